Background: an optimization exercise with open tools, aiming at small area, a short achievable clock period and few clock cycles per item. Do not read the settings as production practice.
Function was checked by simulation only, so behaviour that the tests miss may differ from the original.
The runs stand in the order in which they began. Some may have run side by side, so a run need not build on the results above it, and the first need not be the original design.
The series may have gaps, and a smaller design here may also do less where the tests do not look.
Power figures rest on the tool's default switching activity, not on a simulated workload.

File: flow/design.v
`timescale 1ns / 1ps
module DES_Core(
    input wire clk,
    input wire reset,
    input wire start_i,
    input wire [63:0] plaintext_i,
    input wire [63:0] key_i,
    output reg [63:0] ciphertext_o,
    output reg done_o
    );
    reg [1:0] state;
    localparam IDLE = 2'd0, PROCESS = 2'd1, DONE = 2'd2;
    reg [3:0] round_ctr;
    reg [31:0] L, R, next_L, next_R;
    reg [63:0] k_reg;
    always @(posedge clk or posedge reset) begin
        if (reset) begin
            state <= IDLE;
            done_o <= 0;
            round_ctr <= 0;
            ciphertext_o <= 0;
        end else begin
            case (state)
                IDLE: begin
                    done_o <= 0;
                    if (start_i) begin
                        L <= plaintext_i[63:32];
                        R <= plaintext_i[31:0];
                        k_reg <= key_i;
                        round_ctr <= 0;
                        state <= PROCESS;
                    end
                end
                PROCESS: begin
                    L <= R;
                    R <= L ^ {R[28:0], R[31:29]} ^ k_reg[31:0]; 
                    k_reg <= {k_reg[62:0], k_reg[63]};
                    if (round_ctr == 15) begin
                        state <= DONE;
                    end else begin
                        round_ctr <= round_ctr + 1;
                    end
                end
                DONE: begin
                    ciphertext_o <= {R, L}; 
                    done_o <= 1'b1;
                    if (!start_i) state <= IDLE;  
                end
            endcase
        end
    end
endmodule
File: flow/run.sh
#!/bin/bash
# synth_recipe.tcl (not shown) runs the flow's synth.tcl, then flattens the netlist and writes it again
# the make line also repeats each setting of config.mk as NAME=value (left out here)
make -C /OpenROAD-flow-scripts/flow DESIGN_CONFIG=/design/flow/config.mk WORK_HOME=/design/flow/orfs CLKGATE_MAP_FILE= SYNTH_SCRIPT=/design/flow/synth_recipe.tcl finish
File: flow/config.mk
export PLATFORM = sky130hd
export DESIGN_NAME = DES_Core
export DESIGN_NICKNAME = DES_Core
export VERILOG_FILES = /design/flow/design.v
export SDC_FILE = /design/flow/constraint.sdc
export NUM_CORES = 4
export LEC_CHECK = 0
export CAP_MARGIN = 20
export CORE_MARGIN = 2
export CORE_UTILIZATION = 40
export SLEW_MARGIN = 20
File: flow/constraint.sdc
create_clock -name core_clock -period 5.0 [get_ports {clk}]
set_input_delay 1.0000 -clock core_clock [delete_from_list [all_inputs] [get_ports {clk}]]
set_output_delay 1.0000 -clock core_clock [all_outputs]
set_load 0.01 [all_outputs]
==> results.py, run 1 <==
metrics = {
    "global_route": {
        "grt_pass1_wl_um": 29600,
        "grt_use_met1_pct": 21.6,
        "grt_max_degree": 87,
        "grt.met3_usage_pct": 5.73,
        "overflow": 0,
        "antenna_found_initial": 0,
        "grt_pass1_vias": 5370,
        "track_usage_pct": 16.4,
        "grt_use_met2_pct": 25.7,
        "busiest_layer": "met2",
    },
    "placement": {
        "dp_slack_ns": 1.87,
        "dp_hpwl_um": 12400,
        "place_area_um2": 11000,
        "portBuffers": 195,
        "gp_congestion": 0.700,
    },
    "synth": {
        "yosys-top-cells-count": "193 x mux2_2, 128 x edfxtp_1, 71 x dfrtp_1",
        "syn-num-nets": 650,
        "synth_most_common_cell": "mux2_2",
        "seq_area_frac_synth_pct": 64.3,
        "yosysTopAreaCell": "edfxtp_1",
        "synth_async_sr_flop_share_pct": 35.7,
        "synth_edf_count": 128,
        "synth_flop_cell": "edfxtp_1",
        "synth_top_area_share_pct": 43.9,
        "synth_cells": 513,
        "syn_area_per_cell_um2": 17.0,
        "yosys_warnings": 1,
        "synth_cell_types": 25,
        "syn_area_um2": 8750,
        "ys_seq_elements": 199,
        "ys_top_cells_by_area": "edfxtp_1 44%, mux2_2 25%, dfrtp_1 20%",
    },
    "worst_setup_path": {
        "critPathRequiredTime_ns": 5.06,
        "criticalPathCategory": "input port to flop",
        "end_kind": "flop",
        "start_kind": "input port",
        "crit_path_start": "start_i",
        "r2r_start": "state[0]",
        "worstPathArrival_ns": 2.75,
        "cp_max_fo": 86,
    },
    "sta": {
        "setup_tns_ns": 0,
        "fin_ws_ns": 2.31,
        "hold_viol": 0,
        "layout_min_cycle_time_ns": 2.69,
        "setup_viol": 0,
        "fmax_ghz": 0.372,
        "finalMaxSlewViolations": 0,
        "whs_ns": 0.506,
        "slew_headroom_pct": 32.6,
        "tightestPinTransition_ns": 1.01,
        "period_share_pct": 53.8,
        "grt_setup_unrepaired": "false",
        "finClkSkew_ns": 0.00976,
    },
    "routing": {
        "antenna_left": 0,
        "num_vias": 4851,
        "vias_per_cell": 4.83,
        "drt_iter0_markers": 165,
        "wire_per_inst_um": 18.5,
        "drc": 0,
        "first_pass_iters": 6,
        "wl_um": 18600,
    },
    "final_layout": {
        "nets": 848,
        "areaGrowthSynthToFinish_pct": 32.8,
        "drive_gt1_share_pct": 32.3,
        "fin_area_um2": 11600,
        "fill_cells": 1789,
        "antenna-diode-count": 0,
    },
    "floorplan": {
        "coreArea_um2": 21600,
        "die-area_um2": 23100,
        "start_util_pct": 40.5,
        "die_w_um": 152,
        "die_h_um": 152,
        "pin_count": 196,
        "rows": 54,
    },
    "cts": {
        "htree_levels": 4,
        "holdBufCountCts": 0,
        "clock_sinks": 199,
        "cts-root-buf": "clkbuf_16",
        "cts_resized": 0,
        "cts_buffers": 17,
        "cts.path.max_buffers": 2,
        "path_clk_slew_ns": 0.07,
        "clk_latency_ns": 0.43,
        "cts_tree": "built",
        "cts_setup_buffers": 0,
    },
    "min_path": {
        "hold_class": "flop to flop",
        "hp-start": "ciphertext_o[18]",
    },
    "pwr": {
        "p_leak_nw": 4.12,
        "ir_drop_mv": 0.246,
        "power_density_nw_per_um2": 594,
    },
    "outcome": {
        "status": "no timing/DRC/antenna violations",
    },
    "run": {
        "cap_violations": 0,
    },
}
==> area by class of cell <==
cell class                 count  area (um2)  share of cell area (%)
clock buffer                  20         437                    3.76
clock inverter                12         128                    1.10
inverter                       7        28.8                   0.248
multi-input combinational    285        3020                    26.0
sequential                   199        5620                    48.4
tap                          280         350                    3.02
timing repair buffer         201        2030                    17.5
==> cells by family (layout without fill, tap and decap cells) <==
family | Yosys count | in the layout | share of synthesized area (%)
DFF | 199 | 199 | 64.3
buffers and inverters | 29 | 240 | 1.59
xor gates and xnor gates | 64 | 64 | 6.41
muxes | 196 | 196 | 25.2
AOI/OAI and AO/OA | 6 | 6 | 0.773
and+or+nand+nor | 13 | 13 | 0.916
adders and majority gates | 6 | 6 | 0.858
==> per-layer routing <==
metal,share of wire [%],vias up,wire length [um]
met5,0,-,0
met4,1.1,0,207
met3,7.1,15,1310
met2,47,140,8670
met1,45,2403,8420
li1,-,2293,-
==> where the power goes <==
part	total [mW]	internal [mW]	switching [mW]
clock	1.34	0.738	0.605
combinational	2.59	1.58	1.01
sequential	2.97	2.59	0.378
==> worst max-delay path, cell delays in order <==
cell,delay (ns)
clkdlybuf4s50_1,0.50
mux2i_1,0.19
nor2_4,0.50
buf_12,0.40
==> placed cells by master (no fill, tap or decap), types with 2 or more instances in the layout <==
master,netlist,layout
buf_4,1,4
bufinv_16,0,2
clkbuf_1,0,3
clkbuf_16,0,17
clkdlybuf4s50_1,0,195
clkinv_1,0,2
clkinv_2,0,2
clkinv_4,0,2
clkinvlp_4,0,2
dfrtp_1,71,71
edfxtp_1,128,128
ha_1,6,3
ha_4,0,2
inv_1,7,6
inv_6,0,2
mux2_2,193,193
mux2i_1,3,3
nand3_1,3,3
nor2b_1,2,2
xnor2_1,64,64
==> stage by stage <==
step | total power, mW | utilization, % | std cells
after CTS | 6.98 | 53.6 | 1003
after detailed placement | 5.61 | 51.0 | 971
after global routing | 7.29 | 53.7 | 1004
after global placement | 5.55 | 51.0 | 971
final | 6.90 | 53.7 | 1004
after floorplan | 4.57 | - | 513
==> path summary, 6_finish.rpt <==
check | end | slack, ns | cells after the start
max | k_reg[63] | 2.31 | 4
min | ciphertext_o[18] | 0.51 | 1
max reg2reg | k_reg[63] | 2.53 | 5
min reg2reg | ciphertext_o[18] | 0.51 | 1
max in group asynchronous | ciphertext_o[33] | 3.00 | 3
min in group asynchronous | ciphertext_o[37] | 1.22 | 2
Testbench counts, summed over its fixed seeds: cycles 43,208, blocks 2,400.
==> run 2, diff against run 1 <==
==> flow/design.v (replaced) <==
`timescale 1ns / 1ps
module DES_Core(
    input wire clk,
    input wire reset,
    input wire start_i,
    input wire [63:0] plaintext_i,
    input wire [63:0] key_i,
    output reg [63:0] ciphertext_o,
    output reg done_o
    );
    wire s0, s1, s2, s3, s4, s5, s6, s7, s8, s9, s10, s11, s12, s13, s14, s15, s16, s17, s18, s19, s20, s21, s22, s23, s24, s25, s26, s27, s28, s29, s30, s31, s32, s33, s34, s35, s36, s37, s38, s39, s40, s41, s42, s43, s44, s45, s46, s47, s48, s49, s50, s51, s52, s53, s54, s55, s56, s57, s58, s59, s60, s61, s62, s63, s64, s65, s66, s67, s68, s69, s70, s71, s72, s73, s74, s75, s76, s77, s78, s79, s80, s81, s82, s83, s84, s85, s86, s87, s88, s89, s90, s91, s92, s93, s94, s95, s96, s97, s98, s99, s100, s101, s102, s103, s104, s105, s106, s107, s108, s109, s110, s111, s112, s113, s114, s115, s116, s117, s118, s119, s120, s121, s122, s123, s124, s125, s126, s127, s128, s129, s130, s131, s132, s133, s134, s135, s136, s137, s138, s139, s140, s141, s142, s143, s144, s145, s146, s147, s148, s149, s150, s151, s152, s153, s154, s155, s156, s157, s158, s159, s160, s161, s162, s163, s164, s165, s166, s167, s168, s169, s170, s171, s172, s173, s174, s175, s176, s177, s178, s179, s180, s181, s182, s183, s184, s185, s186, s187, s188, s189, s190, s191, s192, s193, s194, s195, s196, s197, s198, s199, s200, s201, s202, s203, s204, s205, s206, s207, s208, s209, s210, s211, s212, s213, s214, s215, s216, s217, s218, s219, s220, s221, s222, s223, s224, s225, s226, s227, s228, s229, s230, s231, s232, s233, s234, s235, s236, s237, s238, s239, s240, s241, s242, s243, s244, s245, s246, s247, s248, s249, s250, s251, s252, s253, s254, s255, s256, s257, s258, s259, s260, s261, s262, s263, s264, s265, s266, s267, s268, s269, s270, s271, s272, s273, s274, s275, s276, s277, s278, s279, s280, s281, s282, s283, s284, s285, s286, s287, s288, s289, s290, s291, s292, s293, s294, s295, s296, s297, s298, s299, s300, s301, s302, s303, s304, s305, s306, s307, s308, s309, s310, s311, s312, s313, s314, s315, s316, s317, s318, s319, s320, s321, s322, s323, s324, s325, s326, s327, s328, s329, s330, s331, s332, s333, s334, s335, s336, s337, s338, s339, s340, s341, s342, s343, s344, s345, s346, s347, s348, s349, s350, s351, s352, s353, s354, s355, s356, s357, s358, s359, s360, s361, s362, s363, s364, s365, s366, s367, s368, s369, s370, s371, s372, s373, s374, s375, s376, s377, s378, s379, s380, s381, s382, s383, s384, s385, s386, s387, s388, s389, s390, s391, s392, s393, s394, s395, s396, s397, s398, s399, s400, s401, s402, s403, s404, s405, s406, s407, s408, s409, s410, s411, s412, s413, s414, s415, s416, s417, s418, s419, s420, s421, s422, s423, s424, s425, s426, s427, s428, s429, s430, s431, s432, s433, s434, s435, s436, s437, s438, s439, s440, s441, s442, s443, s444, s445, s446, s447, s448, s449, s450, s451, s452, s453, s454, s455, s456, s457, s458, s459, s460, s461, s462, s463, s464, s465, s466, s467, s468, s469, s470, s471, s472, s473, s474, s475, s476, s477, s478, s479, s480, s481, s482, s483, s484, s485, s486, s487, s488, s489, s490, s491, s492, s493, s494, s495, s496, s497, s498, s499, s500, s501, s502, s503, s504, s505, s506, s507, s508, s509, s510, s511, s512, s513, s514, s515, s516, s517, s518, s519, s520, s521, s522, s523, s524, s525, s526, s527, s528, s529, s530, s531, s532, s533, s534, s535, s536, s537, s538, s539, s540, s541, s542, s543, s544, s545, s546, s547;
    assign s0 = key_i[2] ^ key_i[60];
    assign s1 = key_i[1] ^ key_i[59];
    assign s2 = key_i[10] ^ key_i[28];
    assign s3 = key_i[3] ^ key_i[5];
    assign s4 = key_i[4] ^ key_i[6];
    assign s5 = key_i[7] ^ key_i[9];
    assign s6 = key_i[8] ^ key_i[24];
    assign s7 = key_i[11] ^ key_i[13];
    assign s8 = key_i[12] ^ key_i[14];
    assign s9 = key_i[0] ^ key_i[58];
    assign s10 = key_i[15] ^ key_i[17];
    assign s11 = key_i[18] ^ key_i[56];
    assign s12 = key_i[19] ^ key_i[61];
    assign s13 = key_i[16] ^ key_i[20];
    assign s14 = key_i[25] ^ key_i[55];
    assign s15 = key_i[27] ^ key_i[57];
    assign s16 = key_i[23] ^ key_i[63];
    assign s17 = key_i[26] ^ key_i[62];
    assign s18 = key_i[21] ^ s12;
    assign s19 = key_i[22] ^ s2;
    assign s20 = key_i[29] ^ s5;
    assign s21 = key_i[53] ^ s7;
    assign s22 = key_i[54] ^ s8;
    assign s23 = s6 ^ s9;
    assign s24 = key_i[20] ^ s17;
    assign s25 = key_i[30] ^ s0;
    assign s26 = key_i[63] ^ s10;
    assign s27 = s1 ^ s3;
    assign s28 = s15 ^ s16;
    assign s29 = plaintext_i[63] ^ key_i[31];
    assign s30 = key_i[6] ^ s13;
    assign s31 = key_i[16] ^ s4;
    assign s32 = key_i[17] ^ s14;
    assign s33 = s0 ^ s11;
    assign s34 = plaintext_i[6] ^ key_i[5];
    assign s35 = plaintext_i[10] ^ key_i[9];
    assign s36 = plaintext_i[14] ^ key_i[13];
    assign s37 = plaintext_i[15] ^ key_i[14];
    assign s38 = plaintext_i[30] ^ key_i[21];
    assign s39 = key_i[0] ^ key_i[8];
    assign s40 = key_i[2] ^ key_i[4];
    assign s41 = key_i[12] ^ key_i[54];
    assign s42 = key_i[52] ^ key_i[58];
    assign s43 = plaintext_i[8] ^ s1;
    assign s44 = key_i[7] ^ s3;
    assign s45 = plaintext_i[39] ^ s18;
    assign s46 = key_i[11] ^ s20;
    assign s47 = key_i[24] ^ s22;
    assign s48 = key_i[51] ^ s21;
    assign s49 = plaintext_i[0] ^ key_i[3];
    assign s50 = plaintext_i[3] ^ key_i[62];
    assign s51 = plaintext_i[4] ^ key_i[57];
    assign s52 = plaintext_i[12] ^ key_i[15];
    assign s53 = plaintext_i[16] ^ key_i[19];
    assign s54 = plaintext_i[22] ^ key_i[11];
    assign s55 = plaintext_i[35] ^ key_i[61];
    assign s56 = key_i[18] ^ key_i[60];
    assign s57 = key_i[50] ^ key_i[52];
    assign s58 = plaintext_i[1] ^ s40;
    assign s59 = plaintext_i[5] ^ s4;
    assign s60 = plaintext_i[21] ^ s2;
    assign s61 = plaintext_i[33] ^ s14;
    assign s62 = plaintext_i[51] ^ s5;
    assign s63 = plaintext_i[59] ^ s10;
    assign s64 = key_i[0] ^ s11;
    assign s65 = key_i[56] ^ s57;
    assign s66 = s1 ^ s34;
    assign s67 = plaintext_i[2] ^ s27;
    assign s68 = plaintext_i[7] ^ s30;
    assign s69 = plaintext_i[9] ^ s23;
    assign s70 = plaintext_i[18] ^ s32;
    assign s71 = plaintext_i[31] ^ s25;
    assign s72 = plaintext_i[60] ^ s19;
    assign s73 = s12 ^ s21;
    assign s74 = s22 ^ s42;
    assign s75 = plaintext_i[0] ^ plaintext_i[26];
    assign s76 = plaintext_i[1] ^ plaintext_i[13];
    assign s77 = plaintext_i[2] ^ plaintext_i[28];
    assign s78 = plaintext_i[3] ^ plaintext_i[38];
    assign s79 = plaintext_i[4] ^ plaintext_i[28];
    assign s80 = plaintext_i[5] ^ plaintext_i[31];
    assign s81 = plaintext_i[7] ^ plaintext_i[19];
    assign s82 = plaintext_i[8] ^ plaintext_i[24];
    assign s83 = plaintext_i[10] ^ key_i[3];
    assign s84 = plaintext_i[11] ^ plaintext_i[17];
    assign s85 = plaintext_i[12] ^ plaintext_i[18];
    assign s86 = plaintext_i[13] ^ plaintext_i[29];
    assign s87 = plaintext_i[16] ^ key_i[25];
    assign s88 = plaintext_i[17] ^ plaintext_i[25];
    assign s89 = plaintext_i[17] ^ plaintext_i[52];
    assign s90 = plaintext_i[19] ^ plaintext_i[25];
    assign s91 = plaintext_i[19] ^ key_i[4];
    assign s92 = plaintext_i[20] ^ plaintext_i[55];
    assign s93 = plaintext_i[22] ^ plaintext_i[57];
    assign s94 = plaintext_i[23] ^ plaintext_i[29];
    assign s95 = plaintext_i[23] ^ key_i[12];
    assign s96 = plaintext_i[24] ^ key_i[59];
    assign s97 = plaintext_i[26] ^ key_i[15];
    assign s98 = plaintext_i[26] ^ key_i[23];
    assign s99 = plaintext_i[27] ^ plaintext_i[62];
    assign s100 = plaintext_i[30] ^ key_i[63];
    assign s101 = plaintext_i[33] ^ key_i[9];
    assign s102 = plaintext_i[34] ^ key_i[26];
    assign s103 = plaintext_i[34] ^ key_i[62];
    assign s104 = plaintext_i[37] ^ key_i[5];
    assign s105 = plaintext_i[38] ^ key_i[14];
    assign s106 = plaintext_i[42] ^ key_i[22];
    assign s107 = plaintext_i[43] ^ key_i[1];
    assign s108 = plaintext_i[43] ^ key_i[57];
    assign s109 = plaintext_i[45] ^ key_i[13];
    assign s110 = plaintext_i[47] ^ key_i[19];
    assign s111 = plaintext_i[47] ^ key_i[25];
    assign s112 = plaintext_i[49] ^ key_i[59];
    assign s113 = plaintext_i[53] ^ key_i[1];
    assign s114 = plaintext_i[54] ^ key_i[16];
    assign s115 = plaintext_i[61] ^ key_i[21];
    assign s116 = key_i[8] ^ key_i[52];
    assign s117 = key_i[10] ^ key_i[60];
    assign s118 = plaintext_i[9] ^ s6;
    assign s119 = plaintext_i[11] ^ s2;
    assign s120 = plaintext_i[20] ^ s36;
    assign s121 = plaintext_i[32] ^ s0;
    assign s122 = plaintext_i[36] ^ s6;
    assign s123 = plaintext_i[40] ^ s13;
    assign s124 = plaintext_i[42] ^ s4;
    assign s125 = plaintext_i[46] ^ s17;
    assign s126 = plaintext_i[48] ^ s8;
    assign s127 = plaintext_i[50] ^ s39;
    assign s128 = plaintext_i[51] ^ s7;
    assign s129 = plaintext_i[56] ^ s8;
    assign s130 = key_i[16] ^ s80;
    assign s131 = key_i[23] ^ s29;
    assign s132 = key_i[26] ^ s41;
    assign s133 = key_i[29] ^ s16;
    assign s134 = key_i[29] ^ s54;
    assign s135 = key_i[30] ^ s41;
    assign s136 = key_i[53] ^ s53;
    assign s137 = key_i[61] ^ s83;
    assign s138 = key_i[62] ^ s56;
    assign s139 = s11 ^ s37;
    assign s140 = s14 ^ s49;
    assign s141 = s35 ^ s87;
    assign s142 = plaintext_i[27] ^ s31;
    assign s143 = plaintext_i[29] ^ s24;
    assign s144 = plaintext_i[40] ^ s59;
    assign s145 = plaintext_i[41] ^ s28;
    assign s146 = plaintext_i[41] ^ s32;
    assign s147 = plaintext_i[52] ^ s23;
    assign s148 = plaintext_i[54] ^ s25;
    assign s149 = plaintext_i[55] ^ s26;
    assign s150 = plaintext_i[56] ^ s33;
    assign s151 = plaintext_i[57] ^ s27;
    assign s152 = plaintext_i[58] ^ s31;
    assign s153 = key_i[22] ^ s24;
    assign s154 = key_i[27] ^ s20;
    assign s155 = s7 ^ s44;
    assign s156 = s28 ^ s43;
    assign s157 = s30 ^ s105;
    assign s158 = s37 ^ s60;
    assign s159 = s64 ^ s117;
    assign s160 = s65 ^ s132;
    assign s161 = plaintext_i[44] ^ s69;
    assign s162 = s33 ^ s153;
    assign s163 = s44 ^ s48;
    assign s164 = s46 ^ s63;
    assign s165 = s46 ^ s115;
    assign s166 = s47 ^ s159;
    assign s167 = plaintext_i[40] ^ plaintext_i[60];
    assign s168 = s2 ^ s91;
    assign s169 = s114 ^ s167;
    assign s170 = s23 ^ s121;
    assign s171 = s168 ^ s169;
    assign s172 = s160 ^ s170;
    assign s173 = s171 ^ s172;
    assign s174 = plaintext_i[61] ^ s15;
    assign s175 = s92 ^ s101;
    assign s176 = s27 ^ s174;
    assign s177 = s175 ^ s48;
    assign s178 = s146 ^ s176;
    assign s179 = s177 ^ s178;
    assign s180 = plaintext_i[62] ^ s102;
    assign s181 = s60 ^ s124;
    assign s182 = s180 ^ s74;
    assign s183 = s150 ^ s181;
    assign s184 = s182 ^ s183;
    assign s185 = key_i[15] ^ s29;
    assign s186 = s55 ^ s93;
    assign s187 = s108 ^ s133;
    assign s188 = s185 ^ s186;
    assign s189 = s187 ^ s188;
    assign s190 = s163 ^ s189;
    assign s191 = plaintext_i[23] ^ plaintext_i[32];
    assign s192 = plaintext_i[44] ^ s191;
    assign s193 = s122 ^ s192;
    assign s194 = s74 ^ s152;
    assign s195 = s193 ^ s194;
    assign s196 = key_i[53] ^ s5;
    assign s197 = s96 ^ s104;
    assign s198 = s109 ^ s61;
    assign s199 = s63 ^ s196;
    assign s200 = s197 ^ s198;
    assign s201 = s199 ^ s200;
    assign s202 = plaintext_i[25] ^ plaintext_i[34];
    assign s203 = key_i[30] ^ s11;
    assign s204 = s116 ^ s202;
    assign s205 = s125 ^ s203;
    assign s206 = s204 ^ s72;
    assign s207 = s157 ^ s205;
    assign s208 = s206 ^ s207;
    assign s209 = plaintext_i[35] ^ plaintext_i[39];
    assign s210 = key_i[53] ^ s10;
    assign s211 = s15 ^ s98;
    assign s212 = s110 ^ s209;
    assign s213 = s210 ^ s211;
    assign s214 = s212 ^ s213;
    assign s215 = s165 ^ s214;
    assign s216 = plaintext_i[48] ^ key_i[18];
    assign s217 = key_i[58] ^ s99;
    assign s218 = s216 ^ s19;
    assign s219 = s122 ^ s123;
    assign s220 = s135 ^ s217;
    assign s221 = s218 ^ s219;
    assign s222 = s220 ^ s221;
    assign s223 = plaintext_i[28] ^ plaintext_i[37];
    assign s224 = key_i[9] ^ s112;
    assign s225 = s223 ^ s131;
    assign s226 = s224 ^ s73;
    assign s227 = s146 ^ s225;
    assign s228 = s226 ^ s227;
    assign s229 = plaintext_i[32] ^ plaintext_i[38];
    assign s230 = plaintext_i[42] ^ plaintext_i[50];
    assign s231 = s229 ^ s230;
    assign s232 = s231 ^ s143;
    assign s233 = s166 ^ s232;
    assign s234 = key_i[15] ^ s15;
    assign s235 = s100 ^ s107;
    assign s236 = s61 ^ s128;
    assign s237 = s234 ^ s235;
    assign s238 = s45 ^ s236;
    assign s239 = s237 ^ s238;
    assign s240 = plaintext_i[31] ^ plaintext_i[44];
    assign s241 = plaintext_i[52] ^ key_i[0];
    assign s242 = s0 ^ s103;
    assign s243 = s240 ^ s241;
    assign s244 = s123 ^ s242;
    assign s245 = s243 ^ s47;
    assign s246 = s244 ^ s245;
    assign s247 = plaintext_i[41] ^ key_i[21];
    assign s248 = s55 ^ s109;
    assign s249 = s113 ^ s247;
    assign s250 = s26 ^ s140;
    assign s251 = s248 ^ s249;
    assign s252 = s250 ^ s251;
    assign s253 = plaintext_i[36] ^ key_i[14];
    assign s254 = s106 ^ s114;
    assign s255 = s253 ^ s58;
    assign s256 = s64 ^ s125;
    assign s257 = s254 ^ s255;
    assign s258 = s256 ^ s257;
    assign s259 = plaintext_i[37] ^ key_i[55];
    assign s260 = s108 ^ s110;
    assign s261 = s259 ^ s260;
    assign s262 = s67 ^ s149;
    assign s263 = s261 ^ s262;
    assign s264 = plaintext_i[44] ^ plaintext_i[48];
    assign s265 = s4 ^ s9;
    assign s266 = s13 ^ s78;
    assign s267 = s264 ^ s265;
    assign s268 = s266 ^ s150;
    assign s269 = s267 ^ s268;
    assign s270 = plaintext_i[45] ^ plaintext_i[49];
    assign s271 = key_i[7] ^ key_i[17];
    assign s272 = s51 ^ s270;
    assign s273 = s271 ^ s272;
    assign s274 = s45 ^ s151;
    assign s275 = s273 ^ s274;
    assign s276 = plaintext_i[46] ^ plaintext_i[50];
    assign s277 = plaintext_i[58] ^ s6;
    assign s278 = s276 ^ s277;
    assign s279 = s144 ^ s278;
    assign s280 = s162 ^ s279;
    assign s281 = plaintext_i[6] ^ plaintext_i[59];
    assign s282 = s3 ^ s111;
    assign s283 = s281 ^ s18;
    assign s284 = s62 ^ s282;
    assign s285 = s145 ^ s283;
    assign s286 = s284 ^ s285;
    assign s287 = plaintext_i[7] ^ plaintext_i[48];
    assign s288 = s287 ^ s24;
    assign s289 = s124 ^ s72;
    assign s290 = s147 ^ s288;
    assign s291 = s289 ^ s290;
    assign s292 = plaintext_i[43] ^ plaintext_i[49];
    assign s293 = plaintext_i[53] ^ key_i[5];
    assign s294 = s292 ^ s293;
    assign s295 = s294 ^ s156;
    assign s296 = s165 ^ s295;
    assign s297 = plaintext_i[50] ^ plaintext_i[62];
    assign s298 = key_i[6] ^ key_i[12];
    assign s299 = s297 ^ s298;
    assign s300 = s19 ^ s299;
    assign s301 = s148 ^ s300;
    assign s302 = s161 ^ s301;
    assign s303 = plaintext_i[45] ^ plaintext_i[55];
    assign s304 = key_i[25] ^ s1;
    assign s305 = s303 ^ s20;
    assign s306 = s128 ^ s131;
    assign s307 = s137 ^ s304;
    assign s308 = s305 ^ s306;
    assign s309 = s307 ^ s308;
    assign s310 = plaintext_i[32] ^ plaintext_i[46];
    assign s311 = s40 ^ s310;
    assign s312 = s119 ^ s129;
    assign s313 = s311 ^ s147;
    assign s314 = s312 ^ s313;
    assign s315 = plaintext_i[53] ^ key_i[29];
    assign s316 = s7 ^ s52;
    assign s317 = s101 ^ s111;
    assign s318 = s315 ^ s316;
    assign s319 = s317 ^ s151;
    assign s320 = s318 ^ s319;
    assign s321 = plaintext_i[13] ^ key_i[10];
    assign s322 = s102 ^ s321;
    assign s323 = s126 ^ s322;
    assign s324 = s148 ^ s152;
    assign s325 = s323 ^ s324;
    assign s326 = plaintext_i[14] ^ plaintext_i[59];
    assign s327 = s55 ^ s112;
    assign s328 = s326 ^ s327;
    assign s329 = s149 ^ s155;
    assign s330 = s328 ^ s329;
    assign s331 = plaintext_i[15] ^ plaintext_i[36];
    assign s332 = plaintext_i[60] ^ s331;
    assign s333 = s31 ^ s127;
    assign s334 = s129 ^ s138;
    assign s335 = s332 ^ s333;
    assign s336 = s334 ^ s335;
    assign s337 = plaintext_i[16] ^ plaintext_i[57];
    assign s338 = plaintext_i[61] ^ key_i[1];
    assign s339 = key_i[13] ^ s12;
    assign s340 = s104 ^ s337;
    assign s341 = s338 ^ s26;
    assign s342 = s62 ^ s339;
    assign s343 = s340 ^ s341;
    assign s344 = s342 ^ s343;
    assign s345 = plaintext_i[58] ^ plaintext_i[62];
    assign s346 = key_i[18] ^ s2;
    assign s347 = s39 ^ s89;
    assign s348 = s345 ^ s25;
    assign s349 = s346 ^ s347;
    assign s350 = s157 ^ s348;
    assign s351 = s349 ^ s350;
    assign s352 = plaintext_i[18] ^ key_i[3];
    assign s353 = s29 ^ s113;
    assign s354 = s352 ^ s353;
    assign s355 = s45 ^ s354;
    assign s356 = s164 ^ s355;
    assign s357 = plaintext_i[28] ^ key_i[15];
    assign s358 = key_i[49] ^ key_i[51];
    assign s359 = s54 ^ s357;
    assign s360 = s358 ^ s62;
    assign s361 = s136 ^ s140;
    assign s362 = s359 ^ s156;
    assign s363 = s360 ^ s361;
    assign s364 = s362 ^ s363;
    assign s365 = key_i[10] ^ s13;
    assign s366 = s89 ^ s94;
    assign s367 = s58 ^ s365;
    assign s368 = s366 ^ s69;
    assign s369 = s160 ^ s367;
    assign s370 = s368 ^ s369;
    assign s371 = plaintext_i[24] ^ plaintext_i[53];
    assign s372 = s15 ^ s35;
    assign s373 = s38 ^ s371;
    assign s374 = s372 ^ s373;
    assign s375 = s48 ^ s67;
    assign s376 = s70 ^ s374;
    assign s377 = s375 ^ s376;
    assign s378 = plaintext_i[54] ^ s4;
    assign s379 = s8 ^ s50;
    assign s380 = s90 ^ s65;
    assign s381 = s119 ^ s378;
    assign s382 = s379 ^ s71;
    assign s383 = s380 ^ s381;
    assign s384 = s382 ^ s383;
    assign s385 = s51 ^ s52;
    assign s386 = s75 ^ s92;
    assign s387 = s385 ^ s386;
    assign s388 = s387 ^ s163;
    assign s389 = plaintext_i[5] ^ plaintext_i[21];
    assign s390 = plaintext_i[56] ^ key_i[8];
    assign s391 = s76 ^ s389;
    assign s392 = s390 ^ s391;
    assign s393 = s74 ^ s142;
    assign s394 = s392 ^ s393;
    assign s395 = key_i[51] ^ key_i[55];
    assign s396 = s10 ^ s34;
    assign s397 = s36 ^ s77;
    assign s398 = s93 ^ s395;
    assign s399 = s18 ^ s396;
    assign s400 = s397 ^ s398;
    assign s401 = s154 ^ s399;
    assign s402 = s400 ^ s401;
    assign s403 = plaintext_i[3] ^ plaintext_i[58];
    assign s404 = s94 ^ s116;
    assign s405 = s403 ^ s19;
    assign s406 = s139 ^ s404;
    assign s407 = s68 ^ s405;
    assign s408 = s406 ^ s407;
    assign s409 = key_i[23] ^ s38;
    assign s410 = s51 ^ s82;
    assign s411 = s136 ^ s409;
    assign s412 = s410 ^ s411;
    assign s413 = s164 ^ s412;
    assign s414 = s42 ^ s56;
    assign s415 = s88 ^ s118;
    assign s416 = s130 ^ s135;
    assign s417 = s414 ^ s72;
    assign s418 = s415 ^ s416;
    assign s419 = s417 ^ s418;
    assign s420 = plaintext_i[6] ^ plaintext_i[61];
    assign s421 = key_i[59] ^ s35;
    assign s422 = s75 ^ s420;
    assign s423 = s133 ^ s421;
    assign s424 = s422 ^ s70;
    assign s425 = s73 ^ s423;
    assign s426 = s424 ^ s425;
    assign s427 = plaintext_i[1] ^ plaintext_i[11];
    assign s428 = key_i[30] ^ s81;
    assign s429 = s99 ^ s427;
    assign s430 = s24 ^ s428;
    assign s431 = s429 ^ s430;
    assign s432 = s166 ^ s431;
    assign s433 = plaintext_i[20] ^ s16;
    assign s434 = s29 ^ s52;
    assign s435 = s77 ^ s43;
    assign s436 = s433 ^ s434;
    assign s437 = s73 ^ s435;
    assign s438 = s436 ^ s437;
    assign s439 = plaintext_i[9] ^ plaintext_i[21];
    assign s440 = s13 ^ s50;
    assign s441 = s86 ^ s439;
    assign s442 = s121 ^ s440;
    assign s443 = s441 ^ s47;
    assign s444 = s442 ^ s443;
    assign s445 = plaintext_i[4] ^ plaintext_i[22];
    assign s446 = s36 ^ s38;
    assign s447 = s445 ^ s26;
    assign s448 = s61 ^ s137;
    assign s449 = s446 ^ s447;
    assign s450 = s448 ^ s449;
    assign s451 = plaintext_i[11] ^ plaintext_i[23];
    assign s452 = key_i[4] ^ key_i[54];
    assign s453 = s9 ^ s103;
    assign s454 = s451 ^ s452;
    assign s455 = s130 ^ s139;
    assign s456 = s453 ^ s454;
    assign s457 = s455 ^ s456;
    assign s458 = plaintext_i[0] ^ plaintext_i[12];
    assign s459 = plaintext_i[24] ^ plaintext_i[35];
    assign s460 = key_i[55] ^ key_i[57];
    assign s461 = s53 ^ s458;
    assign s462 = s459 ^ s460;
    assign s463 = s26 ^ s66;
    assign s464 = s461 ^ s462;
    assign s465 = s463 ^ s464;
    assign s466 = plaintext_i[36] ^ s9;
    assign s467 = s76 ^ s88;
    assign s468 = s33 ^ s466;
    assign s469 = s467 ^ s68;
    assign s470 = s468 ^ s469;
    assign s471 = plaintext_i[2] ^ plaintext_i[14];
    assign s472 = plaintext_i[37] ^ key_i[3];
    assign s473 = key_i[7] ^ s98;
    assign s474 = s471 ^ s472;
    assign s475 = s18 ^ s43;
    assign s476 = s473 ^ s474;
    assign s477 = s70 ^ s475;
    assign s478 = s476 ^ s477;
    assign s479 = plaintext_i[15] ^ plaintext_i[27];
    assign s480 = s78 ^ s91;
    assign s481 = s479 ^ s118;
    assign s482 = s480 ^ s481;
    assign s483 = s162 ^ s482;
    assign s484 = plaintext_i[20] ^ s3;
    assign s485 = s79 ^ s28;
    assign s486 = s141 ^ s484;
    assign s487 = s45 ^ s485;
    assign s488 = s486 ^ s487;
    assign s489 = plaintext_i[21] ^ key_i[56];
    assign s490 = s9 ^ s84;
    assign s491 = s489 ^ s19;
    assign s492 = s490 ^ s143;
    assign s493 = s144 ^ s491;
    assign s494 = s492 ^ s493;
    assign s495 = key_i[7] ^ s38;
    assign s496 = s85 ^ s66;
    assign s497 = s134 ^ s495;
    assign s498 = s145 ^ s496;
    assign s499 = s497 ^ s498;
    assign s500 = plaintext_i[13] ^ key_i[6];
    assign s501 = key_i[28] ^ s81;
    assign s502 = s95 ^ s106;
    assign s503 = s500 ^ s23;
    assign s504 = s501 ^ s502;
    assign s505 = s71 ^ s503;
    assign s506 = s504 ^ s505;
    assign s507 = s5 ^ s49;
    assign s508 = s82 ^ s107;
    assign s509 = s28 ^ s120;
    assign s510 = s507 ^ s508;
    assign s511 = s509 ^ s510;
    assign s512 = plaintext_i[25] ^ s58;
    assign s513 = s158 ^ s512;
    assign s514 = s161 ^ s513;
    assign s515 = plaintext_i[45] ^ s97;
    assign s516 = s134 ^ s141;
    assign s517 = s515 ^ s67;
    assign s518 = s516 ^ s517;
    assign s519 = plaintext_i[46] ^ key_i[10];
    assign s520 = key_i[58] ^ s0;
    assign s521 = s50 ^ s84;
    assign s522 = s95 ^ s519;
    assign s523 = s520 ^ s521;
    assign s524 = s522 ^ s142;
    assign s525 = s523 ^ s524;
    assign s526 = plaintext_i[47] ^ key_i[17];
    assign s527 = key_i[61] ^ key_i[63];
    assign s528 = s79 ^ s85;
    assign s529 = s96 ^ s526;
    assign s530 = s527 ^ s528;
    assign s531 = s529 ^ s155;
    assign s532 = s530 ^ s531;
    assign s533 = s39 ^ s86;
    assign s534 = s90 ^ s59;
    assign s535 = s126 ^ s138;
    assign s536 = s533 ^ s534;
    assign s537 = s535 ^ s536;
    assign s538 = plaintext_i[49] ^ key_i[19];
    assign s539 = s97 ^ s100;
    assign s540 = s538 ^ s66;
    assign s541 = s120 ^ s539;
    assign s542 = s154 ^ s540;
    assign s543 = s541 ^ s542;
    assign s544 = plaintext_i[27] ^ s127;
    assign s545 = s68 ^ s71;
    assign s546 = s158 ^ s544;
    assign s547 = s545 ^ s546;
    wire [63:0] result;
    assign result[0] = s173;
    assign result[1] = s179;
    assign result[2] = s184;
    assign result[3] = s190;
    assign result[4] = s195;
    assign result[5] = s201;
    assign result[6] = s208;
    assign result[7] = s215;
    assign result[8] = s222;
    assign result[9] = s228;
    assign result[10] = s233;
    assign result[11] = s239;
    assign result[12] = s246;
    assign result[13] = s252;
    assign result[14] = s258;
    assign result[15] = s263;
    assign result[16] = s269;
    assign result[17] = s275;
    assign result[18] = s280;
    assign result[19] = s286;
    assign result[20] = s291;
    assign result[21] = s296;
    assign result[22] = s302;
    assign result[23] = s309;
    assign result[24] = s314;
    assign result[25] = s320;
    assign result[26] = s325;
    assign result[27] = s330;
    assign result[28] = s336;
    assign result[29] = s344;
    assign result[30] = s351;
    assign result[31] = s356;
    assign result[32] = s364;
    assign result[33] = s370;
    assign result[34] = s377;
    assign result[35] = s384;
    assign result[36] = s388;
    assign result[37] = s394;
    assign result[38] = s402;
    assign result[39] = s408;
    assign result[40] = s413;
    assign result[41] = s419;
    assign result[42] = s426;
    assign result[43] = s432;
    assign result[44] = s438;
    assign result[45] = s444;
    assign result[46] = s450;
    assign result[47] = s457;
    assign result[48] = s465;
    assign result[49] = s470;
    assign result[50] = s478;
    assign result[51] = s483;
    assign result[52] = s488;
    assign result[53] = s494;
    assign result[54] = s499;
    assign result[55] = s506;
    assign result[56] = s511;
    assign result[57] = s514;
    assign result[58] = s518;
    assign result[59] = s525;
    assign result[60] = s532;
    assign result[61] = s537;
    assign result[62] = s543;
    assign result[63] = s547;
    reg busy;
    always @(posedge clk or posedge reset) begin
        if (reset) begin
            busy <= 1'b0;
            done_o <= 1'b0;
        end else begin
            busy <= start_i;
            done_o <= busy;
        end
    end
    always @(posedge clk) begin
        if (start_i)
            ciphertext_o <= result;
    end
endmodule
==> run 2 against run 1 <==
Non-clock buffer count down 22. Setup slack worse by 0.49 ns. Largest power group is now combinational cells. Total power shrank 39%. Critical endpoint is now ciphertext_o[46]. Count of clock-buffer cells in the layout is 9 lower. Wire length rose by 20%. Register-to-register slack improved by 2.0 ns.
==> results.py, run 2 <==
metrics = {
    "synth": {
        "synth_edf_count": 64,
        "yosys-top-cells-count": "311 x xnor2_1, 84 x xor2_1, 68 x xnor3_1",
        "synth_flop_cell": "edfxtp_1",
        "ys_top_cells_by_area": "xnor2_1 35%, edfxtp_1 25%, xnor3_1 20%",
        "synth_cells": 600,
        "synth_async_sr_flop_share_pct": 3.03,
        "yosys_warnings": 1,
        "syn-num-nets": 731,
        "yosysTopAreaCell": "xnor2_1",
        "synth_top_area_share_pct": 35.5,
        "ys_seq_elements": 66,
        "synth_most_common_cell": "xnor2_1",
        "synth_cell_types": 16,
        "syn_area_per_cell_um2": 12.8,
        "syn_area_um2": 7670,
        "seq_area_frac_synth_pct": 25.7,
    },
    "floorplan": {
        "start_util_pct": 40.9,
        "die_h_um": 143,
        "pin_count": 196,
        "coreArea_um2": 18800,
        "die-area_um2": 20300,
        "rows": 50,
        "die_w_um": 143,
    },
    "routing": {
        "vias_per_cell": 4.85,
        "drc": 0,
        "antenna_left": 0,
        "first_pass_iters": 5,
        "num_vias": 4773,
        "drt_iter0_markers": 316,
        "wl_um": 22300,
        "wire_per_inst_um": 22.7,
    },
    "global_route": {
        "track_usage_pct": 22.6,
        "antenna_found_initial": 0,
        "grt_pass1_vias": 4992,
        "overflow": 0,
        "grt_pass1_wl_um": 32700,
        "grt_max_degree": 37,
    },
    "placement": {
        "gp_congestion": 0.964,
        "dp_hpwl_um": 18700,
        "dpl.cell_count": 969,
        "portBuffers": 178,
    },
    "final_layout": {
        "drive_gt1_share_pct": 4.26,
        "antenna-diode-count": 0,
        "largest_register_ffs": 64,
        "mostFrequentLayoutCells": "311 x xnor2_1, 177 x clkdlybuf4s50_1, 84 x xor2_1, 68 x xnor3_1, 64 x edfxtp_1",
        "nets": 877,
        "layout_commonest_cell": "xnor2_1",
        "top_register": "ciphertext_o",
        "final_cells": 985,
        "areaGrowthSynthToFinish_pct": 28.4,
    },
    "cts": {
        "cts_tree": "built",
        "path_clk_slew_ns": 0.05,
        "cts_resized": 0,
        "cts-root-buf": "clkbuf_16",
        "clock_sinks": 66,
        "cts.path.max_buffers": 2,
        "cts_buffers": 9,
        "cts_setup_buffers": 0,
        "htree_levels": 3,
        "holdBufCountCts": 0,
        "clk_latency_ns": 0.34,
    },
    "pwr": {
        "ir_drop_mv": 0.226,
        "power_density_nw_per_um2": 428,
        "p_leak_nw": 3.83,
    },
    "worst_setup_path": {
        "worstPathArrival_ns": 3.26,
        "end_kind": "flop",
        "cp_max_fo": 5,
        "critPathRequiredTime_ns": 5.08,
        "start_kind": "input port",
        "cp_slowest_cell": "clkdlybuf4s50_1",
        "criticalPathCategory": "input port to flop",
        "cpPeakStageDelay_ns": 0.69,
        "worstPathCellList": "clkdlybuf4s50_1 > xor3_1 > xnor2_1 > xnor3_1",
    },
    "sta": {
        "finalMaxSlewViolations": 0,
        "setup_viol": 0,
        "finClkSkew_ns": 0.0000585,
        "period_share_pct": 63.7,
        "fmax_ghz": 0.314,
        "grt_setup_unrepaired": "false",
        "slew_headroom_pct": 39.1,
        "setup_tns_ns": 0,
        "tightestPinTransition_ns": 0.907,
        "hold_viol": 0,
        "layout_min_cycle_time_ns": 3.18,
    },
    "run": {
        "cap_violations": 0,
    },
    "min_path": {
        "hold_class": "flop to flop",
    },
    "outcome": {
        "status": "no timing/DRC/antenna violations",
    },
}
-- run 2: cell count changes after synthesis, moves of 27 or more --
cell	change
dfrtp_1	-69
mux2_2	-193
xnor2_1	+247
xor2_1	+84
edfxtp_1	-64
clkbuf_1	+27
xnor3_1	+68
-- run 2: area by class of cell --
class                   count  area (um2)
clock inverters             5        55.1
flip-flops and latches     66        1970
inverters                   2        7.51
repair buffers            179        1780
multi-input cells         488        5510
fillers                  1668        8920
well taps                 234         293
clock buffers              11         233
-- run 2: per-layer routing --
layer	part of all wire, %	vias up	global-route usage [%]
li1	-	2209	-
met1	49	2327	34.8
met2	43	211	32.5
met3	6.9	26	4.10
met4	1.5	0	5.68
met5	0	-	0
-- run 2: final timing paths --
path	cells after the start	startpoint	to	slack (ns)
setup / recovery	4	key_i[17]	ciphertext_o[46]	1.82
hold / removal	0	busy	done_o	0.35
setup reg to reg	0	busy	done_o	4.54
hold reg to reg	0	busy	done_o	0.35
max in group asynchronous	2	reset	busy	4.07
min in group asynchronous	2	reset	done_o	0.82
-- run 2: cells by family (layout without fill, tap and decap cells) --
logic type	after synthesis	in the layout	share of synthesized area, %
XOR/XNOR	488	488	71.7
flip-flops	66	66	25.7
buffers and inverters	46	197	2.56
-- run 2: power by group --
| group | switching, mW | internal [mW] |
|---|---|---|
| logic | 1.07 | 1.43 |
| clock network | 0.250 | 0.385 |
| registers | 0.0810 | 1.01 |
-- run 2: critical path, delay by kind of cell --
family	cells	cell delay [ns]
xor gates and xnor gates	3	1.57
buffers and inverters	1	0.69
-- run 2: metrics by stage --
step           utilization (%)  hold WS [ns]  instance area [um2]  setup WS, ns  power [mW]
2_1_floorplan                -         0.331                 7670          2.31        2.65
3_3_place_gp              51.0         0.338                 9560          1.52        3.59
3_5_place_dp              51.0         0.336                 9560          1.50        3.59
4_1_cts                   52.5         0.349                 9850          1.85        4.26
5_1_grt                   52.5         0.355                 9850          1.77        4.44
6_report                  52.5         0.346                 9850          1.82        4.22
Testbench counts for the RTL of run 2, summed over its fixed seeds: cycles 4,808, blocks 2,400.
==> run 3, diff against run 2 <==
==> flow/flow/run.sh (new file) <==
#!/bin/bash
# The standard layout, with small buffers on the ports instead of the
# delay buffers buffer_ports picks by default, and no 3-input XOR cells
# (two XOR2 are smaller and faster). Make output goes to flow_make.log.
set -euo pipefail
export BUFFER_PORTS_ARGS="-buffer_cell sky130_fd_sc_hd__buf_2"
export DONT_USE_CELLS="sky130_fd_sc_hd__xor3_1 sky130_fd_sc_hd__xor3_2 sky130_fd_sc_hd__xor3_4 sky130_fd_sc_hd__xnor3_1 sky130_fd_sc_hd__xnor3_2 sky130_fd_sc_hd__xnor3_4"
bash standard.sh finish > flow_make.log 2>&1
==> flow/standard.sh (new file) <==
#!/bin/bash
# synth_recipe.tcl (not shown) runs the flow's synth.tcl, then flattens the netlist and writes it again
# the make line also repeats each setting of config.mk as NAME=value (left out here)
make -C /OpenROAD-flow-scripts/flow DESIGN_CONFIG=/design/flow/config.mk WORK_HOME=/design/flow/orfs CLKGATE_MAP_FILE= SYNTH_SCRIPT=/design/flow/synth_recipe.tcl "${@:-finish}"
removed: flow/run.sh
==> run 3 against run 2 <==
Still clean. Sequential share of layout area increased by 2.0 points. Cell count unchanged. Critical path depth is 1 higher. Die area did not move. Total power decreased by 7.2%. Via count fell by 0.84%. Sequential power about the same. Non-clock buffer count stayed put. Highest routed layer unchanged.
==> results.py, run 3 <==
metrics = {
    "outcome": {
        "status": "no timing/DRC/antenna violations",
    },
    "pwr": {
        "ir_drop_mv": 0.208,
        "power_density_nw_per_um2": 437,
        "p_leak_nw": 3.83,
        "power_mw": 3.91,
    },
    "global_route": {
        "grt_use_met1_pct": 31.6,
        "busiest_layer": "met2",
        "grt.met3_usage_pct": 3.20,
        "antenna_found_initial": 0,
        "overflow": 0,
        "grt_use_met2_pct": 33.0,
        "grt_pass1_wl_um": 31400,
        "track_usage_pct": 21.7,
        "grt_pass1_vias": 4969,
        "grt_max_degree": 35,
    },
    "cts": {
        "htree_levels": 3,
        "cts_setup_buffers": 0,
        "clk_latency_ns": 0.34,
        "cts_buffers": 9,
        "holdBufCountCts": 0,
        "cts-root-buf": "clkbuf_16",
        "clock_sinks": 66,
        "cts_resized": 0,
        "cts_tree": "built",
        "cts.path.max_buffers": 2,
        "path_clk_slew_ns": 0.06,
    },
    "final_layout": {
        "antenna-diode-count": 0,
        "nets": 877,
        "fin_area_um2": 8960,
        "top_register": "ciphertext_o",
        "areaGrowthSynthToFinish_pct": 16.8,
        "mostFrequentLayoutCells": "311 x xnor2_1, 178 x buf_2, 84 x xor2_1, 68 x xnor3_1, 64 x edfxtp_1",
        "layout_commonest_cell": "xnor2_1",
        "drive_gt1_share_pct": 27.8,
        "final_cells": 985,
        "largest_register_ffs": 64,
        "fin_util_pct": 47.8,
    },
    "routing": {
        "vias_per_cell": 4.81,
        "drt_iter0_markers": 298,
        "antenna_left": 0,
        "wl_um": 21600,
        "first_pass_iters": 5,
        "wire_per_inst_um": 21.9,
        "num_vias": 4733,
        "drc": 0,
    },
    "sta": {
        "finClkSkew_ns": 0.0000459,
        "finalMaxSlewViolations": 0,
        "tightestPinTransition_ns": 0.800,
        "period_share_pct": 52.9,
        "slew_headroom_pct": 46.7,
        "setup_viol": 0,
        "fmax_ghz": 0.378,
        "setup_tns_ns": 0,
        "layout_min_cycle_time_ns": 2.65,
        "hold_viol": 0,
        "whs_ns": 0.350,
        "fin_ws_ns": 2.35,
        "grt_setup_unrepaired": "false",
    },
    "floorplan": {
        "pin_count": 196,
        "coreArea_um2": 18800,
        "start_util_pct": 40.9,
        "die_w_um": 143,
        "die-area_um2": 20300,
        "rows": 50,
        "die_h_um": 143,
    },
    "synth": {
        "yosys-top-cells-count": "311 x xnor2_1, 84 x xor2_1, 68 x xnor3_1",
        "seq_area_frac_synth_pct": 25.7,
        "syn-num-nets": 731,
        "ys_top_cells_by_area": "xnor2_1 35%, edfxtp_1 25%, xnor3_1 20%",
        "synth_flop_cell": "edfxtp_1",
        "yosysTopAreaCell": "xnor2_1",
        "synth_cell_types": 16,
        "synth_async_sr_flop_share_pct": 3.03,
        "synth_most_common_cell": "xnor2_1",
        "synth_top_area_share_pct": 35.5,
        "syn_area_um2": 7670,
        "synth_cells": 600,
        "syn_area_per_cell_um2": 12.8,
        "yosys_warnings": 1,
        "ys_seq_elements": 66,
        "synth_edf_count": 64,
    },
    "worst_setup_path": {
        "start_kind": "input port",
        "criticalPathCategory": "input port to flop",
        "end_kind": "flop",
        "critPathRequiredTime_ns": 5.07,
        "worstPathArrival_ns": 2.72,
        "cp_max_fo": 6,
    },
    "placement": {
        "gp_congestion": 0.941,
        "place_area_um2": 8680,
        "dp_hpwl_um": 17900,
        "dpl.cell_count": 969,
        "portBuffers": 178,
        "dp_slack_ns": 2.02,
    },
    "min_path": {
        "hold_class": "flop to flop",
    },
    "run": {
        "cap_violations": 0,
    },
}
run 3: cell type report:
type                    instances  area (um2)
clock buffers                  11         233
clock inverters                 5        55.1
fillers                      1721        9800
inverters                       2        7.51
multi-input cells             488        5510
flip-flops and latches         66        1970
well taps                     234         293
repair buffers                179         898
run 3: power breakdown:
| part | internal [mW] | leakage, nW | switching (mW) |
|---|---|---|---|
| Sequential | 1.00 | 0.650 | 0.0733 |
| Clock | 0.385 | 0.137 | 0.262 |
| Combinational | 1.15 | 3.05 | 1.04 |
run 3: metal layers:
metal  part of all wire [%]  vias to the layer above
met5                      0                        -
met4                    2.1                        0
met3                    6.4                       27
met2                     44                      193
met1                     47                     2301
li1                       -                     2212
run 3: worst max-delay path, stage by stage:
cell and delay (ns):
buf_2 0.15, xnor2_2 0.53, xor2_1 0.35, xnor3_1 0.52, xnor2_1 0.17
run 3: cells by family after synthesis:
group | after synthesis | synth area share (%)
buffers and inverters | 46 | 2.56
xor gates and xnor gates | 488 | 71.7
DFF | 66 | 25.7
run 3: worst paths after layout:
path	cells past startpoint	endpoint	startpoint	slack (ns)
max	5	ciphertext_o[17]	key_i[1]	2.35
min	0	done_o	busy	0.35
max reg2reg	0	done_o	busy	4.54
min reg2reg	0	done_o	busy	0.35
max in group asynchronous	2	busy	reset	4.40
min in group asynchronous	2	done_o	reset	0.49
==> run 4, diff against run 3 <==
==> flow/flow/run.sh (replaced) <==
#!/bin/bash
# The standard layout, with small buffers on the ports instead of the
# delay buffers buffer_ports picks by default. Make output goes to flow_make.log.
set -euo pipefail
export BUFFER_PORTS_ARGS="-buffer_cell sky130_fd_sc_hd__buf_2"
bash standard.sh finish > flow_make.log 2>&1
==> run 4 against run 3 <==
Still clean. Count of clock-buffer cells in the layout is the same. First-iteration DRC count unchanged. Final area did not move. Register-to-register slack barely moved. Via count stayed put. Fmax stayed put. Sequential power about the same. Largest cell class unchanged.
==> results.py, run 4 <==
metrics = {
    "synth": {
        "syn-num-nets": 731,
        "ys_top_cells_by_area": "xnor2_1 35%, edfxtp_1 25%, xnor3_1 20%",
        "synth_async_sr_flop_share_pct": 3.03,
        "seq_area_frac_synth_pct": 25.7,
        "synth_top_area_share_pct": 35.5,
        "synth_edf_count": 64,
        "yosys_warnings": 1,
        "syn_area_per_cell_um2": 12.8,
        "synth_flop_cell": "edfxtp_1",
        "yosysTopAreaCell": "xnor2_1",
        "ys_seq_elements": 66,
        "yosys-top-cells-count": "311 x xnor2_1, 84 x xor2_1, 68 x xnor3_1",
        "synth_most_common_cell": "xnor2_1",
        "synth_cell_types": 16,
        "synth_cells": 600,
        "syn_area_um2": 7670,
    },
    "min_path": {
        "hold_class": "flop to flop",
        "hold_path_end": "done_o",
        "hp-start": "busy",
        "hold_path_depth": 0,
    },
    "routing": {
        "drt_iter0_markers": 298,
        "vias_per_cell": 4.81,
        "num_vias": 4733,
        "wire_per_inst_um": 21.9,
        "wl_um": 21600,
        "first_pass_iters": 5,
        "drc": 0,
        "antenna_left": 0,
    },
    "cts": {
        "cts-root-buf": "clkbuf_16",
        "cts_buffers": 9,
        "clock_sinks": 66,
        "cts_tree": "built",
        "clk_latency_ns": 0.34,
        "path_clk_slew_ns": 0.06,
        "cts_setup_buffers": 0,
        "cts_resized": 0,
        "holdBufCountCts": 0,
        "htree_levels": 3,
        "cts.path.max_buffers": 2,
    },
    "worst_setup_path": {
        "reg2reg_depth": 0,
        "cp_max_fo": 6,
        "worstPathArrival_ns": 2.72,
        "r2r_start": "busy",
        "critPathRequiredTime_ns": 5.07,
        "r2r-end": "done_o",
        "path_delay_family": "XOR/XNOR gates",
        "criticalPathCategory": "input port to flop",
        "path_buf_inv": 1,
        "worstPathCellList": "buf_2 > xnor2_2 > xor2_1 > xnor3_1 > xnor2_1",
        "start_kind": "input port",
        "cpPeakStageDelay_ns": 0.53,
        "r2r_slack_ns": 4.54,
        "end_kind": "flop",
        "cp_slowest_cell": "xnor2_2",
    },
    "floorplan": {
        "die_w_um": 143,
        "coreArea_um2": 18800,
        "pin_count": 196,
        "die-area_um2": 20300,
        "start_util_pct": 40.9,
        "rows": 50,
        "die_h_um": 143,
    },
    "sta": {
        "fin_ws_ns": 2.35,
        "period_share_pct": 52.9,
        "tightestPinTransition_ns": 0.800,
        "slew_headroom_pct": 46.7,
        "setup_tns_ns": 0,
        "grt_setup_unrepaired": "false",
        "whs_ns": 0.350,
        "finClkSkew_ns": 0.0000459,
        "finalMaxSlewViolations": 0,
        "setup_viol": 0,
        "layout_min_cycle_time_ns": 2.65,
        "fmax_ghz": 0.378,
        "hold_viol": 0,
    },
    "outcome": {
        "status": "no timing/DRC/antenna violations",
    },
    "final_layout": {
        "areaGrowthSynthToFinish_pct": 16.8,
        "drive_gt1_share_pct": 27.8,
        "largest_register_ffs": 64,
        "nets": 877,
        "layout_commonest_cell": "xnor2_1",
        "multiInputGateArea_um2": 5510,
        "fill_cells": 1721,
        "seqCellArea_um2": 1970,
        "fin_util_pct": 47.8,
        "antenna-diode-count": 0,
        "mostFrequentLayoutCells": "311 x xnor2_1, 178 x buf_2, 84 x xor2_1, 68 x xnor3_1, 64 x edfxtp_1",
        "top_register": "ciphertext_o",
    },
    "pwr": {
        "ir_drop_mv": 0.208,
        "power_density_nw_per_um2": 437,
        "p_leak_nw": 3.83,
    },
    "global_route": {
        "antenna_found_initial": 0,
        "overflow": 0,
        "grt_pass1_vias": 4969,
        "grt_pass1_wl_um": 31400,
        "grt_max_degree": 35,
        "track_usage_pct": 21.7,
    },
    "run": {
        "cap_violations": 0,
    },
    "placement": {
        "dp_hpwl_um": 17900,
        "portBuffers": 178,
        "gp_congestion": 0.941,
        "dp_slack_ns": 2.02,
    },
}
[run 4: cell counts in the layout (fill, tap and decap cells not counted)]
No cell type changed its count.
[run 4: layout make-up]
type	count	share of cell area, %
tap	234	3.27
clock inverter	5	0.614
timing repair buffer	179	10.0
sequential	66	22.0
multi-input combinational	488	61.4
inverter	2	0.0837
clock buffer	11	2.60
[run 4: stage by stage]
step           cell area [um2]  power (mW)  instances
2_1_floorplan             7670        2.65        600
3_3_place_gp              8680        3.26        969
3_5_place_dp              8680        3.28        969
4_1_cts                   8960        3.95        985
5_1_grt                   8960        4.13        985
6_report                  8960        3.91        985
[run 4: logic make-up (layout without fill, tap and decap cells)]
kind of cell	count (synthesis)	count (layout)	synth area share [%]
DFF	66	66	25.7
xor gates and xnor gates	488	488	71.7
buffers and inverters	46	197	2.56
[run 4: worst max-delay path by stage]
stage                                   to  cells after the start  slack [ns]      start
final                     ciphertext_o[17]                      5        2.35   key_i[1]
after global routing      ciphertext_o[21]                      5        2.31  key_i[63]
after global placement    ciphertext_o[21]                      5        2.05  key_i[63]
after floorplan           ciphertext_o[48]                      5        2.31  key_i[63]
after CTS                 ciphertext_o[21]                      5        2.37  key_i[63]
after detailed placement  ciphertext_o[21]                      5        2.02  key_i[63]
[run 4: metal layers]
metal  track usage, %  vias to the layer above  routed length (um)
met1             31.6                     2301               10200
met4             7.30                        0                 444
li1                 -                     2212                   -
met3             3.20                       27                1390
met5                0                        -                   0
met2             33.0                      193                9590
[run 4: power breakdown]
group	switching (mW)	internal, mW	total, mW	leakage (nW)
Sequential	0.0733	1.00	1.08	0.650
Combinational	1.04	1.15	2.19	3.05
Clock	0.262	0.385	0.647	0.137
Total	1.38	2.54	3.91	3.83
==> run 5, diff against run 4 <==
--- a/flow/flow/run.sh
+++ b/flow/flow/run.sh
@@ -4,3 +4,3 @@
 set -euo pipefail
 export BUFFER_PORTS_ARGS="-buffer_cell sky130_fd_sc_hd__buf_2"
-bash standard.sh finish > flow_make.log 2>&1
+bash standard.sh DONT_USE_CELLS="sky130_fd_sc_hd__lpflow_bleeder_1 sky130_fd_sc_hd__lpflow_clkbufkapwr_1 sky130_fd_sc_hd__lpflow_clkbufkapwr_16 sky130_fd_sc_hd__lpflow_clkbufkapwr_2 sky130_fd_sc_hd__lpflow_clkbufkapwr_4 sky130_fd_sc_hd__lpflow_clkbufkapwr_8 sky130_fd_sc_hd__lpflow_clkinvkapwr_1 sky130_fd_sc_hd__lpflow_clkinvkapwr_16 sky130_fd_sc_hd__lpflow_clkinvkapwr_2 sky130_fd_sc_hd__lpflow_clkinvkapwr_4 sky130_fd_sc_hd__lpflow_clkinvkapwr_8 sky130_fd_sc_hd__lpflow_decapkapwr_12 sky130_fd_sc_hd__lpflow_decapkapwr_3 sky130_fd_sc_hd__lpflow_decapkapwr_4 sky130_fd_sc_hd__lpflow_decapkapwr_6 sky130_fd_sc_hd__lpflow_decapkapwr_8 sky130_fd_sc_hd__lpflow_inputiso0n_1 sky130_fd_sc_hd__lpflow_inputiso0p_1 sky130_fd_sc_hd__lpflow_inputiso1n_1 sky130_fd_sc_hd__lpflow_inputiso1p_1 sky130_fd_sc_hd__lpflow_inputisolatch_1 sky130_fd_sc_hd__lpflow_isobufsrc_1 sky130_fd_sc_hd__lpflow_isobufsrc_16 sky130_fd_sc_hd__lpflow_isobufsrc_2 sky130_fd_sc_hd__lpflow_isobufsrc_4 sky130_fd_sc_hd__lpflow_isobufsrc_8 sky130_fd_sc_hd__lpflow_isobufsrckapwr_16 sky130_fd_sc_hd__lpflow_lsbuf_lh_hl_isowell_tap_1 sky130_fd_sc_hd__lpflow_lsbuf_lh_hl_isowell_tap_2 sky130_fd_sc_hd__lpflow_lsbuf_lh_hl_isowell_tap_4 sky130_fd_sc_hd__lpflow_lsbuf_lh_isowell_4 sky130_fd_sc_hd__lpflow_lsbuf_lh_isowell_tap_1 sky130_fd_sc_hd__lpflow_lsbuf_lh_isowell_tap_2 sky130_fd_sc_hd__lpflow_lsbuf_lh_isowell_tap_4 sky130_fd_sc_hd__probe_p_8 sky130_fd_sc_hd__probec_p_8  sky130_fd_sc_hd__xor3_1 sky130_fd_sc_hd__xor3_2 sky130_fd_sc_hd__xor3_4 sky130_fd_sc_hd__xnor3_1 sky130_fd_sc_hd__xnor3_2 sky130_fd_sc_hd__xnor3_4" finish > flow_make.log 2>&1
==> run 5 against run 4 <==
Flip-flop and latch count unchanged. Hold slack improved by 0.0029 ns. Largest cell class unchanged. Critical path type unchanged. Synthesized area fell by 4.8%.
==> results.py, run 5 <==
metrics = {
    "cts": {
        "cts_setup_buffers": 0,
        "holdBufCountCts": 0,
        "cts.path.max_buffers": 2,
        "clock_sinks": 66,
        "clk_latency_ns": 0.34,
        "cts_buffers": 9,
        "cts_tree": "built",
        "htree_levels": 3,
        "cts-root-buf": "clkbuf_16",
        "path_clk_slew_ns": 0.05,
        "cts_resized": 0,
    },
    "pwr": {
        "ir_drop_mv": 0.209,
        "net-switching-power_mw": 1.42,
        "power_mw": 3.96,
        "internal_power_mw": 2.53,
        "p_leak_nw": 2.98,
        "p_seq_share_pct": 27.5,
        "p_clk_share_pct": 18.2,
        "power_density_nw_per_um2": 458,
        "comb_power_share_pct": 54.3,
        "p_sw_share_pct": 36.0,
    },
    "final_layout": {
        "antenna-diode-count": 0,
        "layout_commonest_cell": "xnor2_1",
        "mostFrequentLayoutCells": "459 x xnor2_1, 178 x buf_2, 64 x edfxtp_1, 57 x xor2_1, 26 x xnor2_2",
        "final_cells": 1040,
        "fin_area_um2": 8630,
        "drive_gt1_share_pct": 27.9,
        "largest_register_ffs": 64,
        "nets": 938,
        "areaGrowthSynthToFinish_pct": 18.2,
        "top_register": "ciphertext_o",
        "fin_util_pct": 48.1,
    },
    "sta": {
        "whs_ns": 0.353,
        "slew_headroom_pct": 50.9,
        "period_share_pct": 49.1,
        "grt_setup_unrepaired": "false",
        "tightestPinTransition_ns": 0.737,
        "layout_min_cycle_time_ns": 2.45,
        "setup_viol": 0,
        "fin_ws_ns": 2.55,
        "finClkSkew_ns": 0.0000563,
        "finalMaxSlewViolations": 0,
        "setup_tns_ns": 0,
        "hold_viol": 0,
        "fmax_ghz": 0.407,
    },
    "global_route": {
        "grt_pass1_wl_um": 31000,
        "grt_pass1_vias": 5175,
        "antenna_found_initial": 0,
        "grt_max_degree": 36,
        "overflow": 0,
        "track_usage_pct": 21.5,
    },
    "floorplan": {
        "die_h_um": 139,
        "die-area_um2": 19400,
        "die_w_um": 139,
        "coreArea_um2": 18000,
        "pin_count": 196,
        "start_util_pct": 40.7,
        "rows": 49,
    },
    "min_path": {
        "hold_class": "flop to flop",
        "hold_path_depth": 0,
    },
    "placement": {
        "dp_slack_ns": 2.26,
        "dpl.cell_count": 1025,
        "portBuffers": 178,
        "dp_hpwl_um": 17300,
        "gp_congestion": 0.925,
        "place_area_um2": 8300,
    },
    "run": {
        "cap_violations": 0,
    },
    "routing": {
        "drc": 0,
        "antenna_left": 0,
        "num_vias": 4845,
        "wl_um": 20400,
        "vias_per_cell": 4.66,
        "first_pass_iters": 4,
        "drt_iter0_markers": 291,
        "wire_per_inst_um": 19.6,
    },
    "synth": {
        "seq_area_frac_synth_pct": 27.0,
        "synth_async_sr_flop_share_pct": 3.03,
        "yosysTopAreaCell": "xnor2_1",
        "syn_area_um2": 7300,
        "syn-num-nets": 791,
        "synth_edf_count": 64,
        "synth_flop_cell": "edfxtp_1",
        "syn_area_per_cell_um2": 11.1,
        "synth_cell_types": 10,
        "yosys-top-cells-count": "459 x xnor2_1, 64 x edfxtp_1, 57 x xor2_1",
        "ys_top_cells_by_area": "xnor2_1 55%, edfxtp_1 26%, xor2_1 6.8%",
        "ys_seq_elements": 66,
        "synth_cells": 660,
        "yosys_warnings": 1,
        "synth_top_area_share_pct": 55.0,
        "synth_most_common_cell": "xnor2_1",
    },
    "worst_setup_path": {
        "cp_max_fo": 5,
        "reg2reg_depth": 0,
        "start_kind": "input port",
        "crit_top_cell": "xnor2_1",
        "worstPathArrival_ns": 2.53,
        "worstPathCellList": "buf_2 > xnor2_1 > xnor2_1 > xnor2_1 > xnor2_1 > xnor2_1",
        "criticalPathCategory": "input port to flop",
        "cp_slowest_cell": "xnor2_1",
        "critPathRequiredTime_ns": 5.08,
        "cpPeakStageDelay_ns": 0.58,
        "end_kind": "flop",
    },
    "outcome": {
        "status": "no timing/DRC/antenna violations",
    },
}
==> run 5: changes by cell type in the layout (fill, tap and decap cells not counted), moves of 2 or more <==
| cell | change |
|---|---|
| bufinv_16 | +2 |
| clkbuf_1 | -2 |
| xnor2_1 | +148 |
| xnor2_2 | +15 |
| xnor2_4 | +4 |
| xnor3_1 | -68 |
| xnor3_2 | -2 |
| xor2_1 | -27 |
| xor3_1 | -8 |
==> run 5: power by group through the flow <==
stage               registers (mW)  clock network, mW  logic [mW]
finish                        1.09              0.720        2.15
floorplan                     1.22                  0        1.42
global placement              1.10                  0        2.15
CTS                           1.09              0.736        2.17
global route                  1.12              0.763        2.32
detailed placement            1.10                  0        2.16
==> run 5: layout make-up <==
cell class	instances	area [um2]
sequential	66	1970
clock buffer	9	225
timing repair buffer	179	898
tap	229	287
clock inverter	6	106
fill	1719	9330
inverter	1	3.75
multi-input combinational	550	5140
==> run 5: path summary, 6_finish.rpt <==
kind                                    end      from  slack, ns
min in group asynchronous              busy     reset       0.50
setup reg to reg                     done_o      busy       4.53
hold reg to reg                      done_o      busy       0.35
hold / removal                       done_o      busy       0.35
setup / recovery           ciphertext_o[33]  key_i[2]       2.55
max in group asynchronous            done_o     reset       4.39
==> run 5: worst max-delay path, delay by kind of cell <==
family	cells	cell delay [ns]
buffers and inverters	1	0.22
XOR/XNOR	5	1.31
==> run 5: metal layers <==
layer	share of wire [%]	wire length, um	global-route usage (%)
met5	0	0	0
met4	2.9	597	8.03
met3	6.1	1240	3.97
met2	49	9940	36.1
met1	42	8650	27.6
==> run 5: cell families after synthesis <==
| family | after synthesis | share of synthesized area (%) |
|---|---|---|
| xor+xnor | 550 | 70.4 |
| flops | 66 | 27.0 |
| buf+inv | 44 | 2.64 |
==> run 6, diff against run 5 <==
==> flow/flow/run.sh (replaced) <==
#!/bin/bash
# The standard layout, with small buffers on the ports instead of the
# delay buffers buffer_ports picks by default. Make output goes to flow_make.log.
set -euo pipefail
export BUFFER_PORTS_ARGS="-buffer_cell sky130_fd_sc_hd__buf_2"
bash standard.sh  finish > flow_make.log 2>&1
--- a/flow/config.mk
+++ b/flow/config.mk
@@ -6,4 +6,5 @@
 export NUM_CORES = 4
 export LEC_CHECK = 0
+export ABC_CLOCK_PERIOD_IN_PS = 1500
 export CAP_MARGIN = 20
 export CORE_MARGIN = 2
==> run 6 against run 5 <==
Sequential share of layout area fell by 0.85 points. Count of clock-buffer cells in the layout rose by 2. First-iteration DRC count rose by 2.4%. Critical endpoint is now ciphertext_o[17]. Still clean on timing, DRC and antenna. Synthesized area rose by 5.1%. Wire length rose by 5.8%. Sequential power barely moved. Clock power fell by about 10%. Total power fell by 1.1%.
==> results.py, run 6 <==
metrics = {
    "synth": {
        "ys_seq_elements": 66,
        "synth_cells": 600,
        "ys_top_cells_by_area": "xnor2_1 35%, edfxtp_1 25%, xnor3_1 20%",
        "yosys_warnings": 1,
        "syn_area_per_cell_um2": 12.8,
        "yosysTopAreaCell": "xnor2_1",
        "synth_cell_types": 16,
        "yosys-top-cells-count": "311 x xnor2_1, 84 x xor2_1, 68 x xnor3_1",
        "synth_top_area_share_pct": 35.5,
        "synth_async_sr_flop_share_pct": 3.03,
        "synth_most_common_cell": "xnor2_1",
        "syn_area_um2": 7670,
        "seq_area_frac_synth_pct": 25.7,
        "synth_edf_count": 64,
        "synth_flop_cell": "edfxtp_1",
        "syn-num-nets": 731,
    },
    "final_layout": {
        "drive_gt1_share_pct": 27.8,
        "mostFrequentLayoutCells": "311 x xnor2_1, 178 x buf_2, 84 x xor2_1, 68 x xnor3_1, 64 x edfxtp_1",
        "nets": 877,
        "layout_commonest_cell": "xnor2_1",
        "largest_register_ffs": 64,
        "top_register": "ciphertext_o",
        "fill_cells": 1721,
        "fin_area_um2": 8960,
        "fin_util_pct": 47.8,
        "antenna-diode-count": 0,
        "final_cells": 985,
        "areaGrowthSynthToFinish_pct": 16.8,
    },
    "cts": {
        "cts_resized": 0,
        "clk_latency_ns": 0.34,
        "cts.path.max_buffers": 2,
        "cts_buffers": 9,
        "clock_sinks": 66,
        "path_clk_slew_ns": 0.06,
        "cts_setup_buffers": 0,
        "cts_tree": "built",
        "htree_levels": 3,
        "cts-root-buf": "clkbuf_16",
        "holdBufCountCts": 0,
    },
    "routing": {
        "first_pass_iters": 5,
        "num_vias": 4733,
        "drc": 0,
        "vias_per_cell": 4.81,
        "wl_um": 21600,
        "drt_iter0_markers": 298,
        "wire_per_inst_um": 21.9,
        "antenna_left": 0,
    },
    "global_route": {
        "grt_pass1_wl_um": 31400,
        "grt_max_degree": 35,
        "overflow": 0,
        "grt_pass1_vias": 4969,
        "track_usage_pct": 21.7,
        "antenna_found_initial": 0,
    },
    "floorplan": {
        "coreArea_um2": 18800,
        "die_h_um": 143,
        "start_util_pct": 40.9,
        "die_w_um": 143,
        "rows": 50,
        "die-area_um2": 20300,
        "pin_count": 196,
    },
    "sta": {
        "tightestPinTransition_ns": 0.800,
        "setup_tns_ns": 0,
        "hold_viol": 0,
        "fin_ws_ns": 2.35,
        "setup_viol": 0,
        "fmax_ghz": 0.378,
        "whs_ns": 0.350,
        "slew_headroom_pct": 46.7,
        "finClkSkew_ns": 0.0000459,
        "layout_min_cycle_time_ns": 2.65,
        "grt_setup_unrepaired": "false",
        "finalMaxSlewViolations": 0,
        "period_share_pct": 52.9,
    },
    "worst_setup_path": {
        "r2r_slack_ns": 4.54,
        "start_kind": "input port",
        "criticalPathCategory": "input port to flop",
        "critPathRequiredTime_ns": 5.07,
        "reg2reg_depth": 0,
        "end_kind": "flop",
        "r2r-end": "done_o",
        "worstPathArrival_ns": 2.72,
        "r2r_start": "busy",
        "cp_max_fo": 6,
    },
    "placement": {
        "place_area_um2": 8680,
        "gp_congestion": 0.941,
        "portBuffers": 178,
        "dpl.cell_count": 969,
        "dp_slack_ns": 2.02,
        "dp_hpwl_um": 17900,
    },
    "min_path": {
        "hold_class": "flop to flop",
        "hp-start": "busy",
        "hold_path_depth": 0,
        "hold_path_end": "done_o",
    },
    "pwr": {
        "power_mw": 3.91,
        "ir_drop_mv": 0.208,
        "power_density_nw_per_um2": 437,
        "p_leak_nw": 3.83,
    },
    "outcome": {
        "status": "no timing/DRC/antenna violations",
    },
    "run": {
        "cap_violations": 0,
    },
}
-- run 6: cell type report --
class                           instances  area, um2  share of cell area (%)
Inverter                                2       7.51                  0.0837
Clock buffer                           11        233                    2.60
Multi-Input combinational cell        488       5510                    61.4
Timing Repair Buffer                  179        898                    10.0
Tap cell                              234        293                    3.27
Sequential cell                        66       1970                    22.0
Clock inverter                          5       55.1                   0.614
-- run 6: how the worst max path moves through the flow --
stage / start / to / slack [ns] / cells after the start
3_3_place_gp: key_i[63] / ciphertext_o[21] / 2.05 / 5
6_report: key_i[1] / ciphertext_o[17] / 2.35 / 5
2_1_floorplan: key_i[63] / ciphertext_o[48] / 2.31 / 5
3_5_place_dp: key_i[63] / ciphertext_o[21] / 2.02 / 5
5_1_grt: key_i[63] / ciphertext_o[21] / 2.31 / 5
4_1_cts: key_i[63] / ciphertext_o[21] / 2.37 / 5
-- run 6: per-layer routing --
metal  GRT usage [%]  up-vias  share of wire, %
met5               0        -                 0
met4            7.30        0               2.1
met3            3.20       27               6.4
met2            33.0      193                44
met1            31.6     2301                47
li1                -     2212                 -
-- run 6: cell families after synthesis --
| group | after synthesis | share of synthesized area [%] |
|---|---|---|
| xor+xnor | 488 | 71.7 |
| buf+inv | 46 | 2.56 |
| flops | 66 | 25.7 |
-- run 6: where the power goes --
part           total (mW)  internal [mW]  switching [mW]
Combinational        2.19           1.15            1.04
Clock               0.647          0.385           0.262
Sequential           1.08           1.00          0.0733
Total                3.91           2.54            1.38
-- run 6: critical path: stages --
cell and delay (ns):
buf_2 0.15, xnor2_2 0.53, xor2_1 0.35, xnor3_1 0.52
xnor2_1 0.17
==> run 7, diff against run 6 <==
--- a/flow/flow/run.sh
+++ b/flow/flow/run.sh
@@ -4,3 +4,3 @@
 set -euo pipefail
 export BUFFER_PORTS_ARGS="-buffer_cell sky130_fd_sc_hd__buf_2"
-bash standard.sh  finish > flow_make.log 2>&1
+bash standard.sh DONT_USE_CELLS="sky130_fd_sc_hd__lpflow_bleeder_1 sky130_fd_sc_hd__lpflow_clkbufkapwr_1 sky130_fd_sc_hd__lpflow_clkbufkapwr_16 sky130_fd_sc_hd__lpflow_clkbufkapwr_2 sky130_fd_sc_hd__lpflow_clkbufkapwr_4 sky130_fd_sc_hd__lpflow_clkbufkapwr_8 sky130_fd_sc_hd__lpflow_clkinvkapwr_1 sky130_fd_sc_hd__lpflow_clkinvkapwr_16 sky130_fd_sc_hd__lpflow_clkinvkapwr_2 sky130_fd_sc_hd__lpflow_clkinvkapwr_4 sky130_fd_sc_hd__lpflow_clkinvkapwr_8 sky130_fd_sc_hd__lpflow_decapkapwr_12 sky130_fd_sc_hd__lpflow_decapkapwr_3 sky130_fd_sc_hd__lpflow_decapkapwr_4 sky130_fd_sc_hd__lpflow_decapkapwr_6 sky130_fd_sc_hd__lpflow_decapkapwr_8 sky130_fd_sc_hd__lpflow_inputiso0n_1 sky130_fd_sc_hd__lpflow_inputiso0p_1 sky130_fd_sc_hd__lpflow_inputiso1n_1 sky130_fd_sc_hd__lpflow_inputiso1p_1 sky130_fd_sc_hd__lpflow_inputisolatch_1 sky130_fd_sc_hd__lpflow_isobufsrc_1 sky130_fd_sc_hd__lpflow_isobufsrc_16 sky130_fd_sc_hd__lpflow_isobufsrc_2 sky130_fd_sc_hd__lpflow_isobufsrc_4 sky130_fd_sc_hd__lpflow_isobufsrc_8 sky130_fd_sc_hd__lpflow_isobufsrckapwr_16 sky130_fd_sc_hd__lpflow_lsbuf_lh_hl_isowell_tap_1 sky130_fd_sc_hd__lpflow_lsbuf_lh_hl_isowell_tap_2 sky130_fd_sc_hd__lpflow_lsbuf_lh_hl_isowell_tap_4 sky130_fd_sc_hd__lpflow_lsbuf_lh_isowell_4 sky130_fd_sc_hd__lpflow_lsbuf_lh_isowell_tap_1 sky130_fd_sc_hd__lpflow_lsbuf_lh_isowell_tap_2 sky130_fd_sc_hd__lpflow_lsbuf_lh_isowell_tap_4 sky130_fd_sc_hd__probe_p_8 sky130_fd_sc_hd__probec_p_8  sky130_fd_sc_hd__xor3_1 sky130_fd_sc_hd__xor3_2 sky130_fd_sc_hd__xor3_4 sky130_fd_sc_hd__xnor3_1 sky130_fd_sc_hd__xnor3_2 sky130_fd_sc_hd__xnor3_4" finish > flow_make.log 2>&1
--- a/flow/config.mk
+++ b/flow/config.mk
@@ -6,7 +6,7 @@
 export NUM_CORES = 4
 export LEC_CHECK = 0
-export ABC_CLOCK_PERIOD_IN_PS = 1500
 export CAP_MARGIN = 20
 export CORE_MARGIN = 2
 export CORE_UTILIZATION = 40
+export CTS_BUF_LIST = sky130_fd_sc_hd__clkbuf_4 sky130_fd_sc_hd__clkbuf_8
 export SLEW_MARGIN = 20
==> run 7 against run 6 <==
Largest cell class unchanged. Via count up 2.4%. Count of clock-buffer cells in the layout down 2. Final area is 4.8% lower. Synthesized cell count rose by 10%. Sequential power is essentially flat. Flip-flop and latch count unchanged. Critical path type unchanged. Still clean on timing, DRC and antenna. Wire length decreased by 5.6%. First-iteration DRC count fell by 9.7%. Critical path depth grew 1. Global-route usage is 0.29 points lower.
==> results.py, run 7 <==
metrics = {
    "sta": {
        "grt_setup_unrepaired": "false",
        "whs_ns": 0.356,
        "period_share_pct": 47.8,
        "setup_tns_ns": 0,
        "hold_viol": 0,
        "tightestPinTransition_ns": 0.733,
        "fmax_ghz": 0.418,
        "setup_viol": 0,
        "slew_headroom_pct": 51.1,
        "layout_min_cycle_time_ns": 2.39,
        "fin_ws_ns": 2.61,
        "finClkSkew_ns": 0.0000532,
        "finalMaxSlewViolations": 0,
    },
    "cts": {
        "clk_latency_ns": 0.36,
        "cts-root-buf": "clkbuf_8",
        "cts.path.max_buffers": 2,
        "cts_setup_buffers": 0,
        "cts_resized": 0,
        "clock_sinks": 66,
        "htree_levels": 3,
        "path_clk_slew_ns": 0.06,
        "cts_tree": "built",
        "holdBufCountCts": 0,
        "cts_buffers": 9,
    },
    "worst_setup_path": {
        "start_kind": "input port",
        "worstPathArrival_ns": 2.50,
        "critPathRequiredTime_ns": 5.11,
        "criticalPathCategory": "input port to flop",
        "end_kind": "flop",
        "cp_max_fo": 5,
    },
    "global_route": {
        "track_usage_pct": 21.4,
        "overflow": 0,
        "grt_max_degree": 36,
        "grt_pass1_vias": 5126,
        "grt_pass1_wl_um": 30800,
        "antenna_found_initial": 0,
    },
    "pwr": {
        "ir_drop_mv": 0.209,
        "net-switching-power_mw": 1.41,
        "p_leak_nw": 2.93,
        "power_density_nw_per_um2": 443,
        "p_seq_share_pct": 28.7,
        "p_clk_share_pct": 14.5,
        "internal_power_mw": 2.37,
        "comb_power_share_pct": 56.8,
        "p_sw_share_pct": 37.2,
    },
    "synth": {
        "synth_edf_count": 64,
        "yosys_warnings": 1,
        "synth_cell_types": 10,
        "synth_async_sr_flop_share_pct": 3.03,
        "syn_area_per_cell_um2": 11.1,
        "synth_top_area_share_pct": 55.0,
        "synth_most_common_cell": "xnor2_1",
        "yosysTopAreaCell": "xnor2_1",
        "ys_seq_elements": 66,
        "syn-num-nets": 791,
        "seq_area_frac_synth_pct": 27.0,
        "ys_top_cells_by_area": "xnor2_1 55%, edfxtp_1 26%, xor2_1 6.8%",
        "synth_flop_cell": "edfxtp_1",
        "syn_area_um2": 7300,
        "synth_cells": 660,
        "yosys-top-cells-count": "459 x xnor2_1, 64 x edfxtp_1, 57 x xor2_1",
    },
    "floorplan": {
        "pin_count": 196,
        "start_util_pct": 40.7,
        "coreArea_um2": 18000,
        "rows": 49,
        "die_w_um": 139,
        "die_h_um": 139,
        "die-area_um2": 19400,
    },
    "final_layout": {
        "areaGrowthSynthToFinish_pct": 16.8,
        "nets": 938,
        "antenna-diode-count": 0,
        "top_register": "ciphertext_o",
        "drive_gt1_share_pct": 27.9,
        "fill_cells": 1733,
        "seqCellArea_um2": 1970,
        "final_cells": 1040,
        "fin_util_pct": 47.5,
        "layout_commonest_cell": "xnor2_1",
        "largest_register_ffs": 64,
        "multiInputGateArea_um2": 5140,
        "mostFrequentLayoutCells": "459 x xnor2_1, 178 x buf_2, 64 x edfxtp_1, 57 x xor2_1, 26 x xnor2_2",
    },
    "placement": {
        "gp_congestion": 0.925,
        "dp_hpwl_um": 17300,
        "dpl.cell_count": 1025,
        "portBuffers": 178,
        "dp_slack_ns": 2.26,
    },
    "routing": {
        "drt_iter0_markers": 269,
        "num_vias": 4846,
        "antenna_left": 0,
        "first_pass_iters": 4,
        "vias_per_cell": 4.66,
        "wl_um": 20400,
        "drc": 0,
        "wire_per_inst_um": 19.6,
    },
    "outcome": {
        "status": "no timing/DRC/antenna violations",
    },
    "run": {
        "cap_violations": 0,
    },
    "min_path": {
        "hold_class": "flop to flop",
    },
}
run 7: kinds of logic (layout without fill, tap and decap cells):
logic type | Yosys count | count (layout) | share of synthesized area, %
xor gates and xnor gates | 550 | 550 | 70.4
buffers and inverters | 44 | 195 | 2.64
DFF | 66 | 66 | 27.0
run 7: final timing paths:
check	startpoint	end	slack [ns]	depth (start not counted)
min	busy	done_o	0.36	0
max	key_i[2]	ciphertext_o[33]	2.61	6
min reg2reg	busy	done_o	0.36	0
min in group asynchronous	reset	busy	0.47	2
max in group asynchronous	reset	done_o	4.42	2
max reg2reg	busy	done_o	4.53	0
run 7: power by group through the flow:
stage                     registers, mW  logic (mW)  clock network, mW
after floorplan                    1.22        1.42                  0
after global routing               1.11        2.32              0.583
after CTS                          1.09        2.17              0.560
after detailed placement           1.10        2.16                  0
after global placement             1.10        2.15                  0
final                              1.09        2.15              0.549
run 7: layout make-up:
type | count | share of cell area, %
Tap cell | 229 | 3.36
Timing Repair Buffer | 179 | 10.5
Clock buffer | 9 | 1.45
Clock inverter | 6 | 1.25
Inverter | 1 | 0.0440
Multi-Input combinational cell | 550 | 60.3
Sequential cell | 66 | 23.1
run 7: per-stage QoR:
step           power [mW]  area (um2)
2_1_floorplan        2.64        7300
3_3_place_gp         3.24        8300
3_5_place_dp         3.26        8300
4_1_cts              3.82        8530
5_1_grt              4.01        8530
6_report             3.78        8530
run 7: metal layers:
metal	track usage, %	wire length (um)
met5	0	0
met4	7.66	476
met3	3.45	1260
met2	36.3	10100
met1	27.6	8600
run 7: critical path, stage by stage:
cell     delay, ns
buf_2         0.21
xnor2_1       0.17
xnor2_1       0.59
xnor2_1       0.20
xnor2_1       0.17
xnor2_1       0.15
==> run 8, diff against run 7 <==
--- a/flow/config.mk
+++ b/flow/config.mk
@@ -9,4 +9,4 @@
 export CORE_MARGIN = 2
 export CORE_UTILIZATION = 40
-export CTS_BUF_LIST = sky130_fd_sc_hd__clkbuf_4 sky130_fd_sc_hd__clkbuf_8
+export SETUP_SLACK_MARGIN = 2.9
 export SLEW_MARGIN = 20
==> run 8 against run 7 <==
Fmax is 12% higher. Count of clock-buffer cells in the layout stayed put. Utilization is 13 points higher. Combinational power is 24% higher. Sequential power hardly changed. Die area stayed put. Clock skew hardly changed. Synthesized area stayed put. Sequential share of layout area is 5.1 points lower. Critical path depth is 1 higher. Total power is 17% higher. Wire length is 9.5% higher. Critical path type unchanged. Highest routed layer unchanged.
==> results.py, run 8 <==
metrics = {
    "outcome": {
        "status": "no timing/DRC/antenna violations",
    },
    "cts": {
        "path_clk_slew_ns": 0.05,
        "htree_levels": 3,
        "cts_tree": "built",
        "clk_latency_ns": 0.33,
        "cts_buffers": 9,
        "cts-root-buf": "clkbuf_16",
        "cts.path.max_buffers": 2,
        "clock_sinks": 66,
        "holdBufCountCts": 0,
    },
    "global_route": {
        "grt_max_degree": 44,
        "antenna_found_initial": 0,
        "grt_pass1_vias": 5177,
        "grt_pass1_wl_um": 32600,
        "track_usage_pct": 23.1,
        "overflow": 0,
    },
    "final_layout": {
        "antenna-diode-count": 0,
        "areaGrowthSynthToFinish_pct": 49.7,
        "nets": 992,
        "mostFrequentLayoutCells": "339 x xnor2_1, 144 x buf_2, 96 x xnor2_2, 64 x edfxtp_1, 56 x xnor2_4",
        "drive_gt1_share_pct": 47.7,
        "fill_cells": 1513,
        "top_register": "ciphertext_o",
        "layout_commonest_cell": "xnor2_1",
        "largest_register_ffs": 64,
        "final_cells": 1095,
    },
    "min_path": {
        "hp-start": "busy",
        "hold_path_end": "done_o",
        "hold_class": "flop to flop",
        "hold_path_depth": 0,
    },
    "sta": {
        "fmax_ghz": 0.469,
        "slew_headroom_pct": 54.7,
        "finalMaxSlewViolations": 0,
        "setup_tns_ns": 0,
        "grt_setup_unrepaired": "true",
        "setup_viol": 0,
        "period_share_pct": 42.6,
        "hold_viol": 0,
        "finClkSkew_ns": 0.000134,
        "layout_min_cycle_time_ns": 2.13,
        "tightestPinTransition_ns": 0.680,
        "fin_ws_ns": 2.87,
    },
    "routing": {
        "antenna_left": 0,
        "drt_iter0_markers": 329,
        "route.met3.wl_um": 1300,
        "wl_um": 22400,
        "drt-met1-wl_um": 11400,
        "vias_per_cell": 4.64,
        "highest_layer": "met4",
        "first_pass_iters": 5,
        "num_vias": 5082,
        "drc": 0,
        "wl_met2_um": 9480,
        "wire_per_inst_um": 20.4,
    },
    "floorplan": {
        "rows": 49,
        "die_h_um": 139,
        "start_util_pct": 40.7,
        "die-area_um2": 19400,
        "pin_count": 196,
        "die_w_um": 139,
        "coreArea_um2": 18000,
    },
    "synth": {
        "synth_cell_types": 10,
        "syn_area_um2": 7300,
        "yosys-top-cells-count": "459 x xnor2_1, 64 x edfxtp_1, 57 x xor2_1",
        "synth_async_sr_flop_share_pct": 3.03,
        "ys_seq_elements": 66,
        "syn_area_per_cell_um2": 11.1,
        "ys_top_cells_by_area": "xnor2_1 55%, edfxtp_1 26%, xor2_1 6.8%",
        "yosysTopAreaCell": "xnor2_1",
        "yosys_warnings": 1,
        "synth_cells": 660,
        "synth_edf_count": 64,
        "synth_flop_cell": "edfxtp_1",
        "synth_most_common_cell": "xnor2_1",
        "synth_top_area_share_pct": 55.0,
        "seq_area_frac_synth_pct": 27.0,
        "syn-num-nets": 791,
    },
    "worst_setup_path": {
        "reg2reg_depth": 0,
        "cp_slowest_cell": "xnor2_1",
        "critPathRequiredTime_ns": 5.07,
        "r2r_slack_ns": 4.53,
        "criticalPathCategory": "input port to flop",
        "start_kind": "input port",
        "r2r_start": "busy",
        "worstPathArrival_ns": 2.20,
        "end_kind": "flop",
        "worstPathCellList": "clkbuf_4 > xnor2_4 > buf_12 > xnor2_2 > xnor2_1 > xnor2_1 > xnor2_1",
        "r2r-end": "done_o",
        "cp_max_fo": 5,
        "crit_top_cell": "xnor2_1",
        "cpPeakStageDelay_ns": 0.29,
    },
    "pwr": {
        "power_density_nw_per_um2": 406,
        "p_leak_nw": 4.11,
        "ir_drop_mv": 0.209,
    },
    "placement": {
        "dp_slack_ns": 2.24,
        "portBuffers": 178,
        "gp_congestion": 0.924,
        "dp_hpwl_um": 18500,
        "dpl.cell_count": 1025,
    },
    "run": {
        "cap_violations": 0,
    },
}
run 8: cell counts after synthesis:
No cell type changed its count.
run 8: worst max path at each step:
stage / from / to / slack [ns] / cells past startpoint
after floorplan: key_i[59] / ciphertext_o[34] / 2.64 / 6
after global placement: key_i[53] / ciphertext_o[32] / 2.24 / 6
after detailed placement: key_i[53] / ciphertext_o[32] / 2.24 / 6
after CTS: key_i[61] / ciphertext_o[38] / 2.87 / 6
after global routing: key_i[58] / ciphertext_o[2] / 2.82 / 6
final: key_i[24] / ciphertext_o[8] / 2.87 / 7
run 8: cell families after synthesis:
family	count (synthesis)	synth area share, %
xor+xnor	550	70.4
flops	66	27.0
buf+inv	44	2.64
run 8: routing by layer:
metal	vias up	global-route usage [%]
met2	181	32.3
met4	0	4.89
met1	2447	37.4
li1	2444	-
met3	10	3.14
met5	-	0
run 8: through the flow:
stage | utilization [%] | hold slack [ns] | total power, mW | instance area, um2
3_5_place_dp | 50.2 | 0.347 | 3.38 | 9020
3_3_place_gp | 50.2 | 0.338 | 3.36 | 9020
5_1_grt | 60.9 | 0.376 | 4.68 | 10900
2_1_floorplan | - | 0.331 | 2.77 | 8340
4_1_cts | 56.3 | 0.359 | 4.28 | 10100
6_report | 60.9 | 0.355 | 4.44 | 10900
run 8: critical path: cells and delay by family:
family / cells / cell delay, ns
xor gates and xnor gates: 5 / 0.89
buffers and inverters: 2 / 0.31
run 8: power by group:
part           total [mW]  switching, mW  internal, mW
Sequential           1.07         0.0658          1.00
Combinational        2.66           1.30          1.36
Clock               0.709          0.273         0.436
Total                4.44           1.64          2.80
run 8: what timing repair did:
action,in CTS,in global routing
pin swaps,45,71
cloned,0,0
buffers inserted,28,26
gates resized for setup,76,109
endpoints found under the setup margin,98,53
run 8: area by class of cell:
class | count | area (um2) | area share [%]
inverter | 1 | 3.75 | 0.0343
multi-input combinational | 550 | 6750 | 61.8
timing repair buffer | 233 | 1600 | 14.6
sequential | 66 | 1970 | 18.0
tap | 229 | 287 | 2.62
clock inverter | 7 | 93.8 | 0.858
clock buffer | 9 | 225 | 2.06
==> run 9, diff against run 8 <==
--- a/flow/config.mk
+++ b/flow/config.mk
@@ -8,5 +8,6 @@
 export CAP_MARGIN = 20
 export CORE_MARGIN = 2
-export CORE_UTILIZATION = 40
-export SETUP_SLACK_MARGIN = 2.9
+export CORE_UTILIZATION = 65
+export CTS_BUF_LIST = sky130_fd_sc_hd__clkbuf_4 sky130_fd_sc_hd__clkbuf_8
+export PLACE_DENSITY = 0.75
 export SLEW_MARGIN = 20
==> run 9 against run 8 <==
Sequential share of layout area is 5.4 points higher. Wire length is 15% lower. Clock power is 26% lower. First-iteration DRC count is 23% higher. Clock skew hardly changed. Fmax is 15% lower. Count of clock-buffer cells in the layout is 1 higher. Global-route usage is 9.6 points higher. Final area is 23% lower. Setup slack worse by 0.38 ns. Highest routed layer unchanged.
==> results.py, run 9 <==
metrics = {
    "cts": {
        "cts-root-buf": "clkbuf_8",
        "clk_latency_ns": 0.37,
        "cts_buffers": 9,
        "clock_sinks": 66,
        "htree_levels": 3,
        "cts.path.max_buffers": 2,
        "cts_tree": "built",
        "cts_resized": 0,
        "path_clk_slew_ns": 0.09,
        "holdBufCountCts": 0,
        "cts_setup_buffers": 0,
    },
    "worst_setup_path": {
        "end_kind": "flop",
        "criticalPathCategory": "input port to flop",
        "critPathRequiredTime_ns": 5.13,
        "worstPathArrival_ns": 2.64,
        "start_kind": "input port",
        "cp_max_fo": 4,
    },
    "sta": {
        "layout_min_cycle_time_ns": 2.51,
        "period_share_pct": 50.1,
        "finalMaxSlewViolations": 0,
        "tightestPinTransition_ns": 0.740,
        "fmax_ghz": 0.399,
        "hold_viol": 0,
        "finClkSkew_ns": 0.000384,
        "setup_viol": 0,
        "setup_tns_ns": 0,
        "slew_headroom_pct": 50.3,
        "grt_setup_unrepaired": "false",
        "fin_ws_ns": 2.49,
    },
    "synth": {
        "ys_top_cells_by_area": "xnor2_1 55%, edfxtp_1 26%, xor2_1 6.8%",
        "synth_async_sr_flop_share_pct": 3.03,
        "synth_cell_types": 10,
        "yosys_warnings": 1,
        "yosys-top-cells-count": "459 x xnor2_1, 64 x edfxtp_1, 57 x xor2_1",
        "yosysTopAreaCell": "xnor2_1",
        "syn-num-nets": 791,
        "synth_most_common_cell": "xnor2_1",
        "syn_area_per_cell_um2": 11.1,
        "syn_area_um2": 7300,
        "synth_flop_cell": "edfxtp_1",
        "seq_area_frac_synth_pct": 27.0,
        "ys_seq_elements": 66,
        "synth_edf_count": 64,
        "synth_cells": 660,
        "synth_top_area_share_pct": 55.0,
    },
    "floorplan": {
        "rows": 38,
        "start_util_pct": 67.1,
        "coreArea_um2": 10900,
        "pin_count": 196,
        "die-area_um2": 12100,
        "die_w_um": 110,
        "die_h_um": 110,
    },
    "final_layout": {
        "layout_commonest_cell": "xnor2_1",
        "fill_cells": 727,
        "nets": 938,
        "largest_register_ffs": 64,
        "areaGrowthSynthToFinish_pct": 15.2,
        "mostFrequentLayoutCells": "459 x xnor2_1, 178 x buf_2, 64 x edfxtp_1, 57 x xor2_1, 26 x xnor2_2",
        "drive_gt1_share_pct": 28.2,
        "top_register": "ciphertext_o",
        "antenna-diode-count": 0,
    },
    "global_route": {
        "grt_pass1_vias": 4794,
        "track_usage_pct": 32.6,
        "grt_pass1_wl_um": 27900,
        "grt_max_degree": 53,
        "overflow": 0,
        "antenna_found_initial": 0,
    },
    "pwr": {
        "p_leak_nw": 2.92,
        "power_density_nw_per_um2": 448,
        "power_mw": 3.77,
        "p_sw_share_pct": 38.2,
        "p_clk_share_pct": 14.0,
        "internal_power_mw": 2.33,
        "net-switching-power_mw": 1.44,
        "ir_drop_mv": 0.327,
        "comb_power_share_pct": 57.9,
        "p_seq_share_pct": 28.1,
    },
    "placement": {
        "dp_hpwl_um": 15900,
        "gp_congestion": 1.01,
        "dp_slack_ns": 2.20,
        "portBuffers": 178,
    },
    "routing": {
        "wire_per_inst_um": 19.9,
        "drt_iter0_markers": 405,
        "num_vias": 4960,
        "antenna_left": 0,
        "vias_per_cell": 5.21,
        "first_pass_iters": 5,
        "wl_um": 19000,
        "drc": 0,
    },
    "outcome": {
        "status": "no timing/DRC/antenna violations",
    },
    "run": {
        "cap_violations": 0,
    },
    "min_path": {
        "hold_class": "flop to flop",
    },
}
==> run 9: cell count changes in the layout (fill, tap and decap cells not counted), sizes merged <==
cell / change
clkinvlp: +2
buf: -50
clkbuf: -3
clkinv: -3
==> run 9: power groups by stage <==
stage	clock network, mW	logic, mW	registers (mW)
detailed placement	0	2.15	1.07
floorplan	0	1.42	1.22
CTS	0.534	2.17	1.06
global route	0.555	2.34	1.09
global placement	0	2.11	1.06
finish	0.528	2.18	1.06
==> run 9: metal layers <==
metal	wire length (um)	vias up	global-route usage (%)
met4	205	0	7.05
li1	-	2319	-
met3	1910	20	5.94
met5	0	-	0
met2	7930	278	46.0
met1	8910	2343	51.4
==> run 9: cell type report <==
class | instances | area (um2) | area share [%]
multi-input cells | 550 | 5140 | 61.1
flip-flops and latches | 66 | 1970 | 23.4
repair buffers | 179 | 898 | 10.7
well taps | 140 | 175 | 2.08
clock buffers | 10 | 131 | 1.56
clock inverters | 6 | 91.3 | 1.09
inverters | 1 | 3.75 | 0.0446
==> run 9: worst paths after layout <==
kind                                    end       from  slack [ns]  cells after the start
min                                  done_o       busy        0.37                      0
max                        ciphertext_o[42]  key_i[55]        2.49                      6
min in group asynchronous            done_o      reset        0.47                      2
max reg2reg                          done_o       busy        4.52                      0
max in group asynchronous              busy      reset        4.42                      2
min reg2reg                          done_o       busy        0.37                      0
==> run 9: stage by stage <==
step	cell area [um2]	cells	hold slack, ns	util, %
6_report	8410	952	0.365	77.3
5_1_grt	8410	952	0.374	77.3
4_1_cts	8410	952	0.371	77.3
3_5_place_dp	8190	936	0.338	75.2
3_3_place_gp	8190	936	0.341	75.2
2_1_floorplan	7300	660	0.331	-
==> run 9: logic make-up (layout without fill, tap and decap cells) <==
group | Yosys count | after routing | synth area share (%)
buffers and inverters | 44 | 196 | 2.64
XOR/XNOR | 550 | 550 | 70.4
flip-flops | 66 | 66 | 27.0
==> run 9: critical path, stage by stage <==
cell	delay (ns)
buf_2	0.13
xnor2_2	0.43
xnor2_1	0.21
xnor2_1	0.52
xnor2_1	0.17
xnor2_1	0.17
==> run 10, diff against run 9 <==
==> flow/flow/run.sh (replaced) <==
#!/bin/bash
# The standard layout with three changes:
# - small buffers (buf_2) on the ports instead of the delay buffers
#   buffer_ports picks by default;
# - no 3-input XOR cells (two XOR2 are smaller and faster here);
# - ABC maps the XOR network once (&nf) without its restructuring rounds and
#   upsizing, leaving the sizing to the placer's timing repair.
# Make output goes to flow_make.log.
set -euo pipefail
cp -r "$FLOW_HOME/scripts" scripts_mod
printf '&get -n\n&st\n&dch\n&nf\n&put\nbuffer -c\ntopo\nstime -c\ndnsize -c\n' > scripts_mod/abc_speed.script
export BUFFER_PORTS_ARGS="-buffer_cell sky130_fd_sc_hd__buf_2"
bash standard.sh SCRIPTS_DIR="$PWD/scripts_mod" DONT_USE_CELLS="sky130_fd_sc_hd__lpflow_bleeder_1 sky130_fd_sc_hd__lpflow_clkbufkapwr_1 sky130_fd_sc_hd__lpflow_clkbufkapwr_16 sky130_fd_sc_hd__lpflow_clkbufkapwr_2 sky130_fd_sc_hd__lpflow_clkbufkapwr_4 sky130_fd_sc_hd__lpflow_clkbufkapwr_8 sky130_fd_sc_hd__lpflow_clkinvkapwr_1 sky130_fd_sc_hd__lpflow_clkinvkapwr_16 sky130_fd_sc_hd__lpflow_clkinvkapwr_2 sky130_fd_sc_hd__lpflow_clkinvkapwr_4 sky130_fd_sc_hd__lpflow_clkinvkapwr_8 sky130_fd_sc_hd__lpflow_decapkapwr_12 sky130_fd_sc_hd__lpflow_decapkapwr_3 sky130_fd_sc_hd__lpflow_decapkapwr_4 sky130_fd_sc_hd__lpflow_decapkapwr_6 sky130_fd_sc_hd__lpflow_decapkapwr_8 sky130_fd_sc_hd__lpflow_inputiso0n_1 sky130_fd_sc_hd__lpflow_inputiso0p_1 sky130_fd_sc_hd__lpflow_inputiso1n_1 sky130_fd_sc_hd__lpflow_inputiso1p_1 sky130_fd_sc_hd__lpflow_inputisolatch_1 sky130_fd_sc_hd__lpflow_isobufsrc_1 sky130_fd_sc_hd__lpflow_isobufsrc_16 sky130_fd_sc_hd__lpflow_isobufsrc_2 sky130_fd_sc_hd__lpflow_isobufsrc_4 sky130_fd_sc_hd__lpflow_isobufsrc_8 sky130_fd_sc_hd__lpflow_isobufsrckapwr_16 sky130_fd_sc_hd__lpflow_lsbuf_lh_hl_isowell_tap_1 sky130_fd_sc_hd__lpflow_lsbuf_lh_hl_isowell_tap_2 sky130_fd_sc_hd__lpflow_lsbuf_lh_hl_isowell_tap_4 sky130_fd_sc_hd__lpflow_lsbuf_lh_isowell_4 sky130_fd_sc_hd__lpflow_lsbuf_lh_isowell_tap_1 sky130_fd_sc_hd__lpflow_lsbuf_lh_isowell_tap_2 sky130_fd_sc_hd__lpflow_lsbuf_lh_isowell_tap_4 sky130_fd_sc_hd__probe_p_8 sky130_fd_sc_hd__probec_p_8  sky130_fd_sc_hd__xor3_1 sky130_fd_sc_hd__xor3_2 sky130_fd_sc_hd__xor3_4 sky130_fd_sc_hd__xnor3_1 sky130_fd_sc_hd__xnor3_2 sky130_fd_sc_hd__xnor3_4" finish > flow_make.log 2>&1
--- a/flow/config.mk
+++ b/flow/config.mk
@@ -8,6 +8,6 @@
 export CAP_MARGIN = 20
 export CORE_MARGIN = 2
-export CORE_UTILIZATION = 65
+export CORE_UTILIZATION = 40
 export CTS_BUF_LIST = sky130_fd_sc_hd__clkbuf_4 sky130_fd_sc_hd__clkbuf_8
-export PLACE_DENSITY = 0.75
+export SETUP_SLACK_MARGIN = 2.8
 export SLEW_MARGIN = 20
==> run 10 against run 9 <==
First-iteration DRC count down 29%. Synthesized area shrank 6.6%. Via count is 0.87% higher. Global-route usage shrank 8.0 points. Hold slack got worse by 0.0048 ns. Largest cell class unchanged. Fmax is 11% higher. Final area is 16% higher. Sequential power is essentially flat. Register-to-register slack is essentially flat.
==> results.py, run 10 <==
metrics = {
    "sta": {
        "finClkSkew_ns": 0.0000795,
        "grt_setup_unrepaired": "true",
        "fmax_ghz": 0.444,
        "finalMaxSlewViolations": 0,
        "hold_viol": 0,
        "slew_headroom_pct": 59.0,
        "period_share_pct": 45.0,
        "layout_min_cycle_time_ns": 2.25,
        "tightestPinTransition_ns": 0.615,
        "setup_tns_ns": 0,
        "setup_viol": 0,
    },
    "synth": {
        "synth_most_common_cell": "xnor2_1",
        "seq_area_frac_synth_pct": 28.9,
        "yosysTopAreaCell": "xnor2_1",
        "syn_area_um2": 6820,
        "syn-num-nets": 757,
        "post_synth_fa_ha_maj_area_fraction_pct": 0,
        "synth_top_family_by_area": "XOR/XNOR gates",
        "synth_compound_area_share_pct": 0,
        "ys_top_cells_by_area": "xnor2_1 57%, edfxtp_1 28%, xor2_1 14%",
        "synth_top_area_share_pct": 56.7,
        "synth_edf_count": 64,
        "yosys.area_share.simple_pct": 0,
        "synthMuxAreaShare_pct": 0,
        "synth-xor-area-share_pct": 70.5,
        "synth_cells": 626,
        "synth_cell_types": 7,
        "ys_seq_elements": 66,
        "syn_area_per_cell_um2": 10.9,
        "synth_flop_cell": "edfxtp_1",
        "synth_async_sr_flop_share_pct": 3.03,
        "yosys_warnings": 1,
        "yosys-top-cells-count": "442 x xnor2_1, 107 x xor2_1, 64 x edfxtp_1",
    },
    "global_route": {
        "busiest_layer": "met1",
        "grt_use_met2_pct": 35.6,
        "grt_use_met1_pct": 37.7,
        "track_usage_pct": 24.7,
        "grt_pass1_wl_um": 31900,
        "grt.met3_usage_pct": 4.65,
        "grt_max_degree": 49,
        "grt_pass1_vias": 5148,
        "overflow": 0,
        "antenna_found_initial": 0,
    },
    "pwr": {
        "p_clk_share_pct": 13.3,
        "p_sw_share_pct": 38.3,
        "comb_power_share_pct": 60.4,
        "ir_drop_mv": 0.244,
        "p_leak_nw": 3.64,
        "internal_power_mw": 2.48,
        "p_seq_share_pct": 26.3,
        "power_density_nw_per_um2": 412,
        "net-switching-power_mw": 1.54,
    },
    "cts": {
        "cts_tree": "built",
        "clock_sinks": 66,
        "path_clk_slew_ns": 0.07,
        "holdBufCountCts": 0,
        "htree_levels": 3,
        "cts-root-buf": "clkbuf_8",
        "cts_buffers": 9,
        "clk_latency_ns": 0.34,
        "cts.path.max_buffers": 2,
    },
    "final_layout": {
        "nets": 982,
        "fin_util_pct": 58.7,
        "top_register": "ciphertext_o",
        "antenna-diode-count": 0,
        "layout_commonest_cell": "xnor2_1",
        "mostFrequentLayoutCells": "357 x xnor2_1, 174 x buf_2, 93 x xor2_1, 64 x edfxtp_1, 51 x xnor2_2",
        "largest_register_ffs": 64,
        "areaGrowthSynthToFinish_pct": 43.2,
        "drive_gt1_share_pct": 39.5,
    },
    "floorplan": {
        "die_w_um": 135,
        "coreArea_um2": 16600,
        "die_h_um": 135,
        "pin_count": 196,
        "rows": 47,
        "start_util_pct": 41.0,
        "die-area_um2": 18100,
    },
    "routing": {
        "wire_per_inst_um": 20.6,
        "drt_iter0_markers": 289,
        "wl_um": 22200,
        "antenna_left": 0,
        "num_vias": 5003,
        "first_pass_iters": 6,
        "vias_per_cell": 4.65,
        "drc": 0,
    },
    "worst_setup_path": {
        "worstPathCellList": "buf_2 > xnor2_4 > xnor2_2 > xnor2_1 > xnor2_1 > xnor2_2",
        "reg2reg_depth": 0,
        "worstPathArrival_ns": 2.34,
        "start_kind": "input port",
        "critPathRequiredTime_ns": 5.08,
        "r2r_slack_ns": 4.53,
        "cp_max_fo": 5,
        "cp_slowest_cell": "xnor2_2",
        "end_kind": "flop",
        "cpPeakStageDelay_ns": 0.40,
        "criticalPathCategory": "input port to flop",
    },
    "outcome": {
        "status": "no timing/DRC/antenna violations",
    },
    "placement": {
        "gp_congestion": 0.969,
        "portBuffers": 178,
        "dp_hpwl_um": 18200,
    },
    "run": {
        "cap_violations": 0,
    },
    "min_path": {
        "hold_class": "flop to flop",
        "hold_path_depth": 0,
    },
}
[run 10: repair_timing]
action                                  in CTS  in global routing
resized for setup                           26                 40
endpoints found under the setup margin      46                 51
pin swaps                                   17                 20
buffers inserted                            25                 20
gates cloned                                 0                  0
[run 10: critical path, delay by kind of cell]
kind	cells	cell delay, ns
XOR/XNOR	5	1.15
buffers and inverters	1	0.18
[run 10: stage by stage]
step                      setup WS [ns]  hold WS [ns]  area [um2]  power, mW  std cells
after global placement             2.18         0.339        8620       3.29       1015
after global routing               2.72         0.380        9770       4.26       1076
after CTS                          2.79         0.360        9270       3.94       1056
final                              2.75         0.360        9770       4.03       1076
after detailed placement           2.17         0.344        8620       3.29       1015
after floorplan                    2.63         0.331        7630       2.65        626
[run 10: worst paths after layout]
kind / from / endpoint
min reg2reg: busy / done_o
max in group asynchronous: reset / busy
max: key_i[7] / ciphertext_o[32]
min: busy / done_o
min in group asynchronous: reset / done_o
max reg2reg: busy / done_o
[run 10: logic make-up after synthesis]
family,count (synthesis)
XOR/XNOR,549
flip-flops,66
buffers and inverters,11
[run 10: layout make-up]
| type | instances | area (um2) |
|---|---|---|
| multi-input cells | 549 | 5990 |
| clock inverters | 7 | 93.8 |
| inverters | 1 | 3.75 |
| clock buffers | 9 | 124 |
| well taps | 220 | 275 |
| flip-flops and latches | 66 | 1970 |
| repair buffers | 224 | 1310 |
| fillers | 1448 | 6870 |
[run 10: metal layers]
| metal | up-vias | share of wire (%) | wire, um |
|---|---|---|---|
| li1 | 2408 | - | - |
| met5 | - | 0 | 0 |
| met4 | 0 | 1.7 | 378 |
| met2 | 188 | 43 | 9510 |
| met1 | 2382 | 49 | 10800 |
| met3 | 25 | 6.7 | 1470 |
[run 10: power groups by stage]
stage,clock (mW),combinational (mW),sequential (mW)
finish,0.534,2.43,1.06
global route,0.567,2.61,1.09
CTS,0.549,2.33,1.06
detailed placement,0,2.22,1.07
global placement,0,2.23,1.07
floorplan,0,1.43,1.22
==> run 11, diff against run 10 <==
--- a/flow/config.mk
+++ b/flow/config.mk
@@ -10,4 +10,4 @@
 export CORE_UTILIZATION = 40
 export CTS_BUF_LIST = sky130_fd_sc_hd__clkbuf_4 sky130_fd_sc_hd__clkbuf_8
-export SETUP_SLACK_MARGIN = 2.8
+export SETUP_SLACK_MARGIN = 2.65
 export SLEW_MARGIN = 20
==> run 11 against run 10 <==
Wire length fell by 8.9%. Non-clock buffer count fell by 39. Synthesized area stayed put. Cell count decreased by 3.6%. Count of clock-buffer cells in the layout up 3. Utilization shrank 5.9 points. Fmax shrank 2.6%. Via count is 3.9% lower. Synthesized cell count unchanged. Flip-flop and latch count unchanged. Clock power shrank 25%.
==> results.py, run 11 <==
metrics = {
    "cts": {
        "path_clk_slew_ns": 0.08,
        "clock_sinks": 66,
        "cts-root-buf": "clkbuf_8",
        "cts.path.max_buffers": 2,
        "cts_buffers": 9,
        "cts_tree": "built",
        "htree_levels": 3,
        "clk_latency_ns": 0.34,
    },
    "synth": {
        "synth_cells": 626,
        "seq_area_frac_synth_pct": 28.9,
        "synth_most_common_cell": "xnor2_1",
        "synth_edf_count": 64,
        "yosys_warnings": 1,
        "yosysTopAreaCell": "xnor2_1",
        "ys_seq_elements": 66,
        "syn_area_um2": 6820,
        "synth_flop_cell": "edfxtp_1",
        "synth_async_sr_flop_share_pct": 3.03,
        "synth_top_area_share_pct": 56.7,
        "ys_top_cells_by_area": "xnor2_1 57%, edfxtp_1 28%, xor2_1 14%",
        "syn_area_per_cell_um2": 10.9,
        "syn-num-nets": 757,
        "yosys-top-cells-count": "442 x xnor2_1, 107 x xor2_1, 64 x edfxtp_1",
        "synth_cell_types": 7,
    },
    "sta": {
        "tightestPinTransition_ns": 0.782,
        "fmax_ghz": 0.432,
        "finClkSkew_ns": 0.0000642,
        "finalMaxSlewViolations": 0,
        "grt_setup_unrepaired": "false",
        "hold_viol": 0,
        "setup_viol": 0,
        "whs_ns": 0.359,
        "layout_min_cycle_time_ns": 2.31,
        "period_share_pct": 46.3,
        "setup_tns_ns": 0,
        "slew_headroom_pct": 47.9,
    },
    "final_layout": {
        "areaGrowthSynthToFinish_pct": 28.8,
        "antenna-diode-count": 0,
        "drive_gt1_share_pct": 30.8,
        "mostFrequentLayoutCells": "397 x xnor2_1, 178 x buf_2, 100 x xor2_1, 64 x edfxtp_1, 29 x xnor2_2",
        "multiInputGateArea_um2": 5410,
        "fill_cells": 1516,
        "layout_commonest_cell": "xnor2_1",
        "nets": 943,
        "top_register": "ciphertext_o",
        "largest_register_ffs": 64,
        "final_cells": 1037,
        "seqCellArea_um2": 1970,
    },
    "routing": {
        "first_pass_iters": 4,
        "highest_layer": "met4",
        "wire_per_inst_um": 19.5,
        "drc": 0,
        "route.met3.wl_um": 1010,
        "wl_um": 20200,
        "num_vias": 4806,
        "antenna_left": 0,
        "vias_per_cell": 4.63,
        "drt-met1-wl_um": 7850,
        "wl_met2_um": 10500,
        "drt_iter0_markers": 204,
    },
    "floorplan": {
        "pin_count": 196,
        "rows": 47,
        "die_h_um": 135,
        "coreArea_um2": 16600,
        "die-area_um2": 18100,
        "die_w_um": 135,
        "start_util_pct": 41.0,
    },
    "worst_setup_path": {
        "worstSetupEndpoint": "ciphertext_o[28]",
        "cp_max_fo": 4,
        "crit_path_start": "key_i[8]",
        "r2r_start": "busy",
        "worstPathArrival_ns": 2.42,
        "r2r_slack_ns": 4.53,
        "reg2reg_depth": 0,
        "critPathRequiredTime_ns": 5.10,
        "criticalPathCategory": "input port to flop",
        "r2r-end": "done_o",
        "end_kind": "flop",
        "start_kind": "input port",
    },
    "placement": {
        "portBuffers": 178,
        "dpl.cell_count": 1015,
        "gp_congestion": 0.932,
        "dp_hpwl_um": 17500,
    },
    "pwr": {
        "ir_drop_mv": 0.178,
        "power_density_nw_per_um2": 416,
        "p_leak_nw": 3.15,
    },
    "run": {
        "cap_violations": 0,
    },
    "global_route": {
        "antenna_found_initial": 0,
        "overflow": 0,
        "track_usage_pct": 22.4,
        "grt_max_degree": 35,
        "grt_pass1_vias": 5113,
        "grt_pass1_wl_um": 29600,
    },
    "outcome": {
        "status": "no timing/DRC/antenna violations",
    },
    "min_path": {
        "hold_class": "flop to flop",
    },
}
run 11: what timing repair did:
item,CTS,global route
buffers inserted,0,6
hold buffers,0,0
cloned,0,0
pin swaps,0,3
endpoints found under the setup margin,20,27
gates resized for setup,12,12
run 11: worst min-delay path by stage:
| stage | start | end | slack [ns] | cells past startpoint |
|---|---|---|---|---|
| detailed placement | busy | done_o | 0.35 | 0 |
| global route | busy | done_o | 0.38 | 0 |
| global placement | busy | done_o | 0.33 | 0 |
| floorplan | busy | done_o | 0.33 | 0 |
| finish | busy | done_o | 0.36 | 0 |
| CTS | busy | done_o | 0.36 | 0 |
run 11: cell families (layout without fill, tap and decap cells):
family / Yosys count / count (layout) / share of synthesized area, %
buf+inv: 11 / 202 / 0.623
flops: 66 / 66 / 28.9
xor+xnor: 549 / 549 / 70.5
run 11: power breakdown:
group          switching (mW)  internal [mW]
clock network           0.206          0.193
logic                    1.13           1.06
registers              0.0613           1.00
run 11: layout make-up:
type | instances | area share [%]
timing repair buffer | 185 | 10.9
clock inverter | 4 | 0.214
sequential | 66 | 22.4
multi-input combinational | 549 | 61.6
inverter | 1 | 0.0427
clock buffer | 12 | 1.67
tap | 220 | 3.13
run 11: per-layer routing:
| metal | global-route usage [%] | vias to the layer above |
|---|---|---|
| li1 | - | 2328 |
| met1 | 25.2 | 2259 |
| met2 | 41.2 | 177 |
| met3 | 4.09 | 42 |
| met4 | 9.88 | 0 |
| met5 | 0 | - |
run 11: critical path: stages:
cell	delay [ns]
buf_2	0.17
xnor2_1	0.43
xnor2_1	0.21
xnor2_1	0.18
xnor2_1	0.30
xnor2_1	0.12
run 11: per-stage QoR:
step                      utilization (%)  cell area, um2  power (mW)  setup slack, ns
after global routing                 52.8            8780        3.87             2.63
after detailed placement             50.2            8350        3.24             2.11
after CTS                            51.7            8610        3.67             2.58
final                                52.8            8780        3.65             2.69
after floorplan                         -            7280        2.61             2.60
after global placement               50.2            8350        3.23             2.06
==> run 12, diff against run 11 <==
--- a/flow/config.mk
+++ b/flow/config.mk
@@ -10,4 +10,4 @@
 export CORE_UTILIZATION = 40
 export CTS_BUF_LIST = sky130_fd_sc_hd__clkbuf_4 sky130_fd_sc_hd__clkbuf_8
-export SETUP_SLACK_MARGIN = 2.65
+export SETUP_SLACK_MARGIN = 2.5
 export SLEW_MARGIN = 20
==> run 12 against run 11 <==
Global-route usage rose by 0.32 points. Flip-flop and latch count unchanged. Total power shrank 0.68%. Synthesized cell count is the same. First-iteration DRC count increased by 2.5%. Die area unchanged. Wire length increased by 0.57%. Final area down 4.4%. Cell count is 0.68% lower. Largest cell class unchanged.
==> results.py, run 12 <==
metrics = {
    "outcome": {
        "status": "no timing/DRC/antenna violations",
    },
    "cts": {
        "htree_levels": 3,
        "holdBufCountCts": 0,
        "clock_sinks": 66,
        "cts_setup_buffers": 0,
        "cts_tree": "built",
        "cts_buffers": 9,
        "cts.path.max_buffers": 2,
        "clk_latency_ns": 0.35,
        "path_clk_slew_ns": 0.07,
        "cts-root-buf": "clkbuf_8",
    },
    "sta": {
        "finClkSkew_ns": 0.0000327,
        "setup_tns_ns": 0,
        "layout_min_cycle_time_ns": 2.46,
        "hold_viol": 0,
        "slew_headroom_pct": 41.3,
        "grt_setup_unrepaired": "true",
        "period_share_pct": 49.3,
        "tightestPinTransition_ns": 0.881,
        "finalMaxSlewViolations": 0,
        "fmax_ghz": 0.406,
        "setup_viol": 0,
    },
    "routing": {
        "antenna_left": 0,
        "vias_per_cell": 4.64,
        "drt_iter0_markers": 209,
        "wire_per_inst_um": 19.7,
        "num_vias": 4782,
        "wl_um": 20300,
        "first_pass_iters": 4,
        "drc": 0,
    },
    "worst_setup_path": {
        "criticalPathCategory": "input port to flop",
        "cp_max_fo": 5,
        "critPathRequiredTime_ns": 5.10,
        "r2r_start": "busy",
        "worstPathArrival_ns": 2.56,
        "r2r-end": "done_o",
        "end_kind": "flop",
        "start_kind": "input port",
        "reg2reg_depth": 0,
        "r2r_slack_ns": 4.53,
    },
    "synth": {
        "syn_area_um2": 6820,
        "syn_area_per_cell_um2": 10.9,
        "yosysTopAreaCell": "xnor2_1",
        "yosys_warnings": 1,
        "ys_top_cells_by_area": "xnor2_1 57%, edfxtp_1 28%, xor2_1 14%",
        "synth_async_sr_flop_share_pct": 3.03,
        "synth_top_area_share_pct": 56.7,
        "synth_cells": 626,
        "seq_area_frac_synth_pct": 28.9,
        "synth_cell_types": 7,
        "synth_edf_count": 64,
        "ys_seq_elements": 66,
        "syn-num-nets": 757,
        "synth_most_common_cell": "xnor2_1",
        "synth_flop_cell": "edfxtp_1",
        "yosys-top-cells-count": "442 x xnor2_1, 107 x xor2_1, 64 x edfxtp_1",
    },
    "floorplan": {
        "die-area_um2": 18100,
        "coreArea_um2": 16600,
        "die_w_um": 135,
        "die_h_um": 135,
        "pin_count": 196,
        "start_util_pct": 41.0,
        "rows": 47,
    },
    "final_layout": {
        "fill_cells": 1596,
        "areaGrowthSynthToFinish_pct": 23.1,
        "nets": 937,
        "antenna-diode-count": 0,
        "drive_gt1_share_pct": 27.4,
        "top_register": "ciphertext_o",
        "fin_util_pct": 50.5,
        "layout_commonest_cell": "xnor2_1",
        "largest_register_ffs": 64,
        "mostFrequentLayoutCells": "416 x xnor2_1, 178 x buf_2, 102 x xor2_1, 64 x edfxtp_1, 23 x xnor2_2",
    },
    "pwr": {
        "p_clk_share_pct": 12.1,
        "p_seq_share_pct": 29.3,
        "p_leak_nw": 2.98,
        "internal_power_mw": 2.25,
        "net-switching-power_mw": 1.38,
        "power_density_nw_per_um2": 432,
        "comb_power_share_pct": 58.6,
        "ir_drop_mv": 0.217,
        "p_sw_share_pct": 38.0,
    },
    "placement": {
        "portBuffers": 178,
        "gp_congestion": 0.961,
        "dp_hpwl_um": 17300,
    },
    "min_path": {
        "hold_class": "flop to flop",
        "hp-start": "busy",
        "hold_path_depth": 0,
        "hold_path_end": "done_o",
    },
    "run": {
        "cap_violations": 0,
    },
    "global_route": {
        "grt_pass1_wl_um": 30100,
        "antenna_found_initial": 0,
        "overflow": 0,
        "grt_pass1_vias": 5156,
        "grt_max_degree": 37,
        "track_usage_pct": 22.7,
    },
}
==> run 12: cell count changes in the layout (fill, tap and decap cells not counted), sizes merged <==
cell / delta
clkbuf: -2
buf: -6
bufinv: +1
==> run 12: what timing repair did <==
action                     4_1_cts  5_1_grt
setup endpoints to repair       29       23
resized for setup                7       10
pin swaps                        0        0
gates cloned                     0        0
==> run 12: through the flow <==
step | cell area, um2 | cells | hold slack [ns] | setup WS [ns] | power (mW)
final | 8400 | 1030 | 0.353 | 2.54 | 3.63
after global routing | 8400 | 1030 | 0.369 | 2.45 | 3.85
after CTS | 8320 | 1030 | 0.357 | 2.50 | 3.66
after detailed placement | 8090 | 1015 | 0.341 | 1.87 | 3.20
after global placement | 8090 | 1015 | 0.337 | 1.86 | 3.19
after floorplan | 6960 | 626 | 0.331 | 2.50 | 2.57
==> run 12: final cells by class <==
| type | instances | area, um2 | area share (%) |
|---|---|---|---|
| inverters | 1 | 3.75 | 0.0447 |
| multi-input cells | 549 | 5070 | 60.4 |
| repair buffers | 179 | 898 | 10.7 |
| clock inverters | 5 | 46.3 | 0.551 |
| flip-flops and latches | 66 | 1970 | 23.5 |
| well taps | 220 | 275 | 3.28 |
| clock buffers | 10 | 131 | 1.56 |
==> run 12: metal layers <==
metal | vias up | GRT usage, % | part of all wire (%)
met2 | 181 | 40.8 | 51
met4 | 0 | 10.5 | 4.2
li1 | 2307 | - | -
met3 | 41 | 3.68 | 5.5
met1 | 2253 | 26.5 | 40
met5 | - | 0 | 0
==> run 12: logic make-up after synthesis <==
group,count (synthesis),share of synthesized area [%]
xor gates and xnor gates,549,70.5
DFF,66,28.9
buffers and inverters,11,0.623
==> run 12: power by group through the flow <==
stage,Sequential [mW],Clock (mW),Combinational [mW]
6_report,1.06,0.439,2.13
3_5_place_dp,1.08,0,2.12
2_1_floorplan,1.22,0,1.34
5_1_grt,1.09,0.475,2.29
4_1_cts,1.07,0.456,2.13
3_3_place_gp,1.08,0,2.11
==> run 12: how the worst max path moves through the flow <==
stage | start | endpoint | slack [ns] | cells past startpoint
finish | key_i[58] | ciphertext_o[57] | 2.54 | 6
global route | key_i[12] | ciphertext_o[10] | 2.45 | 6
CTS | key_i[8] | ciphertext_o[57] | 2.50 | 6
detailed placement | key_i[58] | ciphertext_o[57] | 1.87 | 6
global placement | key_i[58] | ciphertext_o[57] | 1.86 | 6
floorplan | key_i[10] | ciphertext_o[41] | 2.50 | 6
==> run 12: critical path, cell delays in order <==
cell	delay [ns]
buf_2	0.19
xor2_2	0.44
xnor2_2	0.23
xnor2_1	0.32
xnor2_1	0.25
xnor2_1	0.12
==> run 13, diff against run 12 <==
--- a/flow/config.mk
+++ b/flow/config.mk
@@ -10,4 +10,3 @@
 export CORE_UTILIZATION = 40
 export CTS_BUF_LIST = sky130_fd_sc_hd__clkbuf_4 sky130_fd_sc_hd__clkbuf_8
-export SETUP_SLACK_MARGIN = 2.5
 export SLEW_MARGIN = 20
==> run 13 against run 12 <==
Count of clock-buffer cells in the layout shrank 1. Synthesized area is the same. Clock skew is essentially flat. Critical endpoint is now ciphertext_o[41]. Largest power group unchanged.
==> results.py, run 13 <==
metrics = {
    "final_layout": {
        "fin_util_pct": 49.1,
        "antenna-diode-count": 0,
        "largest_register_ffs": 64,
        "drive_gt1_share_pct": 24.2,
        "areaGrowthSynthToFinish_pct": 19.7,
        "mostFrequentLayoutCells": "442 x xnor2_1, 178 x buf_2, 107 x xor2_1, 64 x edfxtp_1, 9 x clkbuf_8",
        "top_register": "ciphertext_o",
        "layout_commonest_cell": "xnor2_1",
        "nets": 939,
    },
    "pwr": {
        "ir_drop_mv": 0.201,
        "net-switching-power_mw": 1.36,
        "comb_power_share_pct": 57.8,
        "p_sw_share_pct": 37.9,
        "internal_power_mw": 2.23,
        "p_clk_share_pct": 12.6,
        "p_seq_share_pct": 29.7,
        "p_leak_nw": 2.84,
        "power_density_nw_per_um2": 440,
    },
    "synth": {
        "yosysTopAreaCell": "xnor2_1",
        "synth_flop_cell": "edfxtp_1",
        "synth_async_sr_flop_share_pct": 3.03,
        "synth_edf_count": 64,
        "synth_most_common_cell": "xnor2_1",
        "ys_seq_elements": 66,
        "syn-num-nets": 757,
        "syn_area_um2": 6820,
        "yosys_warnings": 1,
        "seq_area_frac_synth_pct": 28.9,
        "synth_top_area_share_pct": 56.7,
        "synth_cells": 626,
        "synth_cell_types": 7,
        "syn_area_per_cell_um2": 10.9,
        "ys_top_cells_by_area": "xnor2_1 57%, edfxtp_1 28%, xor2_1 14%",
        "yosys-top-cells-count": "442 x xnor2_1, 107 x xor2_1, 64 x edfxtp_1",
    },
    "floorplan": {
        "rows": 47,
        "start_util_pct": 41.0,
        "die-area_um2": 18100,
        "pin_count": 196,
        "die_w_um": 135,
        "coreArea_um2": 16600,
        "die_h_um": 135,
    },
    "worst_setup_path": {
        "cp_max_fo": 5,
        "critPathRequiredTime_ns": 5.11,
        "r2r_slack_ns": 4.53,
        "r2r_start": "busy",
        "start_kind": "input port",
        "criticalPathCategory": "input port to flop",
        "end_kind": "flop",
        "worstPathArrival_ns": 2.97,
        "crit_path_start": "key_i[10]",
    },
    "sta": {
        "layout_min_cycle_time_ns": 2.86,
        "fmax_ghz": 0.349,
        "slew_headroom_pct": 40.5,
        "tightestPinTransition_ns": 0.889,
        "grt_setup_unrepaired": "false",
        "hold_viol": 0,
        "setup_viol": 0,
        "setup_tns_ns": 0,
        "period_share_pct": 57.3,
        "finClkSkew_ns": 0.00000391,
        "finalMaxSlewViolations": 0,
    },
    "global_route": {
        "overflow": 0,
        "track_usage_pct": 22.3,
        "grt_pass1_vias": 5105,
        "antenna_found_initial": 0,
        "grt_max_degree": 34,
        "grt_pass1_wl_um": 29400,
    },
    "cts": {
        "path_clk_slew_ns": 0.07,
        "cts_buffers": 9,
        "cts.path.max_buffers": 2,
        "cts_resized": 0,
        "cts_setup_buffers": 0,
        "cts_tree": "built",
        "htree_levels": 3,
        "holdBufCountCts": 0,
        "cts-root-buf": "clkbuf_8",
        "clk_latency_ns": 0.36,
        "clock_sinks": 66,
    },
    "run": {
        "cap_violations": 0,
    },
    "routing": {
        "num_vias": 4699,
        "drc": 0,
        "vias_per_cell": 4.55,
        "drt_iter0_markers": 217,
        "wire_per_inst_um": 19.1,
        "antenna_left": 0,
        "first_pass_iters": 4,
        "wl_um": 19800,
    },
    "min_path": {
        "hold_class": "flop to flop",
        "hp-start": "busy",
    },
    "placement": {
        "dp_hpwl_um": 17100,
        "portBuffers": 178,
        "gp_congestion": 0.895,
    },
    "outcome": {
        "status": "no timing/DRC/antenna violations",
    },
}
run 13: cell counts after synthesis:
No cell type changed its count.
run 13: layer usage:
metal  share of wire [%]  up-vias  GRT usage [%]
li1                    -     2306              -
met1                  40     2172           25.9
met2                  50      182           40.0
met3                 5.8       39           3.87
met4                 3.8        0           10.1
met5                   0        -              0
run 13: power by group through the flow:
stage	sequential (mW)	combinational, mW	clock, mW
2_1_floorplan	1.22	1.33	0
3_3_place_gp	1.08	2.09	0
3_5_place_dp	1.08	2.10	0
4_1_cts	1.07	2.11	0.469
5_1_grt	1.09	2.24	0.491
6_report	1.07	2.07	0.451
run 13: kinds of logic (layout without fill, tap and decap cells):
logic type | after synthesis | after routing | synth area share (%)
xor gates and xnor gates | 549 | 549 | 70.5
buffers and inverters | 11 | 198 | 0.623
DFF | 66 | 66 | 28.9
run 13: path summary, 6_finish.rpt:
kind                               endpoint  depth (start not counted)
max                        ciphertext_o[41]                          7
min                                  done_o                          0
max reg2reg                          done_o                          0
min reg2reg                          done_o                          0
max in group asynchronous            done_o                          2
min in group asynchronous              busy                          2
run 13: final cells by class:
cell class / count / area [um2]
Timing Repair Buffer: 181 / 913
Multi-Input combinational cell: 549 / 4810
Fill cell: 1618 / 8480
Inverter: 1 / 3.75
Clock inverter: 7 / 70.1
Tap cell: 220 / 275
Sequential cell: 66 / 1970
Clock buffer: 9 / 124
run 13: through the flow:
step	hold WS, ns	setup slack (ns)	cells	instance area, um2	total power, mW
after floorplan	0.331	2.22	626	6820	2.55
after global placement	0.336	1.75	1017	7970	3.17
after detailed placement	0.341	1.74	1017	7970	3.18
after CTS	0.357	2.15	1033	8170	3.65
after global routing	0.370	2.07	1033	8170	3.83
final	0.354	2.14	1033	8170	3.59
run 13: critical path: stages:
cell and delay [ns]:
buf_2 0.16, xnor2_1 0.67, xnor2_1 0.19, buf_4 0.20, xor2_1 0.43, xnor2_1 0.16
xnor2_1 0.15
==> run 14, diff against run 13 <==
==> flow/flow/run.sh (replaced) <==
#!/bin/bash
# The standard layout, with small buffers on the ports instead of the
# delay buffers buffer_ports picks by default. Make output goes to flow_make.log.
set -euo pipefail
export BUFFER_PORTS_ARGS="-buffer_cell sky130_fd_sc_hd__buf_2"
bash standard.sh DONT_USE_CELLS="sky130_fd_sc_hd__lpflow_bleeder_1 sky130_fd_sc_hd__lpflow_clkbufkapwr_1 sky130_fd_sc_hd__lpflow_clkbufkapwr_16 sky130_fd_sc_hd__lpflow_clkbufkapwr_2 sky130_fd_sc_hd__lpflow_clkbufkapwr_4 sky130_fd_sc_hd__lpflow_clkbufkapwr_8 sky130_fd_sc_hd__lpflow_clkinvkapwr_1 sky130_fd_sc_hd__lpflow_clkinvkapwr_16 sky130_fd_sc_hd__lpflow_clkinvkapwr_2 sky130_fd_sc_hd__lpflow_clkinvkapwr_4 sky130_fd_sc_hd__lpflow_clkinvkapwr_8 sky130_fd_sc_hd__lpflow_decapkapwr_12 sky130_fd_sc_hd__lpflow_decapkapwr_3 sky130_fd_sc_hd__lpflow_decapkapwr_4 sky130_fd_sc_hd__lpflow_decapkapwr_6 sky130_fd_sc_hd__lpflow_decapkapwr_8 sky130_fd_sc_hd__lpflow_inputiso0n_1 sky130_fd_sc_hd__lpflow_inputiso0p_1 sky130_fd_sc_hd__lpflow_inputiso1n_1 sky130_fd_sc_hd__lpflow_inputiso1p_1 sky130_fd_sc_hd__lpflow_inputisolatch_1 sky130_fd_sc_hd__lpflow_isobufsrc_1 sky130_fd_sc_hd__lpflow_isobufsrc_16 sky130_fd_sc_hd__lpflow_isobufsrc_2 sky130_fd_sc_hd__lpflow_isobufsrc_4 sky130_fd_sc_hd__lpflow_isobufsrc_8 sky130_fd_sc_hd__lpflow_isobufsrckapwr_16 sky130_fd_sc_hd__lpflow_lsbuf_lh_hl_isowell_tap_1 sky130_fd_sc_hd__lpflow_lsbuf_lh_hl_isowell_tap_2 sky130_fd_sc_hd__lpflow_lsbuf_lh_hl_isowell_tap_4 sky130_fd_sc_hd__lpflow_lsbuf_lh_isowell_4 sky130_fd_sc_hd__lpflow_lsbuf_lh_isowell_tap_1 sky130_fd_sc_hd__lpflow_lsbuf_lh_isowell_tap_2 sky130_fd_sc_hd__lpflow_lsbuf_lh_isowell_tap_4 sky130_fd_sc_hd__probe_p_8 sky130_fd_sc_hd__probec_p_8  sky130_fd_sc_hd__xor3_1 sky130_fd_sc_hd__xor3_2 sky130_fd_sc_hd__xor3_4 sky130_fd_sc_hd__xnor3_1 sky130_fd_sc_hd__xnor3_2 sky130_fd_sc_hd__xnor3_4" finish > flow_make.log 2>&1
--- a/flow/config.mk
+++ b/flow/config.mk
@@ -10,3 +10,4 @@
 export CORE_UTILIZATION = 40
 export CTS_BUF_LIST = sky130_fd_sc_hd__clkbuf_4 sky130_fd_sc_hd__clkbuf_8
+export SETUP_SLACK_MARGIN = 2.65
 export SLEW_MARGIN = 20
==> run 14 against run 13 <==
Still clean. Total power rose by 1.4%. Setup slack improved by 0.54 ns. Die area rose by 6.9%. Hold slack got worse by 0.0050 ns. Critical endpoint is now ciphertext_o[52]. Sequential share of layout area fell by 1.2 points. Synthesized area rose by 7.1%. Clock skew barely moved. Non-clock buffer count rose by 2. Sequential power barely moved. Via count rose by 1.1%. Global-route usage fell by 1.2 points.
==> results.py, run 14 <==
metrics = {
    "outcome": {
        "status": "no timing/DRC/antenna violations",
    },
    "global_route": {
        "grt_pass1_wl_um": 30500,
        "antenna_found_initial": 1,
        "grt_max_degree": 34,
        "track_usage_pct": 21.1,
        "grt_pass1_vias": 5073,
        "overflow": 0,
    },
    "routing": {
        "first_pass_iters": 4,
        "num_vias": 4750,
        "wire_per_inst_um": 19.3,
        "drt_iter0_markers": 182,
        "antenna_left": 0,
        "wl_um": 20200,
        "vias_per_cell": 4.55,
        "drc": 0,
    },
    "placement": {
        "dpl.cell_count": 1025,
        "portBuffers": 178,
        "dp_slack_ns": 2.28,
        "place_area_um2": 8350,
        "gp_congestion": 0.896,
        "dp_hpwl_um": 17300,
    },
    "sta": {
        "tightestPinTransition_ns": 0.778,
        "period_share_pct": 46.4,
        "setup_tns_ns": 0,
        "fmax_ghz": 0.431,
        "setup_viol": 0,
        "finalMaxSlewViolations": 0,
        "finClkSkew_ns": 0.0000159,
        "hold_viol": 0,
        "grt_setup_unrepaired": "false",
        "fin_ws_ns": 2.68,
        "layout_min_cycle_time_ns": 2.32,
        "whs_ns": 0.349,
        "slew_headroom_pct": 48.1,
    },
    "pwr": {
        "ir_drop_mv": 0.209,
        "p_seq_share_pct": 29.5,
        "internal_power_mw": 2.24,
        "power_mw": 3.64,
        "net-switching-power_mw": 1.40,
        "p_leak_nw": 2.95,
        "p_clk_share_pct": 10.9,
        "p_sw_share_pct": 38.5,
        "power_density_nw_per_um2": 423,
        "comb_power_share_pct": 59.6,
    },
    "synth": {
        "synth_async_sr_flop_share_pct": 3.03,
        "seq_area_frac_synth_pct": 27.0,
        "synth_top_area_share_pct": 55.0,
        "ys_seq_elements": 66,
        "yosys_warnings": 1,
        "ys_top_cells_by_area": "xnor2_1 55%, edfxtp_1 26%, xor2_1 6.8%",
        "syn_area_um2": 7300,
        "yosys-top-cells-count": "459 x xnor2_1, 64 x edfxtp_1, 57 x xor2_1",
        "synth_cell_types": 10,
        "synth_edf_count": 64,
        "syn_area_per_cell_um2": 11.1,
        "yosysTopAreaCell": "xnor2_1",
        "synth_most_common_cell": "xnor2_1",
        "synth_flop_cell": "edfxtp_1",
        "syn-num-nets": 791,
        "synth_cells": 660,
    },
    "floorplan": {
        "die-area_um2": 19400,
        "rows": 49,
        "coreArea_um2": 18000,
        "pin_count": 196,
        "die_w_um": 139,
        "die_h_um": 139,
        "start_util_pct": 40.7,
    },
    "worst_setup_path": {
        "r2r_slack_ns": 4.54,
        "cp_max_fo": 6,
        "worstPathCellList": "buf_2 > xnor2_2 > xnor2_1 > xnor2_1 > xnor2_1 > xnor2_1",
        "cp_slowest_cell": "xnor2_1",
        "cpPeakStageDelay_ns": 0.42,
        "r2r_start": "busy",
        "path_delay_family": "XOR/XNOR gates",
        "crit_top_cell": "xnor2_1",
        "end_kind": "flop",
        "critPathRequiredTime_ns": 5.12,
        "cp.depth": 6,
        "reg2reg_depth": 0,
        "criticalPathCategory": "input port to flop",
        "r2r-end": "done_o",
        "worstPathArrival_ns": 2.44,
        "path_buf_inv": 1,
        "start_kind": "input port",
    },
    "final_layout": {
        "top_register": "ciphertext_o",
        "areaGrowthSynthToFinish_pct": 17.7,
        "nets": 942,
        "fin_util_pct": 47.9,
        "drive_gt1_share_pct": 29.0,
        "largest_register_ffs": 64,
        "layout_commonest_cell": "xnor2_1",
        "final_cells": 1045,
        "fin_area_um2": 8600,
        "antenna-diode-count": 0,
        "mostFrequentLayoutCells": "455 x xnor2_1, 178 x buf_2, 64 x edfxtp_1, 55 x xor2_1, 25 x xnor2_2",
    },
    "min_path": {
        "hp-start": "busy",
        "hold_path_depth": 0,
        "hold_class": "flop to flop",
        "hold_path_end": "done_o",
    },
    "cts": {
        "clock_sinks": 66,
        "cts-root-buf": "clkbuf_8",
        "cts_tree": "built",
        "path_clk_slew_ns": 0.08,
        "cts.path.max_buffers": 2,
        "clk_latency_ns": 0.36,
        "holdBufCountCts": 0,
        "htree_levels": 3,
        "cts_buffers": 9,
    },
    "run": {
        "cap_violations": 0,
    },
}
[run 14: cell count changes after synthesis]
cell / change
clkbuf_1: +12
xor2_1: -50
xor2_2: +2
xnor2_4: +6
xnor2_2: +26
xnor2_1: +17
buf_2: +21
[run 14: kinds of logic after synthesis]
kind of cell | after synthesis | share of synthesized area (%)
xor+xnor | 550 | 70.4
flops | 66 | 27.0
buf+inv | 44 | 2.64
[run 14: final cells by class]
type                    count  area, um2
flip-flops and latches     66       1970
clock buffers              10        131
inverters                   1       3.75
repair buffers            183        928
well taps                 229        287
multi-input cells         550       5240
fillers                  1709       9370
clock inverters             6       33.8
[run 14: how the worst max path moves through the flow]
stage	startpoint	slack, ns	to
finish	key_i[57]	2.68	ciphertext_o[52]
CTS	key_i[55]	2.68	ciphertext_o[46]
floorplan	key_i[59]	2.64	ciphertext_o[1]
detailed placement	key_i[55]	2.28	ciphertext_o[46]
global placement	key_i[55]	2.27	ciphertext_o[46]
global route	key_i[17]	2.66	ciphertext_o[13]
[run 14: power groups by stage]
stage                     Clock (mW)  Combinational (mW)  Sequential [mW]
final                          0.396                2.17             1.07
after global routing           0.432                2.33             1.10
after CTS                      0.410                2.18             1.08
after detailed placement           0                2.18             1.09
after global placement             0                2.16             1.09
after floorplan                    0                1.43             1.22
[run 14: metal layers]
layer | GRT usage, % | vias to the layer above | part of all wire [%]
met5 | 0 | - | 0.079
met4 | 5.69 | 2 | 1.3
met3 | 3.21 | 19 | 4.3
met2 | 38.1 | 148 | 51
met1 | 26.1 | 2255 | 43
li1 | - | 2326 | -
[run 14: what timing repair did]
action | CTS | global route
resized for setup | 0 | 5
setup buffers | 0 | 4
endpoints found under the setup margin | 0 | 8
==> run 15, diff against run 14 <==
--- a/flow/flow/run.sh
+++ b/flow/flow/run.sh
@@ -4,3 +4,4 @@
 set -euo pipefail
 export BUFFER_PORTS_ARGS="-buffer_cell sky130_fd_sc_hd__buf_2"
+export POST_GLOBAL_PLACE_TCL="$PWD/flow/outbuf.tcl"
 bash standard.sh DONT_USE_CELLS="sky130_fd_sc_hd__lpflow_bleeder_1 sky130_fd_sc_hd__lpflow_clkbufkapwr_1 sky130_fd_sc_hd__lpflow_clkbufkapwr_16 sky130_fd_sc_hd__lpflow_clkbufkapwr_2 sky130_fd_sc_hd__lpflow_clkbufkapwr_4 sky130_fd_sc_hd__lpflow_clkbufkapwr_8 sky130_fd_sc_hd__lpflow_clkinvkapwr_1 sky130_fd_sc_hd__lpflow_clkinvkapwr_16 sky130_fd_sc_hd__lpflow_clkinvkapwr_2 sky130_fd_sc_hd__lpflow_clkinvkapwr_4 sky130_fd_sc_hd__lpflow_clkinvkapwr_8 sky130_fd_sc_hd__lpflow_decapkapwr_12 sky130_fd_sc_hd__lpflow_decapkapwr_3 sky130_fd_sc_hd__lpflow_decapkapwr_4 sky130_fd_sc_hd__lpflow_decapkapwr_6 sky130_fd_sc_hd__lpflow_decapkapwr_8 sky130_fd_sc_hd__lpflow_inputiso0n_1 sky130_fd_sc_hd__lpflow_inputiso0p_1 sky130_fd_sc_hd__lpflow_inputiso1n_1 sky130_fd_sc_hd__lpflow_inputiso1p_1 sky130_fd_sc_hd__lpflow_inputisolatch_1 sky130_fd_sc_hd__lpflow_isobufsrc_1 sky130_fd_sc_hd__lpflow_isobufsrc_16 sky130_fd_sc_hd__lpflow_isobufsrc_2 sky130_fd_sc_hd__lpflow_isobufsrc_4 sky130_fd_sc_hd__lpflow_isobufsrc_8 sky130_fd_sc_hd__lpflow_isobufsrckapwr_16 sky130_fd_sc_hd__lpflow_lsbuf_lh_hl_isowell_tap_1 sky130_fd_sc_hd__lpflow_lsbuf_lh_hl_isowell_tap_2 sky130_fd_sc_hd__lpflow_lsbuf_lh_hl_isowell_tap_4 sky130_fd_sc_hd__lpflow_lsbuf_lh_isowell_4 sky130_fd_sc_hd__lpflow_lsbuf_lh_isowell_tap_1 sky130_fd_sc_hd__lpflow_lsbuf_lh_isowell_tap_2 sky130_fd_sc_hd__lpflow_lsbuf_lh_isowell_tap_4 sky130_fd_sc_hd__probe_p_8 sky130_fd_sc_hd__probec_p_8  sky130_fd_sc_hd__xor3_1 sky130_fd_sc_hd__xor3_2 sky130_fd_sc_hd__xor3_4 sky130_fd_sc_hd__xnor3_1 sky130_fd_sc_hd__xnor3_2 sky130_fd_sc_hd__xnor3_4" finish > flow_make.log 2>&1
==> flow/flow/outbuf.tcl (new file) <==
# Output ports drive only the 0.01 pF pin load: a buf_1 is enough there.
set n 0
foreach bterm [[ord::get_db_block] getBTerms] {
  if {[$bterm getIoType] != "OUTPUT"} { continue }
  set net [$bterm getNet]
  if {$net == "NULL"} { continue }
  foreach iterm [$net getITerms] {
    if {[$iterm isOutputSignal]} {
      set inst [$iterm getInst]
      if {[[$inst getMaster] getName] == "sky130_fd_sc_hd__buf_2"} {
        replace_cell [$inst getName] sky130_fd_sc_hd__buf_1
        incr n
      }
    }
  }
}
puts "outbuf.tcl: $n output buffers set to buf_1"
==> run 15 against run 14 <==
Still clean. Synthesized area is the same. Sequential power is essentially flat. Register-to-register slack is essentially flat. Clock power shrank 2%. Final area shrank 1.1%. Via count grew 0.40%. Critical endpoint is now ciphertext_o[29]. Largest power group unchanged. Highest routed layer unchanged.
==> results.py, run 15 <==
metrics = {
    "synth": {
        "yosysTopAreaCell": "xnor2_1",
        "synth_async_sr_flop_share_pct": 3.03,
        "yosys_warnings": 1,
        "synth_most_common_cell": "xnor2_1",
        "synth_flop_cell": "edfxtp_1",
        "ys_seq_elements": 66,
        "ys_top_cells_by_area": "xnor2_1 55%, edfxtp_1 26%, xor2_1 6.8%",
        "synth_top_area_share_pct": 55.0,
        "seq_area_frac_synth_pct": 27.0,
        "syn_area_per_cell_um2": 11.1,
        "syn-num-nets": 791,
        "synth_cell_types": 10,
        "syn_area_um2": 7300,
        "synth_edf_count": 64,
        "synth_cells": 660,
        "yosys-top-cells-count": "459 x xnor2_1, 64 x edfxtp_1, 57 x xor2_1",
    },
    "global_route": {
        "busiest_layer": "met2",
        "overflow": 0,
        "grt_use_met2_pct": 37.4,
        "grt_max_degree": 34,
        "track_usage_pct": 20.8,
        "grt_use_met1_pct": 26.1,
        "grt_pass1_wl_um": 30100,
        "grt_pass1_vias": 5038,
        "antenna_found_initial": 1,
        "grt.met3_usage_pct": 3.25,
    },
    "worst_setup_path": {
        "cpPeakStageDelay_ns": 0.54,
        "cp_max_fo": 4,
        "worstPathCellList": "buf_2 > xnor2_2 > xnor2_2 > xnor2_1 > xnor2_1",
        "start_kind": "input port",
        "worstPathArrival_ns": 2.41,
        "end_kind": "flop",
        "cp_slowest_cell": "xnor2_1",
        "critPathRequiredTime_ns": 5.08,
        "criticalPathCategory": "input port to flop",
    },
    "placement": {
        "dp_hpwl_um": 17400,
        "portBuffers": 178,
        "dpl.cell_count": 1025,
        "dp_slack_ns": 2.28,
    },
    "final_layout": {
        "mostFrequentLayoutCells": "454 x xnor2_1, 113 x buf_2, 65 x buf_1, 64 x edfxtp_1, 55 x xor2_1",
        "drive_gt1_share_pct": 21.1,
        "largest_register_ffs": 64,
        "final_cells": 1044,
        "areaGrowthSynthToFinish_pct": 16.4,
        "top_register": "ciphertext_o",
        "antenna-diode-count": 0,
        "nets": 941,
        "layout_commonest_cell": "xnor2_1",
    },
    "pwr": {
        "power_density_nw_per_um2": 420,
        "p_leak_nw": 2.77,
        "ir_drop_mv": 0.205,
    },
    "cts": {
        "cts_buffers": 9,
        "cts_tree": "built",
        "clk_latency_ns": 0.35,
        "path_clk_slew_ns": 0.07,
        "htree_levels": 3,
        "holdBufCountCts": 0,
        "clock_sinks": 66,
        "cts.path.max_buffers": 2,
        "cts-root-buf": "clkbuf_8",
    },
    "sta": {
        "hold_viol": 0,
        "setup_viol": 0,
        "period_share_pct": 46.5,
        "finClkSkew_ns": 0.0000183,
        "fmax_ghz": 0.430,
        "grt_setup_unrepaired": "false",
        "setup_tns_ns": 0,
        "finalMaxSlewViolations": 0,
        "tightestPinTransition_ns": 0.779,
        "slew_headroom_pct": 48.1,
        "fin_ws_ns": 2.68,
        "layout_min_cycle_time_ns": 2.32,
    },
    "min_path": {
        "hold_class": "flop to flop",
    },
    "routing": {
        "wl_um": 20100,
        "first_pass_iters": 4,
        "wire_per_inst_um": 19.2,
        "vias_per_cell": 4.57,
        "drc": 0,
        "drt_iter0_markers": 213,
        "antenna_left": 0,
        "num_vias": 4769,
    },
    "run": {
        "cap_violations": 0,
    },
    "floorplan": {
        "die-area_um2": 19400,
        "rows": 49,
        "start_util_pct": 40.7,
        "die_w_um": 139,
        "die_h_um": 139,
        "coreArea_um2": 18000,
        "pin_count": 196,
    },
    "outcome": {
        "status": "no timing/DRC/antenna violations",
    },
}
run 15: cell types whose count changed in the layout (fill, tap and decap cells not counted):
cell,change
xnor2_1,-1
xnor2_2,+2
xnor2_4,-1
buf_4,-1
buf_2,-65
buf_1,+65
run 15: logic make-up (layout without fill, tap and decap cells):
logic type	Yosys count	count (layout)	synth area share [%]
xor gates and xnor gates	550	550	70.4
DFF	66	66	27.0
buffers and inverters	44	199	2.64
run 15: power by group:
group | switching (mW) | internal [mW] | leakage [nW]
combinational | 1.11 | 0.990 | 2.04
sequential | 0.0787 | 1.00 | 0.650
clock | 0.207 | 0.181 | 0.0845
run 15: per-stage QoR:
step | util, % | cell area (um2) | power (mW) | hold slack (ns)
floorplan | - | 7360 | 2.65 | 0.331
global placement | 46.5 | 8350 | 3.26 | 0.333
detailed placement | 46.0 | 8270 | 3.21 | 0.336
CTS | 47.0 | 8440 | 3.62 | 0.352
global route | 47.3 | 8500 | 3.81 | 0.365
finish | 47.3 | 8500 | 3.57 | 0.348
run 15: layer usage:
layer / share of wire, % / wire [um]
met2: 51 / 10300
met4: 1.6 / 312
met3: 4.9 / 977
met5: 0.035 / 7
met1: 42 / 8490
run 15: worst paths after layout:
check,startpoint,endpoint,slack (ns),cells past startpoint
setup reg to reg,busy,done_o,4.54,0
hold reg to reg,busy,done_o,0.35,0
max in group asynchronous,reset,done_o,4.41,2
min in group asynchronous,reset,busy,0.49,2
hold / removal,busy,done_o,0.35,0
setup / recovery,key_i[17],ciphertext_o[29],2.68,5
run 15: repair_timing:
| action | 4_1_cts | 5_1_grt |
|---|---|---|
| buffers inserted | 0 | 3 |
| resized for setup | 0 | 5 |
| hold endpoints to repair | 0 | 0 |
| setup endpoints to repair | 0 | 10 |
run 15: area by class of cell:
type	count	area (um2)
timing repair buffer	182	840
sequential	66	1970
clock inverter	6	33.8
fill	1751	9460
inverter	1	3.75
multi-input combinational	550	5240
tap	229	287
clock buffer	10	131
run 15: worst max-delay path: cells and delay by family:
| kind | cells | cell delay [ns] |
|---|---|---|
| buf+inv | 1 | 0.15 |
| xor+xnor | 4 | 1.24 |
==> run 16, diff against run 15 <==
--- a/flow/config.mk
+++ b/flow/config.mk
@@ -10,4 +10,6 @@
 export CORE_UTILIZATION = 40
 export CTS_BUF_LIST = sky130_fd_sc_hd__clkbuf_4 sky130_fd_sc_hd__clkbuf_8
+export CTS_CLUSTER_DIAMETER = 120
+export CTS_CLUSTER_SIZE = 30
 export SETUP_SLACK_MARGIN = 2.65
 export SLEW_MARGIN = 20
==> run 16 against run 15 <==
Critical endpoint unchanged. Register-to-register slack is essentially flat. Critical path depth did not move. First-iteration DRC count unchanged. Wire length unchanged. Total power did not move. Count of clock-buffer cells in the layout unchanged. Sequential power about the same. Utilization did not move. Clock skew is the same. Synthesized area did not move. Sequential share of layout area unchanged.
==> results.py, run 16 <==
metrics = {
    "floorplan": {
        "pin_count": 196,
        "start_util_pct": 40.7,
        "coreArea_um2": 18000,
        "die_w_um": 139,
        "rows": 49,
        "die-area_um2": 19400,
        "die_h_um": 139,
    },
    "synth": {
        "synth_cells": 660,
        "synth_most_common_cell": "xnor2_1",
        "ys_seq_elements": 66,
        "synth_flop_cell": "edfxtp_1",
        "synth_top_area_share_pct": 55.0,
        "yosysTopAreaCell": "xnor2_1",
        "yosys-top-cells-count": "459 x xnor2_1, 64 x edfxtp_1, 57 x xor2_1",
        "synth_async_sr_flop_share_pct": 3.03,
        "yosys_warnings": 1,
        "syn_area_um2": 7300,
        "seq_area_frac_synth_pct": 27.0,
        "ys_top_cells_by_area": "xnor2_1 55%, edfxtp_1 26%, xor2_1 6.8%",
        "synth_edf_count": 64,
        "synth_cell_types": 10,
        "syn_area_per_cell_um2": 11.1,
        "syn-num-nets": 791,
    },
    "sta": {
        "finalMaxSlewViolations": 0,
        "hold_viol": 0,
        "slew_headroom_pct": 48.1,
        "fmax_ghz": 0.430,
        "layout_min_cycle_time_ns": 2.32,
        "grt_setup_unrepaired": "false",
        "finClkSkew_ns": 0.0000183,
        "tightestPinTransition_ns": 0.779,
        "setup_viol": 0,
        "setup_tns_ns": 0,
        "period_share_pct": 46.5,
    },
    "routing": {
        "wire_per_inst_um": 19.2,
        "first_pass_iters": 4,
        "num_vias": 4769,
        "route.met3.wl_um": 977,
        "wl_met2_um": 10300,
        "antenna_left": 0,
        "highest_layer": "met5",
        "wl_um": 20100,
        "drc": 0,
        "drt_iter0_markers": 213,
        "vias_per_cell": 4.57,
        "drt-met1-wl_um": 8490,
    },
    "run": {
        "cap_violations": 0,
    },
    "worst_setup_path": {
        "worstPathArrival_ns": 2.41,
        "critPathRequiredTime_ns": 5.08,
        "criticalPathCategory": "input port to flop",
        "end_kind": "flop",
        "start_kind": "input port",
        "cp_max_fo": 4,
    },
    "final_layout": {
        "layout_commonest_cell": "xnor2_1",
        "areaGrowthSynthToFinish_pct": 16.4,
        "antenna-diode-count": 0,
        "fill_cells": 1751,
        "largest_register_ffs": 64,
        "drive_gt1_share_pct": 21.1,
        "nets": 941,
        "top_register": "ciphertext_o",
        "mostFrequentLayoutCells": "454 x xnor2_1, 113 x buf_2, 65 x buf_1, 64 x edfxtp_1, 55 x xor2_1",
    },
    "cts": {
        "cts.path.max_buffers": 2,
        "cts-root-buf": "clkbuf_8",
        "clk_latency_ns": 0.35,
        "clock_sinks": 66,
        "path_clk_slew_ns": 0.07,
        "cts_buffers": 9,
        "cts_tree": "built",
        "htree_levels": 3,
    },
    "global_route": {
        "antenna_found_initial": 1,
        "grt_max_degree": 34,
        "grt_pass1_vias": 5038,
        "grt_pass1_wl_um": 30100,
        "overflow": 0,
        "track_usage_pct": 20.8,
    },
    "pwr": {
        "p_sw_share_pct": 39.1,
        "p_clk_share_pct": 10.9,
        "ir_drop_mv": 0.205,
        "p_seq_share_pct": 30.3,
        "power_density_nw_per_um2": 420,
        "p_leak_nw": 2.77,
        "net-switching-power_mw": 1.40,
        "power_mw": 3.57,
        "internal_power_mw": 2.17,
        "comb_power_share_pct": 58.8,
    },
    "placement": {
        "portBuffers": 178,
        "dp_hpwl_um": 17400,
    },
    "outcome": {
        "status": "no timing/DRC/antenna violations",
    },
    "min_path": {
        "hold_class": "flop to flop",
    },
}
[run 16: cell counts after synthesis]
Identical to the previous run, type by type.
[run 16: cell families (layout without fill, tap and decap cells)]
| family | after synthesis | count (layout) | share of synthesized area [%] |
|---|---|---|---|
| xor+xnor | 550 | 550 | 70.4 |
| flops | 66 | 66 | 27.0 |
| buf+inv | 44 | 199 | 2.64 |
[run 16: stage by stage]
stage	setup slack [ns]	instance area (um2)	hold slack (ns)	cells	utilization [%]
global placement	2.27	8350	0.333	1025	46.5
finish	2.68	8500	0.348	1044	47.3
detailed placement	2.28	8270	0.336	1025	46.0
CTS	2.67	8440	0.352	1041	47.0
floorplan	2.64	7360	0.331	660	-
global route	2.66	8500	0.365	1044	47.3
[run 16: what timing repair did]
item | 4_1_cts | 5_1_grt
resized for setup | 0 | 5
buffers inserted | 0 | 3
endpoints found under the hold margin | 0 | 0
hold buffers | 0 | 0
endpoints found under the setup margin | 0 | 10
[run 16: power by group through the flow]
| stage | registers (mW) | logic, mW | clock network, mW |
|---|---|---|---|
| global placement | 1.09 | 2.16 | 0 |
| floorplan | 1.22 | 1.43 | 0 |
| finish | 1.08 | 2.10 | 0.388 |
| CTS | 1.09 | 2.12 | 0.405 |
| detailed placement | 1.10 | 2.11 | 0 |
| global route | 1.11 | 2.27 | 0.425 |
[run 16: worst max-delay path, stage by stage]
cell	delay (ns)
buf_2	0.15
xnor2_2	0.38
xnor2_2	0.17
xnor2_1	0.54
xnor2_1	0.15
[run 16: metal layers]
metal	vias to the layer above	GRT usage, %
met5	-	0
met4	2	5.58
met3	20	3.25
met2	161	37.4
met1	2258	26.1
li1	2328	-
[run 16: cell type report]
class / instances / area [um2] / share of cell area, %
Clock buffer: 10 / 131 / 1.54
Clock inverter: 6 / 33.8 / 0.397
Inverter: 1 / 3.75 / 0.0441
Multi-Input combinational cell: 550 / 5240 / 61.6
Sequential cell: 66 / 1970 / 23.2
Tap cell: 229 / 287 / 3.37
Timing Repair Buffer: 182 / 840 / 9.87
[run 16: worst paths after layout]
path	from	endpoint	slack (ns)	cells past startpoint
max in group asynchronous	reset	done_o	4.41	2
hold reg to reg	busy	done_o	0.35	0
setup reg to reg	busy	done_o	4.54	0
min in group asynchronous	reset	busy	0.49	2
setup / recovery	key_i[17]	ciphertext_o[29]	2.68	5
hold / removal	busy	done_o	0.35	0
==> run 17, diff against run 16 <==
--- a/flow/config.mk
+++ b/flow/config.mk
@@ -10,6 +10,4 @@
 export CORE_UTILIZATION = 40
 export CTS_BUF_LIST = sky130_fd_sc_hd__clkbuf_4 sky130_fd_sc_hd__clkbuf_8
-export CTS_CLUSTER_DIAMETER = 120
-export CTS_CLUSTER_SIZE = 30
-export SETUP_SLACK_MARGIN = 2.65
+export SETUP_SLACK_MARGIN = 2.75
 export SLEW_MARGIN = 20
==> run 17 against run 16 <==
Still clean on timing, DRC and antenna. Synthesized cell count unchanged. Flip-flop and latch count stayed put. Clock skew about the same. Critical path type unchanged. Critical endpoint is now ciphertext_o[53]. Highest routed layer is now met4.
==> results.py, run 17 <==
metrics = {
    "final_layout": {
        "layout_commonest_cell": "xnor2_1",
        "largest_register_ffs": 64,
        "top_register": "ciphertext_o",
        "fin_area_um2": 8930,
        "areaGrowthSynthToFinish_pct": 22.2,
        "antenna-diode-count": 0,
        "fin_util_pct": 49.7,
        "final_cells": 1047,
        "drive_gt1_share_pct": 25.2,
        "mostFrequentLayoutCells": "427 x xnor2_1, 113 x buf_2, 65 x buf_1, 64 x edfxtp_1, 52 x xor2_1",
        "nets": 944,
    },
    "synth": {
        "seq_area_frac_synth_pct": 27.0,
        "synth_top_area_share_pct": 55.0,
        "syn_area_um2": 7300,
        "yosys-top-cells-count": "459 x xnor2_1, 64 x edfxtp_1, 57 x xor2_1",
        "yosysTopAreaCell": "xnor2_1",
        "yosys_warnings": 1,
        "synth_most_common_cell": "xnor2_1",
        "ys_top_cells_by_area": "xnor2_1 55%, edfxtp_1 26%, xor2_1 6.8%",
        "synth_cell_types": 10,
        "syn-num-nets": 791,
        "synth_flop_cell": "edfxtp_1",
        "synth_edf_count": 64,
        "synth_cells": 660,
        "ys_seq_elements": 66,
        "syn_area_per_cell_um2": 11.1,
        "synth_async_sr_flop_share_pct": 3.03,
    },
    "sta": {
        "tightestPinTransition_ns": 0.843,
        "setup_tns_ns": 0,
        "slew_headroom_pct": 43.8,
        "grt_setup_unrepaired": "true",
        "setup_viol": 0,
        "fmax_ghz": 0.444,
        "period_share_pct": 45.0,
        "finClkSkew_ns": 0.0000730,
        "finalMaxSlewViolations": 0,
        "fin_ws_ns": 2.75,
        "hold_viol": 0,
        "layout_min_cycle_time_ns": 2.25,
        "whs_ns": 0.362,
    },
    "global_route": {
        "grt_use_met2_pct": 41.2,
        "overflow": 0,
        "busiest_layer": "met2",
        "antenna_found_initial": 0,
        "grt.met3_usage_pct": 4.25,
        "track_usage_pct": 21.5,
        "grt_max_degree": 66,
        "grt_pass1_wl_um": 30400,
        "grt_use_met1_pct": 22.9,
        "grt_pass1_vias": 5183,
    },
    "cts": {
        "cts-root-buf": "clkbuf_8",
        "holdBufCountCts": 0,
        "cts_tree": "built",
        "path_clk_slew_ns": 0.07,
        "clk_latency_ns": 0.36,
        "cts_buffers": 9,
        "cts.path.max_buffers": 2,
        "clock_sinks": 66,
        "htree_levels": 3,
    },
    "routing": {
        "wl_um": 20600,
        "antenna_left": 0,
        "vias_per_cell": 4.55,
        "drc": 0,
        "wire_per_inst_um": 19.6,
        "first_pass_iters": 4,
        "num_vias": 4765,
        "drt_iter0_markers": 167,
    },
    "pwr": {
        "power_mw": 3.68,
        "power_density_nw_per_um2": 413,
        "ir_drop_mv": 0.194,
        "p_leak_nw": 2.98,
    },
    "worst_setup_path": {
        "crit_path_start": "key_i[0]",
        "cp_max_fo": 6,
        "end_kind": "flop",
        "criticalPathCategory": "input port to flop",
        "worstSetupEndpoint": "ciphertext_o[53]",
        "r2r_start": "busy",
        "reg2reg_depth": 0,
        "worstPathArrival_ns": 2.36,
        "start_kind": "input port",
        "r2r-end": "done_o",
        "r2r_slack_ns": 4.53,
        "critPathRequiredTime_ns": 5.11,
    },
    "floorplan": {
        "coreArea_um2": 18000,
        "die_w_um": 139,
        "die-area_um2": 19400,
        "pin_count": 196,
        "die_h_um": 139,
        "rows": 49,
        "start_util_pct": 40.7,
    },
    "placement": {
        "portBuffers": 178,
        "place_area_um2": 8610,
        "dpl.cell_count": 1025,
        "dp_hpwl_um": 17800,
        "dp_slack_ns": 2.24,
    },
    "outcome": {
        "status": "no timing/DRC/antenna violations",
    },
    "min_path": {
        "hold_class": "flop to flop",
    },
    "run": {
        "cap_violations": 0,
    },
}
run 17: timing repair:
action	CTS	global route
setup endpoints to repair	11	7
resized for setup	4	4
pin swaps	3	0
gates cloned	0	0
setup buffers	6	0
run 17: power by group:
part | total, mW | internal (mW) | switching [mW]
Clock | 0.453 | 0.228 | 0.225
Sequential | 1.07 | 1.00 | 0.0681
Combinational | 2.16 | 1.03 | 1.13
Total | 3.68 | 2.26 | 1.42
run 17: layout make-up:
type | instances | area [um2]
timing repair buffer | 185 | 875
sequential | 66 | 1970
clock inverter | 7 | 67.6
fill | 1661 | 9040
tap | 229 | 287
multi-input combinational | 550 | 5600
inverter | 1 | 3.75
clock buffer | 9 | 124
run 17: cells by family after synthesis:
logic type	Yosys count	share of synthesized area [%]
xor gates and xnor gates	550	70.4
buffers and inverters	44	2.64
DFF	66	27.0
run 17: worst min-delay path by stage:
stage / startpoint / to / cells after the start
final: busy / done_o / 0
after global routing: busy / done_o / 0
after CTS: busy / done_o / 0
after detailed placement: busy / done_o / 0
after global placement: busy / done_o / 0
after floorplan: busy / done_o / 0
run 17: critical path: stages:
cell     delay [ns]
buf_2          0.17
xnor2_4        0.38
xnor2_1        0.14
xnor2_1        0.35
xnor2_1        0.15
xor2_1         0.16
run 17: per-layer routing:
| layer | vias up | wire, um | part of all wire [%] |
|---|---|---|---|
| met5 | - | 0 | 0 |
| met4 | 0 | 732 | 3.6 |
| met3 | 34 | 1020 | 4.9 |
| met2 | 166 | 11200 | 55 |
| met1 | 2239 | 7600 | 37 |
| li1 | 2326 | - | - |
==> run 18, diff against run 17 <==
--- a/flow/config.mk
+++ b/flow/config.mk
@@ -8,6 +8,7 @@
 export CAP_MARGIN = 20
 export CORE_MARGIN = 2
-export CORE_UTILIZATION = 40
+export CORE_UTILIZATION = 60
 export CTS_BUF_LIST = sky130_fd_sc_hd__clkbuf_4 sky130_fd_sc_hd__clkbuf_8
-export SETUP_SLACK_MARGIN = 2.75
+export PLACE_DENSITY = 0.7
+export SETUP_SLACK_MARGIN = 2.65
 export SLEW_MARGIN = 20
==> run 18 against run 17 <==
Largest power group unchanged. Critical path depth unchanged. Utilization up 21 points. Hold slack worse by 0.0036 ns. Via count increased by 3.2%. Synthesized area unchanged. Setup slack worse by 0.083 ns. First-iteration DRC count grew to 2.6 times the previous value.
==> results.py, run 18 <==
metrics = {
    "cts": {
        "cts.path.max_buffers": 2,
        "cts_buffers": 9,
        "cts_resized": 0,
        "clock_sinks": 66,
        "path_clk_slew_ns": 0.09,
        "clk_latency_ns": 0.34,
        "cts_tree": "built",
        "holdBufCountCts": 0,
        "cts_setup_buffers": 0,
        "htree_levels": 3,
        "cts-root-buf": "clkbuf_8",
    },
    "floorplan": {
        "coreArea_um2": 12000,
        "start_util_pct": 61.1,
        "die-area_um2": 13100,
        "rows": 40,
        "die_w_um": 114,
        "die_h_um": 114,
        "pin_count": 196,
    },
    "global_route": {
        "overflow": 0,
        "antenna_found_initial": 0,
        "track_usage_pct": 30.3,
        "grt_max_degree": 48,
        "grt_pass1_wl_um": 28500,
        "grt_pass1_vias": 4831,
    },
    "min_path": {
        "hp-start": "busy",
        "hold_path_depth": 0,
        "hold_class": "flop to flop",
        "hold_path_end": "done_o",
    },
    "synth": {
        "syn_area_per_cell_um2": 11.1,
        "synth_cells": 660,
        "synth_cell_types": 10,
        "syn_area_um2": 7300,
        "yosys_warnings": 1,
        "yosys-top-cells-count": "459 x xnor2_1, 64 x edfxtp_1, 57 x xor2_1",
        "ys_top_cells_by_area": "xnor2_1 55%, edfxtp_1 26%, xor2_1 6.8%",
        "ys_seq_elements": 66,
        "synth_flop_cell": "edfxtp_1",
        "yosysTopAreaCell": "xnor2_1",
        "synth_top_area_share_pct": 55.0,
        "seq_area_frac_synth_pct": 27.0,
        "synth_async_sr_flop_share_pct": 3.03,
        "synth_most_common_cell": "xnor2_1",
        "synth_edf_count": 64,
        "syn-num-nets": 791,
    },
    "sta": {
        "slew_headroom_pct": 60.7,
        "whs_ns": 0.359,
        "hold_viol": 0,
        "layout_min_cycle_time_ns": 2.33,
        "grt_setup_unrepaired": "true",
        "period_share_pct": 46.7,
        "fmax_ghz": 0.429,
        "finalMaxSlewViolations": 0,
        "setup_viol": 0,
        "setup_tns_ns": 0,
        "tightestPinTransition_ns": 0.585,
        "finClkSkew_ns": 0.0000231,
    },
    "final_layout": {
        "fin_area_um2": 8430,
        "drive_gt1_share_pct": 21.4,
        "layout_commonest_cell": "xnor2_1",
        "areaGrowthSynthToFinish_pct": 15.4,
        "nets": 938,
        "fin_util_pct": 70.5,
        "mostFrequentLayoutCells": "451 x xnor2_1, 113 x buf_2, 65 x buf_1, 64 x edfxtp_1, 55 x xor2_1",
        "largest_register_ffs": 64,
        "antenna-diode-count": 0,
        "top_register": "ciphertext_o",
    },
    "pwr": {
        "power_mw": 3.66,
        "power_density_nw_per_um2": 434,
        "ir_drop_mv": 0.229,
        "p_leak_nw": 2.79,
    },
    "worst_setup_path": {
        "r2r_slack_ns": 4.53,
        "criticalPathCategory": "input port to flop",
        "r2r-end": "done_o",
        "path_delay_family": "XOR/XNOR gates",
        "r2r_start": "busy",
        "critPathRequiredTime_ns": 5.11,
        "cp_slowest_cell": "xnor2_1",
        "cp_max_fo": 5,
        "cpPeakStageDelay_ns": 0.42,
        "crit_top_cell": "xnor2_1",
        "worstPathCellList": "buf_2 > xnor2_2 > xnor2_1 > xnor2_1 > xnor2_1 > xnor2_1",
        "reg2reg_depth": 0,
        "worstPathArrival_ns": 2.44,
        "start_kind": "input port",
        "path_buf_inv": 1,
        "end_kind": "flop",
    },
    "routing": {
        "wire_per_inst_um": 19.9,
        "drc": 0,
        "wl_um": 19100,
        "vias_per_cell": 5.13,
        "antenna_left": 0,
        "drt_iter0_markers": 440,
        "first_pass_iters": 5,
        "num_vias": 4916,
    },
    "run": {
        "cap_violations": 0,
    },
    "placement": {
        "portBuffers": 178,
        "dp_hpwl_um": 16100,
        "place_area_um2": 8170,
    },
    "outcome": {
        "status": "no timing/DRC/antenna violations",
    },
}
## run 18: cell counts after synthesis
No cell type changed its count.
## run 18: power breakdown
group / internal (mW) / leakage (nW) / switching, mW
sequential: 1.00 / 0.650 / 0.0655
clock: 0.240 / 0.0962 / 0.236
combinational: 0.989 / 2.04 / 1.13
## run 18: stage by stage
step | setup WS (ns) | std cells
final | 2.67 | 959
after global routing | 2.64 | 959
after CTS | 2.66 | 959
after detailed placement | 2.28 | 943
after global placement | 2.31 | 943
after floorplan | 2.64 | 660
## run 18: cells by family after synthesis
kind of cell	Yosys count	share of synthesized area, %
buf+inv	44	2.64
xor+xnor	550	70.4
flops	66	27.0
## run 18: cell type report
class	instances	area (um2)
inverters	1	3.75
repair buffers	179	817
multi-input cells	550	5260
flip-flops and latches	66	1970
clock buffers	11	139
fillers	943	3530
clock inverters	5	55.1
well taps	147	184
## run 18: how the worst max path moves through the flow
stage,startpoint,endpoint,slack (ns),depth (start not counted)
after floorplan,key_i[59],ciphertext_o[1],2.64,6
after global placement,key_i[56],ciphertext_o[6],2.31,6
after detailed placement,key_i[19],ciphertext_o[7],2.28,6
after CTS,key_i[53],ciphertext_o[32],2.66,6
after global routing,key_i[11],ciphertext_o[58],2.64,6
final,key_i[63],ciphertext_o[21],2.67,6
## run 18: per-layer routing
metal	vias up	routed length, um	GRT usage [%]
li1	2310	-	-
met4	0	334	7.24
met1	2318	9030	47.7
met5	-	0	0
met2	262	7920	43.7
met3	26	1780	4.02
==> run 19, diff against run 18 <==
--- a/flow/config.mk
+++ b/flow/config.mk
@@ -8,7 +8,7 @@
 export CAP_MARGIN = 20
 export CORE_MARGIN = 2
-export CORE_UTILIZATION = 60
+export CORE_UTILIZATION = 40
 export CTS_BUF_LIST = sky130_fd_sc_hd__clkbuf_4 sky130_fd_sc_hd__clkbuf_8
-export PLACE_DENSITY = 0.7
+export PLACE_DENSITY = 0.85
 export SETUP_SLACK_MARGIN = 2.65
 export SLEW_MARGIN = 20
==> run 19 against run 18 <==
Still clean. Synthesized cell count stayed put. Critical path depth did not move. Setup slack lost 0.0078 ns. Cell count rose by 8.7%. Critical path type unchanged.
==> results.py, run 19 <==
metrics = {
    "final_layout": {
        "fill_cells": 1681,
        "seqCellArea_um2": 1970,
        "largest_register_ffs": 64,
        "final_cells": 1042,
        "fin_util_pct": 47.7,
        "areaGrowthSynthToFinish_pct": 17.2,
        "drive_gt1_share_pct": 21.2,
        "layout_commonest_cell": "xnor2_1",
        "mostFrequentLayoutCells": "453 x xnor2_1, 113 x buf_2, 65 x buf_1, 64 x edfxtp_1, 55 x xor2_1",
        "multiInputGateArea_um2": 5230,
        "top_register": "ciphertext_o",
        "nets": 938,
    },
    "global_route": {
        "grt_pass1_wl_um": 28800,
        "grt_pass1_vias": 4895,
        "track_usage_pct": 19.9,
        "overflow": 0,
        "antenna_found_initial": 3,
        "grt_max_degree": 35,
    },
    "sta": {
        "layout_min_cycle_time_ns": 2.34,
        "setup_viol": 0,
        "hold_viol": 0,
        "fmax_ghz": 0.427,
        "period_share_pct": 46.8,
        "tightestPinTransition_ns": 0.751,
        "whs_ns": 0.352,
        "fin_ws_ns": 2.66,
        "grt_setup_unrepaired": "false",
        "finalMaxSlewViolations": 0,
        "setup_tns_ns": 0,
        "slew_headroom_pct": 49.9,
        "finClkSkew_ns": 0.0000429,
    },
    "routing": {
        "drt_iter0_markers": 365,
        "wl_um": 19400,
        "antenna_left": 0,
        "first_pass_iters": 5,
        "drc": 0,
        "vias_per_cell": 4.62,
        "num_vias": 4812,
        "wire_per_inst_um": 18.7,
    },
    "cts": {
        "clock_sinks": 66,
        "cts_tree": "built",
        "htree_levels": 3,
        "cts.path.max_buffers": 2,
        "cts-root-buf": "clkbuf_8",
        "cts_buffers": 9,
        "path_clk_slew_ns": 0.07,
        "clk_latency_ns": 0.34,
        "cts_setup_buffers": 0,
    },
    "synth": {
        "yosysTopAreaCell": "xnor2_1",
        "syn_area_per_cell_um2": 11.1,
        "synth_cell_types": 10,
        "synth_cells": 660,
        "syn-num-nets": 791,
        "yosys_warnings": 1,
        "synth_async_sr_flop_share_pct": 3.03,
        "seq_area_frac_synth_pct": 27.0,
        "synth_top_area_share_pct": 55.0,
        "synth_most_common_cell": "xnor2_1",
        "ys_top_cells_by_area": "xnor2_1 55%, edfxtp_1 26%, xor2_1 6.8%",
        "ys_seq_elements": 66,
        "yosys-top-cells-count": "459 x xnor2_1, 64 x edfxtp_1, 57 x xor2_1",
        "synth_edf_count": 64,
        "syn_area_um2": 7300,
        "synth_flop_cell": "edfxtp_1",
    },
    "min_path": {
        "hold_class": "flop to flop",
    },
    "pwr": {
        "p_leak_nw": 2.80,
        "power_density_nw_per_um2": 438,
        "ir_drop_mv": 0.200,
    },
    "placement": {
        "dp_slack_ns": 2.25,
        "portBuffers": 178,
        "dpl.cell_count": 1025,
        "dp_hpwl_um": 16600,
    },
    "worst_setup_path": {
        "start_kind": "input port",
        "end_kind": "flop",
        "worstPathArrival_ns": 2.43,
        "cpPeakStageDelay_ns": 0.51,
        "cp_slowest_cell": "xnor2_1",
        "critPathRequiredTime_ns": 5.09,
        "crit_top_cell": "xnor2_1",
        "worstPathCellList": "buf_2 > xnor2_2 > xnor2_1 > xnor2_1 > xnor2_1 > xnor2_1",
        "cp_max_fo": 5,
        "criticalPathCategory": "input port to flop",
        "path_buf_inv": 1,
        "path_delay_family": "XOR/XNOR gates",
    },
    "floorplan": {
        "rows": 49,
        "die_h_um": 139,
        "coreArea_um2": 18000,
        "pin_count": 196,
        "die_w_um": 139,
        "start_util_pct": 40.7,
        "die-area_um2": 19400,
    },
    "outcome": {
        "status": "no timing/DRC/antenna violations",
    },
    "run": {
        "cap_violations": 0,
    },
}
[run 19: cell types whose count changed in the layout (fill, tap and decap cells not counted), sizes merged]
cell,delta
diode,+1
clkinv,-1
inv,+2
clkinvlp,-1
clkbuf,-2
bufinv,+2
[run 19: cells by family (layout without fill, tap and decap cells)]
group                  Yosys count  after routing  synth area share, %
buffers and inverters           44            196                 2.64
other                            0              1                    0
XOR/XNOR                       550            550                 70.4
flip-flops                      66             66                 27.0
[run 19: worst paths after layout]
| kind | start | endpoint | slack [ns] | depth (start not counted) |
|---|---|---|---|---|
| worst min-delay path | busy | done_o | 0.35 | 0 |
| max in group asynchronous | reset | busy | 4.40 | 2 |
| worst min register to register | busy | done_o | 0.35 | 0 |
| worst max register to register | busy | done_o | 4.54 | 0 |
| worst max-delay path | key_i[12] | ciphertext_o[10] | 2.66 | 6 |
| min in group asynchronous | reset | done_o | 0.49 | 2 |
[run 19: cell type report]
| type | count | share of cell area, % |
|---|---|---|
| antenna | 1 | 0.0292 |
| clock buffer | 9 | 1.45 |
| multi-input combinational | 550 | 61.1 |
| tap | 229 | 3.35 |
| clock inverter | 7 | 1.45 |
| inverter | 1 | 0.0438 |
| sequential | 66 | 23.0 |
| timing repair buffer | 179 | 9.54 |
[run 19: stage by stage]
stage                     cell area (um2)  power [mW]
after global routing                 8560        3.98
after detailed placement             8270        3.19
final                                8560        3.75
after global placement               8350        3.22
after floorplan                      7360        2.65
after CTS                            8530        3.78
[run 19: report_power, final]
group | switching [mW] | internal (mW) | total, mW
registers | 0.0800 | 1.00 | 1.08
clock network | 0.238 | 0.336 | 0.574
logic | 1.11 | 0.985 | 2.10
[run 19: layer usage]
metal / vias to the layer above / wire [um] / track usage [%]
met5: - / 24 / 0
met4: 4 / 303 / 5.10
met3: 20 / 1290 / 3.83
met2: 186 / 9130 / 31.8
met1: 2286 / 8700 / 27.8
li1: 2316 / - / -
[run 19: what timing repair did]
action | CTS | global route
endpoints found under the setup margin | 2 | 4
gates resized for setup | 1 | 4
hold buffers | 0 | 0
endpoints found under the hold margin | 0 | 0
==> run 20, diff against run 19 <==
--- a/flow/config.mk
+++ b/flow/config.mk
@@ -10,5 +10,5 @@
 export CORE_UTILIZATION = 40
 export CTS_BUF_LIST = sky130_fd_sc_hd__clkbuf_4 sky130_fd_sc_hd__clkbuf_8
-export PLACE_DENSITY = 0.85
+export PLACE_DENSITY = 0.7
 export SETUP_SLACK_MARGIN = 2.65
 export SLEW_MARGIN = 20
==> run 20 against run 19 <==
Cell count is 0.19% higher. Utilization fell by 0.43 points. Largest cell class unchanged. Hold slack improved by 0.0035 ns. Wire length down 3.0%.
==> results.py, run 20 <==
metrics = {
    "outcome": {
        "status": "no timing/DRC/antenna violations",
    },
    "sta": {
        "grt_setup_unrepaired": "false",
        "fmax_ghz": 0.435,
        "period_share_pct": 46.0,
        "hold_viol": 0,
        "setup_tns_ns": 0,
        "finalMaxSlewViolations": 0,
        "setup_viol": 0,
        "fin_ws_ns": 2.70,
        "layout_min_cycle_time_ns": 2.30,
        "tightestPinTransition_ns": 0.648,
        "slew_headroom_pct": 56.5,
        "finClkSkew_ns": 0.0000139,
    },
    "final_layout": {
        "drive_gt1_share_pct": 21.0,
        "areaGrowthSynthToFinish_pct": 16.2,
        "layout_commonest_cell": "xnor2_1",
        "nets": 941,
        "top_register": "ciphertext_o",
        "mostFrequentLayoutCells": "455 x xnor2_1, 113 x buf_2, 65 x buf_1, 64 x edfxtp_1, 55 x xor2_1",
        "final_cells": 1044,
        "largest_register_ffs": 64,
        "antenna-diode-count": 0,
    },
    "synth": {
        "syn_area_um2": 7300,
        "yosys-top-cells-count": "459 x xnor2_1, 64 x edfxtp_1, 57 x xor2_1",
        "synth_cell_types": 10,
        "yosysTopAreaCell": "xnor2_1",
        "synth_async_sr_flop_share_pct": 3.03,
        "seq_area_frac_synth_pct": 27.0,
        "ys_seq_elements": 66,
        "synth_top_area_share_pct": 55.0,
        "syn-num-nets": 791,
        "synthMuxAreaShare_pct": 0,
        "syn_area_per_cell_um2": 11.1,
        "synth_cells": 660,
        "yosys_warnings": 1,
        "ys_top_cells_by_area": "xnor2_1 55%, edfxtp_1 26%, xor2_1 6.8%",
        "synth_compound_area_share_pct": 0,
        "yosys.area_share.simple_pct": 0,
        "synth_flop_cell": "edfxtp_1",
        "synth_most_common_cell": "xnor2_1",
        "synth-xor-area-share_pct": 70.4,
        "post_synth_fa_ha_maj_area_fraction_pct": 0,
        "synth_edf_count": 64,
        "synth_top_family_by_area": "XOR/XNOR gates",
    },
    "global_route": {
        "grt_pass1_wl_um": 28200,
        "track_usage_pct": 19.6,
        "grt_max_degree": 40,
        "antenna_found_initial": 0,
        "grt_pass1_vias": 4845,
        "overflow": 0,
    },
    "routing": {
        "wire_per_inst_um": 18.1,
        "antenna_left": 0,
        "num_vias": 4732,
        "drc": 0,
        "wl_um": 18900,
        "vias_per_cell": 4.53,
        "first_pass_iters": 4,
        "drt_iter0_markers": 227,
    },
    "cts": {
        "clock_sinks": 66,
        "cts_tree": "built",
        "cts.path.max_buffers": 2,
        "htree_levels": 3,
        "cts-root-buf": "clkbuf_8",
        "holdBufCountCts": 0,
        "clk_latency_ns": 0.35,
        "path_clk_slew_ns": 0.07,
        "cts_buffers": 9,
    },
    "worst_setup_path": {
        "cp_max_fo": 4,
        "start_kind": "input port",
        "reg2reg_depth": 0,
        "end_kind": "flop",
        "criticalPathCategory": "input port to flop",
        "worstPathArrival_ns": 2.40,
        "critPathRequiredTime_ns": 5.10,
    },
    "floorplan": {
        "pin_count": 196,
        "rows": 49,
        "coreArea_um2": 18000,
        "die-area_um2": 19400,
        "start_util_pct": 40.7,
        "die_w_um": 139,
        "die_h_um": 139,
    },
    "min_path": {
        "hold_class": "flop to flop",
        "hold_path_depth": 0,
    },
    "placement": {
        "dpl.cell_count": 1025,
        "portBuffers": 178,
        "dp_hpwl_um": 16300,
        "dp_slack_ns": 2.30,
    },
    "pwr": {
        "p_leak_nw": 2.77,
        "power_density_nw_per_um2": 418,
        "ir_drop_mv": 0.202,
    },
    "run": {
        "cap_violations": 0,
    },
}
==> run 20: power breakdown <==
part | leakage, nW | internal, mW | switching [mW] | total [mW]
Sequential | 0.650 | 1.00 | 0.0788 | 1.08
Clock | 0.0845 | 0.181 | 0.207 | 0.388
Combinational | 2.03 | 0.987 | 1.09 | 2.08
==> run 20: worst paths after layout <==
path,to,start,slack (ns)
worst max register to register,done_o,busy,4.53
worst min-delay path,done_o,busy,0.36
worst max-delay path,ciphertext_o[44],key_i[31],2.70
min in group asynchronous,busy,reset,0.48
worst min register to register,done_o,busy,0.36
max in group asynchronous,done_o,reset,4.42
==> run 20: what timing repair did <==
| action | CTS | global route |
|---|---|---|
| gates resized for setup | 0 | 3 |
| endpoints found under the setup margin | 0 | 5 |
| buffers inserted | 0 | 3 |
==> run 20: logic make-up (layout without fill, tap and decap cells) <==
group,Yosys count,in the layout
xor+xnor,550,550
flops,66,66
buf+inv,44,199
==> run 20: per-stage QoR <==
stage	total power, mW	cell area, um2	hold slack (ns)	utilization (%)
after global placement	3.22	8350	0.334	46.5
after CTS	3.59	8440	0.358	47.0
final	3.55	8490	0.355	47.2
after floorplan	2.65	7360	0.331	-
after global routing	3.78	8490	0.370	47.2
after detailed placement	3.19	8270	0.341	46.0
==> run 20: area by class of cell <==
type | count | area (um2)
multi-input cells | 550 | 5220
flip-flops and latches | 66 | 1970
well taps | 229 | 287
clock inverters | 6 | 33.8
fillers | 1724 | 9480
clock buffers | 10 | 131
inverters | 1 | 3.75
repair buffers | 182 | 840
==> run 20: metal layers <==
layer / global-route usage (%) / share of wire, % / vias to the layer above
li1: - / - / 2315
met1: 24.2 / 42 / 2231
met2: 34.6 / 50 / 162
met3: 3.49 / 5.3 / 24
met4: 6.70 / 2.3 / 0
met5: 0 / 0 / -
==> run 20: worst max-delay path: stages <==
cell     delay (ns)
buf_2          0.10
xnor2_1        0.53
xnor2_1        0.17
xnor2_1        0.28
xnor2_1        0.21
xnor2_1        0.11
==> run 21, diff against run 20 <==
--- a/flow/config.mk
+++ b/flow/config.mk
@@ -10,4 +10,5 @@
 export CORE_UTILIZATION = 40
 export CTS_BUF_LIST = sky130_fd_sc_hd__clkbuf_4 sky130_fd_sc_hd__clkbuf_8
+export GPL_ROUTABILITY_DRIVEN = 0
 export PLACE_DENSITY = 0.7
 export SETUP_SLACK_MARGIN = 2.65
==> run 21 against run 20 <==
Still clean. Fmax is 1.4% lower. First-iteration DRC count up 34%. Die area unchanged. Synthesized area is the same. Critical path depth did not move. Total power up 0.41%. Highest routed layer unchanged.
==> results.py, run 21 <==
metrics = {
    "min_path": {
        "hold_class": "flop to flop",
    },
    "final_layout": {
        "largest_register_ffs": 64,
        "areaGrowthSynthToFinish_pct": 16.4,
        "antenna-diode-count": 0,
        "top_register": "ciphertext_o",
        "layout_commonest_cell": "xnor2_1",
        "mostFrequentLayoutCells": "455 x xnor2_1, 113 x buf_2, 65 x buf_1, 64 x edfxtp_1, 56 x xor2_1",
        "drive_gt1_share_pct": 21.1,
        "fill_cells": 1724,
        "nets": 944,
    },
    "cts": {
        "clock_sinks": 66,
        "cts.path.max_buffers": 2,
        "cts_buffers": 9,
        "htree_levels": 3,
        "clk_latency_ns": 0.36,
        "cts_tree": "built",
        "holdBufCountCts": 0,
        "cts-root-buf": "clkbuf_8",
        "path_clk_slew_ns": 0.07,
    },
    "worst_setup_path": {
        "cpPeakStageDelay_ns": 0.38,
        "cp_slowest_cell": "xnor2_2",
        "cp_max_fo": 4,
        "criticalPathCategory": "input port to flop",
        "worstPathArrival_ns": 2.43,
        "crit_top_cell": "xnor2_1",
        "end_kind": "flop",
        "critPathRequiredTime_ns": 5.10,
        "path_buf_inv": 1,
        "start_kind": "input port",
        "path_delay_family": "XOR/XNOR gates",
        "worstPathCellList": "buf_2 > xnor2_2 > xnor2_1 > xor2_1 > xnor2_1 > xnor2_1",
    },
    "global_route": {
        "grt_pass1_wl_um": 28400,
        "overflow": 0,
        "grt_max_degree": 40,
        "track_usage_pct": 19.8,
        "grt_pass1_vias": 4701,
        "antenna_found_initial": 0,
    },
    "routing": {
        "wl_um": 19100,
        "num_vias": 4715,
        "vias_per_cell": 4.50,
        "drc": 0,
        "drt_iter0_markers": 304,
        "first_pass_iters": 4,
        "wire_per_inst_um": 18.2,
        "antenna_left": 0,
    },
    "sta": {
        "finalMaxSlewViolations": 0,
        "hold_viol": 0,
        "layout_min_cycle_time_ns": 2.33,
        "slew_headroom_pct": 58.2,
        "tightestPinTransition_ns": 0.627,
        "setup_viol": 0,
        "fmax_ghz": 0.429,
        "period_share_pct": 46.6,
        "grt_setup_unrepaired": "true",
        "whs_ns": 0.349,
        "finClkSkew_ns": 0.000672,
        "setup_tns_ns": 0,
    },
    "placement": {
        "portBuffers": 178,
        "dp_hpwl_um": 16300,
    },
    "synth": {
        "synth_cells": 660,
        "ys_seq_elements": 66,
        "ys_top_cells_by_area": "xnor2_1 55%, edfxtp_1 26%, xor2_1 6.8%",
        "seq_area_frac_synth_pct": 27.0,
        "syn-num-nets": 791,
        "yosys_warnings": 1,
        "synth_async_sr_flop_share_pct": 3.03,
        "synth_cell_types": 10,
        "synth_most_common_cell": "xnor2_1",
        "syn_area_um2": 7300,
        "yosysTopAreaCell": "xnor2_1",
        "yosys-top-cells-count": "459 x xnor2_1, 64 x edfxtp_1, 57 x xor2_1",
        "synth_edf_count": 64,
        "synth_top_area_share_pct": 55.0,
        "syn_area_per_cell_um2": 11.1,
        "synth_flop_cell": "edfxtp_1",
    },
    "outcome": {
        "status": "no timing/DRC/antenna violations",
    },
    "floorplan": {
        "die-area_um2": 19400,
        "pin_count": 196,
        "rows": 49,
        "die_w_um": 139,
        "die_h_um": 139,
        "start_util_pct": 40.7,
        "coreArea_um2": 18000,
    },
    "run": {
        "cap_violations": 0,
    },
    "pwr": {
        "power_density_nw_per_um2": 419,
        "p_leak_nw": 2.78,
        "ir_drop_mv": 0.199,
    },
}
==> run 21: cell types whose count changed in the layout (fill, tap and decap cells not counted), sizes merged <==
cell | before | now
buf | 182 | 185
==> run 21: repair_timing <==
| action | CTS | global route |
|---|---|---|
| endpoints found under the setup margin | 0 | 6 |
| setup buffers | 0 | 6 |
| resized for setup | 0 | 2 |
==> run 21: path summary, 6_finish.rpt <==
path                                    end  slack [ns]  cells past startpoint       from
setup / recovery           ciphertext_o[46]        2.67                      6  key_i[55]
setup reg to reg                     done_o        4.54                      0       busy
min in group asynchronous            done_o        0.47                      2      reset
hold reg to reg                      done_o        0.35                      0       busy
hold / removal                       done_o        0.35                      0       busy
max in group asynchronous              busy        4.42                      2      reset
==> run 21: metrics by stage <==
stage               utilization, %  worst slack (ns)  power (mW)  std cells  area (um2)
floorplan                        -              2.64        2.65        660        7360
global placement              46.5              2.29        3.22       1025        8350
detailed placement            46.0              2.30        3.19       1025        8270
CTS                           47.0              2.70        3.59       1041        8440
global route                  47.3              2.64        3.79       1047        8500
finish                        47.3              2.67        3.56       1047        8500
==> run 21: layout make-up <==
class	instances	area, um2	share of cell area (%)
clock buffer	10	131	1.55
clock inverter	6	33.8	0.397
inverter	1	3.75	0.0442
multi-input combinational	550	5210	61.3
sequential	66	1970	23.2
tap	229	287	3.37
timing repair buffer	185	862	10.1
==> run 21: cells by family after synthesis <==
family | synth area share (%)
buffers and inverters | 2.64
DFF | 27.0
xor gates and xnor gates | 70.4
==> run 21: power breakdown <==
part	leakage, nW	switching, mW	internal, mW
registers	0.650	0.0792	1.00
logic	2.05	1.09	0.989
clock network	0.0845	0.215	0.181
total	2.78	1.39	2.17
==> run 21: routing by layer <==
metal  wire length [um]  global-route usage, %  vias to the layer above
met2               9610                   34.8                      160
met1               8080                   24.9                     2204
met3                993                   3.52                       23
met4                395                   5.42                        0
li1                   -                      -                     2328
met5                  0                      0                        -
==> run 22, diff against run 21 <==
--- a/flow/config.mk
+++ b/flow/config.mk
@@ -10,6 +10,5 @@
 export CORE_UTILIZATION = 40
 export CTS_BUF_LIST = sky130_fd_sc_hd__clkbuf_4 sky130_fd_sc_hd__clkbuf_8
-export GPL_ROUTABILITY_DRIVEN = 0
 export PLACE_DENSITY = 0.7
-export SETUP_SLACK_MARGIN = 2.65
+export SETUP_SLACK_MARGIN = 2.6
 export SLEW_MARGIN = 20
==> run 22 against run 21 <==
Still clean on timing, DRC and antenna. Hold slack gained 0.00085 ns. Die area did not move. Synthesized cell count is the same. Wire length is 0.89% lower. First-iteration DRC count is 14% lower. Largest cell class unchanged. Largest power group unchanged.
==> results.py, run 22 <==
metrics = {
    "final_layout": {
        "mostFrequentLayoutCells": "459 x xnor2_1, 113 x buf_2, 65 x buf_1, 64 x edfxtp_1, 56 x xor2_1",
        "antenna-diode-count": 0,
        "largest_register_ffs": 64,
        "nets": 938,
        "fin_area_um2": 8430,
        "drive_gt1_share_pct": 20.3,
        "areaGrowthSynthToFinish_pct": 15.4,
        "layout_commonest_cell": "xnor2_1",
        "top_register": "ciphertext_o",
    },
    "pwr": {
        "net-switching-power_mw": 1.40,
        "p_seq_share_pct": 29.9,
        "p_leak_nw": 2.74,
        "ir_drop_mv": 0.206,
        "p_sw_share_pct": 38.7,
        "internal_power_mw": 2.21,
        "p_clk_share_pct": 12.8,
        "power_density_nw_per_um2": 428,
        "comb_power_share_pct": 57.3,
    },
    "global_route": {
        "overflow": 0,
        "grt_max_degree": 40,
        "grt_pass1_wl_um": 28600,
        "antenna_found_initial": 0,
        "track_usage_pct": 19.8,
        "grt_pass1_vias": 4791,
    },
    "synth": {
        "synth_most_common_cell": "xnor2_1",
        "yosys.area_share.simple_pct": 0,
        "yosys-top-cells-count": "459 x xnor2_1, 64 x edfxtp_1, 57 x xor2_1",
        "synthMuxAreaShare_pct": 0,
        "syn-num-nets": 791,
        "synth-xor-area-share_pct": 70.4,
        "synth_compound_area_share_pct": 0,
        "post_synth_fa_ha_maj_area_fraction_pct": 0,
        "synth_top_family_by_area": "XOR/XNOR gates",
        "synth_async_sr_flop_share_pct": 3.03,
        "synth_top_area_share_pct": 55.0,
        "syn_area_um2": 7300,
        "yosys_warnings": 1,
        "yosysTopAreaCell": "xnor2_1",
        "synth_edf_count": 64,
        "ys_top_cells_by_area": "xnor2_1 55%, edfxtp_1 26%, xor2_1 6.8%",
        "synth_flop_cell": "edfxtp_1",
        "synth_cells": 660,
        "syn_area_per_cell_um2": 11.1,
        "synth_cell_types": 10,
        "seq_area_frac_synth_pct": 27.0,
        "ys_seq_elements": 66,
    },
    "routing": {
        "wl_um": 18900,
        "vias_per_cell": 4.54,
        "drc": 0,
        "antenna_left": 0,
        "drt_iter0_markers": 262,
        "wire_per_inst_um": 18.2,
        "first_pass_iters": 5,
        "num_vias": 4723,
    },
    "run": {
        "cap_violations": 0,
    },
    "cts": {
        "holdBufCountCts": 0,
        "cts_buffers": 9,
        "path_clk_slew_ns": 0.08,
        "cts.path.max_buffers": 2,
        "cts_resized": 0,
        "cts_tree": "built",
        "clk_latency_ns": 0.35,
        "clock_sinks": 66,
        "cts-root-buf": "clkbuf_8",
        "cts_setup_buffers": 0,
        "htree_levels": 3,
    },
    "sta": {
        "slew_headroom_pct": 56.9,
        "setup_tns_ns": 0,
        "finalMaxSlewViolations": 0,
        "period_share_pct": 46.7,
        "layout_min_cycle_time_ns": 2.33,
        "finClkSkew_ns": 0.0000598,
        "whs_ns": 0.350,
        "tightestPinTransition_ns": 0.641,
        "hold_viol": 0,
        "fmax_ghz": 0.428,
        "grt_setup_unrepaired": "false",
        "setup_viol": 0,
    },
    "worst_setup_path": {
        "criticalPathCategory": "input port to flop",
        "start_kind": "input port",
        "end_kind": "flop",
        "critPathRequiredTime_ns": 5.11,
        "cp_max_fo": 7,
        "worstPathArrival_ns": 2.44,
    },
    "floorplan": {
        "die_w_um": 139,
        "die-area_um2": 19400,
        "pin_count": 196,
        "die_h_um": 139,
        "coreArea_um2": 18000,
        "rows": 49,
        "start_util_pct": 40.7,
    },
    "placement": {
        "dp_hpwl_um": 16300,
        "portBuffers": 178,
        "place_area_um2": 8230,
    },
    "min_path": {
        "hold_class": "flop to flop",
    },
    "outcome": {
        "status": "no timing/DRC/antenna violations",
    },
}
## run 22: cell counts after synthesis
No cell type changed its count.
## run 22: final timing paths
kind                       startpoint         endpoint  slack, ns  cells past startpoint
min in group asynchronous       reset             busy       0.48                      2
setup / recovery            key_i[10]  ciphertext_o[8]       2.67                      6
max in group asynchronous       reset           done_o       4.41                      2
setup reg to reg                 busy           done_o       4.54                      0
hold reg to reg                  busy           done_o       0.35                      0
hold / removal                   busy           done_o       0.35                      0
## run 22: routing by layer
metal  vias to the layer above  track usage (%)  part of all wire, %
met1                      2222             25.8                   43
met5                         -                0                    0
li1                       2313                -                    -
met2                       171             34.5                   51
met3                        17             2.76                  5.0
met4                         0             5.32                  1.6
## run 22: through the flow
step	setup WS, ns	util (%)	power [mW]	cells
after floorplan	2.61	-	2.64	660
after global placement	2.31	46.2	3.22	1025
after detailed placement	2.29	45.8	3.19	1025
after CTS	2.69	46.9	3.66	1041
after global routing	2.61	46.9	3.85	1041
final	2.67	46.9	3.61	1041
## run 22: area by class of cell
class	count	area (um2)
clock buffer	9	124
timing repair buffer	179	817
fill	1756	9540
inverter	1	3.75
clock inverter	7	76.3
sequential	66	1970
multi-input combinational	550	5150
tap	229	287
## run 22: power by group through the flow
stage          Sequential, mW  Clock, mW  Combinational (mW)
2_1_floorplan            1.22          0                1.42
3_3_place_gp             1.08          0                2.14
3_5_place_dp             1.10          0                2.09
4_1_cts                  1.09      0.480                2.10
5_1_grt                  1.10      0.500                2.24
6_report                 1.08      0.461                2.07
## run 22: cells by family (layout without fill, tap and decap cells)
kind of cell | after synthesis | after routing
buf+inv | 44 | 196
flops | 66 | 66
xor+xnor | 550 | 550
## run 22: critical path: stages
cell	delay, ns
buf_2	0.17
xnor2_4	0.40
xnor2_1	0.26
xnor2_1	0.17
xnor2_1	0.32
xnor2_1	0.12
==> run 23, diff against run 22 <==
==> flow/flow/run.sh (replaced) <==
#!/bin/bash
# The standard layout, with small buffers on the ports instead of the
# delay buffers buffer_ports picks by default. Make output goes to flow_make.log.
set -euo pipefail
export BUFFER_PORTS_ARGS="-buffer_cell sky130_fd_sc_hd__buf_2"
export POST_GLOBAL_PLACE_TCL="$PWD/flow/outbuf.tcl"
bash standard.sh RECOVER_POWER=50 DONT_USE_CELLS="sky130_fd_sc_hd__lpflow_bleeder_1 sky130_fd_sc_hd__lpflow_clkbufkapwr_1 sky130_fd_sc_hd__lpflow_clkbufkapwr_16 sky130_fd_sc_hd__lpflow_clkbufkapwr_2 sky130_fd_sc_hd__lpflow_clkbufkapwr_4 sky130_fd_sc_hd__lpflow_clkbufkapwr_8 sky130_fd_sc_hd__lpflow_clkinvkapwr_1 sky130_fd_sc_hd__lpflow_clkinvkapwr_16 sky130_fd_sc_hd__lpflow_clkinvkapwr_2 sky130_fd_sc_hd__lpflow_clkinvkapwr_4 sky130_fd_sc_hd__lpflow_clkinvkapwr_8 sky130_fd_sc_hd__lpflow_decapkapwr_12 sky130_fd_sc_hd__lpflow_decapkapwr_3 sky130_fd_sc_hd__lpflow_decapkapwr_4 sky130_fd_sc_hd__lpflow_decapkapwr_6 sky130_fd_sc_hd__lpflow_decapkapwr_8 sky130_fd_sc_hd__lpflow_inputiso0n_1 sky130_fd_sc_hd__lpflow_inputiso0p_1 sky130_fd_sc_hd__lpflow_inputiso1n_1 sky130_fd_sc_hd__lpflow_inputiso1p_1 sky130_fd_sc_hd__lpflow_inputisolatch_1 sky130_fd_sc_hd__lpflow_isobufsrc_1 sky130_fd_sc_hd__lpflow_isobufsrc_16 sky130_fd_sc_hd__lpflow_isobufsrc_2 sky130_fd_sc_hd__lpflow_isobufsrc_4 sky130_fd_sc_hd__lpflow_isobufsrc_8 sky130_fd_sc_hd__lpflow_isobufsrckapwr_16 sky130_fd_sc_hd__lpflow_lsbuf_lh_hl_isowell_tap_1 sky130_fd_sc_hd__lpflow_lsbuf_lh_hl_isowell_tap_2 sky130_fd_sc_hd__lpflow_lsbuf_lh_hl_isowell_tap_4 sky130_fd_sc_hd__lpflow_lsbuf_lh_isowell_4 sky130_fd_sc_hd__lpflow_lsbuf_lh_isowell_tap_1 sky130_fd_sc_hd__lpflow_lsbuf_lh_isowell_tap_2 sky130_fd_sc_hd__lpflow_lsbuf_lh_isowell_tap_4 sky130_fd_sc_hd__probe_p_8 sky130_fd_sc_hd__probec_p_8  sky130_fd_sc_hd__xor3_1 sky130_fd_sc_hd__xor3_2 sky130_fd_sc_hd__xor3_4 sky130_fd_sc_hd__xnor3_1 sky130_fd_sc_hd__xnor3_2 sky130_fd_sc_hd__xnor3_4" finish > flow_make.log 2>&1
--- a/flow/config.mk
+++ b/flow/config.mk
@@ -11,4 +11,4 @@
 export CTS_BUF_LIST = sky130_fd_sc_hd__clkbuf_4 sky130_fd_sc_hd__clkbuf_8
 export PLACE_DENSITY = 0.7
-export SETUP_SLACK_MARGIN = 2.6
+export SETUP_SLACK_MARGIN = 2.65
 export SLEW_MARGIN = 20
==> run 23 against run 22 <==
The layout now fails its checks (max-capacitance violations, max-slew violations). Non-clock buffer count rose by 3. Wire length decreased by 0.31%. Largest power group unchanged. Flip-flop and latch count did not move. Cell count grew 0.29%. Critical endpoint is now ciphertext_o[1]. Final area rose by 0.56%. Combinational power hardly changed. Die area unchanged. Hold slack better by 0.0052 ns. Total power is 1.8% lower. Global-route usage is 0.20 points lower. Setup slack got worse by 0.39 ns. Sequential power hardly changed.
==> results.py, run 23 <==
metrics = {
    "synth": {
        "synth_top_area_share_pct": 55.0,
        "syn-num-nets": 791,
        "syn_area_per_cell_um2": 11.1,
        "synth_most_common_cell": "xnor2_1",
        "synth_async_sr_flop_share_pct": 3.03,
        "synth_cell_types": 10,
        "yosys-top-cells-count": "459 x xnor2_1, 64 x edfxtp_1, 57 x xor2_1",
        "seq_area_frac_synth_pct": 27.0,
        "yosysTopAreaCell": "xnor2_1",
        "syn_area_um2": 7300,
        "yosys_warnings": 1,
        "ys_top_cells_by_area": "xnor2_1 55%, edfxtp_1 26%, xor2_1 6.8%",
        "synth_cells": 660,
        "synth_edf_count": 64,
        "ys_seq_elements": 66,
        "synth_flop_cell": "edfxtp_1",
    },
    "worst_setup_path": {
        "worstPathArrival_ns": 2.72,
        "cp_slowest_cell": "clkbuf_1",
        "criticalPathCategory": "input port to flop",
        "cp_max_fo": 39,
        "end_kind": "flop",
        "worstPathCellList": "clkbuf_1 > buf_4",
        "path_delay_family": "buffers and inverters",
        "critPathRequiredTime_ns": 4.99,
        "start_kind": "input port",
        "cpPeakStageDelay_ns": 1.08,
        "path_buf_inv": 2,
    },
    "floorplan": {
        "coreArea_um2": 18000,
        "die_w_um": 139,
        "start_util_pct": 40.7,
        "rows": 49,
        "die-area_um2": 19400,
        "die_h_um": 139,
        "pin_count": 196,
    },
    "global_route": {
        "grt_pass1_vias": 4845,
        "grt_max_degree": 40,
        "grt_pass1_wl_um": 28200,
        "antenna_found_initial": 0,
        "track_usage_pct": 19.6,
        "overflow": 0,
    },
    "sta": {
        "setup_tns_ns": 0,
        "layout_min_cycle_time_ns": 2.73,
        "setup_viol": 0,
        "finalMaxSlewViolations": 28,
        "fmax_ghz": 0.367,
        "slew_headroom_pct": -1.93,
        "period_share_pct": 54.5,
        "finClkSkew_ns": 0.0000184,
        "hold_viol": 0,
        "grt_setup_unrepaired": "false",
        "tightestPinTransition_ns": 1.53,
    },
    "outcome": {
        "failed_checks": "max-capacitance violations, max-slew violations",
        "status": "finished with violations",
    },
    "placement": {
        "dp_hpwl_um": 16300,
        "portBuffers": 178,
        "place_area_um2": 8270,
    },
    "cts": {
        "cts_buffers": 9,
        "clk_latency_ns": 0.35,
        "cts.path.max_buffers": 2,
        "cts_tree": "built",
        "path_clk_slew_ns": 0.07,
        "cts-root-buf": "clkbuf_8",
        "clock_sinks": 66,
        "htree_levels": 3,
    },
    "final_layout": {
        "areaGrowthSynthToFinish_pct": 16.0,
        "nets": 941,
        "multiInputGateArea_um2": 5210,
        "fin_area_um2": 8470,
        "mostFrequentLayoutCells": "456 x xnor2_1, 110 x buf_2, 65 x buf_1, 64 x edfxtp_1, 55 x xor2_1",
        "fill_cells": 1727,
        "layout_commonest_cell": "xnor2_1",
        "seqCellArea_um2": 1970,
        "drive_gt1_share_pct": 20.5,
        "antenna-diode-count": 0,
        "top_register": "ciphertext_o",
        "largest_register_ffs": 64,
    },
    "routing": {
        "wire_per_inst_um": 18.1,
        "wl_um": 18900,
        "antenna_left": 0,
        "drt_iter0_markers": 219,
        "vias_per_cell": 4.52,
        "first_pass_iters": 4,
        "num_vias": 4722,
        "drc": 0,
    },
    "pwr": {
        "ir_drop_mv": 0.202,
        "p_leak_nw": 2.75,
        "power_mw": 3.55,
        "power_density_nw_per_um2": 418,
    },
    "min_path": {
        "hold_class": "flop to flop",
    },
    "run": {
        "cap_violations": 1,
    },
}
## run 23: metal layers
metal  GRT usage [%]  part of all wire, %
met5               0                    0
met1            24.2                   42
met4            6.70                  2.3
met3            3.49                  5.0
met2            34.6                   51
## run 23: power by group
group | internal (mW) | leakage [nW] | total (mW) | switching, mW
logic | 0.986 | 2.02 | 2.07 | 1.09
registers | 1.00 | 0.650 | 1.08 | 0.0789
clock network | 0.181 | 0.0845 | 0.389 | 0.208
total | 2.17 | 2.75 | 3.55 | 1.37
## run 23: kinds of logic after synthesis
group,after synthesis,share of synthesized area [%]
XOR/XNOR,550,70.4
flip-flops,66,27.0
buffers and inverters,44,2.64
## run 23: timing repair
action,4_1_cts,5_1_grt
gates resized for setup,0,3
hold buffers,0,0
setup endpoints to repair,0,5
setup buffers,0,3
## run 23: per-stage QoR
step / setup WS [ns] / hold WS (ns) / util (%) / std cells
detailed placement: 2.30 / 0.341 / 46.0 / 1025
floorplan: 2.64 / 0.331 / - / 660
global route: 2.09 / 0.370 / 47.2 / 1044
global placement: 2.31 / 0.334 / 46.5 / 1025
CTS: 2.69 / 0.358 / 47.0 / 1041
finish: 2.27 / 0.355 / 47.2 / 1044
## run 23: area by class of cell
class	count	share of cell area [%]
multi-input cells	550	61.5
flip-flops and latches	66	23.3
repair buffers	182	9.86
well taps	229	3.38
clock buffers	10	1.55
clock inverters	6	0.399
inverters	1	0.0443
## run 23: final timing paths
check                           slack, ns     from  cells after the start              end
worst max-delay path                 2.27  start_i                      2  ciphertext_o[1]
worst min-delay path                 0.36     busy                      0           done_o
worst max register to register       4.53     busy                      0           done_o
worst min register to register       0.36     busy                      0           done_o
max in group asynchronous            4.42    reset                      2           done_o
min in group asynchronous            0.48    reset                      2             busy
==> run 24, diff against run 23 <==
==> flow/flow/run.sh (replaced) <==
#!/bin/bash
# The standard layout, with small buffers on the ports instead of the
# delay buffers buffer_ports picks by default. Make output goes to flow_make.log.
set -euo pipefail
export BUFFER_PORTS_ARGS="-buffer_cell sky130_fd_sc_hd__buf_2"
export POST_GLOBAL_PLACE_TCL="$PWD/flow/outbuf.tcl"
bash standard.sh DONT_USE_CELLS="sky130_fd_sc_hd__lpflow_bleeder_1 sky130_fd_sc_hd__lpflow_clkbufkapwr_1 sky130_fd_sc_hd__lpflow_clkbufkapwr_16 sky130_fd_sc_hd__lpflow_clkbufkapwr_2 sky130_fd_sc_hd__lpflow_clkbufkapwr_4 sky130_fd_sc_hd__lpflow_clkbufkapwr_8 sky130_fd_sc_hd__lpflow_clkinvkapwr_1 sky130_fd_sc_hd__lpflow_clkinvkapwr_16 sky130_fd_sc_hd__lpflow_clkinvkapwr_2 sky130_fd_sc_hd__lpflow_clkinvkapwr_4 sky130_fd_sc_hd__lpflow_clkinvkapwr_8 sky130_fd_sc_hd__lpflow_decapkapwr_12 sky130_fd_sc_hd__lpflow_decapkapwr_3 sky130_fd_sc_hd__lpflow_decapkapwr_4 sky130_fd_sc_hd__lpflow_decapkapwr_6 sky130_fd_sc_hd__lpflow_decapkapwr_8 sky130_fd_sc_hd__lpflow_inputiso0n_1 sky130_fd_sc_hd__lpflow_inputiso0p_1 sky130_fd_sc_hd__lpflow_inputiso1n_1 sky130_fd_sc_hd__lpflow_inputiso1p_1 sky130_fd_sc_hd__lpflow_inputisolatch_1 sky130_fd_sc_hd__lpflow_isobufsrc_1 sky130_fd_sc_hd__lpflow_isobufsrc_16 sky130_fd_sc_hd__lpflow_isobufsrc_2 sky130_fd_sc_hd__lpflow_isobufsrc_4 sky130_fd_sc_hd__lpflow_isobufsrc_8 sky130_fd_sc_hd__lpflow_isobufsrckapwr_16 sky130_fd_sc_hd__lpflow_lsbuf_lh_hl_isowell_tap_1 sky130_fd_sc_hd__lpflow_lsbuf_lh_hl_isowell_tap_2 sky130_fd_sc_hd__lpflow_lsbuf_lh_hl_isowell_tap_4 sky130_fd_sc_hd__lpflow_lsbuf_lh_isowell_4 sky130_fd_sc_hd__lpflow_lsbuf_lh_isowell_tap_1 sky130_fd_sc_hd__lpflow_lsbuf_lh_isowell_tap_2 sky130_fd_sc_hd__lpflow_lsbuf_lh_isowell_tap_4 sky130_fd_sc_hd__probe_p_8 sky130_fd_sc_hd__probec_p_8  sky130_fd_sc_hd__xor3_1 sky130_fd_sc_hd__xor3_2 sky130_fd_sc_hd__xor3_4 sky130_fd_sc_hd__xnor3_1 sky130_fd_sc_hd__xnor3_2 sky130_fd_sc_hd__xnor3_4" finish > flow_make.log 2>&1
--- a/flow/config.mk
+++ b/flow/config.mk
@@ -9,5 +9,5 @@
 export CORE_MARGIN = 2
 export CORE_UTILIZATION = 40
-export CTS_BUF_LIST = sky130_fd_sc_hd__clkbuf_4 sky130_fd_sc_hd__clkbuf_8
+export CTS_BUF_LIST = sky130_fd_sc_hd__clkbuf_2 sky130_fd_sc_hd__clkbuf_4
 export PLACE_DENSITY = 0.7
 export SETUP_SLACK_MARGIN = 2.65
==> run 24 against run 23 <==
Now clean on timing, DRC and antenna. Setup slack gained 0.48 ns. Die area is the same. Clock power shrank 23%. Cell count shrank 0.19%. Via count shrank 0.28%. Synthesized area is the same. Register-to-register slack is essentially flat. Count of clock-buffer cells in the layout is the same. Clock skew is essentially flat. Critical path depth grew 4. Utilization shrank 0.51 points. Fmax grew 21%. Critical path type unchanged. Highest routed layer unchanged.
==> results.py, run 24 <==
metrics = {
    "floorplan": {
        "rows": 49,
        "die_w_um": 139,
        "coreArea_um2": 18000,
        "die-area_um2": 19400,
        "die_h_um": 139,
        "pin_count": 196,
        "start_util_pct": 40.7,
    },
    "synth": {
        "syn_area_per_cell_um2": 11.1,
        "synth_flop_cell": "edfxtp_1",
        "seq_area_frac_synth_pct": 27.0,
        "yosys_warnings": 1,
        "synth_top_area_share_pct": 55.0,
        "synth_cell_types": 10,
        "synth_cells": 660,
        "syn-num-nets": 791,
        "yosys-top-cells-count": "459 x xnor2_1, 64 x edfxtp_1, 57 x xor2_1",
        "yosysTopAreaCell": "xnor2_1",
        "synth_async_sr_flop_share_pct": 3.03,
        "ys_seq_elements": 66,
        "syn_area_um2": 7300,
        "synth_most_common_cell": "xnor2_1",
        "synth_edf_count": 64,
        "ys_top_cells_by_area": "xnor2_1 55%, edfxtp_1 26%, xor2_1 6.8%",
    },
    "global_route": {
        "antenna_found_initial": 1,
        "grt_max_degree": 40,
        "grt_pass1_wl_um": 28200,
        "track_usage_pct": 19.6,
        "overflow": 0,
        "grt_pass1_vias": 4838,
    },
    "final_layout": {
        "nets": 938,
        "largest_register_ffs": 64,
        "top_register": "ciphertext_o",
        "layout_commonest_cell": "xnor2_1",
        "drive_gt1_share_pct": 20.4,
        "mostFrequentLayoutCells": "456 x xnor2_1, 113 x buf_2, 65 x buf_1, 64 x edfxtp_1, 56 x xor2_1",
        "areaGrowthSynthToFinish_pct": 14.8,
    },
    "pwr": {
        "p_leak_nw": 2.72,
        "internal_power_mw": 2.09,
        "p_sw_share_pct": 39.4,
        "power_density_nw_per_um2": 411,
        "comb_power_share_pct": 60.0,
        "p_seq_share_pct": 31.4,
        "p_clk_share_pct": 8.7,
        "ir_drop_mv": 0.201,
        "net-switching-power_mw": 1.36,
    },
    "routing": {
        "wire_per_inst_um": 18.1,
        "drt_iter0_markers": 191,
        "first_pass_iters": 4,
        "antenna_left": 0,
        "drc": 0,
        "wl_um": 18800,
        "num_vias": 4709,
        "vias_per_cell": 4.52,
    },
    "outcome": {
        "status": "no timing/DRC/antenna violations",
    },
    "min_path": {
        "hold_path_depth": 0,
        "hold_path_end": "done_o",
        "hold_class": "flop to flop",
        "hp-start": "busy",
    },
    "sta": {
        "period_share_pct": 45.0,
        "grt_setup_unrepaired": "false",
        "hold_viol": 0,
        "finClkSkew_ns": 0.0000129,
        "layout_min_cycle_time_ns": 2.25,
        "slew_headroom_pct": 55.9,
        "finalMaxSlewViolations": 0,
        "whs_ns": 0.364,
        "setup_tns_ns": 0,
        "tightestPinTransition_ns": 0.657,
        "setup_viol": 0,
        "fmax_ghz": 0.445,
    },
    "cts": {
        "cts_setup_buffers": 0,
        "holdBufCountCts": 0,
        "cts-root-buf": "clkbuf_4",
        "htree_levels": 3,
        "clk_latency_ns": 0.41,
        "cts_resized": 0,
        "clock_sinks": 66,
        "cts.path.max_buffers": 2,
        "cts_tree": "built",
        "cts_buffers": 9,
        "path_clk_slew_ns": 0.10,
    },
    "worst_setup_path": {
        "r2r-end": "done_o",
        "cp_max_fo": 4,
        "end_kind": "flop",
        "worstPathArrival_ns": 2.42,
        "reg2reg_depth": 0,
        "criticalPathCategory": "input port to flop",
        "r2r_slack_ns": 4.53,
        "r2r_start": "busy",
        "critPathRequiredTime_ns": 5.17,
        "start_kind": "input port",
    },
    "placement": {
        "portBuffers": 178,
        "dp_hpwl_um": 16300,
    },
    "run": {
        "cap_violations": 0,
    },
}
==> run 24: changes by cell type in the layout (fill, tap and decap cells not counted), moves of 3 or more <==
cell,change
clkbuf_8,-9
buf_4,-3
clkbuf_1,-3
buf_2,+3
clkbuf_4,+9
==> run 24: critical path, stage by stage <==
cell and delay (ns):
buf_2 0.10, xnor2_1 0.54, xnor2_1 0.17, xnor2_1 0.28
xnor2_1 0.21, xnor2_1 0.11
==> run 24: power by group through the flow <==
stage | Combinational [mW] | Clock [mW] | Sequential (mW)
after CTS | 2.09 | 0.316 | 1.09
after global placement | 2.13 | 0 | 1.09
final | 2.07 | 0.298 | 1.08
after global routing | 2.23 | 0.339 | 1.11
after floorplan | 1.43 | 0 | 1.22
after detailed placement | 2.09 | 0 | 1.10
==> run 24: kinds of logic (layout without fill, tap and decap cells) <==
kind of cell	Yosys count	count (layout)	synth area share [%]
buffers and inverters	44	196	2.64
other	0	1	0
DFF	66	66	27.0
xor gates and xnor gates	550	550	70.4
==> run 24: layer usage <==
layer	vias to the layer above	wire, um	GRT usage [%]
met4	0	429	6.22
met1	2214	7930	24.1
met3	23	893	3.80
met5	-	0	0
met2	162	9580	34.6
li1	2310	-	-
==> run 24: area by class of cell <==
cell class / instances / area, um2
fill: 1740 / 9580
tap: 229 / 287
clock inverter: 6 / 33.8
timing repair buffer: 179 / 817
multi-input combinational: 550 / 5190
clock buffer: 10 / 75.1
antenna: 1 / 2.50
inverter: 1 / 3.75
sequential: 66 / 1970
==> run 24: worst max path at each step <==
stage	end	from	slack, ns	depth (start not counted)
6_report	ciphertext_o[44]	key_i[31]	2.75	6
3_3_place_gp	ciphertext_o[46]	key_i[55]	2.31	6
2_1_floorplan	ciphertext_o[1]	key_i[59]	2.64	6
5_1_grt	ciphertext_o[51]	key_i[56]	2.73	6
4_1_cts	ciphertext_o[8]	key_i[10]	2.78	6
3_5_place_dp	ciphertext_o[8]	key_i[10]	2.30	6
==> run 24: metrics by stage <==
stage / power [mW] / setup WS, ns / cells / utilization (%) / instance area, um2
2_1_floorplan: 2.65 / 2.64 / 660 / - / 7360
3_3_place_gp: 3.22 / 2.31 / 1025 / 46.5 / 8350
3_5_place_dp: 3.19 / 2.30 / 1025 / 46.0 / 8270
4_1_cts: 3.50 / 2.78 / 1041 / 46.7 / 8380
5_1_grt: 3.68 / 2.73 / 1042 / 46.7 / 8380
6_report: 3.45 / 2.75 / 1042 / 46.7 / 8380
==> run 25, diff against run 24 <==
==> flow/config.mk (replaced) <==
export PLATFORM = sky130hd
export DESIGN_NAME = DES_Core
export DESIGN_NICKNAME = DES_Core
export VERILOG_FILES = /design/flow/design.v
export SDC_FILE = /design/flow/constraint.sdc
export NUM_CORES = 4
export LEC_CHECK = 0
export CAP_MARGIN = 0
export CORE_MARGIN = 2
export CORE_UTILIZATION = 40
export CTS_BUF_LIST = sky130_fd_sc_hd__clkbuf_4 sky130_fd_sc_hd__clkbuf_8
export PLACE_DENSITY = 0.7
export SETUP_SLACK_MARGIN = 2.65
export SLEW_MARGIN = 0
==> run 25 against run 24 <==
First-iteration DRC count grew 19%. Combinational power about the same. Register-to-register slack hardly changed. Synthesized cell count did not move. Utilization up 0.57 points. Sequential power is essentially flat. Setup slack got worse by 0.050 ns. Sequential share of layout area decreased by 0.28 points. Die area unchanged. Non-clock buffer count increased by 3. Critical endpoint unchanged. Largest cell class unchanged. Highest routed layer unchanged.
==> results.py, run 25 <==
metrics = {
    "floorplan": {
        "die-area_um2": 19400,
        "pin_count": 196,
        "die_w_um": 139,
        "coreArea_um2": 18000,
        "die_h_um": 139,
        "start_util_pct": 40.7,
        "rows": 49,
    },
    "pwr": {
        "ir_drop_mv": 0.202,
        "power_mw": 3.55,
        "power_density_nw_per_um2": 418,
        "p_leak_nw": 2.77,
    },
    "min_path": {
        "hold_path_end": "done_o",
        "hold_path_depth": 0,
        "hp-start": "busy",
        "hold_class": "flop to flop",
    },
    "sta": {
        "setup_viol": 0,
        "tightestPinTransition_ns": 0.648,
        "period_share_pct": 46.0,
        "grt_setup_unrepaired": "false",
        "hold_viol": 0,
        "whs_ns": 0.355,
        "fin_ws_ns": 2.70,
        "finalMaxSlewViolations": 0,
        "fmax_ghz": 0.435,
        "finClkSkew_ns": 0.0000139,
        "slew_headroom_pct": 56.5,
        "setup_tns_ns": 0,
        "layout_min_cycle_time_ns": 2.30,
    },
    "placement": {
        "dp_hpwl_um": 16300,
        "portBuffers": 178,
        "dp_slack_ns": 2.30,
        "dpl.cell_count": 1025,
    },
    "synth": {
        "syn_area_per_cell_um2": 11.1,
        "yosys.area_share.simple_pct": 0,
        "synthMuxAreaShare_pct": 0,
        "syn-num-nets": 791,
        "yosysTopAreaCell": "xnor2_1",
        "synth_top_area_share_pct": 55.0,
        "yosys_warnings": 1,
        "synth_cell_types": 10,
        "synth_edf_count": 64,
        "ys_seq_elements": 66,
        "ys_top_cells_by_area": "xnor2_1 55%, edfxtp_1 26%, xor2_1 6.8%",
        "synth_top_family_by_area": "XOR/XNOR gates",
        "synth-xor-area-share_pct": 70.4,
        "synth_compound_area_share_pct": 0,
        "synth_cells": 660,
        "post_synth_fa_ha_maj_area_fraction_pct": 0,
        "synth_most_common_cell": "xnor2_1",
        "seq_area_frac_synth_pct": 27.0,
        "synth_async_sr_flop_share_pct": 3.03,
        "yosys-top-cells-count": "459 x xnor2_1, 64 x edfxtp_1, 57 x xor2_1",
        "syn_area_um2": 7300,
        "synth_flop_cell": "edfxtp_1",
    },
    "worst_setup_path": {
        "r2r_start": "busy",
        "reg2reg_depth": 0,
        "r2r_slack_ns": 4.53,
        "end_kind": "flop",
        "start_kind": "input port",
        "worstPathArrival_ns": 2.40,
        "r2r-end": "done_o",
        "criticalPathCategory": "input port to flop",
        "cp_max_fo": 4,
        "critPathRequiredTime_ns": 5.10,
    },
    "cts": {
        "htree_levels": 3,
        "clk_latency_ns": 0.35,
        "cts_buffers": 9,
        "cts_tree": "built",
        "cts.path.max_buffers": 2,
        "clock_sinks": 66,
        "path_clk_slew_ns": 0.07,
        "cts-root-buf": "clkbuf_8",
    },
    "outcome": {
        "status": "no timing/DRC/antenna violations",
    },
    "final_layout": {
        "top_register": "ciphertext_o",
        "final_cells": 1044,
        "layout_commonest_cell": "xnor2_1",
        "nets": 941,
        "drive_gt1_share_pct": 21.0,
        "mostFrequentLayoutCells": "455 x xnor2_1, 113 x buf_2, 65 x buf_1, 64 x edfxtp_1, 55 x xor2_1",
        "antenna-diode-count": 0,
        "areaGrowthSynthToFinish_pct": 16.2,
        "largest_register_ffs": 64,
    },
    "run": {
        "cap_violations": 0,
    },
    "routing": {
        "wire_per_inst_um": 18.1,
        "drc": 0,
        "drt_iter0_markers": 227,
        "first_pass_iters": 4,
        "vias_per_cell": 4.53,
        "num_vias": 4732,
        "antenna_left": 0,
        "wl_um": 18900,
    },
    "global_route": {
        "grt_pass1_wl_um": 28200,
        "overflow": 0,
        "antenna_found_initial": 0,
        "track_usage_pct": 19.6,
        "grt_max_degree": 40,
        "grt_pass1_vias": 4845,
    },
}
-- run 25: cell counts after synthesis --
No cell type changed its count.
-- run 25: report_power, final --
group | total [mW] | internal [mW] | switching (mW) | leakage, nW
combinational | 2.08 | 0.987 | 1.09 | 2.03
sequential | 1.08 | 1.00 | 0.0788 | 0.650
clock | 0.388 | 0.181 | 0.207 | 0.0845
-- run 25: critical path, stage by stage --
cell and delay, ns:
buf_2 0.10, xnor2_1 0.53, xnor2_1 0.17, xnor2_1 0.28
xnor2_1 0.21, xnor2_1 0.11
-- run 25: how the worst max path moves through the flow --
| stage | start | end | cells after the start |
|---|---|---|---|
| 6_report | key_i[31] | ciphertext_o[44] | 6 |
| 4_1_cts | key_i[10] | ciphertext_o[8] | 6 |
| 3_5_place_dp | key_i[10] | ciphertext_o[8] | 6 |
| 2_1_floorplan | key_i[59] | ciphertext_o[1] | 6 |
| 3_3_place_gp | key_i[55] | ciphertext_o[46] | 6 |
| 5_1_grt | key_i[55] | ciphertext_o[46] | 6 |
-- run 25: cell type report --
| cell class | count | area [um2] |
|---|---|---|
| fillers | 1724 | 9480 |
| flip-flops and latches | 66 | 1970 |
| clock inverters | 6 | 33.8 |
| repair buffers | 182 | 840 |
| clock buffers | 10 | 131 |
| inverters | 1 | 3.75 |
| well taps | 229 | 287 |
| multi-input cells | 550 | 5220 |
-- run 25: logic make-up (layout without fill, tap and decap cells) --
group	count (synthesis)	after routing
flops	66	66
buf+inv	44	199
xor+xnor	550	550
-- run 25: timing repair --
item                       CTS  global route
hold buffers                 0             0
setup endpoints to repair    0             5
gates resized for setup      0             3
buffers inserted             0             3
-- run 25: metrics by stage --
stage	util, %	cell area (um2)
after floorplan	-	7360
after global placement	46.5	8350
after detailed placement	46.0	8270
after CTS	47.0	8440
after global routing	47.2	8490
final	47.2	8490
-- run 25: metal layers --
metal  GRT usage (%)  vias up  wire length (um)
li1                -     2315                 -
met1            24.2     2231              7920
met2            34.6      162              9520
met3            3.49       24               997
met4            6.70        0               428
met5               0        -                 0
==> run 26, diff against run 25 <==
--- a/flow/flow/run.sh
+++ b/flow/flow/run.sh
@@ -1,5 +1,3 @@
 #!/bin/bash
-# The standard layout, with small buffers on the ports instead of the
-# delay buffers buffer_ports picks by default. Make output goes to flow_make.log.
 set -euo pipefail
 export BUFFER_PORTS_ARGS="-buffer_cell sky130_fd_sc_hd__buf_2"
--- a/flow/config.mk
+++ b/flow/config.mk
@@ -6,5 +6,5 @@
 export NUM_CORES = 4
 export LEC_CHECK = 0
-export CAP_MARGIN = 0
+export CAP_MARGIN = 20
 export CORE_MARGIN = 2
 export CORE_UTILIZATION = 40
@@ -12,3 +12,3 @@
 export PLACE_DENSITY = 0.7
 export SETUP_SLACK_MARGIN = 2.65
-export SLEW_MARGIN = 0
+export SLEW_MARGIN = 20
==> run 26 against run 25 <==
Final area unchanged. Sequential share of layout area unchanged. Count of clock-buffer cells in the layout unchanged. Wire length unchanged. Register-to-register slack about the same. Via count unchanged. Utilization unchanged. Highest routed layer unchanged.
==> results.py, run 26 <==
metrics = {
    "outcome": {
        "status": "no timing/DRC/antenna violations",
    },
    "sta": {
        "layout_min_cycle_time_ns": 2.30,
        "finClkSkew_ns": 0.0000139,
        "period_share_pct": 46.0,
        "grt_setup_unrepaired": "false",
        "whs_ns": 0.355,
        "fin_ws_ns": 2.70,
        "tightestPinTransition_ns": 0.648,
        "hold_viol": 0,
        "fmax_ghz": 0.435,
        "setup_viol": 0,
        "finalMaxSlewViolations": 0,
        "setup_tns_ns": 0,
        "slew_headroom_pct": 56.5,
    },
    "worst_setup_path": {
        "cp_slowest_cell": "xnor2_1",
        "cp.depth": 6,
        "worstPathArrival_ns": 2.40,
        "crit_top_cell": "xnor2_1",
        "r2r_start": "busy",
        "path_buf_inv": 1,
        "start_kind": "input port",
        "reg2reg_depth": 0,
        "r2r_slack_ns": 4.53,
        "end_kind": "flop",
        "critPathRequiredTime_ns": 5.10,
        "path_delay_family": "XOR/XNOR gates",
        "worstPathCellList": "buf_2 > xnor2_1 > xnor2_1 > xnor2_1 > xnor2_1 > xnor2_1",
        "cp_max_fo": 4,
        "cpPeakStageDelay_ns": 0.53,
        "criticalPathCategory": "input port to flop",
        "r2r-end": "done_o",
    },
    "synth": {
        "synth_top_area_share_pct": 55.0,
        "syn-num-nets": 791,
        "yosys_warnings": 1,
        "synth_top_family_by_area": "XOR/XNOR gates",
        "syn_area_per_cell_um2": 11.1,
        "ys_top_cells_by_area": "xnor2_1 55%, edfxtp_1 26%, xor2_1 6.8%",
        "synth_edf_count": 64,
        "seq_area_frac_synth_pct": 27.0,
        "synth-xor-area-share_pct": 70.4,
        "post_synth_fa_ha_maj_area_fraction_pct": 0,
        "synth_most_common_cell": "xnor2_1",
        "yosysTopAreaCell": "xnor2_1",
        "synth_cell_types": 10,
        "syn_area_um2": 7300,
        "synth_flop_cell": "edfxtp_1",
        "yosys.area_share.simple_pct": 0,
        "synth_cells": 660,
        "synthMuxAreaShare_pct": 0,
        "yosys-top-cells-count": "459 x xnor2_1, 64 x edfxtp_1, 57 x xor2_1",
        "ys_seq_elements": 66,
        "synth_async_sr_flop_share_pct": 3.03,
        "synth_compound_area_share_pct": 0,
    },
    "run": {
        "cap_violations": 0,
    },
    "final_layout": {
        "seqCellArea_um2": 1970,
        "drive_gt1_share_pct": 21.0,
        "mostFrequentLayoutCells": "455 x xnor2_1, 113 x buf_2, 65 x buf_1, 64 x edfxtp_1, 55 x xor2_1",
        "areaGrowthSynthToFinish_pct": 16.2,
        "largest_register_ffs": 64,
        "fill_cells": 1724,
        "layout_commonest_cell": "xnor2_1",
        "antenna-diode-count": 0,
        "multiInputGateArea_um2": 5220,
        "top_register": "ciphertext_o",
        "nets": 941,
    },
    "routing": {
        "drt_iter0_markers": 227,
        "antenna_left": 0,
        "num_vias": 4732,
        "wire_per_inst_um": 18.1,
        "drc": 0,
        "first_pass_iters": 4,
        "vias_per_cell": 4.53,
        "wl_um": 18900,
    },
    "global_route": {
        "grt_pass1_vias": 4845,
        "antenna_found_initial": 0,
        "track_usage_pct": 19.6,
        "grt_max_degree": 40,
        "grt_pass1_wl_um": 28200,
        "overflow": 0,
    },
    "floorplan": {
        "rows": 49,
        "start_util_pct": 40.7,
        "die-area_um2": 19400,
        "die_w_um": 139,
        "coreArea_um2": 18000,
        "pin_count": 196,
        "die_h_um": 139,
    },
    "min_path": {
        "hp-start": "busy",
        "hold_path_depth": 0,
        "hold_class": "flop to flop",
        "hold_path_end": "done_o",
    },
    "cts": {
        "cts.path.max_buffers": 2,
        "cts-root-buf": "clkbuf_8",
        "clock_sinks": 66,
        "cts_buffers": 9,
        "path_clk_slew_ns": 0.07,
        "cts_tree": "built",
        "clk_latency_ns": 0.35,
        "htree_levels": 3,
    },
    "placement": {
        "dp_hpwl_um": 16300,
        "dp_slack_ns": 2.30,
        "portBuffers": 178,
    },
    "pwr": {
        "power_density_nw_per_um2": 418,
        "ir_drop_mv": 0.202,
        "p_leak_nw": 2.77,
    },
}
## run 26: cell counts after synthesis
No cell type changed its count.
## run 26: per-stage QoR
step,std cells,power [mW],cell area [um2],util (%)
floorplan,660,2.65,7360,-
global placement,1025,3.22,8350,46.5
detailed placement,1025,3.19,8270,46.0
CTS,1041,3.59,8440,47.0
global route,1044,3.78,8490,47.2
finish,1044,3.55,8490,47.2
## run 26: repair_timing
action | CTS | global route
resized for setup | 0 | 3
setup endpoints to repair | 0 | 5
hold buffers | 0 | 0
buffers inserted | 0 | 3
## run 26: kinds of logic after synthesis
family,after synthesis
xor gates and xnor gates,550
buffers and inverters,44
DFF,66
## run 26: worst max path at each step
stage                            end       from
floorplan            ciphertext_o[1]  key_i[59]
global placement    ciphertext_o[46]  key_i[55]
detailed placement   ciphertext_o[8]  key_i[10]
CTS                  ciphertext_o[8]  key_i[10]
global route        ciphertext_o[46]  key_i[55]
finish              ciphertext_o[44]  key_i[31]
## run 26: layer usage
metal / vias to the layer above / routed length [um] / part of all wire, % / global-route usage [%]
li1: 2315 / - / - / -
met1: 2231 / 7920 / 42 / 24.2
met2: 162 / 9520 / 50 / 34.6
met3: 24 / 997 / 5.3 / 3.49
met4: 0 / 428 / 2.3 / 6.70
met5: - / 0 / 0 / 0
## run 26: report_power, final
group | internal, mW | switching [mW]
Combinational | 0.987 | 1.09
Sequential | 1.00 | 0.0788
Clock | 0.181 | 0.207
## run 26: final cells by class
class | instances | share of cell area (%)
Multi-Input combinational cell | 550 | 61.5
Clock buffer | 10 | 1.55
Timing Repair Buffer | 182 | 9.89
Tap cell | 229 | 3.38
Sequential cell | 66 | 23.2
Clock inverter | 6 | 0.398
Inverter | 1 | 0.0442
==> run 27, diff against run 26 <==
--- a/flow/config.mk
+++ b/flow/config.mk
@@ -10,4 +10,5 @@
 export CORE_UTILIZATION = 40
 export CTS_BUF_LIST = sky130_fd_sc_hd__clkbuf_4 sky130_fd_sc_hd__clkbuf_8
+export GPL_TIMING_DRIVEN = 0
 export PLACE_DENSITY = 0.7
 export SETUP_SLACK_MARGIN = 2.65
==> run 27 against run 26 <==
Combinational power about the same. Die area unchanged. Utilization up 0.24 points. Setup slack worse by 0.0041 ns. Wire length up 0.21%. Flip-flop and latch count unchanged. Cell count down 0.29%. Non-clock buffer count down 4. Highest routed layer unchanged.
==> results.py, run 27 <==
metrics = {
    "outcome": {
        "status": "no timing/DRC/antenna violations",
    },
    "synth": {
        "ys_top_cells_by_area": "xnor2_1 55%, edfxtp_1 26%, xor2_1 6.8%",
        "synth_async_sr_flop_share_pct": 3.03,
        "synth_cell_types": 10,
        "ys_seq_elements": 66,
        "seq_area_frac_synth_pct": 27.0,
        "synth_top_area_share_pct": 55.0,
        "syn_area_um2": 7300,
        "synth_edf_count": 64,
        "synth_most_common_cell": "xnor2_1",
        "syn_area_per_cell_um2": 11.1,
        "synth_flop_cell": "edfxtp_1",
        "yosys_warnings": 1,
        "yosys-top-cells-count": "459 x xnor2_1, 64 x edfxtp_1, 57 x xor2_1",
        "yosysTopAreaCell": "xnor2_1",
        "syn-num-nets": 791,
        "synth_cells": 660,
    },
    "worst_setup_path": {
        "cp_max_fo": 4,
        "critPathRequiredTime_ns": 5.10,
        "cp_slowest_cell": "xnor2_1",
        "cpPeakStageDelay_ns": 0.34,
        "crit_top_cell": "xnor2_1",
        "start_kind": "input port",
        "reg2reg_depth": 0,
        "worstPathCellList": "clkbuf_1 > xnor2_2 > xnor2_1 > xor2_1 > xnor2_1 > xnor2_1",
        "end_kind": "flop",
        "worstPathArrival_ns": 2.40,
        "criticalPathCategory": "input port to flop",
    },
    "cts": {
        "clock_sinks": 66,
        "holdBufCountCts": 0,
        "clk_latency_ns": 0.36,
        "cts_tree": "built",
        "path_clk_slew_ns": 0.07,
        "htree_levels": 3,
        "cts_buffers": 9,
        "cts-root-buf": "clkbuf_8",
        "cts.path.max_buffers": 2,
    },
    "floorplan": {
        "start_util_pct": 40.7,
        "rows": 49,
        "die-area_um2": 19400,
        "die_w_um": 139,
        "die_h_um": 139,
        "pin_count": 196,
        "coreArea_um2": 18000,
    },
    "final_layout": {
        "largest_register_ffs": 64,
        "drive_gt1_share_pct": 18.4,
        "layout_commonest_cell": "xnor2_1",
        "fin_util_pct": 47.5,
        "nets": 937,
        "top_register": "ciphertext_o",
        "mostFrequentLayoutCells": "454 x xnor2_1, 90 x buf_2, 65 x buf_1, 64 x edfxtp_1, 56 x xor2_1",
        "areaGrowthSynthToFinish_pct": 16.8,
    },
    "sta": {
        "period_share_pct": 46.0,
        "grt_setup_unrepaired": "false",
        "finalMaxSlewViolations": 0,
        "setup_viol": 0,
        "fmax_ghz": 0.434,
        "slew_headroom_pct": 43.0,
        "hold_viol": 0,
        "tightestPinTransition_ns": 0.855,
        "finClkSkew_ns": 0.0000278,
        "layout_min_cycle_time_ns": 2.30,
        "setup_tns_ns": 0,
        "whs_ns": 0.356,
    },
    "routing": {
        "antenna_left": 0,
        "wl_um": 18900,
        "vias_per_cell": 4.52,
        "first_pass_iters": 4,
        "wire_per_inst_um": 18.2,
        "drt_iter0_markers": 206,
        "num_vias": 4707,
        "drc": 0,
    },
    "min_path": {
        "hold_class": "flop to flop",
        "hold_path_depth": 0,
    },
    "pwr": {
        "ir_drop_mv": 0.206,
        "p_leak_nw": 2.75,
        "power_mw": 3.76,
        "power_density_nw_per_um2": 441,
    },
    "global_route": {
        "grt_pass1_vias": 4785,
        "busiest_layer": "met2",
        "grt_pass1_wl_um": 28400,
        "grt_use_met1_pct": 24.8,
        "grt.met3_usage_pct": 3.14,
        "track_usage_pct": 19.8,
        "antenna_found_initial": 0,
        "grt_max_degree": 66,
        "grt_use_met2_pct": 34.9,
        "overflow": 0,
    },
    "placement": {
        "portBuffers": 135,
        "dp_hpwl_um": 16000,
    },
    "run": {
        "cap_violations": 0,
    },
}
run 27: cell counts after synthesis:
Identical to the previous run, type by type.
run 27: final cells by class:
type	count	area (um2)
Buffer	43	194
Inverter	1	3.75
Timing Repair Buffer	135	597
Sequential cell	66	1970
Tap cell	229	287
Multi-Input combinational cell	550	5210
Fill cell	1722	9440
Antenna cell	1	2.50
Clock inverter	7	141
Clock buffer	9	124
run 27: per-layer routing:
| metal | vias up | routed length (um) |
|---|---|---|
| met2 | 159 | 9580 |
| met5 | - | 0 |
| li1 | 2319 | - |
| met1 | 2203 | 7980 |
| met4 | 0 | 381 |
| met3 | 26 | 963 |
run 27: final timing paths:
path                                 from               end  slack (ns)
worst max register to register       busy            done_o        4.53
worst min-delay path                 busy            done_o        0.36
min in group asynchronous           reset              busy        0.47
worst max-delay path            key_i[21]  ciphertext_o[46]        2.70
worst min register to register       busy            done_o        0.36
max in group asynchronous           reset            done_o        4.42
run 27: cell families after synthesis:
group                  after synthesis  synth area share, %
XOR/XNOR                           550                 70.4
flip-flops                          66                 27.0
buffers and inverters               44                 2.64
run 27: worst max-delay path: cells and delay by family:
kind / cells / cell delay [ns]
buffers and inverters: 1 / 0.30
xor gates and xnor gates: 5 / 1.09
run 27: per-stage QoR:
stage | setup slack (ns) | std cells | cell area (um2)
5_1_grt | 2.65 | 1040 | 8530
6_report | 2.70 | 1041 | 8530
4_1_cts | 2.72 | 1040 | 8510
3_3_place_gp | 2.30 | 1024 | 8320
2_1_floorplan | 2.64 | 660 | 7360
3_5_place_dp | 2.32 | 1024 | 8250
run 27: power breakdown:
group | leakage [nW] | switching (mW) | internal, mW
Clock | 0.131 | 0.222 | 0.382
Sequential | 0.650 | 0.0755 | 1.00
Combinational | 1.97 | 1.10 | 0.980
Total | 2.75 | 1.39 | 2.37
run 27: repair_timing:
| action | CTS | global route |
|---|---|---|
| endpoints found under the setup margin | 0 | 3 |
| buffers inserted | 0 | 0 |
| gates resized for setup | 0 | 2 |
==> run 28, diff against run 27 <==
--- a/flow/config.mk
+++ b/flow/config.mk
@@ -10,6 +10,5 @@
 export CORE_UTILIZATION = 40
 export CTS_BUF_LIST = sky130_fd_sc_hd__clkbuf_4 sky130_fd_sc_hd__clkbuf_8
-export GPL_TIMING_DRIVEN = 0
-export PLACE_DENSITY = 0.7
+export PLACE_DENSITY = 0.6
 export SETUP_SLACK_MARGIN = 2.65
 export SLEW_MARGIN = 20
==> run 28 against run 27 <==
Flip-flop and latch count unchanged. Still clean on timing, DRC and antenna. Synthesized cell count unchanged. Sequential share of layout area increased by 0.065 points. Fmax decreased by 0.94%. Synthesized area unchanged.
==> results.py, run 28 <==
metrics = {
    "synth": {
        "syn_area_per_cell_um2": 11.1,
        "yosys-top-cells-count": "459 x xnor2_1, 64 x edfxtp_1, 57 x xor2_1",
        "ys_top_cells_by_area": "xnor2_1 55%, edfxtp_1 26%, xor2_1 6.8%",
        "synth_top_area_share_pct": 55.0,
        "seq_area_frac_synth_pct": 27.0,
        "synth_top_family_by_area": "XOR/XNOR gates",
        "syn_area_um2": 7300,
        "yosys.area_share.simple_pct": 0,
        "yosys_warnings": 1,
        "synth_cell_types": 10,
        "synth_flop_cell": "edfxtp_1",
        "synth_cells": 660,
        "syn-num-nets": 791,
        "synth-xor-area-share_pct": 70.4,
        "synth_edf_count": 64,
        "yosysTopAreaCell": "xnor2_1",
        "post_synth_fa_ha_maj_area_fraction_pct": 0,
        "synth_most_common_cell": "xnor2_1",
        "ys_seq_elements": 66,
        "synth_async_sr_flop_share_pct": 3.03,
        "synthMuxAreaShare_pct": 0,
        "synth_compound_area_share_pct": 0,
    },
    "sta": {
        "layout_min_cycle_time_ns": 2.32,
        "period_share_pct": 46.5,
        "grt_setup_unrepaired": "false",
        "setup_viol": 0,
        "tightestPinTransition_ns": 0.779,
        "finClkSkew_ns": 0.0000183,
        "slew_headroom_pct": 48.1,
        "whs_ns": 0.348,
        "setup_tns_ns": 0,
        "fmax_ghz": 0.430,
        "fin_ws_ns": 2.68,
        "hold_viol": 0,
        "finalMaxSlewViolations": 0,
    },
    "routing": {
        "drt_iter0_markers": 213,
        "vias_per_cell": 4.57,
        "num_vias": 4769,
        "antenna_left": 0,
        "first_pass_iters": 4,
        "wl_um": 20100,
        "drc": 0,
        "wire_per_inst_um": 19.2,
    },
    "final_layout": {
        "largest_register_ffs": 64,
        "fill_cells": 1751,
        "final_cells": 1044,
        "top_register": "ciphertext_o",
        "fin_area_um2": 8500,
        "layout_commonest_cell": "xnor2_1",
        "drive_gt1_share_pct": 21.1,
        "mostFrequentLayoutCells": "454 x xnor2_1, 113 x buf_2, 65 x buf_1, 64 x edfxtp_1, 55 x xor2_1",
        "areaGrowthSynthToFinish_pct": 16.4,
        "fin_util_pct": 47.3,
        "nets": 941,
        "antenna-diode-count": 0,
    },
    "pwr": {
        "ir_drop_mv": 0.205,
        "power_density_nw_per_um2": 420,
        "power_mw": 3.57,
        "p_leak_nw": 2.77,
    },
    "min_path": {
        "hold_class": "flop to flop",
        "hp-start": "busy",
    },
    "floorplan": {
        "die-area_um2": 19400,
        "die_w_um": 139,
        "pin_count": 196,
        "rows": 49,
        "start_util_pct": 40.7,
        "coreArea_um2": 18000,
        "die_h_um": 139,
    },
    "placement": {
        "dp_slack_ns": 2.28,
        "dp_hpwl_um": 17400,
        "place_area_um2": 8270,
        "dpl.cell_count": 1025,
        "portBuffers": 178,
    },
    "cts": {
        "htree_levels": 3,
        "clock_sinks": 66,
        "cts.path.max_buffers": 2,
        "clk_latency_ns": 0.35,
        "cts_buffers": 9,
        "cts_tree": "built",
        "holdBufCountCts": 0,
        "path_clk_slew_ns": 0.07,
        "cts-root-buf": "clkbuf_8",
    },
    "outcome": {
        "status": "no timing/DRC/antenna violations",
    },
    "global_route": {
        "track_usage_pct": 20.8,
        "antenna_found_initial": 1,
        "grt_pass1_vias": 5038,
        "grt_max_degree": 34,
        "overflow": 0,
        "grt_pass1_wl_um": 30100,
    },
    "worst_setup_path": {
        "critPathRequiredTime_ns": 5.08,
        "path_delay_family": "XOR/XNOR gates",
        "worstPathArrival_ns": 2.41,
        "crit_path_start": "key_i[17]",
        "start_kind": "input port",
        "worstPathCellList": "buf_2 > xnor2_2 > xnor2_2 > xnor2_1 > xnor2_1",
        "cpPeakStageDelay_ns": 0.54,
        "end_kind": "flop",
        "path_buf_inv": 1,
        "r2r_start": "busy",
        "cp_slowest_cell": "xnor2_1",
        "cp_max_fo": 4,
        "criticalPathCategory": "input port to flop",
    },
    "run": {
        "cap_violations": 0,
    },
}
[run 28: cell counts after synthesis]
No cell type changed its count.
[run 28: area by class of cell]
cell class                 instances  area, um2  share of cell area [%]
clock buffer                      10        131                    1.54
multi-input combinational        550       5240                    61.6
tap                              229        287                    3.37
inverter                           1       3.75                  0.0441
clock inverter                     6       33.8                   0.397
sequential                        66       1970                    23.2
timing repair buffer             182        840                    9.87
[run 28: report_power, final]
part           leakage (nW)  total, mW  internal (mW)  switching (mW)
Combinational          2.04       2.10          0.990            1.11
Clock                0.0845      0.388          0.181           0.207
Sequential            0.650       1.08           1.00          0.0787
Total                  2.77       3.57           2.17            1.40
[run 28: routing by layer]
layer / up-vias / wire length (um) / track usage (%)
li1: 2328 / - / -
met1: 2258 / 8490 / 26.1
met2: 161 / 10300 / 37.4
met3: 20 / 977 / 3.25
met4: 2 / 312 / 5.58
met5: - / 7 / 0
[run 28: what timing repair did]
| action | 4_1_cts | 5_1_grt |
|---|---|---|
| buffers inserted | 0 | 3 |
| endpoints found under the setup margin | 0 | 10 |
| gates resized for setup | 0 | 5 |
[run 28: cells by family (layout without fill, tap and decap cells)]
family	count (synthesis)	in the layout
buf+inv	44	199
flops	66	66
xor+xnor	550	550
[run 28: path summary, 6_finish.rpt]
| path | endpoint | slack, ns | cells after the start |
|---|---|---|---|
| worst min-delay path | done_o | 0.35 | 0 |
| min in group asynchronous | busy | 0.49 | 2 |
| worst max-delay path | ciphertext_o[29] | 2.68 | 5 |
| worst min register to register | done_o | 0.35 | 0 |
| worst max register to register | done_o | 4.54 | 0 |
| max in group asynchronous | done_o | 4.41 | 2 |

[port drivers added, routing unchanged]
How much do the figures lean on ideal ports? The routed layouts below were timed once more, with nothing changed but the port constraints. Step 1 assumes that a clkbuf_16 drives the clock port and a buf_2 every other input. Step 2 moves the port delays by t, midway between the first and last clock arrival at a register: inputs arrive t later, outputs are due t later. That takes back most of the time a late clock gives input paths. Three values: ideal ports, drivers, drivers and shift; two values: the first two.
| run | shift t [ns] | setup WS [ns] | worst hold slack (ns) | worst register clock-pin slew, ns | pins driven straight from the clock port |
|---|---|---|---|---|---|
| run 1 | 0.464 | 2.310 / 2.280 / 1.816 | 0.506 / 0.506 / 0.506 | 0.07 / 0.07 | 1 |
| run 2 | 0.382 | 1.816 / 1.833 / 1.452 | 0.346 / 0.346 / 0.346 | 0.06 / 0.06 | 1 |
| run 3 | 0.387 | 2.353 / 2.376 / 1.990 | 0.350 / 0.350 / 0.350 | 0.06 / 0.06 | 1 |
| run 4 | 0.387 | 2.353 / 2.376 / 1.990 | 0.350 / 0.350 / 0.350 | 0.06 / 0.06 | 1 |
| run 5 | 0.385 | 2.546 / 2.568 / 2.183 | 0.353 / 0.353 / 0.353 | 0.06 / 0.06 | 1 |
| run 6 | 0.387 | 2.353 / 2.376 / 1.990 | 0.350 / 0.350 / 0.350 | 0.06 / 0.06 | 1 |
| run 7 | 0.409 | 2.609 / 2.617 / 2.208 | 0.356 / 0.356 / 0.356 | 0.09 / 0.09 | 1 |
| run 8 | 0.380 | 2.868 / 2.889 / 2.510 | 0.355 / 0.355 / 0.355 | 0.08 / 0.08 | 1 |
| run 9 | 0.409 | 2.493 / 2.507 / 2.097 | 0.365 / 0.365 / 0.365 | 0.09 / 0.09 | 1 |
| run 10 | 0.399 | 2.748 / 2.763 / 2.364 | 0.360 / 0.360 / 0.360 | 0.11 / 0.11 | 1 |
| run 11 | 0.385 | 2.687 / 2.701 / 2.317 | 0.359 / 0.359 / 0.359 | 0.08 / 0.08 | 1 |
| run 12 | 0.384 | 2.535 / 2.538 / 2.154 | 0.353 / 0.353 / 0.353 | 0.08 / 0.08 | 1 |
| run 13 | 0.401 | 2.137 / 2.149 / 1.748 | 0.354 / 0.354 / 0.354 | 0.09 / 0.09 | 1 |
| run 14 | 0.403 | 2.682 / 2.701 / 2.298 | 0.349 / 0.349 / 0.349 | 0.09 / 0.09 | 1 |
| run 15 | 0.390 | 2.676 / 2.693 / 2.303 | 0.348 / 0.348 / 0.348 | 0.08 / 0.08 | 1 |
| run 16 | 0.390 | 2.676 / 2.693 / 2.303 | 0.348 / 0.348 / 0.348 | 0.08 / 0.08 | 1 |
| run 17 | 0.400 | 2.750 / 2.765 / 2.365 | 0.362 / 0.362 / 0.362 | 0.08 / 0.08 | 1 |
| run 18 | 0.389 | 2.666 / 2.672 / 2.283 | 0.359 / 0.359 / 0.359 | 0.09 / 0.09 | 1 |
| run 19 | 0.383 | 2.659 / 2.676 / 2.293 | 0.352 / 0.352 / 0.352 | 0.10 / 0.10 | 1 |
| run 20 | 0.387 | 2.702 / 2.717 / 2.330 | 0.355 / 0.355 / 0.355 | 0.08 / 0.08 | 1 |
| run 21 | 0.393 | 2.669 / 2.684 / 2.291 | 0.349 / 0.349 / 0.349 | 0.08 / 0.08 | 1 |
| run 22 | 0.393 | 2.665 / 2.677 / 2.285 | 0.350 / 0.350 / 0.350 | 0.08 / 0.08 | 1 |
| run 23 | 0.390 | 2.274 / 2.275 / 1.885 | 0.355 / 0.355 / 0.355 | 0.08 / 0.08 | 1 |
| run 24 | 0.458 | 2.752 / 2.769 / 2.311 | 0.364 / 0.364 / 0.364 | 0.12 / 0.12 | 1 |
| run 25 | 0.387 | 2.702 / 2.717 / 2.330 | 0.355 / 0.355 / 0.355 | 0.08 / 0.08 | 1 |
| run 26 | 0.387 | 2.702 / 2.717 / 2.330 | 0.355 / 0.355 / 0.355 | 0.08 / 0.08 | 1 |
| run 27 | 0.400 | 2.698 / 2.713 / 2.313 | 0.356 / 0.356 / 0.356 | 0.09 / 0.09 | 1 |
| run 28 | 0.390 | 2.676 / 2.693 / 2.303 | 0.348 / 0.348 / 0.348 | 0.08 / 0.08 | 1 |
For run 1, which loses most, drivers alone change the setup slack by -0.030 ns; drivers and shift together by -0.494 ns.
